Background: an optimization exercise with open tools, aiming at small area and a short achievable clock period. Do not read the settings as production practice. RTL that was checked went through simulation tests only; none was proved equivalent to the original. Order is by start time. A run may have started before the one above it ended, and the first run may already hold edits. Not every run is shown, and edits may drop behaviour that the tests do not exercise. Only the layout flow was run in runs 4 to 6 and 10; the RTL was not checked for function there. Power is estimated from default activity; no workload was simulated.

--- config.mk ---
export PLATFORM = sky130hd
export DESIGN_NAME = TNS_dec_33
export DESIGN_NICKNAME = TNS_dec_33
export VERILOG_FILES = /design/flow/design.v
export SDC_FILE = /design/flow/constraint.sdc
export NUM_CORES = 4
export LEC_CHECK = 0
export ABC_AREA = 1
export CAP_MARGIN = 20
export CORE_MARGIN = 2
export CORE_UTILIZATION = 40
export SLEW_MARGIN = 20
--- constraint.sdc ---
create_clock -name core_clock -period 12.0 [get_ports {clk}]
set_input_delay 2.4000 -clock core_clock [delete_from_list [all_inputs] [get_ports {clk}]]
set_output_delay 2.4000 -clock core_clock [all_outputs]
set_load 0.01 [all_outputs]
--- design.v ---
`timescale 1ns / 1ps
module TNS_dec_33(
    input wire clk,
    input wire rst_n,
    input wire [32:0] codein,
    output reg [30 - 1 : 0] dataout
    );
    wire [30 - 1 : 0] dataout_wire;
    assign dataout_wire = (codein[32]*847425747) + (codein[31]*564950498) + (codein[30]*282475249) + 
                    (codein[29]*121060821) + (codein[28]*80707214) + (codein[27]*40353607) + 
                    (codein[26]*17294403) + (codein[25]*11529602) + (codein[24]*5764801) + 
                    (codein[23]*2470629) + (codein[22]*1647086) + (codein[21]*823543) + 
                    (codein[20]*352947) + (codein[19]*235298) + (codein[18]*117649) + (codein[17]*50421) + (codein[16]*33614) + 
                    (codein[15]*16807) + (codein[14]*7203) + (codein[13]*4802) + (codein[12]*2401) + (codein[11]*1029) +
                    (codein[10]*686) + (codein[9]*343) + (codein[8]*147) + (codein[7]*98) + (codein[6]*49) +
                    (codein[5]*21) + (codein[4]*14) + (codein[3]*7) + (codein[2]*3) + (codein[1]*2) +
                    (codein[0]*1);
    always @(posedge clk or negedge rst_n) begin
        if (~rst_n) begin
            dataout <= 0;
        end
        else begin
            dataout <= dataout_wire;
        end
    end
endmodule
--- run.sh ---
#!/bin/bash
# synth_recipe.tcl (not shown) runs the flow's synth.tcl, then flattens the netlist and writes it again
# the make line also repeats each setting of config.mk as NAME=value (left out here)
make -C /OpenROAD-flow-scripts/flow DESIGN_CONFIG=/design/flow/config.mk WORK_HOME=/design/flow/orfs CLKGATE_MAP_FILE= SYNTH_SCRIPT=/design/flow/synth_recipe.tcl finish
==> results of run 1 <==
[worst max-delay path by stage]
stage	start	to	slack, ns	cells past startpoint
floorplan	codein[27]	dataout[17]	4.28	23
global placement	codein[32]	dataout[19]	3.08	22
finish	codein[27]	dataout[17]	3.30	24
detailed placement	codein[27]	dataout[17]	3.01	24
CTS	codein[27]	dataout[17]	3.30	24
global route	codein[22]	dataout[17]	2.89	27
[metrics by stage]
step | util (%) | hold WS (ns) | std cells | setup slack (ns) | instance area [um2]
final | 45.49 | 2.509 | 1540 | 3.300 | 11390
after CTS | 45.49 | 2.526 | 1540 | 3.303 | 11390
after global routing | 45.49 | 2.566 | 1540 | 2.893 | 11390
after global placement | 44.82 | 2.824 | 1532 | 3.076 | 11220
after detailed placement | 44.82 | 2.825 | 1532 | 3.008 | 11220
after floorplan | - | 2.104 | 1137 | 4.284 | 10160
[critical path: cells and delay by family]
| kind | cells | cell delay (ns) |
|---|---|---|
| adder cells (fa/ha/maj) | 10 | 4.70 |
| buffers and inverters | 7 | 1.12 |
| AND/OR/NAND/NOR | 7 | 0.66 |
[cell families after synthesis]
| family | after synthesis | share of synthesized area (%) |
|---|---|---|
| buf+inv | 406 | 15.00 |
| compound gates | 24 | 1.342 |
| flops | 30 | 7.388 |
| simple gates | 259 | 11.09 |
| xor+xnor | 15 | 1.293 |
| fa+ha+maj | 403 | 63.88 |
[cell type report]
cell class	count	area share, %
clock buffers	8	1.461
inverters	406	13.38
multi-input cells	701	69.25
flip-flops and latches	30	6.592
well taps	330	3.626
repair buffers	65	5.691
[cells in the mapped netlist]
library cell and number:
nor3_1 1, or2_2 3, xnor2_1 6, nand3_1 28, nand2_1 166, nand3_2 3
nand4_1 8, nor2_1 23, fa_1 193, xor2_1 9, ha_1 210, nor2_2 10
inv_1 406, nand2_2 9, and2_1 4, or2_1 1, a31o_2 1, dfrtp_1 30
a21oi_1 18, and3_1 2, nor2_4 1, o21bai_1 5
[layer usage]
layer | global-route usage, % | vias up
li1 | - | 3431
met5 | 0 | -
met1 | 26.61 | 3484
met2 | 32.82 | 99
met4 | 1.931 | 0
met3 | 1.981 | 10
==> impl_metrics.py, run 1 <==
metrics = {
    "cells_and_area": {
        "reg.largest.list": "dataout (30)",
        "num_antenna_cells": 0,
        "multiInputGateArea_mm2": 0.007886,
        "num-fill-cells": 2455,
        "area_growth_pct": 12.08,
        "final_cell_mix": "406 x inv_1, 210 x ha_1, 193 x fa_1",
        "fin_nets": 1647,
        "largest_reg_flops": 30,
        "drive_above_1_share_pct": 2.975,
        "largest-register": "dataout",
        "regArea_um2": 750.7,
        "layout_commonest_cell": "inv_1",
    },
    "sta": {
        "fin_tns_setup_ns": 0,
        "rsz0062_at_grt": "false",
        "period_needed_ns": 8.700,
        "drv_slew": 0,
        "period_share_pct": 72.50,
        "worst_slew_pin_slew_ns": 0.6358,
        "maxSlewHeadroom_pct": 57.48,
        "setup_viol": 0,
        "fmax_mhz": 114.9,
        "hold_violations": 0,
    },
    "die": {
        "die_area_mm2": 0.02669,
        "die_w_um": 163.4,
        "start_util_pct": 40.58,
        "row_count": 58,
        "die_y_um": 163.4,
        "core-area_mm2": 0.02504,
        "ios": 65,
    },
    "drt": {
        "wl_met3_um": 773,
        "vias": 7024,
        "dr.pass1.iters": 5,
        "drc_errors": 0,
        "highest_layer": "met4",
        "wire_per_inst_um": 15.15,
        "drtIter0Drc": 336,
        "wl_met1_mm": 10.69,
        "wl_mm": 23.34,
        "routed-wl-met2_mm": 11.71,
        "viasPerCell": 4.561,
        "drtAntennaViolNets": 0,
    },
    "critical_path": {
        "end_kind": "flip-flop",
        "critPathLaunchType": "input port",
        "required_ns": 12.17,
        "path_class": "input port to flip-flop",
        "crit_chain": "clkdlybuf4s50_1, fa_1, inv_1, fa_1, fa_1, inv_1, fa_1, fa_1, fa_1, inv_1, fa_1, inv_1, fa_1, ha_1, inv_1, fa_1, inv_1, nand3_1, nand3_2, nand2_1, nand2_2, nand3_1, nand3_1, nand2_1",
        "path_max_fanout": 6,
        "crit_slowest_cell": "fa_1",
        "max_stage_delay_ns": 0.79,
        "crit_arrival_ns": 8.87,
        "cpMostUsedCell": "fa_1",
    },
    "place": {
        "dp_hpwl_mm": 22.04,
        "numPortBuffers": 64,
        "place_congestion": 0.9548,
    },
    "synth": {
        "yosysWarnings": 1,
        "ys_ff_latch": 30,
        "seq_area_frac_synth_pct": 7.388,
        "yosys.area.top_type": "fa_1",
        "synth_cells": 1137,
        "syn-cell-area_mm2": 0.01016,
        "syn_avg_cell_area_um2": 8.937,
        "synth_top_area_share_pct": 38.02,
        "yosysUniqueCellTypes": 22,
        "yosys-top-cells-area": "fa_1 38%, ha_1 26%, inv_1 15%, dfrtp_1 7.4%, nand2_1 6.1%",
    },
    "clock_tree": {
        "cts_resized": 0,
        "cts_tree": "built",
        "htreeDepth": 2,
        "cts_buffers": 5,
        "post_cts_buffers": 0,
        "cts.reportedPaths.clkPinSlew_ns": 0.05,
        "cts.sinks": 30,
        "root_buffer": "clkbuf_16",
        "cts_hold_buf": 0,
        "clk_path_buf_depth": 2,
    },
    "global_routing": {
        "grt_pass1_vias": 7481,
        "antenna_found_initial": 0,
        "grt_use_total_pct": 18.97,
        "grt_overflow_total": 0,
        "grt_max_degree": 31,
        "grt_pass1_wl_mm": 38.63,
    },
    "min_path": {
        "hold_class": "input port to asynchronous set/reset pin",
    },
    "run_status": {
        "status": "finished clean",
    },
    "run": {
        "maxCapViolCount": 0,
    },
}
Power of run 1 is left out: the tool's default activity adds up to more than one toggle a clock period on the data nets, which glitch-free logic cannot reach.
==> run 2: changes to the inputs <==
==> design.v (replaced) <==
`timescale 1ns / 1ps
module TNS_dec_33(
    input wire clk,
    input wire rst_n,
    input wire [32:0] codein,
    output reg [30 - 1 : 0] dataout
    );
    wire [29:0] sum;
    wire ci3;
    wire ci4;
    wire ci9;
    wire ci10;
    wire ci14;
    wire ci15;
    wire ci16;
    wire ci17;
    wire ci18;
    wire ci19;
    wire ci21;
    wire ci22;
    wire ci23;
    wire ci24;
    wire ci25;
    wire ci26;
    wire ci27;
    wire ci28;
    wire ci29;
    wire ci30;
    wire ci31;
    wire ci32;
    wire s1, c2;
    wire s3, c4;
    wire s5, c6;
    wire s7, c8;
    wire s9, c10;
    wire s11, c12;
    wire s13, c14;
    wire s15, c16;
    wire s17, c18;
    wire s19, c20;
    wire s21, c22;
    wire s23, c24;
    wire s25, c26;
    wire s27, c28;
    wire s29, c30;
    wire s31, c32;
    wire s33, c34;
    wire s35, c36;
    wire s37, c38;
    wire s39, c40;
    wire s41, c42;
    wire s43, c44;
    wire s45, c46;
    wire s47, c48;
    wire s49, c50;
    wire s51, c52;
    wire s53, c54;
    wire s55, c56;
    wire s57, c58;
    wire s59, c60;
    wire s61, c62;
    wire s63, c64;
    wire s65, c66;
    wire s67, c68;
    wire s69, c70;
    wire s71, c72;
    wire s73, c74;
    wire s75, c76;
    wire s77, c78;
    wire s79, c80;
    wire s81, c82;
    wire s83, c84;
    wire s85, c86;
    wire s87, c88;
    wire s89, c90;
    wire s91, c92;
    wire s93, c94;
    wire s95, c96;
    wire s97, c98;
    wire s99, c100;
    wire s101, c102;
    wire s103, c104;
    wire s105, c106;
    wire s107, c108;
    wire s109, c110;
    wire s111, c112;
    wire s113, c114;
    wire s115, c116;
    wire s117, c118;
    wire s119, c120;
    wire s121, c122;
    wire s123, c124;
    wire s125, c126;
    wire s127, c128;
    wire s129, c130;
    wire s131, c132;
    wire s133, c134;
    wire s135, c136;
    wire s137, c138;
    wire s139, c140;
    wire s141, c142;
    wire s143, c144;
    wire s145, c146;
    wire s147, c148;
    wire s149, c150;
    wire s151, c152;
    wire s153, c154;
    wire s155, c156;
    wire s157, c158;
    wire s159, c160;
    wire s161, c162;
    wire s163, c164;
    wire s165, c166;
    wire s167, c168;
    wire s169, c170;
    wire s171, c172;
    wire s173, c174;
    wire s175, c176;
    wire s177, c178;
    wire s179, c180;
    wire s181, c182;
    wire s183, c184;
    wire s185, c186;
    wire s187, c188;
    wire s189, c190;
    wire s191, c192;
    wire s193, c194;
    wire s195, c196;
    wire s197, c198;
    wire s199, c200;
    wire s201, c202;
    wire s203, c204;
    wire s205, c206;
    wire s207, c208;
    wire s209, c210;
    wire s211, c212;
    wire s213, c214;
    wire s215, c216;
    wire s217, c218;
    wire s219, c220;
    wire s221, c222;
    wire s223, c224;
    wire s225, c226;
    wire s227, c228;
    wire s229, c230;
    wire s231, c232;
    wire s233, c234;
    wire s235, c236;
    wire s237, c238;
    wire s239, c240;
    wire s241, c242;
    wire s243, c244;
    wire s245, c246;
    wire s247, c248;
    wire s249, c250;
    wire s251, c252;
    wire s253, c254;
    wire s255, c256;
    wire s257, c258;
    wire s259, c260;
    wire s261, c262;
    wire s263, c264;
    wire s265, c266;
    wire s267, c268;
    wire s269, c270;
    wire s271, c272;
    wire s273, c274;
    wire s275, c276;
    wire s277, c278;
    wire s279, c280;
    wire s281, c282;
    wire s283, c284;
    wire s285, c286;
    wire s287, c288;
    wire s289, c290;
    wire s291, c292;
    wire s293, c294;
    wire s295, c296;
    wire s297, c298;
    wire s299, c300;
    wire s301, c302;
    wire s303, c304;
    wire s305, c306;
    wire s307, c308;
    wire s309, c310;
    wire s311, c312;
    wire s313, c314;
    wire s315, c316;
    wire s317, c318;
    wire s319, c320;
    wire s321, c322;
    wire s323, c324;
    wire s325, c326;
    wire s327, c328;
    wire s329, c330;
    wire s331, c332;
    wire s333, c334;
    wire s335, c336;
    wire s337, c338;
    wire s339, c340;
    wire s341, c342;
    wire s343, c344;
    wire s345, c346;
    wire g0, p0;
    wire g1, p1;
    wire g2, p2;
    wire g3, p3;
    wire g4, p4;
    wire g5, p5;
    wire g6, p6;
    wire g7, p7;
    wire g8, p8;
    wire g9, p9;
    wire g10, p10;
    wire g11, p11;
    wire g12, p12;
    wire g13, p13;
    wire g14, p14;
    wire g15, p15;
    wire g16, p16;
    wire g17, p17;
    wire g18, p18;
    wire g19, p19;
    wire g20, p20;
    wire g21, p21;
    wire g22, p22;
    wire g23, p23;
    wire g24, p24;
    wire g25, p25;
    wire g26, p26;
    wire g27, p27;
    wire g28, p28;
    wire g29, p29;
    wire gg347;
    wire gp348;
    wire gg349;
    wire gp350;
    wire gg351;
    wire gp352;
    wire gg353;
    wire gp354;
    wire gg355;
    wire gp356;
    wire gg357;
    wire gp358;
    wire gg359;
    wire gp360;
    wire gg361;
    wire gp362;
    wire gg363;
    wire gp364;
    wire gg365;
    wire gp366;
    wire gg367;
    wire gp368;
    wire gg369;
    wire gp370;
    wire gg371;
    wire gp372;
    wire gg373;
    wire gp374;
    wire gg375;
    wire gp376;
    wire gg377;
    wire gp378;
    wire gg379;
    wire gp380;
    wire gg381;
    wire gp382;
    wire gg383;
    wire gp384;
    wire gg385;
    wire gp386;
    wire gg387;
    wire gp388;
    wire gg389;
    wire gp390;
    wire gg391;
    wire gp392;
    wire gg393;
    wire gp394;
    wire gg395;
    wire gp396;
    wire gg397;
    wire gp398;
    wire gg399;
    wire gp400;
    wire gg401;
    wire gp402;
    wire gg403;
    wire gp404;
    wire gg405;
    wire gp406;
    wire gg407;
    wire gp408;
    wire gg409;
    wire gp410;
    wire gg411;
    wire gp412;
    wire gg413;
    wire gp414;
    wire gg415;
    wire gp416;
    wire gg417;
    wire gp418;
    wire gg419;
    wire gp420;
    wire gg421;
    wire gp422;
    wire gg423;
    wire gp424;
    wire gg425;
    wire gp426;
    wire gg427;
    wire gp428;
    wire gg429;
    wire gp430;
    wire gg431;
    wire gp432;
    wire gg433;
    wire gp434;
    wire gg435;
    wire gp436;
    wire gg437;
    wire gp438;
    wire gg439;
    wire gp440;
    wire gg441;
    wire gp442;
    wire gg443;
    wire gp444;
    wire gg445;
    wire gp446;
    wire gg447;
    wire gp448;
    wire gg449;
    wire gp450;
    wire gg451;
    wire gp452;
    wire gg453;
    wire gp454;
    wire gg455;
    wire gp456;
    wire gg457;
    wire gp458;
    wire gg459;
    wire gp460;
    wire gg461;
    wire gp462;
    wire gg463;
    wire gp464;
    wire gg465;
    wire gp466;
    wire gg467;
    wire gp468;
    wire gg469;
    wire gp470;
    wire gg471;
    wire gp472;
    wire gg473;
    wire gp474;
    wire gg475;
    wire gp476;
    wire gg477;
    wire gp478;
    wire gg479;
    wire gp480;
    wire gg481;
    wire gp482;
    wire gg483;
    wire gp484;
    wire gg485;
    wire gp486;
    wire gg487;
    wire gp488;
    assign ci3 = ~codein[3];
    assign ci4 = ~codein[4];
    assign ci9 = ~codein[9];
    assign ci10 = ~codein[10];
    assign ci14 = ~codein[14];
    assign ci15 = ~codein[15];
    assign ci16 = ~codein[16];
    assign ci17 = ~codein[17];
    assign ci18 = ~codein[18];
    assign ci19 = ~codein[19];
    assign ci21 = ~codein[21];
    assign ci22 = ~codein[22];
    assign ci23 = ~codein[23];
    assign ci24 = ~codein[24];
    assign ci25 = ~codein[25];
    assign ci26 = ~codein[26];
    assign ci27 = ~codein[27];
    assign ci28 = ~codein[28];
    assign ci29 = ~codein[29];
    assign ci30 = ~codein[30];
    assign ci31 = ~codein[31];
    assign ci32 = ~codein[32];
    TNS_fa u_s1 (.a(codein[0]), .b(codein[2]), .ci(codein[5]), .s(s1), .co(c2));
    TNS_fa u_s3 (.a(codein[6]), .b(codein[8]), .ci(codein[11]), .s(s3), .co(c4));
    TNS_fa u_s5 (.a(codein[12]), .b(codein[17]), .ci(codein[18]), .s(s5), .co(c6));
    TNS_fa u_s7 (.a(codein[20]), .b(codein[23]), .ci(codein[24]), .s(s7), .co(c8));
    TNS_fa u_s9 (.a(codein[29]), .b(codein[30]), .ci(ci3), .s(s9), .co(c10));
    TNS_fa u_s11 (.a(ci9), .b(ci14), .ci(ci15), .s(s11), .co(c12));
    TNS_fa u_s13 (.a(ci21), .b(ci26), .ci(ci27), .s(s13), .co(c14));
    TNS_fa u_s15 (.a(ci32), .b(s1), .ci(s3), .s(s15), .co(c16));
    TNS_fa u_s17 (.a(s5), .b(s7), .ci(s9), .s(s17), .co(c18));
    TNS_fa u_s19 (.a(s11), .b(s13), .ci(s15), .s(s19), .co(c20));
    assign s21 = ~(codein[1] ^ codein[2]);
    assign c22 = codein[1] | codein[2];
    TNS_fa u_s23 (.a(codein[7]), .b(codein[8]), .ci(codein[13]), .s(s23), .co(c24));
    TNS_fa u_s25 (.a(codein[19]), .b(codein[20]), .ci(codein[25]), .s(s25), .co(c26));
    TNS_fa u_s27 (.a(codein[31]), .b(ci4), .ci(ci10), .s(s27), .co(c28));
    TNS_fa u_s29 (.a(ci16), .b(ci22), .ci(ci28), .s(s29), .co(c30));
    TNS_fa u_s31 (.a(s21), .b(c2), .ci(c4), .s(s31), .co(c32));
    TNS_fa u_s33 (.a(c6), .b(c8), .ci(c10), .s(s33), .co(c34));
    TNS_fa u_s35 (.a(c12), .b(c14), .ci(s23), .s(s35), .co(c36));
    TNS_fa u_s37 (.a(s25), .b(s27), .ci(s29), .s(s37), .co(c38));
    TNS_fa u_s39 (.a(c16), .b(s31), .ci(c18), .s(s39), .co(c40));
    TNS_fa u_s41 (.a(s33), .b(s35), .ci(s37), .s(s41), .co(c42));
    TNS_fa u_s43 (.a(c20), .b(s39), .ci(s41), .s(s43), .co(c44));
    assign s45 = ~(codein[5] ^ codein[11]);
    assign c46 = codein[5] | codein[11];
    TNS_fa u_s47 (.a(codein[14]), .b(codein[17]), .ci(codein[23]), .s(s47), .co(c48));
    TNS_fa u_s49 (.a(codein[26]), .b(codein[29]), .ci(codein[32]), .s(s49), .co(c50));
    TNS_fa u_s51 (.a(c22), .b(s45), .ci(c24), .s(s51), .co(c52));
    TNS_fa u_s53 (.a(c26), .b(c28), .ci(c30), .s(s53), .co(c54));
    TNS_fa u_s55 (.a(s47), .b(s49), .ci(c32), .s(s55), .co(c56));
    TNS_fa u_s57 (.a(c34), .b(c36), .ci(s51), .s(s57), .co(c58));
    TNS_fa u_s59 (.a(c38), .b(s53), .ci(s55), .s(s59), .co(c60));
    TNS_fa u_s61 (.a(c40), .b(s57), .ci(c42), .s(s61), .co(c62));
    TNS_fa u_s63 (.a(s59), .b(c44), .ci(s61), .s(s63), .co(c64));
    assign s65 = ~(codein[3] ^ codein[15]);
    assign c66 = codein[3] | codein[15];
    TNS_fa u_s67 (.a(codein[27]), .b(ci9), .ci(ci21), .s(s67), .co(c68));
    TNS_fa u_s69 (.a(c46), .b(s65), .ci(c48), .s(s69), .co(c70));
    TNS_fa u_s71 (.a(c50), .b(s67), .ci(c52), .s(s71), .co(c72));
    TNS_fa u_s73 (.a(c54), .b(s69), .ci(c56), .s(s73), .co(c74));
    TNS_fa u_s75 (.a(c58), .b(s71), .ci(c60), .s(s75), .co(c76));
    TNS_fa u_s77 (.a(s73), .b(c62), .ci(s75), .s(s77), .co(c78));
    assign s79 = ~(codein[4] ^ codein[5]);
    assign c80 = codein[4] | codein[5];
    TNS_fa u_s81 (.a(codein[6]), .b(codein[8]), .ci(codein[16]), .s(s81), .co(c82));
    TNS_fa u_s83 (.a(codein[18]), .b(codein[20]), .ci(codein[28]), .s(s83), .co(c84));
    TNS_fa u_s85 (.a(codein[29]), .b(codein[32]), .ci(ci10), .s(s85), .co(c86));
    TNS_fa u_s87 (.a(ci17), .b(ci22), .ci(ci30), .s(s87), .co(c88));
    TNS_fa u_s89 (.a(c66), .b(s79), .ci(c68), .s(s89), .co(c90));
    TNS_fa u_s91 (.a(s81), .b(s83), .ci(s85), .s(s91), .co(c92));
    TNS_fa u_s93 (.a(s87), .b(c70), .ci(s89), .s(s93), .co(c94));
    TNS_fa u_s95 (.a(s91), .b(c72), .ci(s93), .s(s95), .co(c96));
    TNS_fa u_s97 (.a(c74), .b(s95), .ci(c76), .s(s97), .co(c98));
    assign s99 = ~(codein[6] ^ codein[7]);
    assign c100 = codein[6] | codein[7];
    TNS_fa u_s101 (.a(codein[12]), .b(codein[14]), .ci(codein[15]), .s(s101), .co(c102));
    TNS_fa u_s103 (.a(codein[19]), .b(codein[20]), .ci(ci9), .s(s103), .co(c104));
    TNS_fa u_s105 (.a(ci23), .b(ci31), .ci(c80), .s(s105), .co(c106));
    TNS_fa u_s107 (.a(s99), .b(c82), .ci(c84), .s(s107), .co(c108));
    TNS_fa u_s109 (.a(c86), .b(c88), .ci(s101), .s(s109), .co(c110));
    TNS_fa u_s111 (.a(s103), .b(s105), .ci(c90), .s(s111), .co(c112));
    TNS_fa u_s113 (.a(s107), .b(c92), .ci(s109), .s(s113), .co(c114));
    TNS_fa u_s115 (.a(c94), .b(s111), .ci(s113), .s(s115), .co(c116));
    TNS_fa u_s117 (.a(c96), .b(s115), .ci(c98), .s(s117), .co(c118));
    TNS_fa u_s119 (.a(codein[7]), .b(codein[12]), .ci(codein[13]), .s(s119), .co(c120));
    TNS_fa u_s121 (.a(codein[16]), .b(codein[26]), .ci(codein[27]), .s(s121), .co(c122));
    TNS_fa u_s123 (.a(ci10), .b(ci24), .ci(ci29), .s(s123), .co(c124));
    TNS_fa u_s125 (.a(ci32), .b(c100), .ci(c102), .s(s125), .co(c126));
    TNS_fa u_s127 (.a(c104), .b(s119), .ci(s121), .s(s127), .co(c128));
    TNS_fa u_s129 (.a(s123), .b(c106), .ci(c108), .s(s129), .co(c130));
    TNS_fa u_s131 (.a(c110), .b(s125), .ci(s127), .s(s131), .co(c132));
    TNS_fa u_s133 (.a(c112), .b(s129), .ci(c114), .s(s133), .co(c134));
    TNS_fa u_s135 (.a(s131), .b(c116), .ci(s133), .s(s135), .co(c136));
    TNS_fa u_s137 (.a(codein[8]), .b(codein[13]), .ci(codein[20]), .s(s137), .co(c138));
    TNS_fa u_s139 (.a(codein[28]), .b(ci9), .ci(ci15), .s(s139), .co(c140));
    TNS_fa u_s141 (.a(ci18), .b(ci25), .ci(c120), .s(s141), .co(c142));
    TNS_fa u_s143 (.a(c122), .b(c124), .ci(s137), .s(s143), .co(c144));
    TNS_fa u_s145 (.a(s139), .b(c126), .ci(c128), .s(s145), .co(c146));
    TNS_fa u_s147 (.a(s141), .b(s143), .ci(c130), .s(s147), .co(c148));
    TNS_fa u_s149 (.a(c132), .b(s145), .ci(s147), .s(s149), .co(c150));
    TNS_fa u_s151 (.a(c134), .b(s149), .ci(c136), .s(s151), .co(c152));
    assign s153 = ~(codein[12] ^ codein[17]);
    assign c154 = codein[12] | codein[17];
    TNS_fa u_s155 (.a(codein[21]), .b(codein[32]), .ci(ci10), .s(s155), .co(c156));
    TNS_fa u_s157 (.a(ci16), .b(ci19), .ci(ci23), .s(s157), .co(c158));
    TNS_fa u_s159 (.a(ci24), .b(ci27), .ci(ci30), .s(s159), .co(c160));
    TNS_fa u_s161 (.a(s153), .b(c138), .ci(c140), .s(s161), .co(c162));
    TNS_fa u_s163 (.a(s155), .b(s157), .ci(s159), .s(s163), .co(c164));
    TNS_fa u_s165 (.a(c142), .b(c144), .ci(s161), .s(s165), .co(c166));
    TNS_fa u_s167 (.a(s163), .b(c146), .ci(s165), .s(s167), .co(c168));
    TNS_fa u_s169 (.a(c148), .b(s167), .ci(c150), .s(s169), .co(c170));
    TNS_fa u_s171 (.a(codein[9]), .b(codein[13]), .ci(codein[15]), .s(s171), .co(c172));
    TNS_fa u_s173 (.a(codein[20]), .b(codein[22]), .ci(ci25), .s(s173), .co(c174));
    TNS_fa u_s175 (.a(ci28), .b(ci29), .ci(ci31), .s(s175), .co(c176));
    TNS_fa u_s177 (.a(c154), .b(c156), .ci(c158), .s(s177), .co(c178));
    TNS_fa u_s179 (.a(c160), .b(s171), .ci(s173), .s(s179), .co(c180));
    TNS_fa u_s181 (.a(s175), .b(c162), .ci(c164), .s(s181), .co(c182));
    TNS_fa u_s183 (.a(s177), .b(s179), .ci(c166), .s(s183), .co(c184));
    TNS_fa u_s185 (.a(s181), .b(c168), .ci(s183), .s(s185), .co(c186));
    TNS_fa u_s187 (.a(codein[10]), .b(codein[11]), .ci(codein[16]), .s(s187), .co(c188));
    TNS_fa u_s189 (.a(codein[17]), .b(codein[23]), .ci(codein[26]), .s(s189), .co(c190));
    TNS_fa u_s191 (.a(ci14), .b(ci18), .ci(ci30), .s(s191), .co(c192));
    TNS_fa u_s193 (.a(c172), .b(c174), .ci(c176), .s(s193), .co(c194));
    TNS_fa u_s195 (.a(s187), .b(s189), .ci(s191), .s(s195), .co(c196));
    TNS_fa u_s197 (.a(c178), .b(c180), .ci(s193), .s(s197), .co(c198));
    TNS_fa u_s199 (.a(s195), .b(c182), .ci(s197), .s(s199), .co(c200));
    TNS_fa u_s201 (.a(c184), .b(s199), .ci(c186), .s(s201), .co(c202));
    assign s203 = ~(codein[12] ^ ci19);
    assign c204 = codein[12] | ci19;
    TNS_fa u_s205 (.a(ci24), .b(ci31), .ci(s203), .s(s205), .co(c206));
    TNS_fa u_s207 (.a(c188), .b(c190), .ci(c192), .s(s207), .co(c208));
    TNS_fa u_s209 (.a(s205), .b(c194), .ci(c196), .s(s209), .co(c210));
    TNS_fa u_s211 (.a(s207), .b(c198), .ci(s209), .s(s211), .co(c212));
    TNS_fa u_s213 (.a(c200), .b(s211), .ci(c202), .s(s213), .co(c214));
    assign s215 = ~(codein[13] ^ codein[18]);
    assign c216 = codein[13] | codein[18];
    TNS_fa u_s217 (.a(codein[21]), .b(ci23), .ci(ci25), .s(s217), .co(c218));
    TNS_fa u_s219 (.a(ci32), .b(c204), .ci(s215), .s(s219), .co(c220));
    TNS_fa u_s221 (.a(s217), .b(c206), .ci(s219), .s(s221), .co(c222));
    TNS_fa u_s223 (.a(c208), .b(s221), .ci(c210), .s(s223), .co(c224));
    TNS_fa u_s225 (.a(c212), .b(s223), .ci(c214), .s(s225), .co(c226));
    assign s227 = ~(codein[14] ^ codein[19]);
    assign c228 = codein[14] | codein[19];
    TNS_fa u_s229 (.a(codein[20]), .b(codein[22]), .ci(ci26), .s(s229), .co(c230));
    TNS_fa u_s231 (.a(c216), .b(s227), .ci(c218), .s(s231), .co(c232));
    TNS_fa u_s233 (.a(s229), .b(c220), .ci(s231), .s(s233), .co(c234));
    TNS_fa u_s235 (.a(c222), .b(s233), .ci(c224), .s(s235), .co(c236));
    TNS_fa u_s237 (.a(codein[15]), .b(codein[20]), .ci(codein[29]), .s(s237), .co(c238));
    TNS_fa u_s239 (.a(codein[30]), .b(ci17), .ci(ci18), .s(s239), .co(c240));
    TNS_fa u_s241 (.a(ci23), .b(ci27), .ci(ci32), .s(s241), .co(c242));
    TNS_fa u_s243 (.a(c228), .b(c230), .ci(s237), .s(s243), .co(c244));
    TNS_fa u_s245 (.a(s239), .b(s241), .ci(c232), .s(s245), .co(c246));
    TNS_fa u_s247 (.a(s243), .b(c234), .ci(s245), .s(s247), .co(c248));
    TNS_fa u_s249 (.a(codein[16]), .b(codein[21]), .ci(codein[31]), .s(s249), .co(c250));
    TNS_fa u_s251 (.a(ci19), .b(ci28), .ci(c238), .s(s251), .co(c252));
    TNS_fa u_s253 (.a(c240), .b(c242), .ci(s249), .s(s253), .co(c254));
    TNS_fa u_s255 (.a(c244), .b(s251), .ci(s253), .s(s255), .co(c256));
    TNS_fa u_s257 (.a(c246), .b(s255), .ci(c248), .s(s257), .co(c258));
    assign s259 = ~(codein[17] ^ codein[20]);
    assign c260 = codein[17] | codein[20];
    TNS_fa u_s261 (.a(codein[22]), .b(ci29), .ci(ci32), .s(s261), .co(c262));
    TNS_fa u_s263 (.a(s259), .b(c250), .ci(s261), .s(s263), .co(c264));
    TNS_fa u_s265 (.a(c252), .b(c254), .ci(s263), .s(s265), .co(c266));
    TNS_fa u_s267 (.a(c256), .b(s265), .ci(c258), .s(s267), .co(c268));
    assign s269 = ~(codein[18] ^ ci23);
    assign c270 = codein[18] | ci23;
    TNS_fa u_s271 (.a(ci30), .b(c260), .ci(s269), .s(s271), .co(c272));
    TNS_fa u_s273 (.a(c262), .b(s271), .ci(c264), .s(s273), .co(c274));
    TNS_fa u_s275 (.a(c266), .b(s273), .ci(c268), .s(s275), .co(c276));
    assign s277 = ~(codein[19] ^ codein[20]);
    assign c278 = codein[19] | codein[20];
    TNS_fa u_s279 (.a(codein[32]), .b(ci21), .ci(ci31), .s(s279), .co(c280));
    TNS_fa u_s281 (.a(c270), .b(s277), .ci(s279), .s(s281), .co(c282));
    TNS_fa u_s283 (.a(c272), .b(s281), .ci(c274), .s(s283), .co(c284));
    assign s285 = ~(codein[23] ^ codein[26]);
    assign c286 = codein[23] | codein[26];
    TNS_fa u_s287 (.a(codein[27]), .b(ci22), .ci(ci24), .s(s287), .co(c288));
    TNS_fa u_s289 (.a(ci29), .b(ci30), .ci(c278), .s(s289), .co(c290));
    TNS_fa u_s291 (.a(s285), .b(c280), .ci(s287), .s(s291), .co(c292));
    TNS_fa u_s293 (.a(s289), .b(c282), .ci(s291), .s(s293), .co(c294));
    TNS_fa u_s295 (.a(codein[21]), .b(codein[28]), .ci(ci25), .s(s295), .co(c296));
    TNS_fa u_s297 (.a(ci31), .b(c286), .ci(c288), .s(s297), .co(c298));
    TNS_fa u_s299 (.a(s295), .b(c290), .ci(c292), .s(s299), .co(c300));
    TNS_fa u_s301 (.a(s297), .b(c294), .ci(s299), .s(s301), .co(c302));
    TNS_fa u_s303 (.a(codein[22]), .b(codein[23]), .ci(ci24), .s(s303), .co(c304));
    TNS_fa u_s305 (.a(ci27), .b(ci30), .ci(c296), .s(s305), .co(c306));
    TNS_fa u_s307 (.a(s303), .b(c298), .ci(s305), .s(s307), .co(c308));
    TNS_fa u_s309 (.a(c300), .b(s307), .ci(c302), .s(s309), .co(c310));
    TNS_fa u_s311 (.a(codein[29]), .b(ci25), .ci(ci28), .s(s311), .co(c312));
    TNS_fa u_s313 (.a(ci31), .b(c304), .ci(s311), .s(s313), .co(c314));
    TNS_fa u_s315 (.a(c306), .b(s313), .ci(c308), .s(s315), .co(c316));
    assign s317 = ~(codein[24] ^ codein[27]);
    assign c318 = codein[24] | codein[27];
    TNS_fa u_s319 (.a(codein[32]), .b(s317), .ci(c312), .s(s319), .co(c320));
    TNS_fa u_s321 (.a(c314), .b(s319), .ci(c316), .s(s321), .co(c322));
    assign s323 = ~(codein[25] ^ codein[26]);
    assign c324 = codein[25] | codein[26];
    TNS_fa u_s325 (.a(codein[28]), .b(codein[30]), .ci(ci29), .s(s325), .co(c326));
    TNS_fa u_s327 (.a(c318), .b(s323), .ci(s325), .s(s327), .co(c328));
    TNS_fa u_s329 (.a(c320), .b(s327), .ci(c322), .s(s329), .co(c330));
    TNS_fa u_s331 (.a(codein[27]), .b(codein[31]), .ci(codein[32]), .s(s331), .co(c332));
    TNS_fa u_s333 (.a(c324), .b(c326), .ci(s331), .s(s333), .co(c334));
    TNS_fa u_s335 (.a(c328), .b(s333), .ci(c330), .s(s335), .co(c336));
    assign s337 = ~(codein[28] ^ c332);
    assign c338 = codein[28] | c332;
    TNS_fa u_s339 (.a(s337), .b(c334), .ci(c336), .s(s339), .co(c340));
    assign s341 = ~(codein[29] ^ c338);
    assign c342 = codein[29] | c338;
    TNS_fa u_s343 (.a(codein[30]), .b(ci32), .ci(c342), .s(s343), .co(c344));
    assign s345 = ~(codein[31] ^ c344);
    assign c346 = codein[31] | c344;
    assign g0 = s17 & s19;
    assign p0 = s17 ^ s19;
    assign g1 = s43 & 1'b0;
    assign p1 = s43 ^ 1'b0;
    assign g2 = s63 & 1'b0;
    assign p2 = s63 ^ 1'b0;
    assign g3 = c64 & s77;
    assign p3 = c64 ^ s77;
    assign g4 = c78 & s97;
    assign p4 = c78 ^ s97;
    assign g5 = s117 & 1'b0;
    assign p5 = s117 ^ 1'b0;
    assign g6 = c118 & s135;
    assign p6 = c118 ^ s135;
    assign g7 = s151 & 1'b0;
    assign p7 = s151 ^ 1'b0;
    assign g8 = c152 & s169;
    assign p8 = c152 ^ s169;
    assign g9 = c170 & s185;
    assign p9 = c170 ^ s185;
    assign g10 = s201 & 1'b0;
    assign p10 = s201 ^ 1'b0;
    assign g11 = s213 & 1'b0;
    assign p11 = s213 ^ 1'b0;
    assign g12 = s225 & 1'b0;
    assign p12 = s225 ^ 1'b0;
    assign g13 = c226 & s235;
    assign p13 = c226 ^ s235;
    assign g14 = c236 & s247;
    assign p14 = c236 ^ s247;
    assign g15 = s257 & 1'b0;
    assign p15 = s257 ^ 1'b0;
    assign g16 = s267 & 1'b0;
    assign p16 = s267 ^ 1'b0;
    assign g17 = s275 & 1'b0;
    assign p17 = s275 ^ 1'b0;
    assign g18 = c276 & s283;
    assign p18 = c276 ^ s283;
    assign g19 = c284 & s293;
    assign p19 = c284 ^ s293;
    assign g20 = s301 & 1'b0;
    assign p20 = s301 ^ 1'b0;
    assign g21 = s309 & 1'b0;
    assign p21 = s309 ^ 1'b0;
    assign g22 = c310 & s315;
    assign p22 = c310 ^ s315;
    assign g23 = s321 & 1'b0;
    assign p23 = s321 ^ 1'b0;
    assign g24 = s329 & 1'b0;
    assign p24 = s329 ^ 1'b0;
    assign g25 = s335 & 1'b0;
    assign p25 = s335 ^ 1'b0;
    assign g26 = s339 & 1'b0;
    assign p26 = s339 ^ 1'b0;
    assign g27 = c340 & s341;
    assign p27 = c340 ^ s341;
    assign g28 = s343 & 1'b0;
    assign p28 = s343 ^ 1'b0;
    assign g29 = s345 & 1'b0;
    assign p29 = s345 ^ 1'b0;
    assign gg347 = g1 | (p1 & g0);
    assign gp348 = p1 & p0;
    assign gg349 = g3 | (p3 & g2);
    assign gp350 = p3 & p2;
    assign gg351 = g5 | (p5 & g4);
    assign gp352 = p5 & p4;
    assign gg353 = g7 | (p7 & g6);
    assign gp354 = p7 & p6;
    assign gg355 = g9 | (p9 & g8);
    assign gp356 = p9 & p8;
    assign gg357 = g11 | (p11 & g10);
    assign gp358 = p11 & p10;
    assign gg359 = g13 | (p13 & g12);
    assign gp360 = p13 & p12;
    assign gg361 = g15 | (p15 & g14);
    assign gp362 = p15 & p14;
    assign gg363 = g17 | (p17 & g16);
    assign gp364 = p17 & p16;
    assign gg365 = g19 | (p19 & g18);
    assign gp366 = p19 & p18;
    assign gg367 = g21 | (p21 & g20);
    assign gp368 = p21 & p20;
    assign gg369 = g23 | (p23 & g22);
    assign gp370 = p23 & p22;
    assign gg371 = g25 | (p25 & g24);
    assign gp372 = p25 & p24;
    assign gg373 = g27 | (p27 & g26);
    assign gp374 = p27 & p26;
    assign gg375 = g29 | (p29 & g28);
    assign gp376 = p29 & p28;
    assign gg377 = g2 | (p2 & gg347);
    assign gp378 = p2 & gp348;
    assign gg379 = gg349 | (gp350 & gg347);
    assign gp380 = gp350 & gp348;
    assign gg381 = g6 | (p6 & gg351);
    assign gp382 = p6 & gp352;
    assign gg383 = gg353 | (gp354 & gg351);
    assign gp384 = gp354 & gp352;
    assign gg385 = g10 | (p10 & gg355);
    assign gp386 = p10 & gp356;
    assign gg387 = gg357 | (gp358 & gg355);
    assign gp388 = gp358 & gp356;
    assign gg389 = g14 | (p14 & gg359);
    assign gp390 = p14 & gp360;
    assign gg391 = gg361 | (gp362 & gg359);
    assign gp392 = gp362 & gp360;
    assign gg393 = g18 | (p18 & gg363);
    assign gp394 = p18 & gp364;
    assign gg395 = gg365 | (gp366 & gg363);
    assign gp396 = gp366 & gp364;
    assign gg397 = g22 | (p22 & gg367);
    assign gp398 = p22 & gp368;
    assign gg399 = gg369 | (gp370 & gg367);
    assign gp400 = gp370 & gp368;
    assign gg401 = g26 | (p26 & gg371);
    assign gp402 = p26 & gp372;
    assign gg403 = gg373 | (gp374 & gg371);
    assign gp404 = gp374 & gp372;
    assign gg405 = g4 | (p4 & gg379);
    assign gp406 = p4 & gp380;
    assign gg407 = gg351 | (gp352 & gg379);
    assign gp408 = gp352 & gp380;
    assign gg409 = gg381 | (gp382 & gg379);
    assign gp410 = gp382 & gp380;
    assign gg411 = gg383 | (gp384 & gg379);
    assign gp412 = gp384 & gp380;
    assign gg413 = g12 | (p12 & gg387);
    assign gp414 = p12 & gp388;
    assign gg415 = gg359 | (gp360 & gg387);
    assign gp416 = gp360 & gp388;
    assign gg417 = gg389 | (gp390 & gg387);
    assign gp418 = gp390 & gp388;
    assign gg419 = gg391 | (gp392 & gg387);
    assign gp420 = gp392 & gp388;
    assign gg421 = g20 | (p20 & gg395);
    assign gp422 = p20 & gp396;
    assign gg423 = gg367 | (gp368 & gg395);
    assign gp424 = gp368 & gp396;
    assign gg425 = gg397 | (gp398 & gg395);
    assign gp426 = gp398 & gp396;
    assign gg427 = gg399 | (gp400 & gg395);
    assign gp428 = gp400 & gp396;
    assign gg429 = g28 | (p28 & gg403);
    assign gp430 = p28 & gp404;
    assign gg431 = gg375 | (gp376 & gg403);
    assign gp432 = gp376 & gp404;
    assign gg433 = g8 | (p8 & gg411);
    assign gp434 = p8 & gp412;
    assign gg435 = gg355 | (gp356 & gg411);
    assign gp436 = gp356 & gp412;
    assign gg437 = gg385 | (gp386 & gg411);
    assign gp438 = gp386 & gp412;
    assign gg439 = gg387 | (gp388 & gg411);
    assign gp440 = gp388 & gp412;
    assign gg441 = gg413 | (gp414 & gg411);
    assign gp442 = gp414 & gp412;
    assign gg443 = gg415 | (gp416 & gg411);
    assign gp444 = gp416 & gp412;
    assign gg445 = gg417 | (gp418 & gg411);
    assign gp446 = gp418 & gp412;
    assign gg447 = gg419 | (gp420 & gg411);
    assign gp448 = gp420 & gp412;
    assign gg449 = g24 | (p24 & gg427);
    assign gp450 = p24 & gp428;
    assign gg451 = gg371 | (gp372 & gg427);
    assign gp452 = gp372 & gp428;
    assign gg453 = gg401 | (gp402 & gg427);
    assign gp454 = gp402 & gp428;
    assign gg455 = gg403 | (gp404 & gg427);
    assign gp456 = gp404 & gp428;
    assign gg457 = gg429 | (gp430 & gg427);
    assign gp458 = gp430 & gp428;
    assign gg459 = gg431 | (gp432 & gg427);
    assign gp460 = gp432 & gp428;
    assign gg461 = g16 | (p16 & gg447);
    assign gp462 = p16 & gp448;
    assign gg463 = gg363 | (gp364 & gg447);
    assign gp464 = gp364 & gp448;
    assign gg465 = gg393 | (gp394 & gg447);
    assign gp466 = gp394 & gp448;
    assign gg467 = gg395 | (gp396 & gg447);
    assign gp468 = gp396 & gp448;
    assign gg469 = gg421 | (gp422 & gg447);
    assign gp470 = gp422 & gp448;
    assign gg471 = gg423 | (gp424 & gg447);
    assign gp472 = gp424 & gp448;
    assign gg473 = gg425 | (gp426 & gg447);
    assign gp474 = gp426 & gp448;
    assign gg475 = gg427 | (gp428 & gg447);
    assign gp476 = gp428 & gp448;
    assign gg477 = gg449 | (gp450 & gg447);
    assign gp478 = gp450 & gp448;
    assign gg479 = gg451 | (gp452 & gg447);
    assign gp480 = gp452 & gp448;
    assign gg481 = gg453 | (gp454 & gg447);
    assign gp482 = gp454 & gp448;
    assign gg483 = gg455 | (gp456 & gg447);
    assign gp484 = gp456 & gp448;
    assign gg485 = gg457 | (gp458 & gg447);
    assign gp486 = gp458 & gp448;
    assign gg487 = gg459 | (gp460 & gg447);
    assign gp488 = gp460 & gp448;
    assign sum[0] = p0;
    assign sum[1] = p1 ^ g0;
    assign sum[2] = p2 ^ gg347;
    assign sum[3] = p3 ^ gg377;
    assign sum[4] = p4 ^ gg379;
    assign sum[5] = p5 ^ gg405;
    assign sum[6] = p6 ^ gg407;
    assign sum[7] = p7 ^ gg409;
    assign sum[8] = p8 ^ gg411;
    assign sum[9] = p9 ^ gg433;
    assign sum[10] = p10 ^ gg435;
    assign sum[11] = p11 ^ gg437;
    assign sum[12] = p12 ^ gg439;
    assign sum[13] = p13 ^ gg441;
    assign sum[14] = p14 ^ gg443;
    assign sum[15] = p15 ^ gg445;
    assign sum[16] = p16 ^ gg447;
    assign sum[17] = p17 ^ gg461;
    assign sum[18] = p18 ^ gg463;
    assign sum[19] = p19 ^ gg465;
    assign sum[20] = p20 ^ gg467;
    assign sum[21] = p21 ^ gg469;
    assign sum[22] = p22 ^ gg471;
    assign sum[23] = p23 ^ gg473;
    assign sum[24] = p24 ^ gg475;
    assign sum[25] = p25 ^ gg477;
    assign sum[26] = p26 ^ gg479;
    assign sum[27] = p27 ^ gg481;
    assign sum[28] = p28 ^ gg483;
    assign sum[29] = p29 ^ gg485;
    always @(posedge clk or negedge rst_n) begin
        if (~rst_n) begin
            dataout <= 0;
        end
        else begin
            dataout <= sum;
        end
    end
endmodule
module TNS_fa(
    input wire a,
    input wire b,
    input wire ci,
    output wire s,
    output wire co
    );
    assign s = a ^ b ^ ci;
    assign co = (a & b) | (a & ci) | (b & ci);
endmodule
--- a/config.mk
+++ b/config.mk
@@ -10,3 +10,5 @@
 export CORE_MARGIN = 2
 export CORE_UTILIZATION = 40
 export SLEW_MARGIN = 20
+export SYNTH_HIERARCHICAL = 1
+export SYNTH_MINIMUM_KEEP_SIZE = 0
==> run 2 against run 1 <==
Effect of this change: still clean; sequential cell count stayed put; global-route usage is 0.22 points lower; critical path type unchanged; synthesized cell count is 58% lower.
==> impl_metrics.py, run 2 <==
metrics = {
    "clock_tree": {
        "cts_hold_buf": 0,
        "cts_tree": "built",
        "clk_path_buf_depth": 2,
        "cts_resized": 0,
        "root_buffer": "clkbuf_16",
        "cts_buffers": 5,
        "cts.sinks": 30,
        "htreeDepth": 2,
        "cts.reportedPaths.clkPinSlew_ns": 0.05,
        "post_cts_buffers": 0,
    },
    "cells_and_area": {
        "multiInputGateArea_mm2": 0.004265,
        "layout_commonest_cell": "fa_1",
        "reg.largest.list": "dataout (30)",
        "largest-register": "dataout",
        "drive_above_1_share_pct": 4.702,
        "area_growth_pct": 19.23,
        "final_cells": 729,
        "num_antenna_cells": 0,
        "fin_area_mm2": 0.006492,
        "largest_reg_flops": 30,
        "fin_nets": 776,
        "final_util_pct": 49.03,
        "final_cell_mix": "157 x fa_1, 107 x inv_1, 74 x nand2_1",
        "num-fill-cells": 1210,
        "regArea_um2": 750.7,
    },
    "sta": {
        "period_needed_ns": 8.075,
        "drv_slew": 0,
        "fmax_mhz": 123.8,
        "maxSlewHeadroom_pct": 50.91,
        "fin_tns_setup_ns": 0,
        "period_share_pct": 67.29,
        "worst_slew_pin_slew_ns": 0.7341,
        "setup_viol": 0,
        "rsz0062_at_grt": "false",
        "hold_violations": 0,
    },
    "synth": {
        "synth_cells": 481,
        "seq_area_frac_synth_pct": 13.79,
        "yosys-top-cells-area": "fa_1 58%, dfrtp_1 14%, inv_1 7.4%, ha_1 7.4%, nand2_1 5.1%",
        "synth_ff_type": "dfrtp_1",
        "yosysWarnings": 7,
        "ys_ff_latch": 30,
        "synth_top_area_share_pct": 57.72,
        "yosysMostFrequentCell": "fa_1",
        "yosysUniqueCellTypes": 20,
        "ys_async_sr_fraction_pct": 100.0,
        "yosys.area.top_type": "fa_1",
        "yosys-top-cells-count": "157 x fa_1, 107 x inv_1, 74 x nand2_1",
        "synth-edff-count": 0,
        "syn_avg_cell_area_um2": 11.32,
        "syn-cell-area_mm2": 0.005445,
    },
    "drt": {
        "wl_met1_mm": 5.099,
        "highest_layer": "met4",
        "wl_met3_um": 578,
        "vias": 3409,
        "wl_mm": 11.99,
        "dr.pass1.iters": 4,
        "viasPerCell": 4.676,
        "drc_errors": 0,
        "routed-wl-met2_mm": 6.099,
        "wire_per_inst_um": 16.44,
        "drtAntennaViolNets": 0,
        "drtIter0Drc": 169,
    },
    "die": {
        "core-area_mm2": 0.01324,
        "die_area_mm2": 0.01456,
        "row_count": 42,
        "start_util_pct": 41.12,
        "ios": 65,
        "die_y_um": 120.7,
        "die_w_um": 120.7,
    },
    "critical_path": {
        "path_max_fanout": 16,
        "required_ns": 12.17,
        "critPathLaunchType": "input port",
        "path_class": "input port to flip-flop",
        "crit_arrival_ns": 8.25,
        "end_kind": "flip-flop",
    },
    "run_status": {
        "status": "finished clean",
    },
    "min_path": {
        "hold_class": "input port to asynchronous set/reset pin",
    },
    "global_routing": {
        "antenna_found_initial": 0,
        "grt_use_total_pct": 18.74,
        "grt_overflow_total": 0,
        "grt_pass1_vias": 3919,
        "grt_max_degree": 31,
        "grt_pass1_wl_mm": 20.14,
    },
    "run": {
        "maxCapViolCount": 0,
    },
    "place": {
        "place_inst": 721,
        "numPortBuffers": 64,
        "placed_area_mm2": 0.006294,
        "dp_hpwl_mm": 10.75,
        "place_congestion": 0.8976,
    },
}
==> run 2: cell count changes in the layout (fill, tap and decap cells not counted), sizes merged, moves of 4 or more <==
cell    previous run  this run
inv              406       109
ha               210        32
nand2            175        83
fa               193       157
nand3             31        15
a21oi             18         7
nand4              8         0
o21ai              0         5
o21bai             5         0
and2               4         0
nor2              34        30
xnor2              6         2
==> run 2: metal layers <==
metal / vias to the layer above / track usage (%)
li1: 1549 / -
met1: 1772 / 24.37
met2: 74 / 31.57
met3: 14 / 4.057
met4: 0 / 5.741
met5: - / 0
==> run 2: per-module statistics from Yosys, one instance, submodules excluded <==
module	flip-flops and latches	cell area, um2	cells inside
TNS_dec_33	30	2342	326
TNS_fa	0	20.02	1
==> run 2: area by class of cell <==
| type | instances | share of cell area [%] |
|---|---|---|
| Timing Repair Buffer | 65 | 9.983 |
| Clock inverter | 2 | 0.9250 |
| Tap cell | 176 | 3.392 |
| Clock buffer | 6 | 2.139 |
| Sequential cell | 30 | 11.56 |
| Inverter | 109 | 6.302 |
| Multi-Input combinational cell | 341 | 65.70 |
==> run 2: worst max path at each step <==
stage                     cells past startpoint     endpoint  startpoint  slack (ns)
after floorplan                              19  dataout[17]  codein[24]        4.86
after global placement                       19  dataout[17]  codein[29]        3.70
after detailed placement                     19  dataout[17]  codein[29]        3.61
after CTS                                    19  dataout[17]  codein[29]        3.90
after global routing                         19  dataout[17]  codein[29]        3.59
final                                        19  dataout[17]  codein[29]        3.93
==> run 2: cell families (layout without fill, tap and decap cells) <==
family	after synthesis	in the layout	share of synthesized area, %
adder cells (fa/ha/maj)	189	189	65.07
AND/OR/NAND/NOR	131	131	10.71
buffers and inverters	110	182	7.882
flip-flops	30	30	13.79
AO/OA/AOI/OAI	12	12	1.103
XOR/XNOR	9	9	1.448
==> run 2: worst max-delay path, cell delays in order <==
cell	delay [ns]
clkdlybuf4s50_1	0.78
inv_1	0.34
fa_1	0.51
fa_1	0.44
fa_1	0.48
fa_1	0.40
fa_1	0.42
fa_1	0.39
fa_1	0.39
fa_1	0.38
ha_1	0.33
nand2_1	0.11
inv_1	0.08
nand2_2	0.07
nor2_1	0.05
nor2_2	0.13
nand2_4	0.16
ha_1	0.23
xor2_1	0.15
==> run 2: stage by stage <==
stage                     setup WS [ns]  hold slack, ns
after CTS                         3.897           2.534
after floorplan                   4.857           2.104
after detailed placement          3.610           2.845
after global placement            3.704           2.840
after global routing              3.589           2.578
final                             3.925           2.514
Power of run 2 is not shown: the default activity estimate is doubtful for this run.
==> run 3: changes to the inputs <==
==> flow/run.sh (new file) <==
#!/bin/bash
# Standard ORFS layout with two changes: ports get buf_2 buffers instead of
# the resizer's default pick (a delay cell), and CTS uses small clock
# buffers without dummy loads.
set -euo pipefail
cd "$(dirname "$0")/.."
export BUFFER_PORTS_ARGS="-buffer_cell sky130_fd_sc_hd__buf_2"
export CTS_ARGS="-sink_clustering_enable -repair_clock_nets -dont_use_dummy_load -buf_list {sky130_fd_sc_hd__clkbuf_4 sky130_fd_sc_hd__clkbuf_8}"
bash standard.sh > flow_standard.log 2>&1
==> standard.sh (new file) <==
#!/bin/bash
# synth_recipe.tcl (not shown) runs the flow's synth.tcl, then flattens the netlist and writes it again
# the make line also repeats each setting of config.mk as NAME=value (left out here)
make -C /OpenROAD-flow-scripts/flow DESIGN_CONFIG=/design/flow/config.mk WORK_HOME=/design/flow/orfs CLKGATE_MAP_FILE= SYNTH_SCRIPT=/design/flow/synth_recipe.tcl "${@:-finish}"
removed: run.sh
==> run 3 against run 2 <==
Effect of this change: sequential share of layout area is 0.88 points higher; core utilization down 3.5 points; first-iteration DRC count down 8.3%; hold slack worse by 0.35 ns; synthesized cell count unchanged; worst setup slack better by 0.69 ns; critical path type unchanged; final area decreased by 7.1%; largest cell class unchanged; highest routed layer unchanged.
==> impl_metrics.py, run 3 <==
metrics = {
    "run_status": {
        "status": "finished clean",
    },
    "critical_path": {
        "crit_slowest_cell": "fa_1",
        "crit_chain": "buf_2, inv_1, fa_1, fa_1, fa_1, fa_1, fa_1, fa_1, fa_1, fa_1, ha_1, nand2_1, inv_1, nand2_2, nor2_1, nor2_2, nand2_4, ha_1, xor2_1",
        "path_max_fanout": 16,
        "crit_path_end": "dataout[17]",
        "cp-startpoint": "codein[29]",
        "path_class": "input port to flip-flop",
        "end_kind": "flip-flop",
        "critPathLaunchType": "input port",
        "required_ns": 12.18,
        "cpMostUsedCell": "fa_1",
        "cp.depth": 19,
        "crit_arrival_ns": 7.56,
        "crit_buf_inv": 3,
        "max_stage_delay_ns": 0.49,
        "critical_path.top_delay_family": "adder cells",
    },
    "die": {
        "core-area_mm2": 0.01324,
        "die_y_um": 120.7,
        "start_util_pct": 41.12,
        "ios": 65,
        "row_count": 42,
        "die_w_um": 120.7,
        "die_area_mm2": 0.01456,
    },
    "cells_and_area": {
        "layout_commonest_cell": "fa_1",
        "largest_reg_flops": 30,
        "reg.largest.list": "dataout (30)",
        "final_cell_mix": "157 x fa_1, 107 x inv_1, 74 x nand2_1",
        "drive_above_1_share_pct": 15.66,
        "area_growth_pct": 10.82,
        "fin_nets": 775,
        "largest-register": "dataout",
        "num_antenna_cells": 0,
    },
    "clock_tree": {
        "htreeDepth": 2,
        "cts_hold_buf": 0,
        "clk_path_buf_depth": 2,
        "cts_buffers": 5,
        "cts_resized": 0,
        "root_buffer": "clkbuf_8",
        "cts.sinks": 30,
        "cts.reportedPaths.clkPinSlew_ns": 0.08,
        "cts_tree": "built",
        "post_cts_buffers": 0,
    },
    "sta": {
        "period_needed_ns": 7.388,
        "rsz0062_at_grt": "false",
        "worst_slew_pin_slew_ns": 0.7545,
        "fin_tns_setup_ns": 0,
        "drv_slew": 0,
        "maxSlewHeadroom_pct": 49.70,
        "hold_violations": 0,
        "fmax_mhz": 135.4,
        "period_share_pct": 61.57,
        "setup_viol": 0,
    },
    "place": {
        "place_congestion": 0.9052,
        "dp_hpwl_mm": 10.67,
        "numPortBuffers": 64,
    },
    "synth": {
        "ys_ff_latch": 30,
        "yosys-top-cells-count": "157 x fa_1, 107 x inv_1, 74 x nand2_1",
        "yosys-top-cells-area": "fa_1 58%, dfrtp_1 14%, inv_1 7.4%, ha_1 7.4%, nand2_1 5.1%",
        "ys_async_sr_fraction_pct": 100.0,
        "synth_ff_type": "dfrtp_1",
        "yosysUniqueCellTypes": 20,
        "seq_area_frac_synth_pct": 13.79,
        "synth_cells": 481,
        "yosysWarnings": 7,
        "yosys.area.top_type": "fa_1",
        "syn-cell-area_mm2": 0.005445,
        "synth_top_area_share_pct": 57.72,
        "synth-edff-count": 0,
        "syn_avg_cell_area_um2": 11.32,
        "yosysMostFrequentCell": "fa_1",
    },
    "drt": {
        "drtIter0Drc": 155,
        "vias": 3413,
        "drc_errors": 0,
        "dr.pass1.iters": 7,
        "wire_per_inst_um": 16.72,
        "drtAntennaViolNets": 0,
        "viasPerCell": 4.708,
        "wl_mm": 12.12,
    },
    "global_routing": {
        "grt_pass1_wl_mm": 20.49,
        "grt_use_total_pct": 18.72,
        "grt_max_degree": 31,
        "grt_pass1_vias": 3983,
        "antenna_found_initial": 0,
        "grt_overflow_total": 0,
    },
    "min_path": {
        "hold_class": "input port to asynchronous set/reset pin",
    },
    "run": {
        "maxCapViolCount": 0,
    },
}
[run 3: cell types whose count changed in the layout (fill, tap and decap cells not counted)]
cell,delta
buf_2,+64
clkdlybuf4s50_1,-64
clkbuf_16,-5
clkbuf_8,+4
bufinv_16,-2
buf_4,-1
[run 3: cell type report]
type	count	area (um2)
clock buffers	5	68.82
flip-flops and latches	30	750.7
multi-input cells	341	4265
inverters	109	409.1
repair buffers	64	320.3
fillers	1246	7208
well taps	176	220.2
[run 3: how the worst min path moves through the flow]
stage | from | slack, ns | to
6_report | rst_n | 2.16 | dataout[26]
5_1_grt | rst_n | 2.23 | dataout[27]
4_1_cts | rst_n | 2.20 | dataout[27]
3_5_place_dp | rst_n | 2.53 | dataout[1]
3_3_place_gp | rst_n | 2.51 | dataout[0]
2_1_floorplan | rst_n | 2.10 | dataout[0]
[run 3: metrics by stage]
step                      cell area (um2)  setup WS, ns  cells  util (%)  hold slack (ns)
final                                6035         4.612    725     45.57            2.163
after global routing                 6035         4.289    725     45.57            2.228
after CTS                            6035         4.610    725     45.57            2.197
after detailed placement             5966         4.328    720     45.05            2.526
after global placement               5966         4.360    720     45.05            2.510
after floorplan                      5445         4.857    481         -            2.104
[run 3: modules after synthesis (local to each module, per instance)]
| module | cells | cell area [um2] |
|---|---|---|
| TNS_dec_33 | 326 | 2342 |
| TNS_fa | 1 | 20.02 |
[run 3: kinds of logic (layout without fill, tap and decap cells)]
kind of cell / after synthesis / in the layout / share of synthesized area (%)
XOR/XNOR: 9 / 9 / 1.448
adder cells (fa/ha/maj): 189 / 189 / 65.07
buffers and inverters: 110 / 178 / 7.882
AO/OA/AOI/OAI: 12 / 12 / 1.103
flip-flops: 30 / 30 / 13.79
AND/OR/NAND/NOR: 131 / 131 / 10.71
[run 3: layer usage]
metal / part of all wire [%] / vias up / track usage (%)
met5: 0 / - / 0
li1: - / 1535 / -
met1: 42 / 1772 / 25.05
met3: 5.4 / 16 / 3.349
met4: 2.0 / 0 / 5.087
met2: 51 / 90 / 31.57
Power of run 3 is not shown: the default activity estimate is doubtful for this run.
==> run 4: changes to the inputs <==
==> design.v (replaced) <==
`timescale 1ns / 1ps
module TNS_dec_33(
    input wire clk,
    input wire rst_n,
    input wire [32:0] codein,
    output reg [30 - 1 : 0] dataout
    );
    wire [29:0] sum;
    wire ci3;
    wire ci4;
    wire ci9;
    wire ci10;
    wire ci14;
    wire ci15;
    wire ci16;
    wire ci17;
    wire ci18;
    wire ci19;
    wire ci21;
    wire ci22;
    wire ci23;
    wire ci24;
    wire ci25;
    wire ci26;
    wire ci27;
    wire ci28;
    wire ci29;
    wire ci30;
    wire ci31;
    wire ci32;
    wire s1, c2;
    wire s3, c4;
    wire s5, c6;
    wire s7, c8;
    wire s9, c10;
    wire s11, c12;
    wire s13, c14;
    wire s15, c16;
    wire s17, c18;
    wire s19, c20;
    wire s21, c22;
    wire s23, c24;
    wire s25, c26;
    wire s27, c28;
    wire s29, c30;
    wire s31, c32;
    wire s33, c34;
    wire s35, c36;
    wire s37, c38;
    wire s39, c40;
    wire s41, c42;
    wire s43, c44;
    wire s45, c46;
    wire s47, c48;
    wire s49, c50;
    wire s51, c52;
    wire s53, c54;
    wire s55, c56;
    wire s57, c58;
    wire s59, c60;
    wire s61, c62;
    wire s63, c64;
    wire s65, c66;
    wire s67, c68;
    wire s69, c70;
    wire s71, c72;
    wire s73, c74;
    wire s75, c76;
    wire s77, c78;
    wire s79, c80;
    wire s81, c82;
    wire s83, c84;
    wire s85, c86;
    wire s87, c88;
    wire s89, c90;
    wire s91, c92;
    wire s93, c94;
    wire s95, c96;
    wire s97, c98;
    wire s99, c100;
    wire s101, c102;
    wire s103, c104;
    wire s105, c106;
    wire s107, c108;
    wire s109, c110;
    wire s111, c112;
    wire s113, c114;
    wire s115, c116;
    wire s117, c118;
    wire s119, c120;
    wire s121, c122;
    wire s123, c124;
    wire s125, c126;
    wire s127, c128;
    wire s129, c130;
    wire s131, c132;
    wire s133, c134;
    wire s135, c136;
    wire s137, c138;
    wire s139, c140;
    wire s141, c142;
    wire s143, c144;
    wire s145, c146;
    wire s147, c148;
    wire s149, c150;
    wire s151, c152;
    wire s153, c154;
    wire s155, c156;
    wire s157, c158;
    wire s159, c160;
    wire s161, c162;
    wire s163, c164;
    wire s165, c166;
    wire s167, c168;
    wire s169, c170;
    wire s171, c172;
    wire s173, c174;
    wire s175, c176;
    wire s177, c178;
    wire s179, c180;
    wire s181, c182;
    wire s183, c184;
    wire s185, c186;
    wire s187, c188;
    wire s189, c190;
    wire s191, c192;
    wire s193, c194;
    wire s195, c196;
    wire s197, c198;
    wire s199, c200;
    wire s201, c202;
    wire s203, c204;
    wire s205, c206;
    wire s207, c208;
    wire s209, c210;
    wire s211, c212;
    wire s213, c214;
    wire s215, c216;
    wire s217, c218;
    wire s219, c220;
    wire s221, c222;
    wire s223, c224;
    wire s225, c226;
    wire s227, c228;
    wire s229, c230;
    wire s231, c232;
    wire s233, c234;
    wire s235, c236;
    wire s237, c238;
    wire s239, c240;
    wire s241, c242;
    wire s243, c244;
    wire s245, c246;
    wire s247, c248;
    wire s249, c250;
    wire s251, c252;
    wire s253, c254;
    wire s255, c256;
    wire s257, c258;
    wire s259, c260;
    wire s261, c262;
    wire s263, c264;
    wire s265, c266;
    wire s267, c268;
    wire s269, c270;
    wire s271, c272;
    wire s273, c274;
    wire s275, c276;
    wire s277, c278;
    wire s279, c280;
    wire s281, c282;
    wire s283, c284;
    wire s285, c286;
    wire s287, c288;
    wire s289, c290;
    wire s291, c292;
    wire s293, c294;
    wire s295, c296;
    wire s297, c298;
    wire s299, c300;
    wire s301, c302;
    wire s303, c304;
    wire s305, c306;
    wire s307, c308;
    wire s309, c310;
    wire s311, c312;
    wire s313, c314;
    wire s315, c316;
    wire s317, c318;
    wire s319, c320;
    wire s321, c322;
    wire s323, c324;
    wire s325, c326;
    wire s327, c328;
    wire s329, c330;
    wire s331, c332;
    wire s333, c334;
    wire s335, c336;
    wire s337, c338;
    wire s339, c340;
    wire s341, c342;
    wire s343, c344;
    wire s345, c346;
    wire s347, c348;
    wire s349, c350;
    wire s351, c352;
    wire s353, c354;
    wire s355, c356;
    wire g0, p0;
    wire g1, p1;
    wire g2, p2;
    wire g3, p3;
    wire g4, p4;
    wire g5, p5;
    wire g6, p6;
    wire g7, p7;
    wire g8, p8;
    wire g9, p9;
    wire g10, p10;
    wire g11, p11;
    wire g12, p12;
    wire g13, p13;
    wire g14, p14;
    wire g15, p15;
    wire g16, p16;
    wire g17, p17;
    wire g18, p18;
    wire g19, p19;
    wire g20, p20;
    wire g21, p21;
    wire g22, p22;
    wire g23, p23;
    wire g24, p24;
    wire g25, p25;
    wire g26, p26;
    wire g27, p27;
    wire g28, p28;
    wire g29, p29;
    wire gg357;
    wire gp358;
    wire gg359;
    wire gp360;
    wire gg361;
    wire gp362;
    wire gg363;
    wire gp364;
    wire gg365;
    wire gp366;
    wire gg367;
    wire gp368;
    wire gg369;
    wire gp370;
    wire gg371;
    wire gp372;
    wire gg373;
    wire gp374;
    wire gg375;
    wire gp376;
    wire gg377;
    wire gp378;
    wire gg379;
    wire gp380;
    wire gg381;
    wire gp382;
    wire gg383;
    wire gp384;
    wire gg385;
    wire gp386;
    wire gg387;
    wire gp388;
    wire gg389;
    wire gp390;
    wire gg391;
    wire gp392;
    wire gg393;
    wire gp394;
    wire gg395;
    wire gp396;
    wire gg397;
    wire gp398;
    wire gg399;
    wire gp400;
    wire gg401;
    wire gp402;
    wire gg403;
    wire gp404;
    wire gg405;
    wire gp406;
    wire gg407;
    wire gp408;
    wire gg409;
    wire gp410;
    wire gg411;
    wire gp412;
    wire gg413;
    wire gp414;
    wire gg415;
    wire gp416;
    wire gg417;
    wire gp418;
    wire gg419;
    wire gp420;
    wire gg421;
    wire gp422;
    wire gg423;
    wire gp424;
    wire gg425;
    wire gp426;
    wire gg427;
    wire gp428;
    wire gg429;
    wire gp430;
    wire gg431;
    wire gp432;
    wire gg433;
    wire gp434;
    wire gg435;
    wire gp436;
    wire gg437;
    wire gp438;
    wire gg439;
    wire gp440;
    wire gg441;
    wire gp442;
    wire gg443;
    wire gp444;
    wire gg445;
    wire gp446;
    wire gg447;
    wire gp448;
    wire gg449;
    wire gp450;
    wire gg451;
    wire gp452;
    wire gg453;
    wire gp454;
    wire gg455;
    wire gp456;
    wire gg457;
    wire gp458;
    wire gg459;
    wire gp460;
    wire gg461;
    wire gp462;
    wire gg463;
    wire gp464;
    wire gg465;
    wire gp466;
    wire gg467;
    wire gp468;
    wire gg469;
    wire gp470;
    assign ci3 = ~codein[3];
    assign ci4 = ~codein[4];
    assign ci9 = ~codein[9];
    assign ci10 = ~codein[10];
    assign ci14 = ~codein[14];
    assign ci15 = ~codein[15];
    assign ci16 = ~codein[16];
    assign ci17 = ~codein[17];
    assign ci18 = ~codein[18];
    assign ci19 = ~codein[19];
    assign ci21 = ~codein[21];
    assign ci22 = ~codein[22];
    assign ci23 = ~codein[23];
    assign ci24 = ~codein[24];
    assign ci25 = ~codein[25];
    assign ci26 = ~codein[26];
    assign ci27 = ~codein[27];
    assign ci28 = ~codein[28];
    assign ci29 = ~codein[29];
    assign ci30 = ~codein[30];
    assign ci31 = ~codein[31];
    assign ci32 = ~codein[32];
    TNS_fa u_s1 (.a(codein[0]), .b(codein[2]), .ci(codein[5]), .s(s1), .co(c2));
    TNS_fa u_s3 (.a(codein[6]), .b(codein[8]), .ci(codein[11]), .s(s3), .co(c4));
    TNS_fa u_s5 (.a(codein[12]), .b(codein[17]), .ci(codein[18]), .s(s5), .co(c6));
    TNS_fa u_s7 (.a(codein[20]), .b(codein[23]), .ci(codein[24]), .s(s7), .co(c8));
    TNS_fa u_s9 (.a(codein[29]), .b(codein[30]), .ci(ci3), .s(s9), .co(c10));
    TNS_fa u_s11 (.a(ci9), .b(ci14), .ci(ci15), .s(s11), .co(c12));
    TNS_fa u_s13 (.a(ci21), .b(ci26), .ci(ci27), .s(s13), .co(c14));
    TNS_fa u_s15 (.a(ci32), .b(s1), .ci(s3), .s(s15), .co(c16));
    TNS_fa u_s17 (.a(s5), .b(s7), .ci(s9), .s(s17), .co(c18));
    TNS_fa u_s19 (.a(s11), .b(s13), .ci(s15), .s(s19), .co(c20));
    TNS_ha u_s21 (.a(s17), .b(s19), .s(s21), .co(c22));
    assign s23 = ~(codein[1] ^ codein[2]);
    TNS_or u_c24 (.a(codein[1]), .b(codein[2]), .y(c24));
    TNS_fa u_s25 (.a(codein[7]), .b(codein[8]), .ci(codein[13]), .s(s25), .co(c26));
    TNS_fa u_s27 (.a(codein[19]), .b(codein[20]), .ci(codein[25]), .s(s27), .co(c28));
    TNS_fa u_s29 (.a(codein[31]), .b(ci4), .ci(ci10), .s(s29), .co(c30));
    TNS_fa u_s31 (.a(ci16), .b(ci22), .ci(ci28), .s(s31), .co(c32));
    TNS_fa u_s33 (.a(s23), .b(c2), .ci(c4), .s(s33), .co(c34));
    TNS_fa u_s35 (.a(c6), .b(c8), .ci(s25), .s(s35), .co(c36));
    TNS_fa u_s37 (.a(s27), .b(c10), .ci(c12), .s(s37), .co(c38));
    TNS_fa u_s39 (.a(c14), .b(s29), .ci(s31), .s(s39), .co(c40));
    TNS_fa u_s41 (.a(c16), .b(s33), .ci(s35), .s(s41), .co(c42));
    TNS_fa u_s43 (.a(c18), .b(s37), .ci(s39), .s(s43), .co(c44));
    TNS_fa u_s45 (.a(c20), .b(s41), .ci(s43), .s(s45), .co(c46));
    TNS_ha u_s47 (.a(c22), .b(s45), .s(s47), .co(c48));
    assign s49 = ~(codein[5] ^ codein[11]);
    TNS_or u_c50 (.a(codein[5]), .b(codein[11]), .y(c50));
    TNS_fa u_s51 (.a(codein[14]), .b(codein[17]), .ci(codein[23]), .s(s51), .co(c52));
    TNS_fa u_s53 (.a(codein[26]), .b(codein[29]), .ci(codein[32]), .s(s53), .co(c54));
    TNS_fa u_s55 (.a(c24), .b(s49), .ci(c26), .s(s55), .co(c56));
    TNS_fa u_s57 (.a(c28), .b(s51), .ci(s53), .s(s57), .co(c58));
    TNS_fa u_s59 (.a(c30), .b(c32), .ci(c34), .s(s59), .co(c60));
    TNS_fa u_s61 (.a(c36), .b(s55), .ci(s57), .s(s61), .co(c62));
    TNS_fa u_s63 (.a(c38), .b(c40), .ci(s59), .s(s63), .co(c64));
    TNS_fa u_s65 (.a(c42), .b(s61), .ci(c44), .s(s65), .co(c66));
    TNS_fa u_s67 (.a(s63), .b(s65), .ci(c46), .s(s67), .co(c68));
    TNS_ha u_s69 (.a(c48), .b(s67), .s(s69), .co(c70));
    assign s71 = ~(codein[3] ^ codein[15]);
    TNS_or u_c72 (.a(codein[3]), .b(codein[15]), .y(c72));
    TNS_fa u_s73 (.a(codein[27]), .b(c50), .ci(ci9), .s(s73), .co(c74));
    TNS_fa u_s75 (.a(ci21), .b(s71), .ci(c52), .s(s75), .co(c76));
    TNS_fa u_s77 (.a(c54), .b(s73), .ci(c56), .s(s77), .co(c78));
    TNS_fa u_s79 (.a(c58), .b(s75), .ci(c60), .s(s79), .co(c80));
    TNS_fa u_s81 (.a(s77), .b(c62), .ci(c64), .s(s81), .co(c82));
    TNS_fa u_s83 (.a(s79), .b(c66), .ci(s81), .s(s83), .co(c84));
    TNS_fa u_s85 (.a(c68), .b(s83), .ci(c70), .s(s85), .co(c86));
    assign s87 = ~(codein[4] ^ codein[5]);
    TNS_or u_c88 (.a(codein[4]), .b(codein[5]), .y(c88));
    TNS_fa u_s89 (.a(codein[6]), .b(codein[8]), .ci(codein[16]), .s(s89), .co(c90));
    TNS_fa u_s91 (.a(codein[18]), .b(codein[20]), .ci(codein[28]), .s(s91), .co(c92));
    TNS_fa u_s93 (.a(codein[29]), .b(codein[32]), .ci(c72), .s(s93), .co(c94));
    TNS_fa u_s95 (.a(ci10), .b(ci17), .ci(ci22), .s(s95), .co(c96));
    TNS_fa u_s97 (.a(ci30), .b(s87), .ci(s89), .s(s97), .co(c98));
    TNS_fa u_s99 (.a(s91), .b(c74), .ci(s93), .s(s99), .co(c100));
    TNS_fa u_s101 (.a(s95), .b(c76), .ci(s97), .s(s101), .co(c102));
    TNS_fa u_s103 (.a(s99), .b(c78), .ci(s101), .s(s103), .co(c104));
    TNS_fa u_s105 (.a(c80), .b(s103), .ci(c82), .s(s105), .co(c106));
    TNS_fa u_s107 (.a(c84), .b(s105), .ci(c86), .s(s107), .co(c108));
    assign s109 = ~(codein[6] ^ codein[7]);
    TNS_or u_c110 (.a(codein[6]), .b(codein[7]), .y(c110));
    TNS_fa u_s111 (.a(codein[12]), .b(codein[14]), .ci(codein[15]), .s(s111), .co(c112));
    TNS_fa u_s113 (.a(codein[19]), .b(codein[20]), .ci(c88), .s(s113), .co(c114));
    TNS_fa u_s115 (.a(ci9), .b(ci23), .ci(ci31), .s(s115), .co(c116));
    TNS_fa u_s117 (.a(s109), .b(c90), .ci(c92), .s(s117), .co(c118));
    TNS_fa u_s119 (.a(s111), .b(c94), .ci(c96), .s(s119), .co(c120));
    TNS_fa u_s121 (.a(s113), .b(s115), .ci(c98), .s(s121), .co(c122));
    TNS_fa u_s123 (.a(s117), .b(c100), .ci(s119), .s(s123), .co(c124));
    TNS_fa u_s125 (.a(c102), .b(s121), .ci(s123), .s(s125), .co(c126));
    TNS_fa u_s127 (.a(c104), .b(s125), .ci(c106), .s(s127), .co(c128));
    TNS_fa u_s129 (.a(codein[7]), .b(codein[12]), .ci(codein[13]), .s(s129), .co(c130));
    TNS_fa u_s131 (.a(codein[16]), .b(codein[26]), .ci(codein[27]), .s(s131), .co(c132));
    TNS_fa u_s133 (.a(c110), .b(ci10), .ci(ci24), .s(s133), .co(c134));
    TNS_fa u_s135 (.a(ci29), .b(ci32), .ci(c112), .s(s135), .co(c136));
    TNS_fa u_s137 (.a(s129), .b(s131), .ci(c114), .s(s137), .co(c138));
    TNS_fa u_s139 (.a(c116), .b(s133), .ci(c118), .s(s139), .co(c140));
    TNS_fa u_s141 (.a(s135), .b(c120), .ci(s137), .s(s141), .co(c142));
    TNS_fa u_s143 (.a(c122), .b(s139), .ci(c124), .s(s143), .co(c144));
    TNS_fa u_s145 (.a(s141), .b(s143), .ci(c126), .s(s145), .co(c146));
    TNS_fa u_s147 (.a(codein[8]), .b(codein[13]), .ci(codein[20]), .s(s147), .co(c148));
    TNS_fa u_s149 (.a(codein[28]), .b(ci9), .ci(ci15), .s(s149), .co(c150));
    TNS_fa u_s151 (.a(ci18), .b(ci25), .ci(c130), .s(s151), .co(c152));
    TNS_fa u_s153 (.a(c132), .b(s147), .ci(c134), .s(s153), .co(c154));
    TNS_fa u_s155 (.a(s149), .b(c136), .ci(s151), .s(s155), .co(c156));
    TNS_fa u_s157 (.a(c138), .b(s153), .ci(c140), .s(s157), .co(c158));
    TNS_fa u_s159 (.a(s155), .b(c142), .ci(s157), .s(s159), .co(c160));
    TNS_fa u_s161 (.a(c144), .b(s159), .ci(c146), .s(s161), .co(c162));
    assign s163 = ~(codein[12] ^ codein[17]);
    TNS_or u_c164 (.a(codein[12]), .b(codein[17]), .y(c164));
    TNS_fa u_s165 (.a(codein[21]), .b(codein[32]), .ci(ci10), .s(s165), .co(c166));
    TNS_fa u_s167 (.a(ci16), .b(ci19), .ci(ci23), .s(s167), .co(c168));
    TNS_fa u_s169 (.a(ci24), .b(ci27), .ci(ci30), .s(s169), .co(c170));
    TNS_fa u_s171 (.a(s163), .b(c148), .ci(c150), .s(s171), .co(c172));
    TNS_fa u_s173 (.a(s165), .b(s167), .ci(s169), .s(s173), .co(c174));
    TNS_fa u_s175 (.a(c152), .b(c154), .ci(s171), .s(s175), .co(c176));
    TNS_fa u_s177 (.a(s173), .b(c156), .ci(s175), .s(s177), .co(c178));
    TNS_fa u_s179 (.a(c158), .b(s177), .ci(c160), .s(s179), .co(c180));
    TNS_fa u_s181 (.a(codein[9]), .b(codein[13]), .ci(codein[15]), .s(s181), .co(c182));
    TNS_fa u_s183 (.a(codein[20]), .b(codein[22]), .ci(c164), .s(s183), .co(c184));
    TNS_fa u_s185 (.a(ci25), .b(ci28), .ci(ci29), .s(s185), .co(c186));
    TNS_fa u_s187 (.a(ci31), .b(s181), .ci(c166), .s(s187), .co(c188));
    TNS_fa u_s189 (.a(c168), .b(c170), .ci(s183), .s(s189), .co(c190));
    TNS_fa u_s191 (.a(s185), .b(c172), .ci(c174), .s(s191), .co(c192));
    TNS_fa u_s193 (.a(s187), .b(s189), .ci(c176), .s(s193), .co(c194));
    TNS_fa u_s195 (.a(s191), .b(s193), .ci(c178), .s(s195), .co(c196));
    TNS_fa u_s197 (.a(codein[10]), .b(codein[11]), .ci(codein[16]), .s(s197), .co(c198));
    TNS_fa u_s199 (.a(codein[17]), .b(codein[23]), .ci(codein[26]), .s(s199), .co(c200));
    TNS_fa u_s201 (.a(ci14), .b(ci18), .ci(ci30), .s(s201), .co(c202));
    TNS_fa u_s203 (.a(c182), .b(s197), .ci(s199), .s(s203), .co(c204));
    TNS_fa u_s205 (.a(c184), .b(c186), .ci(s201), .s(s205), .co(c206));
    TNS_fa u_s207 (.a(s203), .b(c188), .ci(c190), .s(s207), .co(c208));
    TNS_fa u_s209 (.a(s205), .b(c192), .ci(s207), .s(s209), .co(c210));
    TNS_fa u_s211 (.a(c194), .b(s209), .ci(c196), .s(s211), .co(c212));
    assign s213 = ~(codein[12] ^ ci19);
    TNS_or u_c214 (.a(codein[12]), .b(ci19), .y(c214));
    TNS_fa u_s215 (.a(ci24), .b(ci31), .ci(c198), .s(s215), .co(c216));
    TNS_fa u_s217 (.a(c200), .b(s213), .ci(c202), .s(s217), .co(c218));
    TNS_fa u_s219 (.a(c204), .b(s215), .ci(c206), .s(s219), .co(c220));
    TNS_fa u_s221 (.a(s217), .b(c208), .ci(s219), .s(s221), .co(c222));
    TNS_fa u_s223 (.a(c210), .b(s221), .ci(c212), .s(s223), .co(c224));
    assign s225 = ~(codein[13] ^ codein[18]);
    TNS_or u_c226 (.a(codein[13]), .b(codein[18]), .y(c226));
    TNS_fa u_s227 (.a(codein[21]), .b(ci23), .ci(ci25), .s(s227), .co(c228));
    TNS_fa u_s229 (.a(ci32), .b(s225), .ci(c214), .s(s229), .co(c230));
    TNS_fa u_s231 (.a(s227), .b(c216), .ci(s229), .s(s231), .co(c232));
    TNS_fa u_s233 (.a(c218), .b(s231), .ci(c220), .s(s233), .co(c234));
    TNS_fa u_s235 (.a(s233), .b(c222), .ci(c224), .s(s235), .co(c236));
    assign s237 = ~(codein[14] ^ codein[19]);
    TNS_or u_c238 (.a(codein[14]), .b(codein[19]), .y(c238));
    TNS_fa u_s239 (.a(codein[20]), .b(codein[22]), .ci(c226), .s(s239), .co(c240));
    TNS_fa u_s241 (.a(ci26), .b(s237), .ci(c228), .s(s241), .co(c242));
    TNS_fa u_s243 (.a(s239), .b(c230), .ci(s241), .s(s243), .co(c244));
    TNS_fa u_s245 (.a(c232), .b(s243), .ci(c234), .s(s245), .co(c246));
    TNS_fa u_s247 (.a(codein[15]), .b(codein[20]), .ci(codein[29]), .s(s247), .co(c248));
    TNS_fa u_s249 (.a(codein[30]), .b(c238), .ci(ci17), .s(s249), .co(c250));
    TNS_fa u_s251 (.a(ci18), .b(ci23), .ci(ci27), .s(s251), .co(c252));
    TNS_fa u_s253 (.a(ci32), .b(s247), .ci(c240), .s(s253), .co(c254));
    TNS_fa u_s255 (.a(s249), .b(s251), .ci(c242), .s(s255), .co(c256));
    TNS_fa u_s257 (.a(s253), .b(c244), .ci(s255), .s(s257), .co(c258));
    TNS_fa u_s259 (.a(codein[16]), .b(codein[21]), .ci(codein[31]), .s(s259), .co(c260));
    TNS_fa u_s261 (.a(ci19), .b(ci28), .ci(c248), .s(s261), .co(c262));
    TNS_fa u_s263 (.a(s259), .b(c250), .ci(c252), .s(s263), .co(c264));
    TNS_fa u_s265 (.a(s261), .b(c254), .ci(s263), .s(s265), .co(c266));
    TNS_fa u_s267 (.a(c256), .b(s265), .ci(c258), .s(s267), .co(c268));
    assign s269 = ~(codein[17] ^ codein[20]);
    TNS_or u_c270 (.a(codein[17]), .b(codein[20]), .y(c270));
    TNS_fa u_s271 (.a(codein[22]), .b(ci29), .ci(ci32), .s(s271), .co(c272));
    TNS_fa u_s273 (.a(s269), .b(c260), .ci(s271), .s(s273), .co(c274));
    TNS_fa u_s275 (.a(c262), .b(c264), .ci(s273), .s(s275), .co(c276));
    TNS_fa u_s277 (.a(c266), .b(s275), .ci(c268), .s(s277), .co(c278));
    assign s279 = ~(codein[18] ^ c270);
    TNS_or u_c280 (.a(codein[18]), .b(c270), .y(c280));
    TNS_fa u_s281 (.a(ci23), .b(ci30), .ci(s279), .s(s281), .co(c282));
    TNS_fa u_s283 (.a(c272), .b(s281), .ci(c274), .s(s283), .co(c284));
    TNS_fa u_s285 (.a(c276), .b(s283), .ci(c278), .s(s285), .co(c286));
    assign s287 = ~(codein[19] ^ codein[20]);
    TNS_or u_c288 (.a(codein[19]), .b(codein[20]), .y(c288));
    TNS_fa u_s289 (.a(codein[32]), .b(ci21), .ci(ci31), .s(s289), .co(c290));
    TNS_fa u_s291 (.a(s287), .b(c280), .ci(s289), .s(s291), .co(c292));
    TNS_fa u_s293 (.a(c282), .b(s291), .ci(c284), .s(s293), .co(c294));
    assign s295 = ~(codein[23] ^ codein[26]);
    TNS_or u_c296 (.a(codein[23]), .b(codein[26]), .y(c296));
    TNS_fa u_s297 (.a(codein[27]), .b(c288), .ci(ci22), .s(s297), .co(c298));
    TNS_fa u_s299 (.a(ci24), .b(ci29), .ci(ci30), .s(s299), .co(c300));
    TNS_fa u_s301 (.a(s295), .b(c290), .ci(s297), .s(s301), .co(c302));
    TNS_fa u_s303 (.a(s299), .b(c292), .ci(s301), .s(s303), .co(c304));
    TNS_fa u_s305 (.a(codein[21]), .b(codein[28]), .ci(c296), .s(s305), .co(c306));
    TNS_fa u_s307 (.a(ci25), .b(ci31), .ci(c298), .s(s307), .co(c308));
    TNS_fa u_s309 (.a(c300), .b(s305), .ci(c302), .s(s309), .co(c310));
    TNS_fa u_s311 (.a(s307), .b(c304), .ci(s309), .s(s311), .co(c312));
    TNS_fa u_s313 (.a(codein[22]), .b(codein[23]), .ci(ci24), .s(s313), .co(c314));
    TNS_fa u_s315 (.a(ci27), .b(ci30), .ci(c306), .s(s315), .co(c316));
    TNS_fa u_s317 (.a(s313), .b(c308), .ci(s315), .s(s317), .co(c318));
    TNS_fa u_s319 (.a(c310), .b(s317), .ci(c312), .s(s319), .co(c320));
    TNS_fa u_s321 (.a(codein[29]), .b(ci25), .ci(ci28), .s(s321), .co(c322));
    TNS_fa u_s323 (.a(ci31), .b(c314), .ci(s321), .s(s323), .co(c324));
    TNS_fa u_s325 (.a(c316), .b(s323), .ci(c318), .s(s325), .co(c326));
    assign s327 = ~(codein[24] ^ codein[27]);
    TNS_or u_c328 (.a(codein[24]), .b(codein[27]), .y(c328));
    TNS_fa u_s329 (.a(codein[32]), .b(s327), .ci(c322), .s(s329), .co(c330));
    TNS_fa u_s331 (.a(c324), .b(s329), .ci(c326), .s(s331), .co(c332));
    assign s333 = ~(codein[25] ^ codein[26]);
    TNS_or u_c334 (.a(codein[25]), .b(codein[26]), .y(c334));
    TNS_fa u_s335 (.a(codein[28]), .b(codein[30]), .ci(c328), .s(s335), .co(c336));
    TNS_fa u_s337 (.a(ci29), .b(s333), .ci(s335), .s(s337), .co(c338));
    TNS_fa u_s339 (.a(c330), .b(s337), .ci(c332), .s(s339), .co(c340));
    TNS_fa u_s341 (.a(codein[27]), .b(codein[31]), .ci(codein[32]), .s(s341), .co(c342));
    TNS_fa u_s343 (.a(c334), .b(s341), .ci(c336), .s(s343), .co(c344));
    TNS_fa u_s345 (.a(c338), .b(s343), .ci(c340), .s(s345), .co(c346));
    assign s347 = ~(codein[28] ^ c342);
    TNS_or u_c348 (.a(codein[28]), .b(c342), .y(c348));
    TNS_fa u_s349 (.a(s347), .b(c344), .ci(c346), .s(s349), .co(c350));
    assign s351 = ~(codein[29] ^ c348);
    TNS_or u_c352 (.a(codein[29]), .b(c348), .y(c352));
    TNS_fa u_s353 (.a(codein[30]), .b(ci32), .ci(c352), .s(s353), .co(c354));
    assign s355 = ~(codein[31] ^ c354);
    TNS_or u_c356 (.a(codein[31]), .b(c354), .y(c356));
    assign g0 = s21 & 1'b0;
    assign p0 = s21 ^ 1'b0;
    assign g1 = s47 & 1'b0;
    assign p1 = s47 ^ 1'b0;
    assign g2 = s69 & 1'b0;
    assign p2 = s69 ^ 1'b0;
    assign g3 = s85 & 1'b0;
    assign p3 = s85 ^ 1'b0;
    assign g4 = s107 & 1'b0;
    assign p4 = s107 ^ 1'b0;
    assign g5 = c108 & s127;
    assign p5 = c108 ^ s127;
    assign g6 = c128 & s145;
    assign p6 = c128 ^ s145;
    assign g7 = s161 & 1'b0;
    assign p7 = s161 ^ 1'b0;
    assign g8 = c162 & s179;
    assign p8 = c162 ^ s179;
    assign g9 = c180 & s195;
    assign p9 = c180 ^ s195;
    assign g10 = s211 & 1'b0;
    assign p10 = s211 ^ 1'b0;
    assign g11 = s223 & 1'b0;
    assign p11 = s223 ^ 1'b0;
    assign g12 = s235 & 1'b0;
    assign p12 = s235 ^ 1'b0;
    assign g13 = c236 & s245;
    assign p13 = c236 ^ s245;
    assign g14 = c246 & s257;
    assign p14 = c246 ^ s257;
    assign g15 = s267 & 1'b0;
    assign p15 = s267 ^ 1'b0;
    assign g16 = s277 & 1'b0;
    assign p16 = s277 ^ 1'b0;
    assign g17 = s285 & 1'b0;
    assign p17 = s285 ^ 1'b0;
    assign g18 = c286 & s293;
    assign p18 = c286 ^ s293;
    assign g19 = c294 & s303;
    assign p19 = c294 ^ s303;
    assign g20 = s311 & 1'b0;
    assign p20 = s311 ^ 1'b0;
    assign g21 = s319 & 1'b0;
    assign p21 = s319 ^ 1'b0;
    assign g22 = c320 & s325;
    assign p22 = c320 ^ s325;
    assign g23 = s331 & 1'b0;
    assign p23 = s331 ^ 1'b0;
    assign g24 = s339 & 1'b0;
    assign p24 = s339 ^ 1'b0;
    assign g25 = s345 & 1'b0;
    assign p25 = s345 ^ 1'b0;
    assign g26 = s349 & 1'b0;
    assign p26 = s349 ^ 1'b0;
    assign g27 = c350 & s351;
    assign p27 = c350 ^ s351;
    assign g28 = s353 & 1'b0;
    assign p28 = s353 ^ 1'b0;
    assign g29 = s355 & 1'b0;
    assign p29 = s355 ^ 1'b0;
    assign gg357 = g5 | (p5 & g4);
    assign gp358 = p5 & p4;
    assign gg359 = g7 | (p7 & g6);
    assign gp360 = p7 & p6;
    assign gg361 = g9 | (p9 & g8);
    assign gp362 = p9 & p8;
    assign gg363 = g11 | (p11 & g10);
    assign gp364 = p11 & p10;
    assign gg365 = g13 | (p13 & g12);
    assign gp366 = p13 & p12;
    assign gg367 = g15 | (p15 & g14);
    assign gp368 = p15 & p14;
    assign gg369 = g17 | (p17 & g16);
    assign gp370 = p17 & p16;
    assign gg371 = g19 | (p19 & g18);
    assign gp372 = p19 & p18;
    assign gg373 = g21 | (p21 & g20);
    assign gp374 = p21 & p20;
    assign gg375 = g23 | (p23 & g22);
    assign gp376 = p23 & p22;
    assign gg377 = g25 | (p25 & g24);
    assign gp378 = p25 & p24;
    assign gg379 = g27 | (p27 & g26);
    assign gp380 = p27 & p26;
    assign gg381 = g29 | (p29 & g28);
    assign gp382 = p29 & p28;
    assign gg383 = g6 | (p6 & gg357);
    assign gp384 = p6 & gp358;
    assign gg385 = gg359 | (gp360 & gg357);
    assign gp386 = gp360 & gp358;
    assign gg387 = g10 | (p10 & gg361);
    assign gp388 = p10 & gp362;
    assign gg389 = gg363 | (gp364 & gg361);
    assign gp390 = gp364 & gp362;
    assign gg391 = g14 | (p14 & gg365);
    assign gp392 = p14 & gp366;
    assign gg393 = gg367 | (gp368 & gg365);
    assign gp394 = gp368 & gp366;
    assign gg395 = g18 | (p18 & gg369);
    assign gp396 = p18 & gp370;
    assign gg397 = gg371 | (gp372 & gg369);
    assign gp398 = gp372 & gp370;
    assign gg399 = g22 | (p22 & gg373);
    assign gp400 = p22 & gp374;
    assign gg401 = gg375 | (gp376 & gg373);
    assign gp402 = gp376 & gp374;
    assign gg403 = g26 | (p26 & gg377);
    assign gp404 = p26 & gp378;
    assign gg405 = gg379 | (gp380 & gg377);
    assign gp406 = gp380 & gp378;
    assign gg407 = g8 | (p8 & gg385);
    assign gp408 = p8 & gp386;
    assign gg409 = gg361 | (gp362 & gg385);
    assign gp410 = gp362 & gp386;
    assign gg411 = gg387 | (gp388 & gg385);
    assign gp412 = gp388 & gp386;
    assign gg413 = gg389 | (gp390 & gg385);
    assign gp414 = gp390 & gp386;
    assign gg415 = g16 | (p16 & gg393);
    assign gp416 = p16 & gp394;
    assign gg417 = gg369 | (gp370 & gg393);
    assign gp418 = gp370 & gp394;
    assign gg419 = gg395 | (gp396 & gg393);
    assign gp420 = gp396 & gp394;
    assign gg421 = gg397 | (gp398 & gg393);
    assign gp422 = gp398 & gp394;
    assign gg423 = g24 | (p24 & gg401);
    assign gp424 = p24 & gp402;
    assign gg425 = gg377 | (gp378 & gg401);
    assign gp426 = gp378 & gp402;
    assign gg427 = gg403 | (gp404 & gg401);
    assign gp428 = gp404 & gp402;
    assign gg429 = gg405 | (gp406 & gg401);
    assign gp430 = gp406 & gp402;
    assign gg431 = g12 | (p12 & gg413);
    assign gp432 = p12 & gp414;
    assign gg433 = gg365 | (gp366 & gg413);
    assign gp434 = gp366 & gp414;
    assign gg435 = gg391 | (gp392 & gg413);
    assign gp436 = gp392 & gp414;
    assign gg437 = gg393 | (gp394 & gg413);
    assign gp438 = gp394 & gp414;
    assign gg439 = gg415 | (gp416 & gg413);
    assign gp440 = gp416 & gp414;
    assign gg441 = gg417 | (gp418 & gg413);
    assign gp442 = gp418 & gp414;
    assign gg443 = gg419 | (gp420 & gg413);
    assign gp444 = gp420 & gp414;
    assign gg445 = gg421 | (gp422 & gg413);
    assign gp446 = gp422 & gp414;
    assign gg447 = g28 | (p28 & gg429);
    assign gp448 = p28 & gp430;
    assign gg449 = gg381 | (gp382 & gg429);
    assign gp450 = gp382 & gp430;
    assign gg451 = g20 | (p20 & gg445);
    assign gp452 = p20 & gp446;
    assign gg453 = gg373 | (gp374 & gg445);
    assign gp454 = gp374 & gp446;
    assign gg455 = gg399 | (gp400 & gg445);
    assign gp456 = gp400 & gp446;
    assign gg457 = gg401 | (gp402 & gg445);
    assign gp458 = gp402 & gp446;
    assign gg459 = gg423 | (gp424 & gg445);
    assign gp460 = gp424 & gp446;
    assign gg461 = gg425 | (gp426 & gg445);
    assign gp462 = gp426 & gp446;
    assign gg463 = gg427 | (gp428 & gg445);
    assign gp464 = gp428 & gp446;
    assign gg465 = gg429 | (gp430 & gg445);
    assign gp466 = gp430 & gp446;
    assign gg467 = gg447 | (gp448 & gg445);
    assign gp468 = gp448 & gp446;
    assign gg469 = gg449 | (gp450 & gg445);
    assign gp470 = gp450 & gp446;
    assign sum[0] = p0;
    assign sum[1] = p1 ^ 1'b0;
    assign sum[2] = p2 ^ 1'b0;
    assign sum[3] = p3 ^ 1'b0;
    assign sum[4] = p4 ^ 1'b0;
    assign sum[5] = p5 ^ g4;
    assign sum[6] = p6 ^ gg357;
    assign sum[7] = p7 ^ gg383;
    assign sum[8] = p8 ^ gg385;
    assign sum[9] = p9 ^ gg407;
    assign sum[10] = p10 ^ gg409;
    assign sum[11] = p11 ^ gg411;
    assign sum[12] = p12 ^ gg413;
    assign sum[13] = p13 ^ gg431;
    assign sum[14] = p14 ^ gg433;
    assign sum[15] = p15 ^ gg435;
    assign sum[16] = p16 ^ gg437;
    assign sum[17] = p17 ^ gg439;
    assign sum[18] = p18 ^ gg441;
    assign sum[19] = p19 ^ gg443;
    assign sum[20] = p20 ^ gg445;
    assign sum[21] = p21 ^ gg451;
    assign sum[22] = p22 ^ gg453;
    assign sum[23] = p23 ^ gg455;
    assign sum[24] = p24 ^ gg457;
    assign sum[25] = p25 ^ gg459;
    assign sum[26] = p26 ^ gg461;
    assign sum[27] = p27 ^ gg463;
    assign sum[28] = p28 ^ gg465;
    assign sum[29] = p29 ^ gg467;
    always @(posedge clk or negedge rst_n) begin
        if (~rst_n) begin
            dataout <= 0;
        end
        else begin
            dataout <= sum;
        end
    end
endmodule
module TNS_fa(
    input wire a,
    input wire b,
    input wire ci,
    output wire s,
    output wire co
    );
    assign s = a ^ b ^ ci;
    assign co = (a & b) | (a & ci) | (b & ci);
endmodule
module TNS_ha(
    input wire a,
    input wire b,
    output wire s,
    output wire co
    );
    assign s = a ^ b;
    assign co = a & b;
endmodule
module TNS_or(
    input wire a,
    input wire b,
    output wire y
    );
    assign y = a | b;
endmodule
==> run 4 against run 3 <==
Effect of this change: still clean; global-route usage is 0.11 points lower; final area is 4.0% lower; first-iteration DRC count is 9.0% lower; hold slack better by 0.010 ns; worst setup slack better by 0.057 ns; clock-buffer cell count stayed put; non-clock buffer count stayed put; maximum frequency is 0.78% higher; via count is 7.0% lower; wire length is 3.2% lower; critical path type unchanged.
==> impl_metrics.py, run 4 <==
metrics = {
    "synth": {
        "yosys-top-cells-count": "159 x fa_1, 84 x inv_1, 59 x nand2_1",
        "ys_async_sr_fraction_pct": 100.0,
        "synth-edff-count": 0,
        "syn_avg_cell_area_um2": 11.95,
        "seq_area_frac_synth_pct": 14.44,
        "yosysWarnings": 7,
        "yosysMostFrequentCell": "fa_1",
        "ys_ff_latch": 30,
        "yosys-top-cells-area": "fa_1 61%, dfrtp_1 14%, inv_1 6.1%, nand2_1 4.3%, ha_1 3.6%",
        "synth_ff_type": "dfrtp_1",
        "yosys.area.top_type": "fa_1",
        "synth_cells": 435,
        "synth_top_area_share_pct": 61.23,
        "syn-cell-area_mm2": 0.005199,
        "yosysUniqueCellTypes": 22,
    },
    "clock_tree": {
        "root_buffer": "clkbuf_8",
        "cts_resized": 0,
        "cts_hold_buf": 0,
        "clk_path_buf_depth": 2,
        "cts_tree": "built",
        "cts.reportedPaths.clkPinSlew_ns": 0.07,
        "cts.sinks": 30,
        "cts_buffers": 5,
        "post_cts_buffers": 0,
        "htreeDepth": 2,
    },
    "drt": {
        "drtAntennaViolNets": 0,
        "drtIter0Drc": 141,
        "wire_per_inst_um": 17.39,
        "drc_errors": 0,
        "vias": 3174,
        "wl_mm": 11.74,
        "dr.pass1.iters": 6,
        "viasPerCell": 4.702,
    },
    "critical_path": {
        "crit_arrival_ns": 7.51,
        "end_kind": "flip-flop",
        "required_ns": 12.18,
        "critPathLaunchType": "input port",
        "path_max_fanout": 12,
        "path_class": "input port to flip-flop",
    },
    "sta": {
        "rsz0062_at_grt": "false",
        "finalHoldWorstSlack_ns": 2.173,
        "drv_slew": 0,
        "worst_slew_pin_slew_ns": 0.7391,
        "hold_violations": 0,
        "period_needed_ns": 7.331,
        "fmax_mhz": 136.4,
        "setup_viol": 0,
        "fin_tns_setup_ns": 0,
        "maxSlewHeadroom_pct": 50.73,
        "period_share_pct": 61.09,
    },
    "global_routing": {
        "grt_overflow_total": 0,
        "antenna_found_initial": 0,
        "grt_pass1_wl_mm": 19.44,
        "grt_pass1_vias": 3672,
        "grt_use_total_pct": 18.61,
        "grt_max_degree": 31,
    },
    "die": {
        "die_y_um": 118.0,
        "row_count": 41,
        "core-area_mm2": 0.01267,
        "ios": 65,
        "die_w_um": 118.0,
        "die_area_mm2": 0.01393,
        "start_util_pct": 41.03,
    },
    "place": {
        "numPortBuffers": 64,
        "placed_area_mm2": 0.005723,
        "dp_hpwl_mm": 10.31,
        "place_congestion": 0.9358,
    },
    "cells_and_area": {
        "layout_commonest_cell": "fa_1",
        "reg.largest.list": "dataout (30)",
        "num_antenna_cells": 0,
        "largest-register": "dataout",
        "fin_nets": 714,
        "multiInputGateArea_mm2": 0.004121,
        "num-fill-cells": 1184,
        "final_cell_mix": "159 x fa_1, 84 x inv_1, 64 x buf_2",
        "largest_reg_flops": 30,
        "fin_area_mm2": 0.005792,
        "drive_above_1_share_pct": 15.90,
        "regArea_um2": 750.7,
        "area_growth_pct": 11.41,
    },
    "pwr": {
        "power_w": 0.001588,
        "power_leakage_nw": 2.696,
        "powerDensity_mw_per_mm2": 274.2,
        "irDropWorstVdd_uv": 153.1,
    },
    "run": {
        "maxCapViolCount": 0,
    },
    "min_path": {
        "hold_class": "input port to asynchronous set/reset pin",
    },
    "run_status": {
        "status": "finished clean",
    },
}
-- run 4: stage by stage --
stage / setup slack [ns] / utilization, % / std cells
finish: 4.669 / 45.71 / 675
global placement: 4.410 / 45.17 / 670
global route: 4.398 / 45.71 / 675
CTS: 4.650 / 45.71 / 675
floorplan: 5.026 / - / 435
detailed placement: 4.317 / 45.17 / 670
-- run 4: report_power, final --
group	switching (W)	total, W	internal, W
Clock	0.0000377	0.0000751	0.0000373
Sequential	0.0000106	0.000192	0.000182
Combinational	0.000750	0.00132	0.000570
Total	0.000798	0.00159	0.000790
-- run 4: cell families (layout without fill, tap and decap cells) --
group,after synthesis,in the layout,share of synthesized area (%)
flip-flops,30,30,14.44
AO/OA/AOI/OAI,14,14,1.492
buffers and inverters,85,153,6.282
XOR/XNOR,24,24,4.043
adder cells (fa/ha/maj),174,174,64.84
AND/OR/NAND/NOR,108,108,8.905
-- run 4: final cells by class --
cell class | count | share of cell area, %
sequential | 30 | 12.96
tap | 172 | 3.716
timing repair buffer | 64 | 5.530
clock buffer | 5 | 1.188
multi-input combinational | 320 | 71.16
inverter | 84 | 5.444
-- run 4: worst paths after layout --
path	start	end	slack [ns]	cells past startpoint
worst max-delay path	codein[20]	dataout[21]	4.67	18
worst min-delay path	rst_n	dataout[24]	2.17	1
max in group asynchronous	rst_n	dataout[19]	9.35	1
min in group core_clock	codein[31]	dataout[29]	2.57	4
-- run 4: layer usage --
metal / track usage (%) / share of wire [%]
met1: 25.70 / 44
met2: 30.74 / 49
met3: 3.343 / 5.2
met4: 4.593 / 1.6
met5: 0 / 0
-- run 4: critical path, cell delays in order --
cell,delay [ns]
buf_2,0.38
fa_1,0.54
fa_1,0.53
fa_1,0.42
fa_1,0.52
fa_1,0.44
ha_1,0.21
fa_1,0.38
fa_1,0.38
ha_1,0.28
nand3_1,0.09
nand2_1,0.07
nand2_1,0.10
nand2_4,0.10
nand2_2,0.07
nand2_2,0.17
ha_1,0.26
xor2_1,0.15
-- run 4: modules after synthesis (local to each module, per instance) --
module,copies in the design,cells inside,area (um2),flops+latches
TNS_dec_33,1,224,1827,30
TNS_fa,157,1,20.02,0
TNS_ha,3,1,12.51,0
TNS_or,17,3,11.26,0
==> run 5: changes to the inputs <==
--- a/config.mk
+++ b/config.mk
@@ -9,6 +9,7 @@
 export CAP_MARGIN = 20
 export CORE_MARGIN = 2
 export CORE_UTILIZATION = 40
+export SETUP_SLACK_MARGIN = 5
 export SLEW_MARGIN = 20
 export SYNTH_HIERARCHICAL = 1
 export SYNTH_MINIMUM_KEEP_SIZE = 0
==> run 5 against run 4 <==
Effect of this change: still clean; global-route usage increased by 0.37 points; non-clock buffer count increased by 16; cell count increased by 2.5%; maximum frequency increased by 6.8%; via count increased by 2.6%; critical path depth unchanged; critical path type unchanged; critical endpoint unchanged.
==> impl_metrics.py, run 5 <==
metrics = {
    "synth": {
        "synth_cells": 435,
        "seq_area_frac_synth_pct": 14.44,
        "yosys-top-cells-area": "fa_1 61%, dfrtp_1 14%, inv_1 6.1%, nand2_1 4.3%, ha_1 3.6%",
        "synth_ff_type": "dfrtp_1",
        "yosysMostFrequentCell": "fa_1",
        "synthAdderAreaFrac_pct": 64.84,
        "ys_async_sr_fraction_pct": 100.0,
        "yosys-top-cells-count": "159 x fa_1, 84 x inv_1, 59 x nand2_1",
        "synth_top_area_share_pct": 61.23,
        "yosysWarnings": 7,
        "synth_top_family_by_area": "adder cells",
        "synthMuxAreaShare_pct": 0,
        "synth_compound_area_share_pct": 1.492,
        "ys_ff_latch": 30,
        "synth-edff-count": 0,
        "yosys.area.top_type": "fa_1",
        "synth_xor_area_share_pct": 4.043,
        "synthSimpleGateAreaFrac_pct": 8.905,
        "yosysUniqueCellTypes": 22,
        "syn_avg_cell_area_um2": 11.95,
        "syn-cell-area_mm2": 0.005199,
    },
    "critical_path": {
        "cpMostUsedCell": "fa_1",
        "required_ns": 12.18,
        "crit_arrival_ns": 7.05,
        "critPathLaunchType": "input port",
        "crit_chain": "buf_8, fa_1, fa_1, fa_1, fa_1, fa_1, ha_2, fa_2, fa_2, ha_4, nand3_2, nand2_2, nand2_2, nand2_4, nand2_8, nand2_8, ha_4, xor2_1",
        "crit_buf_inv": 1,
        "end_kind": "flip-flop",
        "cp.depth": 18,
        "path_max_fanout": 8,
        "critical_path.top_delay_family": "adder cells",
        "path_class": "input port to flip-flop",
        "max_stage_delay_ns": 0.59,
        "crit_slowest_cell": "fa_1",
    },
    "global_routing": {
        "grt_max_degree": 31,
        "grt_overflow_total": 0,
        "grt_pass1_wl_mm": 19.78,
        "grt_pass1_vias": 3764,
        "grt_use_total_pct": 18.98,
        "antenna_found_initial": 0,
    },
    "cells_and_area": {
        "final_cell_mix": "138 x fa_1, 74 x inv_1, 56 x nand2_1",
        "num-fill-cells": 1155,
        "drive_above_1_share_pct": 26.92,
        "largest_reg_flops": 30,
        "num_antenna_cells": 0,
        "fin_area_mm2": 0.006150,
        "area_growth_pct": 18.29,
        "reg.largest.list": "dataout (30)",
        "fin_nets": 731,
        "layout_commonest_cell": "fa_1",
        "largest-register": "dataout",
    },
    "place": {
        "place_congestion": 0.9358,
        "dp_hpwl_mm": 10.31,
        "placed_area_mm2": 0.005723,
        "numPortBuffers": 64,
    },
    "drt": {
        "drtIter0Drc": 138,
        "vias": 3255,
        "drc_errors": 0,
        "wl_mm": 12.20,
        "viasPerCell": 4.704,
        "wire_per_inst_um": 17.64,
        "dr.pass1.iters": 7,
        "drtAntennaViolNets": 0,
    },
    "sta": {
        "period_needed_ns": 6.865,
        "rsz0062_at_grt": "true",
        "maxSlewHeadroom_pct": 50.80,
        "drv_slew": 0,
        "period_share_pct": 57.21,
        "worst_slew_pin_slew_ns": 0.7380,
        "setup_viol": 0,
        "hold_violations": 0,
        "fmax_mhz": 145.7,
        "fin_tns_setup_ns": 0,
    },
    "clock_tree": {
        "clk_path_buf_depth": 2,
        "htreeDepth": 2,
        "cts.sinks": 30,
        "cts_tree": "built",
        "cts_buffers": 5,
        "cts_hold_buf": 0,
        "root_buffer": "clkbuf_8",
        "cts.reportedPaths.clkPinSlew_ns": 0.07,
    },
    "run": {
        "maxCapViolCount": 0,
    },
    "die": {
        "die_w_um": 118.0,
        "row_count": 41,
        "ios": 65,
        "die_y_um": 118.0,
        "core-area_mm2": 0.01267,
        "die_area_mm2": 0.01393,
        "start_util_pct": 41.03,
    },
    "run_status": {
        "status": "finished clean",
    },
    "min_path": {
        "hold_class": "input port to asynchronous set/reset pin",
    },
}
==> run 5: worst max-delay path by stage <==
stage	start	end	slack [ns]
4_1_cts	codein[9]	dataout[21]	5.00
6_report	codein[17]	dataout[21]	5.13
2_1_floorplan	codein[0]	dataout[21]	5.03
5_1_grt	codein[17]	dataout[21]	4.99
3_3_place_gp	codein[20]	dataout[21]	4.41
3_5_place_dp	codein[20]	dataout[21]	4.32
==> run 5: per-stage QoR <==
stage                     setup WS (ns)  cells  hold slack [ns]  utilization (%)
after global placement            4.410    670            2.505            45.17
after CTS                         5.003    680            2.196            46.72
after detailed placement          4.317    670            2.512            45.17
after global routing              4.992    692            2.243            48.53
after floorplan                   5.026    435            2.104                -
final                             5.135    692            2.175            48.53
==> run 5: per-layer routing <==
metal  vias up  GRT usage (%)  share of wire (%)
met2        91          31.40                 50
li1       1443              -                  -
met4         0          4.669                1.4
met5         -              0                  0
met3        12          3.634                5.0
met1      1709          26.02                 43
==> run 5: timing repair <==
action | in CTS | in global routing
gates resized for setup | 31 | 40
pin swaps | 9 | 21
setup endpoints to repair | 15 | 14
setup buffers | 4 | 12
cloned | 1 | 0
hold endpoints to repair | 0 | 0
==> run 5: Yosys stat by module, one instance, submodules excluded <==
module      copies in the design  flip-flops and latches  cells inside
TNS_fa                       157                       0             1
TNS_ha                         3                       0             1
TNS_or                        17                       0             3
TNS_dec_33                     1                      30           224
==> run 5: layout make-up <==
class	instances	area, um2	area share, %
clock buffers	5	68.82	1.119
inverters	84	330.3	5.371
multi-input cells	321	4293	69.81
flip-flops and latches	30	750.7	12.21
well taps	172	215.2	3.499
repair buffers	80	491.7	7.996
==> run 5: kinds of logic (layout without fill, tap and decap cells) <==
kind of cell | count (synthesis) | count (layout)
adder cells (fa/ha/maj) | 174 | 174
AND/OR/NAND/NOR | 108 | 109
buffers and inverters | 85 | 169
flip-flops | 30 | 30
XOR/XNOR | 24 | 24
AO/OA/AOI/OAI | 14 | 14
Power of run 5 is not shown: the default activity estimate is doubtful for this run.
==> run 6: changes to the inputs <==
==> design.v (replaced) <==
`timescale 1ns / 1ps
module TNS_dec_33(
    input wire clk,
    input wire rst_n,
    input wire [32:0] codein,
    output reg [30 - 1 : 0] dataout
    );
    wire [29:0] sum;
    wire ci2;
    wire ci3;
    wire ci4;
    wire ci6;
    wire ci7;
    wire ci8;
    wire ci9;
    wire ci10;
    wire ci12;
    wire ci13;
    wire ci14;
    wire ci15;
    wire ci16;
    wire ci17;
    wire ci18;
    wire ci19;
    wire ci20;
    wire ci21;
    wire ci22;
    wire ci23;
    wire ci24;
    wire ci25;
    wire ci26;
    wire ci27;
    wire ci28;
    wire ci29;
    wire ci30;
    wire ci31;
    wire ci32;
    wire s1, c2;
    wire s3, c4;
    wire s5, c6;
    wire s7, c8;
    wire s9, c10;
    wire s11, c12;
    wire s13, c14;
    wire s15, c16;
    wire s17, c18;
    wire s19, c20;
    wire s21, c22;
    wire s23, c24;
    wire s25, c26;
    wire s27, c28;
    wire s29, c30;
    wire s31, c32;
    wire s33, c34;
    wire s35, c36;
    wire s37, c38;
    wire s39, c40;
    wire s41, c42;
    wire s43, c44;
    wire s45, c46;
    wire s47, c48;
    wire s49, c50;
    wire s51, c52;
    wire s53, c54;
    wire s55, c56;
    wire s57, c58;
    wire s59, c60;
    wire s61, c62;
    wire s63, c64;
    wire s65, c66;
    wire s67, c68;
    wire s69, c70;
    wire s71, c72;
    wire s73, c74;
    wire s75, c76;
    wire s77, c78;
    wire s79, c80;
    wire s81, c82;
    wire s83, c84;
    wire s85, c86;
    wire s87, c88;
    wire s89, c90;
    wire s91, c92;
    wire s93, c94;
    wire s95, c96;
    wire s97, c98;
    wire s99, c100;
    wire s101, c102;
    wire s103, c104;
    wire s105, c106;
    wire s107, c108;
    wire s109, c110;
    wire s111, c112;
    wire s113, c114;
    wire s115, c116;
    wire s117, c118;
    wire s119, c120;
    wire s121, c122;
    wire s123, c124;
    wire s125, c126;
    wire s127, c128;
    wire s129, c130;
    wire s131, c132;
    wire s133, c134;
    wire s135, c136;
    wire s137, c138;
    wire s139, c140;
    wire s141, c142;
    wire s143, c144;
    wire s145, c146;
    wire s147, c148;
    wire s149, c150;
    wire s151, c152;
    wire s153, c154;
    wire s155, c156;
    wire s157, c158;
    wire s159, c160;
    wire s161, c162;
    wire s163, c164;
    wire s165, c166;
    wire s167, c168;
    wire s169, c170;
    wire s171, c172;
    wire s173, c174;
    wire s175, c176;
    wire s177, c178;
    wire s179, c180;
    wire s181, c182;
    wire s183, c184;
    wire s185, c186;
    wire s187, c188;
    wire s189, c190;
    wire s191, c192;
    wire s193, c194;
    wire s195, c196;
    wire s197, c198;
    wire s199, c200;
    wire s201, c202;
    wire s203, c204;
    wire s205, c206;
    wire s207, c208;
    wire s209, c210;
    wire s211, c212;
    wire s213, c214;
    wire s215, c216;
    wire s217, c218;
    wire s219, c220;
    wire s221, c222;
    wire s223, c224;
    wire s225, c226;
    wire s227, c228;
    wire s229, c230;
    wire s231, c232;
    wire s233, c234;
    wire s235, c236;
    wire s237, c238;
    wire s239, c240;
    wire s241, c242;
    wire s243, c244;
    wire s245, c246;
    wire s247, c248;
    wire s249, c250;
    wire s251, c252;
    wire s253, c254;
    wire s255, c256;
    wire s257, c258;
    wire s259, c260;
    wire s261, c262;
    wire s263, c264;
    wire s265, c266;
    wire s267, c268;
    wire s269, c270;
    wire s271, c272;
    wire s273, c274;
    wire s275, c276;
    wire s277, c278;
    wire s279, c280;
    wire s281, c282;
    wire s283, c284;
    wire s285, c286;
    wire s287, c288;
    wire s289, c290;
    wire s291, c292;
    wire s293, c294;
    wire s295, c296;
    wire s297, c298;
    wire s299, c300;
    wire s301, c302;
    wire s303, c304;
    wire s305, c306;
    wire s307, c308;
    wire s309, c310;
    wire s311, c312;
    wire s313, c314;
    wire s315, c316;
    wire s317, c318;
    wire s319, c320;
    wire s321, c322;
    wire s323, c324;
    wire s325, c326;
    wire s327, c328;
    wire s329, c330;
    wire s331, c332;
    wire s333, c334;
    wire s335, c336;
    wire s337, c338;
    wire g4, p4;
    wire g5, p5;
    wire g6, p6;
    wire g7, p7;
    wire g8, p8;
    wire g9, p9;
    wire g10, p10;
    wire g11, p11;
    wire g12, p12;
    wire g13, p13;
    wire g14, p14;
    wire g15, p15;
    wire g16, p16;
    wire g17, p17;
    wire g18, p18;
    wire g19, p19;
    wire g20, p20;
    wire g21, p21;
    wire g22, p22;
    wire g23, p23;
    wire g24, p24;
    wire g25, p25;
    wire g26, p26;
    wire g27, p27;
    wire g28, p28;
    wire g29, p29;
    wire gg339;
    wire gp340;
    wire gg341;
    wire gp342;
    wire gg343;
    wire gp344;
    wire gg345;
    wire gp346;
    wire gg347;
    wire gp348;
    wire gg349;
    wire gp350;
    wire gg351;
    wire gp352;
    wire gg353;
    wire gp354;
    wire gg355;
    wire gp356;
    wire gg357;
    wire gp358;
    wire gg359;
    wire gp360;
    wire gg361;
    wire gp362;
    wire gg363;
    wire gp364;
    wire gg365;
    wire gp366;
    wire gg367;
    wire gp368;
    wire gg369;
    wire gp370;
    wire gg371;
    wire gp372;
    wire gg373;
    wire gp374;
    wire gg375;
    wire gp376;
    wire gg377;
    wire gp378;
    wire gg379;
    wire gp380;
    wire gg381;
    wire gp382;
    wire gg383;
    wire gp384;
    wire gg385;
    wire gp386;
    wire gg387;
    wire gp388;
    wire gg389;
    wire gp390;
    wire gg391;
    wire gp392;
    wire gg393;
    wire gp394;
    wire gg395;
    wire gp396;
    wire gg397;
    wire gp398;
    wire gg399;
    wire gp400;
    wire gg401;
    wire gp402;
    wire gg403;
    wire gp404;
    wire gg405;
    wire gp406;
    wire gg407;
    wire gp408;
    wire gg409;
    wire gp410;
    wire gg411;
    wire gp412;
    wire gg413;
    wire gp414;
    wire gg415;
    wire gp416;
    wire gg417;
    wire gp418;
    wire gg419;
    wire gp420;
    wire gg421;
    wire gp422;
    wire gg423;
    wire gp424;
    wire gg425;
    wire gp426;
    wire gg427;
    wire gp428;
    wire gg429;
    wire gp430;
    wire gg431;
    wire gp432;
    wire gg433;
    wire gp434;
    wire gg435;
    wire gp436;
    wire gg437;
    wire gp438;
    wire gg439;
    wire gp440;
    wire gg441;
    wire gp442;
    wire gg443;
    wire gp444;
    wire gg445;
    wire gp446;
    wire gg447;
    wire gp448;
    wire gg449;
    wire gp450;
    wire gg451;
    wire gp452;
    assign ci2 = ~codein[2];
    assign ci3 = ~codein[3];
    assign ci4 = ~codein[4];
    assign ci6 = ~codein[6];
    assign ci7 = ~codein[7];
    assign ci8 = ~codein[8];
    assign ci9 = ~codein[9];
    assign ci10 = ~codein[10];
    assign ci12 = ~codein[12];
    assign ci13 = ~codein[13];
    assign ci14 = ~codein[14];
    assign ci15 = ~codein[15];
    assign ci16 = ~codein[16];
    assign ci17 = ~codein[17];
    assign ci18 = ~codein[18];
    assign ci19 = ~codein[19];
    assign ci20 = ~codein[20];
    assign ci21 = ~codein[21];
    assign ci22 = ~codein[22];
    assign ci23 = ~codein[23];
    assign ci24 = ~codein[24];
    assign ci25 = ~codein[25];
    assign ci26 = ~codein[26];
    assign ci27 = ~codein[27];
    assign ci28 = ~codein[28];
    assign ci29 = ~codein[29];
    assign ci30 = ~codein[30];
    assign ci31 = ~codein[31];
    assign ci32 = ~codein[32];
    TNS_fa u_s1 (.a(codein[0]), .b(codein[5]), .ci(1'b1), .s(s1), .co(c2));
    TNS_fa u_s3 (.a(codein[6]), .b(codein[11]), .ci(codein[12]), .s(s3), .co(c4));
    TNS_fa u_s5 (.a(codein[17]), .b(codein[18]), .ci(codein[23]), .s(s5), .co(c6));
    TNS_fa u_s7 (.a(codein[24]), .b(codein[29]), .ci(codein[30]), .s(s7), .co(c8));
    TNS_fa u_s9 (.a(ci2), .b(ci3), .ci(ci8), .s(s9), .co(c10));
    TNS_fa u_s11 (.a(ci9), .b(ci14), .ci(ci15), .s(s11), .co(c12));
    TNS_fa u_s13 (.a(ci20), .b(ci21), .ci(ci26), .s(s13), .co(c14));
    TNS_fa u_s15 (.a(ci27), .b(ci32), .ci(s1), .s(s15), .co(c16));
    TNS_fa u_s17 (.a(s3), .b(s5), .ci(s7), .s(s17), .co(c18));
    TNS_fa u_s19 (.a(s9), .b(s11), .ci(s13), .s(s19), .co(c20));
    TNS_fa u_s21 (.a(s15), .b(s17), .ci(s19), .s(s21), .co(c22));
    TNS_fa u_s23 (.a(codein[1]), .b(codein[7]), .ci(1'b1), .s(s23), .co(c24));
    TNS_fa u_s25 (.a(codein[13]), .b(codein[19]), .ci(codein[25]), .s(s25), .co(c26));
    TNS_fa u_s27 (.a(codein[31]), .b(ci4), .ci(ci10), .s(s27), .co(c28));
    TNS_fa u_s29 (.a(ci16), .b(ci22), .ci(ci28), .s(s29), .co(c30));
    TNS_fa u_s31 (.a(c2), .b(c4), .ci(c6), .s(s31), .co(c32));
    TNS_fa u_s33 (.a(c8), .b(s23), .ci(s25), .s(s33), .co(c34));
    TNS_fa u_s35 (.a(c10), .b(c12), .ci(c14), .s(s35), .co(c36));
    TNS_fa u_s37 (.a(s27), .b(s29), .ci(c16), .s(s37), .co(c38));
    TNS_fa u_s39 (.a(c18), .b(s31), .ci(s33), .s(s39), .co(c40));
    TNS_fa u_s41 (.a(c20), .b(s35), .ci(s37), .s(s41), .co(c42));
    TNS_fa u_s43 (.a(s39), .b(c22), .ci(s41), .s(s43), .co(c44));
    TNS_fa u_s45 (.a(codein[2]), .b(codein[5]), .ci(codein[11]), .s(s45), .co(c46));
    TNS_fa u_s47 (.a(codein[14]), .b(codein[20]), .ci(codein[23]), .s(s47), .co(c48));
    TNS_fa u_s49 (.a(codein[26]), .b(codein[29]), .ci(codein[32]), .s(s49), .co(c50));
    TNS_fa u_s51 (.a(ci8), .b(ci17), .ci(c24), .s(s51), .co(c52));
    TNS_fa u_s53 (.a(c26), .b(s45), .ci(s47), .s(s53), .co(c54));
    TNS_fa u_s55 (.a(s49), .b(c28), .ci(c30), .s(s55), .co(c56));
    TNS_fa u_s57 (.a(c32), .b(c34), .ci(s51), .s(s57), .co(c58));
    TNS_fa u_s59 (.a(s53), .b(c36), .ci(s55), .s(s59), .co(c60));
    TNS_fa u_s61 (.a(c38), .b(c40), .ci(s57), .s(s61), .co(c62));
    TNS_fa u_s63 (.a(s59), .b(c42), .ci(s61), .s(s63), .co(c64));
    TNS_ha u_s65 (.a(c44), .b(s63), .s(s65), .co(c66));
    TNS_fa u_s67 (.a(codein[3]), .b(codein[8]), .ci(1'b1), .s(s67), .co(c68));
    TNS_fa u_s69 (.a(codein[15]), .b(codein[27]), .ci(ci9), .s(s69), .co(c70));
    TNS_fa u_s71 (.a(ci17), .b(ci21), .ci(c46), .s(s71), .co(c72));
    TNS_fa u_s73 (.a(c48), .b(c50), .ci(s67), .s(s73), .co(c74));
    TNS_fa u_s75 (.a(s69), .b(c52), .ci(c54), .s(s75), .co(c76));
    TNS_fa u_s77 (.a(s71), .b(s73), .ci(c56), .s(s77), .co(c78));
    TNS_fa u_s79 (.a(c58), .b(s75), .ci(c60), .s(s79), .co(c80));
    TNS_fa u_s81 (.a(s77), .b(c62), .ci(s79), .s(s81), .co(c82));
    TNS_fa u_s83 (.a(c64), .b(s81), .ci(c66), .s(s83), .co(c84));
    TNS_fa u_s85 (.a(codein[4]), .b(codein[5]), .ci(codein[8]), .s(s85), .co(c86));
    TNS_fa u_s87 (.a(codein[16]), .b(codein[28]), .ci(codein[29]), .s(s87), .co(c88));
    TNS_fa u_s89 (.a(codein[32]), .b(ci6), .ci(ci10), .s(s89), .co(c90));
    TNS_fa u_s91 (.a(ci18), .b(ci20), .ci(ci22), .s(s91), .co(c92));
    TNS_fa u_s93 (.a(ci30), .b(c68), .ci(s85), .s(s93), .co(c94));
    TNS_fa u_s95 (.a(s87), .b(c70), .ci(s89), .s(s95), .co(c96));
    TNS_fa u_s97 (.a(s91), .b(c72), .ci(c74), .s(s97), .co(c98));
    TNS_fa u_s99 (.a(s93), .b(s95), .ci(c76), .s(s99), .co(c100));
    TNS_fa u_s101 (.a(s97), .b(c78), .ci(s99), .s(s101), .co(c102));
    TNS_fa u_s103 (.a(c80), .b(s101), .ci(c82), .s(s103), .co(c104));
    TNS_fa u_s105 (.a(codein[14]), .b(codein[15]), .ci(1'b1), .s(s105), .co(c106));
    TNS_fa u_s107 (.a(codein[18]), .b(codein[19]), .ci(codein[31]), .s(s107), .co(c108));
    TNS_fa u_s109 (.a(ci7), .b(ci9), .ci(ci12), .s(s109), .co(c110));
    TNS_fa u_s111 (.a(ci23), .b(c86), .ci(c88), .s(s111), .co(c112));
    TNS_fa u_s113 (.a(s105), .b(s107), .ci(c90), .s(s113), .co(c114));
    TNS_fa u_s115 (.a(c92), .b(s109), .ci(c94), .s(s115), .co(c116));
    TNS_fa u_s117 (.a(s111), .b(c96), .ci(s113), .s(s117), .co(c118));
    TNS_fa u_s119 (.a(c98), .b(s115), .ci(s117), .s(s119), .co(c120));
    TNS_fa u_s121 (.a(c100), .b(s119), .ci(c102), .s(s121), .co(c122));
    TNS_fa u_s123 (.a(codein[6]), .b(codein[16]), .ci(codein[26]), .s(s123), .co(c124));
    TNS_fa u_s125 (.a(codein[27]), .b(ci10), .ci(ci13), .s(s125), .co(c126));
    TNS_fa u_s127 (.a(ci20), .b(ci24), .ci(ci29), .s(s127), .co(c128));
    TNS_fa u_s129 (.a(ci31), .b(ci32), .ci(c106), .s(s129), .co(c130));
    TNS_fa u_s131 (.a(c108), .b(s123), .ci(c110), .s(s131), .co(c132));
    TNS_fa u_s133 (.a(s125), .b(s127), .ci(c112), .s(s133), .co(c134));
    TNS_fa u_s135 (.a(s129), .b(c114), .ci(s131), .s(s135), .co(c136));
    TNS_fa u_s137 (.a(c116), .b(s133), .ci(c118), .s(s137), .co(c138));
    TNS_fa u_s139 (.a(s135), .b(c120), .ci(s137), .s(s139), .co(c140));
    TNS_fa u_s141 (.a(codein[8]), .b(codein[12]), .ci(1'b1), .s(s141), .co(c142));
    TNS_fa u_s143 (.a(codein[28]), .b(ci7), .ci(ci9), .s(s143), .co(c144));
    TNS_fa u_s145 (.a(ci15), .b(ci18), .ci(ci25), .s(s145), .co(c146));
    TNS_fa u_s147 (.a(c124), .b(s141), .ci(c126), .s(s147), .co(c148));
    TNS_fa u_s149 (.a(c128), .b(s143), .ci(s145), .s(s149), .co(c150));
    TNS_fa u_s151 (.a(c130), .b(c132), .ci(s147), .s(s151), .co(c152));
    TNS_fa u_s153 (.a(s149), .b(c134), .ci(c136), .s(s153), .co(c154));
    TNS_fa u_s155 (.a(s151), .b(c138), .ci(s153), .s(s155), .co(c156));
    TNS_fa u_s157 (.a(codein[7]), .b(codein[13]), .ci(codein[17]), .s(s157), .co(c158));
    TNS_fa u_s159 (.a(codein[32]), .b(ci10), .ci(ci12), .s(s159), .co(c160));
    TNS_fa u_s161 (.a(ci16), .b(ci19), .ci(ci20), .s(s161), .co(c162));
    TNS_fa u_s163 (.a(ci21), .b(ci23), .ci(ci24), .s(s163), .co(c164));
    TNS_fa u_s165 (.a(ci27), .b(ci30), .ci(c142), .s(s165), .co(c166));
    TNS_fa u_s167 (.a(s157), .b(c144), .ci(c146), .s(s167), .co(c168));
    TNS_fa u_s169 (.a(s159), .b(s161), .ci(s163), .s(s169), .co(c170));
    TNS_fa u_s171 (.a(s165), .b(c148), .ci(c150), .s(s171), .co(c172));
    TNS_fa u_s173 (.a(s167), .b(s169), .ci(c152), .s(s173), .co(c174));
    TNS_fa u_s175 (.a(s171), .b(c154), .ci(s173), .s(s175), .co(c176));
    TNS_fa u_s177 (.a(codein[9]), .b(codein[12]), .ci(codein[13]), .s(s177), .co(c178));
    TNS_fa u_s179 (.a(codein[15]), .b(codein[21]), .ci(codein[22]), .s(s179), .co(c180));
    TNS_fa u_s181 (.a(ci25), .b(ci28), .ci(ci29), .s(s181), .co(c182));
    TNS_fa u_s183 (.a(ci31), .b(c158), .ci(s177), .s(s183), .co(c184));
    TNS_fa u_s185 (.a(s179), .b(c160), .ci(c162), .s(s185), .co(c186));
    TNS_fa u_s187 (.a(c164), .b(s181), .ci(c166), .s(s187), .co(c188));
    TNS_fa u_s189 (.a(s183), .b(c168), .ci(c170), .s(s189), .co(c190));
    TNS_fa u_s191 (.a(s185), .b(s187), .ci(c172), .s(s191), .co(c192));
    TNS_fa u_s193 (.a(s189), .b(c174), .ci(s191), .s(s193), .co(c194));
    TNS_fa u_s195 (.a(codein[10]), .b(codein[11]), .ci(codein[16]), .s(s195), .co(c196));
    TNS_fa u_s197 (.a(codein[17]), .b(codein[20]), .ci(codein[26]), .s(s197), .co(c198));
    TNS_fa u_s199 (.a(ci14), .b(ci18), .ci(ci23), .s(s199), .co(c200));
    TNS_fa u_s201 (.a(ci30), .b(c178), .ci(c180), .s(s201), .co(c202));
    TNS_fa u_s203 (.a(s195), .b(s197), .ci(c182), .s(s203), .co(c204));
    TNS_fa u_s205 (.a(s199), .b(c184), .ci(s201), .s(s205), .co(c206));
    TNS_fa u_s207 (.a(c186), .b(s203), .ci(c188), .s(s207), .co(c208));
    TNS_fa u_s209 (.a(s205), .b(c190), .ci(s207), .s(s209), .co(c210));
    TNS_fa u_s211 (.a(c192), .b(s209), .ci(c194), .s(s211), .co(c212));
    TNS_fa u_s213 (.a(codein[12]), .b(codein[23]), .ci(ci19), .s(s213), .co(c214));
    TNS_fa u_s215 (.a(ci24), .b(ci31), .ci(c196), .s(s215), .co(c216));
    TNS_fa u_s217 (.a(c198), .b(c200), .ci(s213), .s(s217), .co(c218));
    TNS_fa u_s219 (.a(c202), .b(s215), .ci(c204), .s(s219), .co(c220));
    TNS_fa u_s221 (.a(s217), .b(c206), .ci(s219), .s(s221), .co(c222));
    TNS_fa u_s223 (.a(c208), .b(s221), .ci(c210), .s(s223), .co(c224));
    TNS_fa u_s225 (.a(codein[18]), .b(codein[21]), .ci(ci13), .s(s225), .co(c226));
    TNS_fa u_s227 (.a(ci23), .b(ci25), .ci(ci32), .s(s227), .co(c228));
    TNS_fa u_s229 (.a(c214), .b(s225), .ci(s227), .s(s229), .co(c230));
    TNS_fa u_s231 (.a(c216), .b(c218), .ci(s229), .s(s231), .co(c232));
    TNS_fa u_s233 (.a(c220), .b(s231), .ci(c222), .s(s233), .co(c234));
    TNS_fa u_s235 (.a(codein[13]), .b(codein[14]), .ci(codein[19]), .s(s235), .co(c236));
    TNS_fa u_s237 (.a(codein[22]), .b(ci20), .ci(ci26), .s(s237), .co(c238));
    TNS_fa u_s239 (.a(s235), .b(c226), .ci(c228), .s(s239), .co(c240));
    TNS_fa u_s241 (.a(s237), .b(c230), .ci(s239), .s(s241), .co(c242));
    TNS_fa u_s243 (.a(c232), .b(s241), .ci(c234), .s(s243), .co(c244));
    TNS_fa u_s245 (.a(codein[15]), .b(codein[17]), .ci(1'b1), .s(s245), .co(c246));
    TNS_fa u_s247 (.a(codein[29]), .b(codein[30]), .ci(ci18), .s(s247), .co(c248));
    TNS_fa u_s249 (.a(ci23), .b(ci27), .ci(ci32), .s(s249), .co(c250));
    TNS_fa u_s251 (.a(c236), .b(s245), .ci(c238), .s(s251), .co(c252));
    TNS_fa u_s253 (.a(s247), .b(s249), .ci(c240), .s(s253), .co(c254));
    TNS_fa u_s255 (.a(s251), .b(c242), .ci(s253), .s(s255), .co(c256));
    TNS_fa u_s257 (.a(codein[17]), .b(codein[21]), .ci(codein[31]), .s(s257), .co(c258));
    TNS_fa u_s259 (.a(ci16), .b(ci19), .ci(ci20), .s(s259), .co(c260));
    TNS_fa u_s261 (.a(ci28), .b(c246), .ci(s257), .s(s261), .co(c262));
    TNS_fa u_s263 (.a(c248), .b(c250), .ci(s259), .s(s263), .co(c264));
    TNS_fa u_s265 (.a(s261), .b(c252), .ci(s263), .s(s265), .co(c266));
    TNS_fa u_s267 (.a(c254), .b(s265), .ci(c256), .s(s267), .co(c268));
    TNS_fa u_s269 (.a(codein[16]), .b(codein[22]), .ci(ci29), .s(s269), .co(c270));
    TNS_fa u_s271 (.a(ci32), .b(c258), .ci(c260), .s(s271), .co(c272));
    TNS_fa u_s273 (.a(s269), .b(c262), .ci(c264), .s(s273), .co(c274));
    TNS_fa u_s275 (.a(s271), .b(c266), .ci(s273), .s(s275), .co(c276));
    TNS_fa u_s277 (.a(codein[18]), .b(ci20), .ci(ci23), .s(s277), .co(c278));
    TNS_fa u_s279 (.a(ci30), .b(c270), .ci(s277), .s(s279), .co(c280));
    TNS_fa u_s281 (.a(c272), .b(s279), .ci(c274), .s(s281), .co(c282));
    TNS_fa u_s283 (.a(codein[19]), .b(codein[32]), .ci(1'b1), .s(s283), .co(c284));
    TNS_fa u_s285 (.a(ci21), .b(ci31), .ci(s283), .s(s285), .co(c286));
    TNS_fa u_s287 (.a(c278), .b(s285), .ci(c280), .s(s287), .co(c288));
    TNS_fa u_s289 (.a(codein[20]), .b(codein[23]), .ci(codein[26]), .s(s289), .co(c290));
    TNS_fa u_s291 (.a(ci22), .b(ci24), .ci(ci27), .s(s291), .co(c292));
    TNS_fa u_s293 (.a(ci29), .b(ci30), .ci(c284), .s(s293), .co(c294));
    TNS_fa u_s295 (.a(s289), .b(s291), .ci(c286), .s(s295), .co(c296));
    TNS_fa u_s297 (.a(s293), .b(s295), .ci(c288), .s(s297), .co(c298));
    TNS_fa u_s299 (.a(codein[21]), .b(codein[25]), .ci(codein[28]), .s(s299), .co(c300));
    TNS_fa u_s301 (.a(ci27), .b(ci31), .ci(c290), .s(s301), .co(c302));
    TNS_fa u_s303 (.a(s299), .b(c292), .ci(c294), .s(s303), .co(c304));
    TNS_fa u_s305 (.a(s301), .b(c296), .ci(s303), .s(s305), .co(c306));
    TNS_fa u_s307 (.a(codein[22]), .b(codein[23]), .ci(codein[24]), .s(s307), .co(c308));
    TNS_fa u_s309 (.a(codein[25]), .b(ci30), .ci(c300), .s(s309), .co(c310));
    TNS_fa u_s311 (.a(s307), .b(c302), .ci(s309), .s(s311), .co(c312));
    TNS_fa u_s313 (.a(c304), .b(s311), .ci(c306), .s(s313), .co(c314));
    TNS_fa u_s315 (.a(codein[24]), .b(codein[29]), .ci(ci28), .s(s315), .co(c316));
    TNS_fa u_s317 (.a(ci31), .b(c308), .ci(s315), .s(s317), .co(c318));
    TNS_fa u_s319 (.a(c310), .b(s317), .ci(c312), .s(s319), .co(c320));
    TNS_fa u_s321 (.a(codein[25]), .b(codein[27]), .ci(codein[32]), .s(s321), .co(c322));
    TNS_fa u_s323 (.a(s321), .b(c316), .ci(c318), .s(s323), .co(c324));
    TNS_fa u_s325 (.a(codein[26]), .b(codein[28]), .ci(codein[30]), .s(s325), .co(c326));
    TNS_fa u_s327 (.a(ci29), .b(c322), .ci(s325), .s(s327), .co(c328));
    TNS_fa u_s329 (.a(codein[27]), .b(codein[31]), .ci(1'b1), .s(s329), .co(c330));
    TNS_fa u_s331 (.a(codein[32]), .b(c326), .ci(s329), .s(s331), .co(c332));
    TNS_fa u_s333 (.a(codein[28]), .b(c330), .ci(1'b1), .s(s333), .co(c334));
    TNS_fa u_s335 (.a(codein[29]), .b(codein[30]), .ci(1'b1), .s(s335), .co(c336));
    TNS_fa u_s337 (.a(codein[31]), .b(codein[32]), .ci(1'b1), .s(s337), .co(c338));
    assign g4 = c84 & s103;
    assign p4 = c84 ^ s103;
    assign g5 = c104 & s121;
    assign p5 = c104 ^ s121;
    assign g6 = c122 & s139;
    assign p6 = c122 ^ s139;
    assign g7 = c140 & s155;
    assign p7 = c140 ^ s155;
    assign g8 = c156 & s175;
    assign p8 = c156 ^ s175;
    assign g9 = c176 & s193;
    assign p9 = c176 ^ s193;
    assign g10 = s211 & 1'b0;
    assign p10 = s211 ^ 1'b0;
    assign g11 = c212 & s223;
    assign p11 = c212 ^ s223;
    assign g12 = c224 & s233;
    assign p12 = c224 ^ s233;
    assign g13 = s243 & 1'b0;
    assign p13 = s243 ^ 1'b0;
    assign g14 = c244 & s255;
    assign p14 = c244 ^ s255;
    assign g15 = s267 & 1'b0;
    assign p15 = s267 ^ 1'b0;
    assign g16 = c268 & s275;
    assign p16 = c268 ^ s275;
    assign g17 = c276 & s281;
    assign p17 = c276 ^ s281;
    assign g18 = c282 & s287;
    assign p18 = c282 ^ s287;
    assign g19 = s297 & 1'b0;
    assign p19 = s297 ^ 1'b0;
    assign g20 = c298 & s305;
    assign p20 = c298 ^ s305;
    assign g21 = s313 & 1'b0;
    assign p21 = s313 ^ 1'b0;
    assign g22 = c314 & s319;
    assign p22 = c314 ^ s319;
    assign g23 = c320 & s323;
    assign p23 = c320 ^ s323;
    assign g24 = c324 & s327;
    assign p24 = c324 ^ s327;
    assign g25 = c328 & s331;
    assign p25 = c328 ^ s331;
    assign g26 = c332 & s333;
    assign p26 = c332 ^ s333;
    assign g27 = ci29 & c334;
    assign p27 = ci29 ^ c334;
    assign g28 = codein[32] & s335;
    assign p28 = codein[32] ^ s335;
    assign g29 = c336 & s337;
    assign p29 = c336 ^ s337;
    assign gg339 = g5 | (p5 & g4);
    assign gp340 = p5 & p4;
    assign gg341 = g7 | (p7 & g6);
    assign gp342 = p7 & p6;
    assign gg343 = g9 | (p9 & g8);
    assign gp344 = p9 & p8;
    assign gg345 = g11 | (p11 & g10);
    assign gp346 = p11 & p10;
    assign gg347 = g13 | (p13 & g12);
    assign gp348 = p13 & p12;
    assign gg349 = g15 | (p15 & g14);
    assign gp350 = p15 & p14;
    assign gg351 = g17 | (p17 & g16);
    assign gp352 = p17 & p16;
    assign gg353 = g19 | (p19 & g18);
    assign gp354 = p19 & p18;
    assign gg355 = g21 | (p21 & g20);
    assign gp356 = p21 & p20;
    assign gg357 = g23 | (p23 & g22);
    assign gp358 = p23 & p22;
    assign gg359 = g25 | (p25 & g24);
    assign gp360 = p25 & p24;
    assign gg361 = g27 | (p27 & g26);
    assign gp362 = p27 & p26;
    assign gg363 = g29 | (p29 & g28);
    assign gp364 = p29 & p28;
    assign gg365 = g6 | (p6 & gg339);
    assign gp366 = p6 & gp340;
    assign gg367 = gg341 | (gp342 & gg339);
    assign gp368 = gp342 & gp340;
    assign gg369 = g10 | (p10 & gg343);
    assign gp370 = p10 & gp344;
    assign gg371 = gg345 | (gp346 & gg343);
    assign gp372 = gp346 & gp344;
    assign gg373 = g14 | (p14 & gg347);
    assign gp374 = p14 & gp348;
    assign gg375 = gg349 | (gp350 & gg347);
    assign gp376 = gp350 & gp348;
    assign gg377 = g18 | (p18 & gg351);
    assign gp378 = p18 & gp352;
    assign gg379 = gg353 | (gp354 & gg351);
    assign gp380 = gp354 & gp352;
    assign gg381 = g22 | (p22 & gg355);
    assign gp382 = p22 & gp356;
    assign gg383 = gg357 | (gp358 & gg355);
    assign gp384 = gp358 & gp356;
    assign gg385 = g26 | (p26 & gg359);
    assign gp386 = p26 & gp360;
    assign gg387 = gg361 | (gp362 & gg359);
    assign gp388 = gp362 & gp360;
    assign gg389 = g8 | (p8 & gg367);
    assign gp390 = p8 & gp368;
    assign gg391 = gg343 | (gp344 & gg367);
    assign gp392 = gp344 & gp368;
    assign gg393 = gg369 | (gp370 & gg367);
    assign gp394 = gp370 & gp368;
    assign gg395 = gg371 | (gp372 & gg367);
    assign gp396 = gp372 & gp368;
    assign gg397 = g16 | (p16 & gg375);
    assign gp398 = p16 & gp376;
    assign gg399 = gg351 | (gp352 & gg375);
    assign gp400 = gp352 & gp376;
    assign gg401 = gg377 | (gp378 & gg375);
    assign gp402 = gp378 & gp376;
    assign gg403 = gg379 | (gp380 & gg375);
    assign gp404 = gp380 & gp376;
    assign gg405 = g24 | (p24 & gg383);
    assign gp406 = p24 & gp384;
    assign gg407 = gg359 | (gp360 & gg383);
    assign gp408 = gp360 & gp384;
    assign gg409 = gg385 | (gp386 & gg383);
    assign gp410 = gp386 & gp384;
    assign gg411 = gg387 | (gp388 & gg383);
    assign gp412 = gp388 & gp384;
    assign gg413 = g12 | (p12 & gg395);
    assign gp414 = p12 & gp396;
    assign gg415 = gg347 | (gp348 & gg395);
    assign gp416 = gp348 & gp396;
    assign gg417 = gg373 | (gp374 & gg395);
    assign gp418 = gp374 & gp396;
    assign gg419 = gg375 | (gp376 & gg395);
    assign gp420 = gp376 & gp396;
    assign gg421 = gg397 | (gp398 & gg395);
    assign gp422 = gp398 & gp396;
    assign gg423 = gg399 | (gp400 & gg395);
    assign gp424 = gp400 & gp396;
    assign gg425 = gg401 | (gp402 & gg395);
    assign gp426 = gp402 & gp396;
    assign gg427 = gg403 | (gp404 & gg395);
    assign gp428 = gp404 & gp396;
    assign gg429 = g28 | (p28 & gg411);
    assign gp430 = p28 & gp412;
    assign gg431 = gg363 | (gp364 & gg411);
    assign gp432 = gp364 & gp412;
    assign gg433 = g20 | (p20 & gg427);
    assign gp434 = p20 & gp428;
    assign gg435 = gg355 | (gp356 & gg427);
    assign gp436 = gp356 & gp428;
    assign gg437 = gg381 | (gp382 & gg427);
    assign gp438 = gp382 & gp428;
    assign gg439 = gg383 | (gp384 & gg427);
    assign gp440 = gp384 & gp428;
    assign gg441 = gg405 | (gp406 & gg427);
    assign gp442 = gp406 & gp428;
    assign gg443 = gg407 | (gp408 & gg427);
    assign gp444 = gp408 & gp428;
    assign gg445 = gg409 | (gp410 & gg427);
    assign gp446 = gp410 & gp428;
    assign gg447 = gg411 | (gp412 & gg427);
    assign gp448 = gp412 & gp428;
    assign gg449 = gg429 | (gp430 & gg427);
    assign gp450 = gp430 & gp428;
    assign gg451 = gg431 | (gp432 & gg427);
    assign gp452 = gp432 & gp428;
    assign sum[0] = s21;
    assign sum[1] = s43;
    assign sum[2] = s65;
    assign sum[3] = s83;
    assign sum[4] = p4;
    assign sum[5] = p5 ^ g4;
    assign sum[6] = p6 ^ gg339;
    assign sum[7] = p7 ^ gg365;
    assign sum[8] = p8 ^ gg367;
    assign sum[9] = p9 ^ gg389;
    assign sum[10] = p10 ^ gg391;
    assign sum[11] = p11 ^ gg393;
    assign sum[12] = p12 ^ gg395;
    assign sum[13] = p13 ^ gg413;
    assign sum[14] = p14 ^ gg415;
    assign sum[15] = p15 ^ gg417;
    assign sum[16] = p16 ^ gg419;
    assign sum[17] = p17 ^ gg421;
    assign sum[18] = p18 ^ gg423;
    assign sum[19] = p19 ^ gg425;
    assign sum[20] = p20 ^ gg427;
    assign sum[21] = p21 ^ gg433;
    assign sum[22] = p22 ^ gg435;
    assign sum[23] = p23 ^ gg437;
    assign sum[24] = p24 ^ gg439;
    assign sum[25] = p25 ^ gg441;
    assign sum[26] = p26 ^ gg443;
    assign sum[27] = p27 ^ gg445;
    assign sum[28] = p28 ^ gg447;
    assign sum[29] = p29 ^ gg449;
    always @(posedge clk or negedge rst_n) begin
        if (~rst_n) begin
            dataout <= 0;
        end
        else begin
            dataout <= sum;
        end
    end
endmodule
module TNS_fa(
    input wire a,
    input wire b,
    input wire ci,
    output wire s,
    output wire co
    );
    assign s = a ^ b ^ ci;
    assign co = (a & b) | (a & ci) | (b & ci);
endmodule
module TNS_ha(
    input wire a,
    input wire b,
    output wire s,
    output wire co
    );
    assign s = a ^ b;
    assign co = a & b;
endmodule
--- a/config.mk
+++ b/config.mk
@@ -9,7 +9,6 @@
 export CAP_MARGIN = 20
 export CORE_MARGIN = 2
 export CORE_UTILIZATION = 40
-export SETUP_SLACK_MARGIN = 5
 export SLEW_MARGIN = 20
 export SYNTH_HIERARCHICAL = 1
 export SYNTH_MINIMUM_KEEP_SIZE = 0
==> run 6 against run 5 <==
Effect of this change: first-iteration DRC count grew 18%; die area grew 5.6%; maximum frequency shrank 3.4%; cell count grew 1.4%; critical endpoint unchanged; via count grew 4.1%; hold slack lost 0.035 ns; clock-buffer cell count is the same; synthesized cell count grew 2.8%; global-route usage grew 0.88 points; wire length grew 4.6%; core utilization shrank 2.5 points; area after synthesis grew 5.8%.
==> impl_metrics.py, run 6 <==
metrics = {
    "cells_and_area": {
        "largest_reg_flops": 30,
        "regArea_um2": 750.7,
        "largest-register": "dataout",
        "num-fill-cells": 1270,
        "multiInputGateArea_mm2": 0.004472,
        "final_util_pct": 46.05,
        "reg.largest.list": "dataout (30)",
        "fin_nets": 756,
        "layout_commonest_cell": "fa_1",
        "num_antenna_cells": 0,
        "final_cell_mix": "173 x fa_1, 82 x inv_1, 70 x nand2_1",
        "area_growth_pct": 11.76,
        "drive_above_1_share_pct": 17.87,
    },
    "synth": {
        "yosysUniqueCellTypes": 25,
        "yosys-top-cells-area": "fa_1 63%, dfrtp_1 14%, inv_1 5.6%, nand2_1 4.8%, ha_1 4.5%",
        "synth_top_area_share_pct": 62.97,
        "synth_cells": 447,
        "syn_avg_cell_area_um2": 12.30,
        "seq_area_frac_synth_pct": 13.65,
        "syn-cell-area_mm2": 0.005500,
        "yosys.area.top_type": "fa_1",
        "yosys-top-cells-count": "173 x fa_1, 82 x inv_1, 70 x nand2_1",
        "yosysMostFrequentCell": "fa_1",
        "synth-edff-count": 0,
        "synth_ff_type": "dfrtp_1",
        "yosysWarnings": 7,
        "ys_ff_latch": 30,
        "ys_async_sr_fraction_pct": 100.0,
    },
    "sta": {
        "fmax_mhz": 140.6,
        "setup_viol": 0,
        "setup_slack_ns": 4.890,
        "hold_violations": 0,
        "maxSlewHeadroom_pct": 51.19,
        "period_share_pct": 59.25,
        "drv_slew": 0,
        "rsz0062_at_grt": "false",
        "period_needed_ns": 7.110,
        "fin_tns_setup_ns": 0,
        "worst_slew_pin_slew_ns": 0.7322,
    },
    "die": {
        "die_w_um": 121.3,
        "ios": 65,
        "row_count": 42,
        "start_util_pct": 41.21,
        "core-area_mm2": 0.01335,
        "die_y_um": 121.3,
        "die_area_mm2": 0.01471,
    },
    "run_status": {
        "status": "finished clean",
    },
    "clock_tree": {
        "root_buffer": "clkbuf_8",
        "cts.sinks": 30,
        "cts_resized": 0,
        "cts.reportedPaths.clkPinSlew_ns": 0.08,
        "cts_tree": "built",
        "post_cts_buffers": 0,
        "htreeDepth": 2,
        "cts_hold_buf": 0,
        "cts_buffers": 5,
        "clk_path_buf_depth": 2,
    },
    "place": {
        "pre_cts_ws_ns": 4.558,
        "numPortBuffers": 64,
        "place_congestion": 0.9666,
        "dp_hpwl_mm": 11.38,
    },
    "critical_path": {
        "end_kind": "flip-flop",
        "required_ns": 12.19,
        "critPathLaunchType": "input port",
        "crit_arrival_ns": 7.30,
        "path_class": "input port to flip-flop",
        "path_max_fanout": 9,
    },
    "min_path": {
        "hold_class": "input port to asynchronous set/reset pin",
    },
    "drt": {
        "drtIter0Drc": 163,
        "drtAntennaViolNets": 0,
        "wl_met1_mm": 5.438,
        "drc_errors": 0,
        "highest_layer": "met4",
        "vias": 3390,
        "wl_met3_um": 804,
        "wire_per_inst_um": 18.19,
        "wl_mm": 12.77,
        "dr.pass1.iters": 4,
        "routed-wl-met2_mm": 6.408,
        "viasPerCell": 4.829,
    },
    "global_routing": {
        "grt_pass1_vias": 4013,
        "grt_overflow_total": 0,
        "grt_use_total_pct": 19.86,
        "antenna_found_initial": 0,
        "grt_max_degree": 31,
        "grt_pass1_wl_mm": 21.22,
    },
    "run": {
        "maxCapViolCount": 0,
    },
}
run 6: changes by cell type in the layout (fill, tap and decap cells not counted), moves of 13 or more:
| cell | before | now |
|---|---|---|
| fa_1 | 138 | 173 |
| xnor2_1 | 18 | 5 |
| nand2_1 | 56 | 70 |
| fa_2 | 21 | 0 |
| buf_4 | 25 | 0 |
| buf_2 | 51 | 64 |
run 6: area by class of cell:
cell class / count / share of cell area (%)
inverters: 84 / 5.129
multi-input cells: 343 / 72.75
well taps: 176 / 3.582
clock buffers: 5 / 1.119
repair buffers: 64 / 5.211
flip-flops and latches: 30 / 12.21
run 6: modules after synthesis, one instance, submodules excluded:
module | cells inside | flops+latches | cell area, um2 | copies in the design
TNS_fa | 1 | 0 | 20.02 | 168
TNS_dec_33 | 278 | 30 | 2125 | 1
TNS_ha | 1 | 0 | 12.51 | 1
run 6: final timing paths:
check	end	slack (ns)	startpoint	cells after the start
setup / recovery	dataout[21]	4.89	codein[28]	21
hold / removal	dataout[0]	2.14	rst_n	1
max in group asynchronous	dataout[18]	9.37	rst_n	1
min in group core_clock	dataout[29]	2.73	codein[30]	5
run 6: kinds of logic (layout without fill, tap and decap cells):
kind of cell             after synthesis  count (layout)  share of synthesized area (%)
other                                  1              11                        0.06818
buffers and inverters                 84             153                          5.733
AO/OA/AOI/OAI                         13              13                          1.501
adder cells (fa/ha/maj)              193             193                          67.52
flip-flops                            30              30                          13.65
XOR/XNOR                               8               8                          1.274
AND/OR/NAND/NOR                      118             118                          10.26
run 6: per-layer routing:
layer | global-route usage, % | vias up
met4 | 3.520 | 0
met2 | 32.62 | 96
met1 | 27.49 | 1835
li1 | - | 1452
met3 | 4.793 | 7
met5 | 0 | -
run 6: worst max-delay path: stages:
cell and delay (ns):
buf_2 0.22, inv_1 0.20, fa_1 0.43, fa_1 0.47
fa_1 0.40, fa_1 0.46, fa_1 0.39, fa_1 0.50
ha_1 0.14, inv_1 0.05, fa_1 0.46, inv_1 0.08
nand2_1 0.05, nand2_1 0.08, nand3_2 0.08, nand2_4 0.11
nand2_4 0.05, nand2_4 0.13, inv_1 0.08, fa_1 0.37
xnor2_1 0.13
run 6: through the flow:
stage,instance area [um2],hold slack [ns],std cells
6_report,6147,2.139,702
5_1_grt,6147,2.224,702
4_1_cts,6147,2.179,702
3_5_place_dp,6078,2.524,697
3_3_place_gp,6078,2.519,697
2_1_floorplan,5538,2.104,457
Power of run 6 is not shown: the default activity estimate is doubtful for this run.
==> run 7: changes to the inputs <==
==> design.v (replaced) <==
`timescale 1ns / 1ps
module TNS_dec_33(
    input wire clk,
    input wire rst_n,
    input wire [32:0] codein,
    output reg [30 - 1 : 0] dataout
    );
    wire [29:0] sum;
    wire ci2;
    wire ci3;
    wire ci4;
    wire ci6;
    wire ci7;
    wire ci8;
    wire ci9;
    wire ci10;
    wire ci12;
    wire ci13;
    wire ci14;
    wire ci15;
    wire ci16;
    wire ci17;
    wire ci18;
    wire ci19;
    wire ci20;
    wire ci21;
    wire ci22;
    wire ci23;
    wire ci24;
    wire ci25;
    wire ci26;
    wire ci27;
    wire ci28;
    wire ci29;
    wire ci30;
    wire ci31;
    wire ci32;
    wire s1, c2;
    wire s3, c4;
    wire s5, c6;
    wire s7, c8;
    wire s9, c10;
    wire s11, c12;
    wire s13, c14;
    wire s15, c16;
    wire s17, c18;
    wire s19, c20;
    wire s21, c22;
    wire s23, c24;
    wire s25, c26;
    wire s27, c28;
    wire s29, c30;
    wire s31, c32;
    wire s33, c34;
    wire s35, c36;
    wire s37, c38;
    wire s39, c40;
    wire s41, c42;
    wire s43, c44;
    wire s45, c46;
    wire s47, c48;
    wire s49, c50;
    wire s51, c52;
    wire s53, c54;
    wire s55, c56;
    wire s57, c58;
    wire s59, c60;
    wire s61, c62;
    wire s63, c64;
    wire s65, c66;
    wire s67, c68;
    wire s69, c70;
    wire s71, c72;
    wire s73, c74;
    wire s75, c76;
    wire s77, c78;
    wire s79, c80;
    wire s81, c82;
    wire s83, c84;
    wire s85, c86;
    wire s87, c88;
    wire s89, c90;
    wire s91, c92;
    wire s93, c94;
    wire s95, c96;
    wire s97, c98;
    wire s99, c100;
    wire s101, c102;
    wire s103, c104;
    wire s105, c106;
    wire s107, c108;
    wire s109, c110;
    wire s111, c112;
    wire s113, c114;
    wire s115, c116;
    wire s117, c118;
    wire s119, c120;
    wire s121, c122;
    wire s123, c124;
    wire s125, c126;
    wire s127, c128;
    wire s129, c130;
    wire s131, c132;
    wire s133, c134;
    wire s135, c136;
    wire s137, c138;
    wire s139, c140;
    wire s141, c142;
    wire s143, c144;
    wire s145, c146;
    wire s147, c148;
    wire s149, c150;
    wire s151, c152;
    wire s153, c154;
    wire s155, c156;
    wire s157, c158;
    wire s159, c160;
    wire s161, c162;
    wire s163, c164;
    wire s165, c166;
    wire s167, c168;
    wire s169, c170;
    wire s171, c172;
    wire s173, c174;
    wire s175, c176;
    wire s177, c178;
    wire s179, c180;
    wire s181, c182;
    wire s183, c184;
    wire s185, c186;
    wire s187, c188;
    wire s189, c190;
    wire s191, c192;
    wire s193, c194;
    wire s195, c196;
    wire s197, c198;
    wire s199, c200;
    wire s201, c202;
    wire s203, c204;
    wire s205, c206;
    wire s207, c208;
    wire s209, c210;
    wire s211, c212;
    wire s213, c214;
    wire s215, c216;
    wire s217, c218;
    wire s219, c220;
    wire s221, c222;
    wire s223, c224;
    wire s225, c226;
    wire s227, c228;
    wire s229, c230;
    wire s231, c232;
    wire s233, c234;
    wire s235, c236;
    wire s237, c238;
    wire s239, c240;
    wire s241, c242;
    wire s243, c244;
    wire s245, c246;
    wire s247, c248;
    wire s249, c250;
    wire s251, c252;
    wire s253, c254;
    wire s255, c256;
    wire s257, c258;
    wire s259, c260;
    wire s261, c262;
    wire s263, c264;
    wire s265, c266;
    wire s267, c268;
    wire s269, c270;
    wire s271, c272;
    wire s273, c274;
    wire s275, c276;
    wire s277, c278;
    wire s279, c280;
    wire s281, c282;
    wire s283, c284;
    wire s285, c286;
    wire s287, c288;
    wire s289, c290;
    wire s291, c292;
    wire s293, c294;
    wire s295, c296;
    wire s297, c298;
    wire s299, c300;
    wire s301, c302;
    wire s303, c304;
    wire s305, c306;
    wire s307, c308;
    wire s309, c310;
    wire s311, c312;
    wire s313, c314;
    wire s315, c316;
    wire s317, c318;
    wire s319, c320;
    wire s321, c322;
    wire s323, c324;
    wire g4, p4;
    wire g5, p5;
    wire g6, p6;
    wire g7, p7;
    wire g8, p8;
    wire g9, p9;
    wire g10, p10;
    wire g11, p11;
    wire g12, p12;
    wire g13, p13;
    wire g14, p14;
    wire g15, p15;
    wire g16, p16;
    wire g17, p17;
    wire g18, p18;
    wire g19, p19;
    wire g20, p20;
    wire g21, p21;
    wire g22, p22;
    wire g23, p23;
    wire g24, p24;
    wire g25, p25;
    wire g26, p26;
    wire g27, p27;
    wire g28, p28;
    wire g29, p29;
    wire gg325;
    wire gp326;
    wire gg327;
    wire gp328;
    wire gg329;
    wire gp330;
    wire gg331;
    wire gp332;
    wire gg333;
    wire gp334;
    wire gg335;
    wire gp336;
    wire gg337;
    wire gp338;
    wire gg339;
    wire gp340;
    wire gg341;
    wire gp342;
    wire gg343;
    wire gp344;
    wire gg345;
    wire gp346;
    wire gg347;
    wire gp348;
    wire gg349;
    wire gp350;
    wire gg351;
    wire gp352;
    wire gg353;
    wire gp354;
    wire gg355;
    wire gp356;
    wire gg357;
    wire gp358;
    wire gg359;
    wire gp360;
    wire gg361;
    wire gp362;
    wire gg363;
    wire gp364;
    wire gg365;
    wire gp366;
    wire gg367;
    wire gp368;
    wire gg369;
    wire gp370;
    wire gg371;
    wire gp372;
    wire gg373;
    wire gp374;
    wire gg375;
    wire gp376;
    wire gg377;
    wire gp378;
    wire gg379;
    wire gp380;
    wire gg381;
    wire gp382;
    wire gg383;
    wire gp384;
    wire gg385;
    wire gp386;
    wire gg387;
    wire gp388;
    wire gg389;
    wire gp390;
    wire gg391;
    wire gp392;
    wire gg393;
    wire gp394;
    wire gg395;
    wire gp396;
    wire gg397;
    wire gp398;
    wire gg399;
    wire gp400;
    wire gg401;
    wire gp402;
    wire gg403;
    wire gp404;
    wire gg405;
    wire gp406;
    wire gg407;
    wire gp408;
    wire gg409;
    wire gp410;
    wire gg411;
    wire gp412;
    wire gg413;
    wire gp414;
    wire gg415;
    wire gp416;
    wire gg417;
    wire gp418;
    wire gg419;
    wire gp420;
    wire gg421;
    wire gp422;
    wire gg423;
    wire gp424;
    wire gg425;
    wire gp426;
    wire gg427;
    wire gp428;
    wire gg429;
    wire gp430;
    wire gg431;
    wire gp432;
    wire gg433;
    wire gp434;
    wire gg435;
    wire gp436;
    wire gg437;
    wire gp438;
    assign ci2 = ~codein[2];
    assign ci3 = ~codein[3];
    assign ci4 = ~codein[4];
    assign ci6 = ~codein[6];
    assign ci7 = ~codein[7];
    assign ci8 = ~codein[8];
    assign ci9 = ~codein[9];
    assign ci10 = ~codein[10];
    assign ci12 = ~codein[12];
    assign ci13 = ~codein[13];
    assign ci14 = ~codein[14];
    assign ci15 = ~codein[15];
    assign ci16 = ~codein[16];
    assign ci17 = ~codein[17];
    assign ci18 = ~codein[18];
    assign ci19 = ~codein[19];
    assign ci20 = ~codein[20];
    assign ci21 = ~codein[21];
    assign ci22 = ~codein[22];
    assign ci23 = ~codein[23];
    assign ci24 = ~codein[24];
    assign ci25 = ~codein[25];
    assign ci26 = ~codein[26];
    assign ci27 = ~codein[27];
    assign ci28 = ~codein[28];
    assign ci29 = ~codein[29];
    assign ci30 = ~codein[30];
    assign ci31 = ~codein[31];
    assign ci32 = ~codein[32];
    TNS_fa u_s1 (.a(codein[0]), .b(codein[5]), .ci(codein[6]), .s(s1), .co(c2));
    TNS_fa u_s3 (.a(codein[11]), .b(codein[12]), .ci(codein[17]), .s(s3), .co(c4));
    TNS_fa u_s5 (.a(codein[18]), .b(codein[23]), .ci(codein[24]), .s(s5), .co(c6));
    TNS_fa u_s7 (.a(codein[29]), .b(codein[30]), .ci(codein[32]), .s(s7), .co(c8));
    TNS_fa u_s9 (.a(ci2), .b(ci3), .ci(ci8), .s(s9), .co(c10));
    TNS_fa u_s11 (.a(ci9), .b(ci14), .ci(ci15), .s(s11), .co(c12));
    TNS_fa u_s13 (.a(ci20), .b(ci21), .ci(ci26), .s(s13), .co(c14));
    TNS_fa u_s15 (.a(ci27), .b(s1), .ci(s3), .s(s15), .co(c16));
    TNS_fa u_s17 (.a(s5), .b(s7), .ci(s9), .s(s17), .co(c18));
    TNS_fa u_s19 (.a(s11), .b(s13), .ci(s15), .s(s19), .co(c20));
    TNS_ha u_s21 (.a(s17), .b(s19), .s(s21), .co(c22));
    TNS_fa u_s23 (.a(codein[1]), .b(codein[7]), .ci(codein[13]), .s(s23), .co(c24));
    TNS_fa u_s25 (.a(codein[19]), .b(codein[25]), .ci(codein[31]), .s(s25), .co(c26));
    TNS_fa u_s27 (.a(codein[32]), .b(ci4), .ci(ci10), .s(s27), .co(c28));
    TNS_fa u_s29 (.a(ci16), .b(ci22), .ci(ci28), .s(s29), .co(c30));
    TNS_fa u_s31 (.a(c2), .b(c4), .ci(c6), .s(s31), .co(c32));
    TNS_fa u_s33 (.a(c8), .b(s23), .ci(s25), .s(s33), .co(c34));
    TNS_fa u_s35 (.a(c10), .b(c12), .ci(c14), .s(s35), .co(c36));
    TNS_fa u_s37 (.a(s27), .b(s29), .ci(c16), .s(s37), .co(c38));
    TNS_fa u_s39 (.a(s31), .b(s33), .ci(c18), .s(s39), .co(c40));
    TNS_fa u_s41 (.a(s35), .b(c20), .ci(s37), .s(s41), .co(c42));
    TNS_fa u_s43 (.a(s39), .b(c22), .ci(s41), .s(s43), .co(c44));
    TNS_fa u_s45 (.a(codein[2]), .b(codein[5]), .ci(codein[8]), .s(s45), .co(c46));
    TNS_fa u_s47 (.a(codein[11]), .b(codein[14]), .ci(codein[20]), .s(s47), .co(c48));
    TNS_fa u_s49 (.a(codein[23]), .b(codein[26]), .ci(codein[29]), .s(s49), .co(c50));
    TNS_fa u_s51 (.a(ci17), .b(c24), .ci(c26), .s(s51), .co(c52));
    TNS_fa u_s53 (.a(s45), .b(s47), .ci(s49), .s(s53), .co(c54));
    TNS_fa u_s55 (.a(c28), .b(c30), .ci(c32), .s(s55), .co(c56));
    TNS_fa u_s57 (.a(c34), .b(s51), .ci(s53), .s(s57), .co(c58));
    TNS_fa u_s59 (.a(c36), .b(c38), .ci(s55), .s(s59), .co(c60));
    TNS_fa u_s61 (.a(s57), .b(c40), .ci(c42), .s(s61), .co(c62));
    TNS_fa u_s63 (.a(s59), .b(c44), .ci(s61), .s(s63), .co(c64));
    TNS_fa u_s65 (.a(codein[3]), .b(codein[15]), .ci(codein[27]), .s(s65), .co(c66));
    TNS_fa u_s67 (.a(ci9), .b(ci17), .ci(ci21), .s(s67), .co(c68));
    TNS_fa u_s69 (.a(c46), .b(c48), .ci(c50), .s(s69), .co(c70));
    TNS_fa u_s71 (.a(s65), .b(s67), .ci(c52), .s(s71), .co(c72));
    TNS_fa u_s73 (.a(c54), .b(s69), .ci(c56), .s(s73), .co(c74));
    TNS_fa u_s75 (.a(s71), .b(c58), .ci(c60), .s(s75), .co(c76));
    TNS_fa u_s77 (.a(s73), .b(c62), .ci(s75), .s(s77), .co(c78));
    TNS_ha u_s79 (.a(c64), .b(s77), .s(s79), .co(c80));
    TNS_fa u_s81 (.a(codein[4]), .b(codein[5]), .ci(codein[8]), .s(s81), .co(c82));
    TNS_fa u_s83 (.a(codein[16]), .b(codein[18]), .ci(codein[28]), .s(s83), .co(c84));
    TNS_fa u_s85 (.a(codein[29]), .b(codein[32]), .ci(ci6), .s(s85), .co(c86));
    TNS_fa u_s87 (.a(ci10), .b(ci20), .ci(ci22), .s(s87), .co(c88));
    TNS_fa u_s89 (.a(ci30), .b(c66), .ci(s81), .s(s89), .co(c90));
    TNS_fa u_s91 (.a(s83), .b(c68), .ci(s85), .s(s91), .co(c92));
    TNS_fa u_s93 (.a(s87), .b(c70), .ci(s89), .s(s93), .co(c94));
    TNS_fa u_s95 (.a(s91), .b(c72), .ci(s93), .s(s95), .co(c96));
    TNS_fa u_s97 (.a(c74), .b(s95), .ci(c76), .s(s97), .co(c98));
    TNS_fa u_s99 (.a(c78), .b(s97), .ci(c80), .s(s99), .co(c100));
    TNS_fa u_s101 (.a(codein[14]), .b(codein[15]), .ci(codein[19]), .s(s101), .co(c102));
    TNS_fa u_s103 (.a(codein[31]), .b(ci7), .ci(ci9), .s(s103), .co(c104));
    TNS_fa u_s105 (.a(ci12), .b(ci23), .ci(c82), .s(s105), .co(c106));
    TNS_fa u_s107 (.a(c84), .b(s101), .ci(c86), .s(s107), .co(c108));
    TNS_fa u_s109 (.a(c88), .b(s103), .ci(c90), .s(s109), .co(c110));
    TNS_fa u_s111 (.a(s105), .b(c92), .ci(s107), .s(s111), .co(c112));
    TNS_fa u_s113 (.a(c94), .b(s109), .ci(s111), .s(s113), .co(c114));
    TNS_fa u_s115 (.a(c96), .b(s113), .ci(c98), .s(s115), .co(c116));
    TNS_fa u_s117 (.a(codein[6]), .b(codein[26]), .ci(codein[27]), .s(s117), .co(c118));
    TNS_fa u_s119 (.a(ci10), .b(ci13), .ci(ci16), .s(s119), .co(c120));
    TNS_fa u_s121 (.a(ci20), .b(ci24), .ci(ci29), .s(s121), .co(c122));
    TNS_fa u_s123 (.a(ci31), .b(ci32), .ci(c102), .s(s123), .co(c124));
    TNS_fa u_s125 (.a(s117), .b(c104), .ci(s119), .s(s125), .co(c126));
    TNS_fa u_s127 (.a(s121), .b(c106), .ci(s123), .s(s127), .co(c128));
    TNS_fa u_s129 (.a(c108), .b(s125), .ci(c110), .s(s129), .co(c130));
    TNS_fa u_s131 (.a(s127), .b(c112), .ci(s129), .s(s131), .co(c132));
    TNS_fa u_s133 (.a(c114), .b(s131), .ci(c116), .s(s133), .co(c134));
    TNS_fa u_s135 (.a(codein[7]), .b(codein[8]), .ci(codein[9]), .s(s135), .co(c136));
    TNS_fa u_s137 (.a(ci12), .b(ci15), .ci(ci16), .s(s137), .co(c138));
    TNS_fa u_s139 (.a(ci18), .b(ci25), .ci(ci28), .s(s139), .co(c140));
    TNS_fa u_s141 (.a(c118), .b(s135), .ci(c120), .s(s141), .co(c142));
    TNS_fa u_s143 (.a(c122), .b(s137), .ci(s139), .s(s143), .co(c144));
    TNS_fa u_s145 (.a(c124), .b(c126), .ci(s141), .s(s145), .co(c146));
    TNS_fa u_s147 (.a(s143), .b(c128), .ci(s145), .s(s147), .co(c148));
    TNS_fa u_s149 (.a(c130), .b(s147), .ci(c132), .s(s149), .co(c150));
    TNS_fa u_s151 (.a(codein[9]), .b(codein[17]), .ci(1'b1), .s(s151), .co(c152));
    TNS_fa u_s153 (.a(codein[21]), .b(codein[32]), .ci(ci10), .s(s153), .co(c154));
    TNS_fa u_s155 (.a(ci13), .b(ci19), .ci(ci20), .s(s155), .co(c156));
    TNS_fa u_s157 (.a(ci23), .b(ci24), .ci(ci27), .s(s157), .co(c158));
    TNS_fa u_s159 (.a(ci28), .b(ci30), .ci(c136), .s(s159), .co(c160));
    TNS_fa u_s161 (.a(s151), .b(c138), .ci(c140), .s(s161), .co(c162));
    TNS_fa u_s163 (.a(s153), .b(s155), .ci(s157), .s(s163), .co(c164));
    TNS_fa u_s165 (.a(s159), .b(c142), .ci(c144), .s(s165), .co(c166));
    TNS_fa u_s167 (.a(s161), .b(s163), .ci(c146), .s(s167), .co(c168));
    TNS_fa u_s169 (.a(s165), .b(c148), .ci(s167), .s(s169), .co(c170));
    TNS_fa u_s171 (.a(codein[15]), .b(codein[22]), .ci(ci12), .s(s171), .co(c172));
    TNS_fa u_s173 (.a(ci25), .b(ci29), .ci(ci31), .s(s173), .co(c174));
    TNS_fa u_s175 (.a(c152), .b(c154), .ci(c156), .s(s175), .co(c176));
    TNS_fa u_s177 (.a(c158), .b(s171), .ci(s173), .s(s177), .co(c178));
    TNS_fa u_s179 (.a(c160), .b(c162), .ci(c164), .s(s179), .co(c180));
    TNS_fa u_s181 (.a(s175), .b(s177), .ci(c166), .s(s181), .co(c182));
    TNS_fa u_s183 (.a(s179), .b(c168), .ci(s181), .s(s183), .co(c184));
    TNS_fa u_s185 (.a(codein[10]), .b(codein[11]), .ci(codein[13]), .s(s185), .co(c186));
    TNS_fa u_s187 (.a(codein[16]), .b(codein[17]), .ci(codein[20]), .s(s187), .co(c188));
    TNS_fa u_s189 (.a(codein[23]), .b(codein[26]), .ci(ci12), .s(s189), .co(c190));
    TNS_fa u_s191 (.a(ci14), .b(ci18), .ci(ci30), .s(s191), .co(c192));
    TNS_fa u_s193 (.a(s185), .b(s187), .ci(c172), .s(s193), .co(c194));
    TNS_fa u_s195 (.a(c174), .b(s189), .ci(s191), .s(s195), .co(c196));
    TNS_fa u_s197 (.a(c176), .b(c178), .ci(s193), .s(s197), .co(c198));
    TNS_fa u_s199 (.a(s195), .b(c180), .ci(s197), .s(s199), .co(c200));
    TNS_fa u_s201 (.a(c182), .b(s199), .ci(c184), .s(s201), .co(c202));
    TNS_fa u_s203 (.a(ci19), .b(ci24), .ci(ci31), .s(s203), .co(c204));
    TNS_fa u_s205 (.a(c186), .b(c188), .ci(c190), .s(s205), .co(c206));
    TNS_fa u_s207 (.a(c192), .b(s203), .ci(c194), .s(s207), .co(c208));
    TNS_fa u_s209 (.a(c196), .b(s205), .ci(c198), .s(s209), .co(c210));
    TNS_fa u_s211 (.a(s207), .b(c200), .ci(s209), .s(s211), .co(c212));
    TNS_fa u_s213 (.a(codein[12]), .b(codein[18]), .ci(codein[21]), .s(s213), .co(c214));
    TNS_fa u_s215 (.a(ci13), .b(ci23), .ci(ci25), .s(s215), .co(c216));
    TNS_fa u_s217 (.a(ci32), .b(s213), .ci(c204), .s(s217), .co(c218));
    TNS_fa u_s219 (.a(s215), .b(c206), .ci(s217), .s(s219), .co(c220));
    TNS_fa u_s221 (.a(c208), .b(s219), .ci(c210), .s(s221), .co(c222));
    TNS_fa u_s223 (.a(codein[13]), .b(codein[14]), .ci(codein[19]), .s(s223), .co(c224));
    TNS_fa u_s225 (.a(codein[22]), .b(ci20), .ci(ci26), .s(s225), .co(c226));
    TNS_fa u_s227 (.a(c214), .b(s223), .ci(c216), .s(s227), .co(c228));
    TNS_fa u_s229 (.a(s225), .b(c218), .ci(s227), .s(s229), .co(c230));
    TNS_fa u_s231 (.a(c220), .b(s229), .ci(c222), .s(s231), .co(c232));
    TNS_fa u_s233 (.a(codein[15]), .b(codein[17]), .ci(codein[29]), .s(s233), .co(c234));
    TNS_fa u_s235 (.a(codein[30]), .b(codein[32]), .ci(ci18), .s(s235), .co(c236));
    TNS_fa u_s237 (.a(ci23), .b(ci27), .ci(c224), .s(s237), .co(c238));
    TNS_fa u_s239 (.a(s233), .b(c226), .ci(s235), .s(s239), .co(c240));
    TNS_fa u_s241 (.a(s237), .b(c228), .ci(s239), .s(s241), .co(c242));
    TNS_fa u_s243 (.a(c230), .b(s241), .ci(c232), .s(s243), .co(c244));
    TNS_fa u_s245 (.a(codein[16]), .b(codein[17]), .ci(codein[21]), .s(s245), .co(c246));
    TNS_fa u_s247 (.a(codein[31]), .b(codein[32]), .ci(ci19), .s(s247), .co(c248));
    TNS_fa u_s249 (.a(ci20), .b(ci28), .ci(c234), .s(s249), .co(c250));
    TNS_fa u_s251 (.a(s245), .b(c236), .ci(s247), .s(s251), .co(c252));
    TNS_fa u_s253 (.a(c238), .b(s249), .ci(c240), .s(s253), .co(c254));
    TNS_fa u_s255 (.a(s251), .b(c242), .ci(s253), .s(s255), .co(c256));
    TNS_fa u_s257 (.a(codein[22]), .b(ci29), .ci(c246), .s(s257), .co(c258));
    TNS_fa u_s259 (.a(c248), .b(c250), .ci(s257), .s(s259), .co(c260));
    TNS_fa u_s261 (.a(c252), .b(s259), .ci(c254), .s(s261), .co(c262));
    TNS_fa u_s263 (.a(codein[18]), .b(codein[23]), .ci(codein[32]), .s(s263), .co(c264));
    TNS_fa u_s265 (.a(ci20), .b(ci30), .ci(s263), .s(s265), .co(c266));
    TNS_fa u_s267 (.a(c258), .b(s265), .ci(c260), .s(s267), .co(c268));
    TNS_fa u_s269 (.a(codein[19]), .b(codein[23]), .ci(ci21), .s(s269), .co(c270));
    TNS_fa u_s271 (.a(ci31), .b(c264), .ci(s269), .s(s271), .co(c272));
    TNS_fa u_s273 (.a(c266), .b(s271), .ci(c268), .s(s273), .co(c274));
    TNS_fa u_s275 (.a(codein[20]), .b(codein[22]), .ci(codein[26]), .s(s275), .co(c276));
    TNS_fa u_s277 (.a(codein[27]), .b(codein[30]), .ci(ci24), .s(s277), .co(c278));
    TNS_fa u_s279 (.a(ci29), .b(s275), .ci(c270), .s(s279), .co(c280));
    TNS_fa u_s281 (.a(s277), .b(c272), .ci(s279), .s(s281), .co(c282));
    TNS_fa u_s283 (.a(codein[21]), .b(codein[22]), .ci(codein[25]), .s(s283), .co(c284));
    TNS_fa u_s285 (.a(codein[28]), .b(ci30), .ci(ci31), .s(s285), .co(c286));
    TNS_fa u_s287 (.a(c276), .b(s283), .ci(c278), .s(s287), .co(c288));
    TNS_fa u_s289 (.a(s285), .b(c280), .ci(s287), .s(s289), .co(c290));
    TNS_fa u_s291 (.a(codein[23]), .b(codein[24]), .ci(codein[25]), .s(s291), .co(c292));
    TNS_fa u_s293 (.a(ci27), .b(ci30), .ci(c284), .s(s293), .co(c294));
    TNS_fa u_s295 (.a(s291), .b(c286), .ci(s293), .s(s295), .co(c296));
    TNS_fa u_s297 (.a(c288), .b(s295), .ci(c290), .s(s297), .co(c298));
    TNS_fa u_s299 (.a(codein[24]), .b(codein[29]), .ci(ci28), .s(s299), .co(c300));
    TNS_fa u_s301 (.a(ci31), .b(c292), .ci(s299), .s(s301), .co(c302));
    TNS_fa u_s303 (.a(c294), .b(s301), .ci(c296), .s(s303), .co(c304));
    TNS_fa u_s305 (.a(codein[25]), .b(codein[27]), .ci(codein[32]), .s(s305), .co(c306));
    TNS_fa u_s307 (.a(s305), .b(c300), .ci(c302), .s(s307), .co(c308));
    TNS_fa u_s309 (.a(codein[26]), .b(codein[28]), .ci(codein[30]), .s(s309), .co(c310));
    TNS_fa u_s311 (.a(ci29), .b(c306), .ci(s309), .s(s311), .co(c312));
    TNS_fa u_s313 (.a(codein[27]), .b(codein[31]), .ci(1'b1), .s(s313), .co(c314));
    TNS_fa u_s315 (.a(codein[32]), .b(c310), .ci(s313), .s(s315), .co(c316));
    TNS_fa u_s317 (.a(ci28), .b(c314), .ci(c316), .s(s317), .co(c318));
    TNS_fa u_s319 (.a(codein[28]), .b(codein[29]), .ci(1'b1), .s(s319), .co(c320));
    TNS_fa u_s321 (.a(codein[30]), .b(codein[32]), .ci(1'b1), .s(s321), .co(c322));
    TNS_fa u_s323 (.a(codein[31]), .b(codein[32]), .ci(1'b1), .s(s323), .co(c324));
    assign g4 = s99 & 1'b0;
    assign p4 = s99 ^ 1'b0;
    assign g5 = c100 & s115;
    assign p5 = c100 ^ s115;
    assign g6 = s133 & 1'b0;
    assign p6 = s133 ^ 1'b0;
    assign g7 = c134 & s149;
    assign p7 = c134 ^ s149;
    assign g8 = c150 & s169;
    assign p8 = c150 ^ s169;
    assign g9 = c170 & s183;
    assign p9 = c170 ^ s183;
    assign g10 = s201 & 1'b0;
    assign p10 = s201 ^ 1'b0;
    assign g11 = c202 & s211;
    assign p11 = c202 ^ s211;
    assign g12 = c212 & s221;
    assign p12 = c212 ^ s221;
    assign g13 = s231 & 1'b0;
    assign p13 = s231 ^ 1'b0;
    assign g14 = s243 & 1'b0;
    assign p14 = s243 ^ 1'b0;
    assign g15 = c244 & s255;
    assign p15 = c244 ^ s255;
    assign g16 = c256 & s261;
    assign p16 = c256 ^ s261;
    assign g17 = c262 & s267;
    assign p17 = c262 ^ s267;
    assign g18 = s273 & 1'b0;
    assign p18 = s273 ^ 1'b0;
    assign g19 = c274 & s281;
    assign p19 = c274 ^ s281;
    assign g20 = c282 & s289;
    assign p20 = c282 ^ s289;
    assign g21 = s297 & 1'b0;
    assign p21 = s297 ^ 1'b0;
    assign g22 = c298 & s303;
    assign p22 = c298 ^ s303;
    assign g23 = c304 & s307;
    assign p23 = c304 ^ s307;
    assign g24 = c308 & s311;
    assign p24 = c308 ^ s311;
    assign g25 = c312 & s315;
    assign p25 = c312 ^ s315;
    assign g26 = s317 & 1'b0;
    assign p26 = s317 ^ 1'b0;
    assign g27 = c318 & s319;
    assign p27 = c318 ^ s319;
    assign g28 = c320 & s321;
    assign p28 = c320 ^ s321;
    assign g29 = c322 & s323;
    assign p29 = c322 ^ s323;
    assign gg325 = g5 | (p5 & g4);
    assign gp326 = p5 & p4;
    assign gg327 = g7 | (p7 & g6);
    assign gp328 = p7 & p6;
    assign gg329 = g9 | (p9 & g8);
    assign gp330 = p9 & p8;
    assign gg331 = g11 | (p11 & g10);
    assign gp332 = p11 & p10;
    assign gg333 = g13 | (p13 & g12);
    assign gp334 = p13 & p12;
    assign gg335 = g15 | (p15 & g14);
    assign gp336 = p15 & p14;
    assign gg337 = g17 | (p17 & g16);
    assign gp338 = p17 & p16;
    assign gg339 = g19 | (p19 & g18);
    assign gp340 = p19 & p18;
    assign gg341 = g21 | (p21 & g20);
    assign gp342 = p21 & p20;
    assign gg343 = g23 | (p23 & g22);
    assign gp344 = p23 & p22;
    assign gg345 = g25 | (p25 & g24);
    assign gp346 = p25 & p24;
    assign gg347 = g27 | (p27 & g26);
    assign gp348 = p27 & p26;
    assign gg349 = g29 | (p29 & g28);
    assign gp350 = p29 & p28;
    assign gg351 = g6 | (p6 & gg325);
    assign gp352 = p6 & gp326;
    assign gg353 = gg327 | (gp328 & gg325);
    assign gp354 = gp328 & gp326;
    assign gg355 = g10 | (p10 & gg329);
    assign gp356 = p10 & gp330;
    assign gg357 = gg331 | (gp332 & gg329);
    assign gp358 = gp332 & gp330;
    assign gg359 = g14 | (p14 & gg333);
    assign gp360 = p14 & gp334;
    assign gg361 = gg335 | (gp336 & gg333);
    assign gp362 = gp336 & gp334;
    assign gg363 = g18 | (p18 & gg337);
    assign gp364 = p18 & gp338;
    assign gg365 = gg339 | (gp340 & gg337);
    assign gp366 = gp340 & gp338;
    assign gg367 = g22 | (p22 & gg341);
    assign gp368 = p22 & gp342;
    assign gg369 = gg343 | (gp344 & gg341);
    assign gp370 = gp344 & gp342;
    assign gg371 = g26 | (p26 & gg345);
    assign gp372 = p26 & gp346;
    assign gg373 = gg347 | (gp348 & gg345);
    assign gp374 = gp348 & gp346;
    assign gg375 = g8 | (p8 & gg353);
    assign gp376 = p8 & gp354;
    assign gg377 = gg329 | (gp330 & gg353);
    assign gp378 = gp330 & gp354;
    assign gg379 = gg355 | (gp356 & gg353);
    assign gp380 = gp356 & gp354;
    assign gg381 = gg357 | (gp358 & gg353);
    assign gp382 = gp358 & gp354;
    assign gg383 = g16 | (p16 & gg361);
    assign gp384 = p16 & gp362;
    assign gg385 = gg337 | (gp338 & gg361);
    assign gp386 = gp338 & gp362;
    assign gg387 = gg363 | (gp364 & gg361);
    assign gp388 = gp364 & gp362;
    assign gg389 = gg365 | (gp366 & gg361);
    assign gp390 = gp366 & gp362;
    assign gg391 = g24 | (p24 & gg369);
    assign gp392 = p24 & gp370;
    assign gg393 = gg345 | (gp346 & gg369);
    assign gp394 = gp346 & gp370;
    assign gg395 = gg371 | (gp372 & gg369);
    assign gp396 = gp372 & gp370;
    assign gg397 = gg373 | (gp374 & gg369);
    assign gp398 = gp374 & gp370;
    assign gg399 = g12 | (p12 & gg381);
    assign gp400 = p12 & gp382;
    assign gg401 = gg333 | (gp334 & gg381);
    assign gp402 = gp334 & gp382;
    assign gg403 = gg359 | (gp360 & gg381);
    assign gp404 = gp360 & gp382;
    assign gg405 = gg361 | (gp362 & gg381);
    assign gp406 = gp362 & gp382;
    assign gg407 = gg383 | (gp384 & gg381);
    assign gp408 = gp384 & gp382;
    assign gg409 = gg385 | (gp386 & gg381);
    assign gp410 = gp386 & gp382;
    assign gg411 = gg387 | (gp388 & gg381);
    assign gp412 = gp388 & gp382;
    assign gg413 = gg389 | (gp390 & gg381);
    assign gp414 = gp390 & gp382;
    assign gg415 = g28 | (p28 & gg397);
    assign gp416 = p28 & gp398;
    assign gg417 = gg349 | (gp350 & gg397);
    assign gp418 = gp350 & gp398;
    assign gg419 = g20 | (p20 & gg413);
    assign gp420 = p20 & gp414;
    assign gg421 = gg341 | (gp342 & gg413);
    assign gp422 = gp342 & gp414;
    assign gg423 = gg367 | (gp368 & gg413);
    assign gp424 = gp368 & gp414;
    assign gg425 = gg369 | (gp370 & gg413);
    assign gp426 = gp370 & gp414;
    assign gg427 = gg391 | (gp392 & gg413);
    assign gp428 = gp392 & gp414;
    assign gg429 = gg393 | (gp394 & gg413);
    assign gp430 = gp394 & gp414;
    assign gg431 = gg395 | (gp396 & gg413);
    assign gp432 = gp396 & gp414;
    assign gg433 = gg397 | (gp398 & gg413);
    assign gp434 = gp398 & gp414;
    assign gg435 = gg415 | (gp416 & gg413);
    assign gp436 = gp416 & gp414;
    assign gg437 = gg417 | (gp418 & gg413);
    assign gp438 = gp418 & gp414;
    assign sum[0] = s21;
    assign sum[1] = s43;
    assign sum[2] = s63;
    assign sum[3] = s79;
    assign sum[4] = p4;
    assign sum[5] = p5 ^ g4;
    assign sum[6] = p6 ^ gg325;
    assign sum[7] = p7 ^ gg351;
    assign sum[8] = p8 ^ gg353;
    assign sum[9] = p9 ^ gg375;
    assign sum[10] = p10 ^ gg377;
    assign sum[11] = p11 ^ gg379;
    assign sum[12] = p12 ^ gg381;
    assign sum[13] = p13 ^ gg399;
    assign sum[14] = p14 ^ gg401;
    assign sum[15] = p15 ^ gg403;
    assign sum[16] = p16 ^ gg405;
    assign sum[17] = p17 ^ gg407;
    assign sum[18] = p18 ^ gg409;
    assign sum[19] = p19 ^ gg411;
    assign sum[20] = p20 ^ gg413;
    assign sum[21] = p21 ^ gg419;
    assign sum[22] = p22 ^ gg421;
    assign sum[23] = p23 ^ gg423;
    assign sum[24] = p24 ^ gg425;
    assign sum[25] = p25 ^ gg427;
    assign sum[26] = p26 ^ gg429;
    assign sum[27] = p27 ^ gg431;
    assign sum[28] = p28 ^ gg433;
    assign sum[29] = p29 ^ gg435;
    always @(posedge clk or negedge rst_n) begin
        if (~rst_n) begin
            dataout <= 0;
        end
        else begin
            dataout <= sum;
        end
    end
endmodule
module TNS_fa(
    input wire a,
    input wire b,
    input wire ci,
    output wire s,
    output wire co
    );
    assign s = a ^ b ^ ci;
    assign co = (a & b) | (a & ci) | (b & ci);
endmodule
module TNS_ha(
    input wire a,
    input wire b,
    output wire s,
    output wire co
    );
    assign s = a ^ b;
    assign co = a & b;
endmodule
--- a/config.mk
+++ b/config.mk
@@ -5,7 +5,7 @@
 export SDC_FILE = /design/flow/constraint.sdc
 export NUM_CORES = 4
 export LEC_CHECK = 0
-export ABC_AREA = 1
+export ABC_AREA = 0
 export CAP_MARGIN = 20
 export CORE_MARGIN = 2
 export CORE_UTILIZATION = 40
==> run 7 against run 6 <==
Effect of this change: first-iteration DRC count shrank 28%; worst setup slack lost 0.55 ns; area after synthesis shrank 9.0%; sequential share of layout area grew 1.1 points; critical endpoint unchanged; still clean; maximum frequency shrank 7.2%.
==> impl_metrics.py, run 7 <==
metrics = {
    "synth": {
        "synth_top_area_share_pct": 65.18,
        "syn-cell-area_mm2": 0.005006,
        "syn_avg_cell_area_um2": 14.94,
        "yosysMostFrequentCell": "fa_1",
        "yosys.area.top_type": "fa_1",
        "yosysWarnings": 7,
        "synth-edff-count": 0,
        "yosys-top-cells-area": "fa_1 65%, dfrtp_1 15%, ha_1 5.0%, inv_1 3.3%, xnor2_1 2.1%",
        "synth_cells": 335,
        "seq_area_frac_synth_pct": 15.00,
        "yosys-top-cells-count": "163 x fa_1, 44 x inv_1, 30 x dfrtp_1",
        "ys_ff_latch": 30,
        "yosysUniqueCellTypes": 40,
        "synth_ff_type": "dfrtp_1",
        "ys_async_sr_fraction_pct": 100.0,
    },
    "sta": {
        "period_needed_ns": 7.660,
        "rsz0062_at_grt": "false",
        "hold_violations": 0,
        "period_share_pct": 63.83,
        "fmax_mhz": 130.5,
        "drv_slew": 0,
        "worst_slew_pin_slew_ns": 0.7375,
        "fin_tns_setup_ns": 0,
        "setup_viol": 0,
        "maxSlewHeadroom_pct": 50.84,
    },
    "drt": {
        "drtAntennaViolNets": 0,
        "viasPerCell": 4.990,
        "dr.pass1.iters": 4,
        "drtIter0Drc": 117,
        "vias": 2874,
        "wire_per_inst_um": 19.90,
        "drc_errors": 0,
        "wl_mm": 11.46,
    },
    "global_routing": {
        "grt_pass1_vias": 3539,
        "antenna_found_initial": 0,
        "grt_pass1_wl_mm": 19.17,
        "grt_max_degree": 31,
        "grt_use_total_pct": 20.07,
        "grt_overflow_total": 0,
    },
    "pwr": {
        "power_leakage_nw": 2.412,
        "irDropWorstVdd_uv": 218.8,
        "power_w": 0.001553,
        "powerDensity_mw_per_mm2": 276.3,
    },
    "place": {
        "dp_hpwl_mm": 10.11,
        "place_congestion": 0.8838,
        "place_inst": 571,
        "numPortBuffers": 64,
    },
    "critical_path": {
        "end_kind": "flip-flop",
        "critPathLaunchType": "input port",
        "crit_arrival_ns": 7.85,
        "path_class": "input port to flip-flop",
        "path_max_fanout": 6,
        "required_ns": 12.19,
    },
    "clock_tree": {
        "cts.reportedPaths.clkPinSlew_ns": 0.07,
        "cts_resized": 0,
        "cts.sinks": 30,
        "cts_hold_buf": 0,
        "cts_buffers": 5,
        "root_buffer": "clkbuf_8",
        "htreeDepth": 2,
        "post_cts_buffers": 0,
        "clk_path_buf_depth": 2,
        "cts_tree": "built",
    },
    "cells_and_area": {
        "reg.largest.list": "dataout (30)",
        "final_util_pct": 46.41,
        "final_cells": 576,
        "largest-register": "dataout",
        "area_growth_pct": 12.27,
        "fin_nets": 628,
        "final_cell_mix": "163 x fa_1, 64 x buf_2, 44 x inv_1",
        "layout_commonest_cell": "fa_1",
        "num_antenna_cells": 0,
        "num-fill-cells": 1132,
        "largest_reg_flops": 30,
        "drive_above_1_share_pct": 19.36,
    },
    "die": {
        "core-area_mm2": 0.01211,
        "die_area_mm2": 0.01343,
        "start_util_pct": 41.33,
        "row_count": 40,
        "die_w_um": 115.9,
        "ios": 65,
        "die_y_um": 115.9,
    },
    "run_status": {
        "status": "finished clean",
    },
    "run": {
        "maxCapViolCount": 0,
    },
    "min_path": {
        "hold_class": "input port to asynchronous set/reset pin",
    },
}
-- run 7: worst paths after layout --
check                      startpoint          end  slack (ns)  depth (start not counted)
max                        codein[17]  dataout[21]        4.34                         16
min                             rst_n   dataout[3]        2.16                          1
max in group asynchronous       rst_n  dataout[12]        9.36                          1
min in group core_clock    codein[24]   dataout[0]        2.79                          4
-- run 7: area by class of cell --
| type | count | area [um2] | share of cell area [%] |
|---|---|---|---|
| Clock buffer | 5 | 68.82 | 1.224 |
| Inverter | 44 | 165.2 | 2.939 |
| Multi-Input combinational cell | 265 | 4105 | 73.04 |
| Sequential cell | 30 | 750.7 | 13.36 |
| Tap cell | 168 | 210.2 | 3.740 |
| Timing Repair Buffer | 64 | 320.3 | 5.699 |
-- run 7: critical path: stages --
cell and delay (ns):
buf_2 0.22, fa_1 0.51, fa_1 0.41, fa_1 0.40
fa_1 0.41, fa_1 0.39, fa_1 0.39, fa_1 0.38
fa_1 0.37, ha_1 0.33, a31oi_2 0.13, a22o_1 0.36
o32a_4 0.45, and2_4 0.19, fa_1 0.39, xnor2_1 0.14
-- run 7: logic make-up (layout without fill, tap and decap cells) --
| group | after synthesis | after routing | synth area share, % |
|---|---|---|---|
| AO/OA/AOI/OAI | 31 | 31 | 5.024 |
| XOR/XNOR | 18 | 18 | 3.299 |
| adder cells (fa/ha/maj) | 183 | 183 | 70.18 |
| buffers and inverters | 44 | 113 | 3.299 |
| flip-flops | 30 | 30 | 15.00 |
| other | 1 | 5 | 0.07491 |
| AND/OR/NAND/NOR | 28 | 28 | 3.124 |
-- run 7: per-module statistics from Yosys (local to each module, per instance) --
module | times used | flops+latches | area [um2]
TNS_fa | 160 | 0 | 20.02
TNS_dec_33 | 1 | 30 | 1778
TNS_ha | 2 | 0 | 12.51
-- run 7: through the flow --
step / hold WS, ns / area [um2] / worst slack, ns
after floorplan: 2.104 / 5021 / 4.484
after global routing: 2.214 / 5620 / 4.191
after global placement: 2.512 / 5552 / 4.091
final: 2.157 / 5620 / 4.340
after CTS: 2.178 / 5620 / 4.354
after detailed placement: 2.520 / 5552 / 4.007
-- run 7: metal layers --
metal / vias up / global-route usage, % / share of wire, %
li1: 1196 / - / -
met1: 1567 / 27.48 / 42
met2: 95 / 31.85 / 50
met3: 16 / 4.812 / 5.9
met4: 0 / 6.905 / 2.4
met5: - / 0 / 0
-- run 7: report_power, final --
part / internal (W) / switching [W]
Clock: 0.0000373 / 0.0000407
Sequential: 0.000184 / 0.0000112
Combinational: 0.000572 / 0.000707
Total: 0.000794 / 0.000759
==> run 8: changes to the inputs <==
==> flow/run.sh (replaced) <==
#!/bin/bash
# Standard ORFS layout with these changes: ports get plain buffers instead of
# the resizer's default pick (a delay cell), resized before detailed placement
# (buf_4 on inputs, buf_1 on outputs); CTS uses small clock buffers without
# dummy loads.
set -euo pipefail
cd "$(dirname "$0")/.."
export BUFFER_PORTS_ARGS="-buffer_cell sky130_fd_sc_hd__buf_2"
export PRE_DETAIL_PLACE_TCL="$PWD/flow/bufsize.tcl"
export CTS_ARGS="-sink_clustering_enable -repair_clock_nets -dont_use_dummy_load -buf_list {sky130_fd_sc_hd__clkbuf_4 sky130_fd_sc_hd__clkbuf_8}"
bash standard.sh > flow_standard.log 2>&1
==> flow/bufsize.tcl (new file) <==
# Resize the port buffers: inputs feed many full adders, outputs only a pad load.
foreach inst [get_cells input*] {
  if {[get_property [get_lib_cells -of_objects $inst] name] == "sky130_fd_sc_hd__buf_2"} {
    replace_cell $inst sky130_fd_sc_hd__buf_4
  }
}
foreach inst [get_cells output*] {
  if {[get_property [get_lib_cells -of_objects $inst] name] == "sky130_fd_sc_hd__buf_2"} {
    replace_cell $inst sky130_fd_sc_hd__buf_1
  }
}
--- a/config.mk
+++ b/config.mk
@@ -5,7 +5,7 @@
 export SDC_FILE = /design/flow/constraint.sdc
 export NUM_CORES = 4
 export LEC_CHECK = 0
-export ABC_AREA = 0
+export ABC_AREA = 1
 export CAP_MARGIN = 20
 export CORE_MARGIN = 2
 export CORE_UTILIZATION = 40
==> run 8 against run 7 <==
Effect of this change: largest cell class unchanged; power hardly changed; cell count is 13% higher; critical endpoint unchanged; sequential share of layout area is 0.56 points lower; highest routed layer unchanged; synthesized cell count is 22% higher; critical path depth is 1 higher; die area is 3.7% higher; sequential cell count stayed put; non-clock buffer count stayed put; first-iteration DRC count is 38% lower; via count is 5.9% higher.
==> impl_metrics.py, run 8 <==
metrics = {
    "cells_and_area": {
        "reg.largest.list": "dataout (30)",
        "area_growth_pct": 12.83,
        "num_antenna_cells": 0,
        "drive_above_1_share_pct": 12.89,
        "final_cells": 653,
        "final_cell_mix": "163 x fa_1, 72 x inv_1, 51 x nand2_1",
        "layout_commonest_cell": "fa_1",
        "largest-register": "dataout",
        "largest_reg_flops": 30,
        "fin_nets": 701,
    },
    "place": {
        "pre_cts_ws_ns": 4.464,
        "place_congestion": 1.024,
        "numPortBuffers": 64,
        "dp_hpwl_mm": 10.62,
        "place_inst": 648,
    },
    "die": {
        "ios": 65,
        "die_y_um": 118.0,
        "die_area_mm2": 0.01393,
        "die_w_um": 118.0,
        "start_util_pct": 41.03,
        "row_count": 41,
        "core-area_mm2": 0.01267,
    },
    "global_routing": {
        "grt_overflow_total": 0,
        "antenna_found_initial": 0,
        "grt_use_total_pct": 19.03,
        "grt_max_degree": 31,
        "grt_pass1_wl_mm": 19.69,
        "grt_pass1_vias": 3673,
    },
    "pwr": {
        "switching_share_pct": 51.09,
        "clockPowerShare_pct": 4.9,
        "seq_power_share_pct": 12.5,
        "power_w": 0.001554,
        "power.internal_w": 0.0007601,
        "switchingPower_w": 0.0007941,
        "power_leakage_nw": 2.655,
        "powerDensity_mw_per_mm2": 265.0,
        "combPwrFrac_pct": 82.6,
        "irDropWorstVdd_uv": 203.4,
    },
    "drt": {
        "drtAntennaViolNets": 0,
        "dr.pass1.iters": 4,
        "viasPerCell": 4.663,
        "vias": 3045,
        "wl_mm": 11.76,
        "drc_errors": 0,
        "drtIter0Drc": 73,
        "wire_per_inst_um": 18.01,
    },
    "clock_tree": {
        "htreeDepth": 2,
        "cts_resized": 0,
        "cts.reportedPaths.clkPinSlew_ns": 0.07,
        "cts_buffers": 5,
        "clk_path_buf_depth": 2,
        "post_cts_buffers": 0,
        "cts.sinks": 30,
        "root_buffer": "clkbuf_8",
        "cts_tree": "built",
        "cts_hold_buf": 0,
    },
    "synth": {
        "synth_cells": 408,
        "synth_ff_type": "dfrtp_1",
        "yosysMostFrequentCell": "fa_1",
        "seq_area_frac_synth_pct": 14.44,
        "ys_ff_latch": 30,
        "yosys.area.top_type": "fa_1",
        "yosys-top-cells-count": "163 x fa_1, 72 x inv_1, 51 x nand2_1",
        "syn_avg_cell_area_um2": 12.74,
        "synth-edff-count": 0,
        "yosysWarnings": 7,
        "yosysUniqueCellTypes": 26,
        "synth_top_area_share_pct": 62.77,
        "yosys-top-cells-area": "fa_1 63%, dfrtp_1 14%, inv_1 5.2%, ha_1 4.8%, nand2_1 3.7%",
        "ys_async_sr_fraction_pct": 100.0,
        "syn-cell-area_mm2": 0.005199,
    },
    "sta": {
        "worst_slew_pin_slew_ns": 0.5196,
        "drv_slew": 0,
        "finalHoldWorstSlack_ns": 2.024,
        "hold_violations": 0,
        "fin_tns_setup_ns": 0,
        "setup_viol": 0,
        "setup_slack_ns": 4.827,
        "period_needed_ns": 7.173,
        "rsz0062_at_grt": "false",
        "period_share_pct": 59.78,
        "fmax_mhz": 139.4,
        "maxSlewHeadroom_pct": 65.32,
    },
    "critical_path": {
        "end_kind": "flip-flop",
        "crit_arrival_ns": 7.37,
        "path_class": "input port to flip-flop",
        "cp-startpoint": "codein[31]",
        "path_max_fanout": 9,
        "critPathLaunchType": "input port",
        "required_ns": 12.20,
    },
    "run_status": {
        "status": "finished clean",
    },
    "run": {
        "maxCapViolCount": 0,
    },
    "min_path": {
        "hold_class": "input port to asynchronous set/reset pin",
    },
}
[run 8: cell types whose count changed in the layout (fill, tap and decap cells not counted), sizes merged, moves of 3 or more]
cell,change
nand3,+7
nand2,+61
and3,-3
o21ai,-4
xnor2,-8
nor2,+12
inv,+28
a21oi,+4
o311ai,-3
[run 8: cell type report]
type,instances,area (um2)
multi-input combinational,310,4193
clock buffer,5,68.82
fill,1192,6805
tap,172,215.2
inverter,72,270.3
sequential,30,750.7
timing repair buffer,64,367.9
[run 8: kinds of logic after synthesis]
| logic type | after synthesis | share of synthesized area (%) |
|---|---|---|
| adders and majority gates | 183 | 67.58 |
| and+or+nand+nor | 99 | 9.410 |
| buffers and inverters | 72 | 5.199 |
| DFF | 30 | 14.44 |
| AOI/OAI and AO/OA | 14 | 1.781 |
| xor gates and xnor gates | 9 | 1.516 |
| other | 1 | 0.07213 |
[run 8: Yosys stat by module (local to each module, per instance)]
module | cells inside | copies in the design | cell area, um2 | flops+latches
TNS_fa | 1 | 160 | 20.02 | 0
TNS_dec_33 | 246 | 1 | 1971 | 30
TNS_ha | 1 | 2 | 12.51 | 0
[run 8: routing by layer]
metal  global-route usage, %  part of all wire (%)  routed length [um]  vias up
li1                        -                     -                   -     1349
met1                   24.69                    41                4872     1606
met2                   30.41                    49                5750       80
met3                   6.831                   8.1                 955       10
met4                   5.196                   1.5                 182        0
met5                       0                     0                   0        -
[run 8: power groups by stage]
stage               Sequential (W)   Clock, W  Combinational [W]
floorplan                 0.000226          0           0.000944
global placement          0.000195          0            0.00129
detailed placement        0.000197          0            0.00131
CTS                       0.000195  0.0000835            0.00132
finish                    0.000194  0.0000767            0.00128
global route              0.000200  0.0000848            0.00151
[run 8: through the flow]
| stage | instance area [um2] | utilization [%] |
|---|---|---|
| floorplan | 5214 | - |
| global placement | 5749 | 45.37 |
| detailed placement | 5797 | 45.75 |
| CTS | 5866 | 46.29 |
| global route | 5866 | 46.29 |
| finish | 5866 | 46.29 |
[run 8: worst max path at each step]
stage,endpoint,depth (start not counted)
2_1_floorplan,dataout[21],18
3_5_place_dp,dataout[21],19
3_3_place_gp,dataout[20],17
5_1_grt,dataout[21],17
6_report,dataout[21],17
4_1_cts,dataout[21],19
[run 8: critical path: stages]
cell and delay, ns:
buf_4 0.17, inv_1 0.34, fa_1 0.51, fa_1 0.45, fa_1 0.43, fa_1 0.39
fa_1 0.39, fa_1 0.39, fa_1 0.38, ha_1 0.32, nand2_1 0.08, o21bai_1 0.29
a21oi_2 0.12, nand2_4 0.16, inv_1 0.07, fa_1 0.37, xnor2_1 0.13
==> run 9: changes to the inputs <==
--- a/design.v
+++ b/design.v
@@ -197,175 +197,209 @@
     wire s319, c320;
     wire s321, c322;
     wire s323, c324;
-    wire g4, p4;
-    wire g5, p5;
-    wire g6, p6;
-    wire g7, p7;
-    wire g8, p8;
-    wire g9, p9;
-    wire g10, p10;
-    wire g11, p11;
-    wire g12, p12;
-    wire g13, p13;
-    wire g14, p14;
-    wire g15, p15;
-    wire g16, p16;
-    wire g17, p17;
-    wire g18, p18;
-    wire g19, p19;
-    wire g20, p20;
-    wire g21, p21;
-    wire g22, p22;
-    wire g23, p23;
-    wire g24, p24;
-    wire g25, p25;
-    wire g26, p26;
-    wire g27, p27;
-    wire g28, p28;
-    wire g29, p29;
-    wire gg325;
-    wire gp326;
-    wire gg327;
-    wire gp328;
-    wire gg329;
-    wire gp330;
-    wire gg331;
-    wire gp332;
-    wire gg333;
-    wire gp334;
-    wire gg335;
-    wire gp336;
-    wire gg337;
-    wire gp338;
-    wire gg339;
-    wire gp340;
-    wire gg341;
-    wire gp342;
-    wire gg343;
-    wire gp344;
-    wire gg345;
-    wire gp346;
-    wire gg347;
-    wire gp348;
-    wire gg349;
-    wire gp350;
-    wire gg351;
-    wire gp352;
-    wire gg353;
-    wire gp354;
-    wire gg355;
-    wire gp356;
-    wire gg357;
-    wire gp358;
-    wire gg359;
-    wire gp360;
-    wire gg361;
-    wire gp362;
-    wire gg363;
-    wire gp364;
-    wire gg365;
-    wire gp366;
-    wire gg367;
-    wire gp368;
-    wire gg369;
-    wire gp370;
-    wire gg371;
-    wire gp372;
-    wire gg373;
-    wire gp374;
-    wire gg375;
-    wire gp376;
-    wire gg377;
-    wire gp378;
-    wire gg379;
-    wire gp380;
-    wire gg381;
-    wire gp382;
-    wire gg383;
-    wire gp384;
-    wire gg385;
-    wire gp386;
-    wire gg387;
-    wire gp388;
-    wire gg389;
-    wire gp390;
-    wire gg391;
-    wire gp392;
-    wire gg393;
-    wire gp394;
-    wire gg395;
-    wire gp396;
-    wire gg397;
-    wire gp398;
-    wire gg399;
-    wire gp400;
-    wire gg401;
-    wire gp402;
-    wire gg403;
-    wire gp404;
-    wire gg405;
-    wire gp406;
-    wire gg407;
-    wire gp408;
-    wire gg409;
-    wire gp410;
-    wire gg411;
-    wire gp412;
-    wire gg413;
-    wire gp414;
-    wire gg415;
-    wire gp416;
-    wire gg417;
-    wire gp418;
-    wire gg419;
-    wire gp420;
-    wire gg421;
-    wire gp422;
-    wire gg423;
-    wire gp424;
-    wire gg425;
-    wire gp426;
-    wire gg427;
-    wire gp428;
-    wire gg429;
-    wire gp430;
-    wire gg431;
-    wire gp432;
-    wire gg433;
-    wire gp434;
-    wire gg435;
-    wire gp436;
-    wire gg437;
-    wire gp438;
-    assign ci2 = ~codein[2];
-    assign ci3 = ~codein[3];
-    assign ci4 = ~codein[4];
-    assign ci6 = ~codein[6];
-    assign ci7 = ~codein[7];
-    assign ci8 = ~codein[8];
-    assign ci9 = ~codein[9];
-    assign ci10 = ~codein[10];
-    assign ci12 = ~codein[12];
-    assign ci13 = ~codein[13];
-    assign ci14 = ~codein[14];
-    assign ci15 = ~codein[15];
-    assign ci16 = ~codein[16];
-    assign ci17 = ~codein[17];
-    assign ci18 = ~codein[18];
-    assign ci19 = ~codein[19];
-    assign ci20 = ~codein[20];
-    assign ci21 = ~codein[21];
-    assign ci22 = ~codein[22];
-    assign ci23 = ~codein[23];
-    assign ci24 = ~codein[24];
-    assign ci25 = ~codein[25];
-    assign ci26 = ~codein[26];
-    assign ci27 = ~codein[27];
-    assign ci28 = ~codein[28];
-    assign ci29 = ~codein[29];
-    assign ci30 = ~codein[30];
-    assign ci31 = ~codein[31];
-    assign ci32 = ~codein[32];
+    wire y325;
+    wire y326;
+    wire y327;
+    wire y328;
+    wire y329;
+    wire y330;
+    wire y331;
+    wire y332;
+    wire y333;
+    wire y334;
+    wire y335;
+    wire y336;
+    wire y337;
+    wire y338;
+    wire y339;
+    wire y340;
+    wire y341;
+    wire y342;
+    wire y343;
+    wire y344;
+    wire y345;
+    wire y346;
+    wire y347;
+    wire y348;
+    wire y349;
+    wire y350;
+    wire y351;
+    wire y352;
+    wire y353;
+    wire y354;
+    wire y355;
+    wire y356;
+    wire y357;
+    wire y358;
+    wire y360;
+    wire y361;
+    wire y363;
+    wire y364;
+    wire y365;
+    wire y366;
+    wire y367;
+    wire y368;
+    wire y369;
+    wire y370;
+    wire y371;
+    wire y372;
+    wire y373;
+    wire y374;
+    wire y375;
+    wire y376;
+    wire y377;
+    wire y378;
+    wire y379;
+    wire y380;
+    wire y381;
+    wire y382;
+    wire y383;
+    wire y384;
+    wire y385;
+    wire y386;
+    wire y387;
+    wire y388;
+    wire y391;
+    wire y392;
+    wire y395;
+    wire y397;
+    wire y398;
+    wire y399;
+    wire y400;
+    wire y401;
+    wire y402;
+    wire y403;
+    wire y404;
+    wire y405;
+    wire y406;
+    wire y407;
+    wire y408;
+    wire y409;
+    wire y410;
+    wire y411;
+    wire y412;
+    wire y413;
+    wire y414;
+    wire y415;
+    wire y416;
+    wire y417;
+    wire y418;
+    wire y419;
+    wire y420;
+    wire y421;
+    wire y422;
+    wire y423;
+    wire y424;
+    wire y425;
+    wire y426;
+    wire y427;
+    wire y428;
+    wire y431;
+    wire y433;
+    wire y436;
+    wire y437;
+    wire y439;
+    wire y440;
+    wire y441;
+    wire y442;
+    wire y443;
+    wire y444;
+    wire y445;
+    wire y446;
+    wire y447;
+    wire y448;
+    wire y449;
+    wire y450;
+    wire y451;
+    wire y452;
+    wire y453;
+    wire y454;
+    wire y455;
+    wire y456;
+    wire y457;
+    wire y458;
+    wire y459;
+    wire y460;
+    wire y461;
+    wire y462;
+    wire y464;
+    wire y466;
+    wire y468;
+    wire y469;
+    wire y472;
+    wire y473;
+    wire y475;
+    wire y477;
+    wire y478;
+    wire y480;
+    wire y482;
+    wire y483;
+    wire y484;
+    wire y485;
+    wire y488;
+    wire y489;
+    wire y491;
+    wire y493;
+    wire y495;
+    wire y497;
+    wire y499;
+    wire y502;
+    wire y504;
+    wire y506;
+    wire y507;
+    wire y512;
+    wire y513;
+    wire y514;
+    wire y515;
+    wire y516;
+    wire y517;
+    wire y518;
+    wire y519;
+    wire y520;
+    wire y521;
+    wire y522;
+    wire y523;
+    wire y524;
+    wire y525;
+    wire y526;
+    wire y527;
+    wire y528;
+    wire y529;
+    wire y530;
+    wire y531;
+    wire y532;
+    wire y533;
+    wire y534;
+    wire y535;
+    TNS_inv u_ci2 (.a(codein[2]), .y(ci2));
+    TNS_inv u_ci3 (.a(codein[3]), .y(ci3));
+    TNS_inv u_ci4 (.a(codein[4]), .y(ci4));
+    TNS_inv u_ci6 (.a(codein[6]), .y(ci6));
+    TNS_inv u_ci7 (.a(codein[7]), .y(ci7));
+    TNS_inv u_ci8 (.a(codein[8]), .y(ci8));
+    TNS_inv u_ci9 (.a(codein[9]), .y(ci9));
+    TNS_inv u_ci10 (.a(codein[10]), .y(ci10));
+    TNS_inv u_ci12 (.a(codein[12]), .y(ci12));
+    TNS_inv u_ci13 (.a(codein[13]), .y(ci13));
+    TNS_inv u_ci14 (.a(codein[14]), .y(ci14));
+    TNS_inv u_ci15 (.a(codein[15]), .y(ci15));
+    TNS_inv u_ci16 (.a(codein[16]), .y(ci16));
+    TNS_inv u_ci17 (.a(codein[17]), .y(ci17));
+    TNS_inv u_ci18 (.a(codein[18]), .y(ci18));
+    TNS_inv u_ci19 (.a(codein[19]), .y(ci19));
+    TNS_inv u_ci20 (.a(codein[20]), .y(ci20));
+    TNS_inv u_ci21 (.a(codein[21]), .y(ci21));
+    TNS_inv u_ci22 (.a(codein[22]), .y(ci22));
+    TNS_inv u_ci23 (.a(codein[23]), .y(ci23));
+    TNS_inv u_ci24 (.a(codein[24]), .y(ci24));
+    TNS_inv u_ci25 (.a(codein[25]), .y(ci25));
+    TNS_inv u_ci26 (.a(codein[26]), .y(ci26));
+    TNS_inv u_ci27 (.a(codein[27]), .y(ci27));
+    TNS_inv u_ci28 (.a(codein[28]), .y(ci28));
+    TNS_inv u_ci29 (.a(codein[29]), .y(ci29));
+    TNS_inv u_ci30 (.a(codein[30]), .y(ci30));
+    TNS_inv u_ci31 (.a(codein[31]), .y(ci31));
+    TNS_inv u_ci32 (.a(codein[32]), .y(ci32));
     TNS_fa u_s1 (.a(codein[0]), .b(codein[5]), .ci(codein[6]), .s(s1), .co(c2));
     TNS_fa u_s3 (.a(codein[11]), .b(codein[12]), .ci(codein[17]), .s(s3), .co(c4));
     TNS_fa u_s5 (.a(codein[18]), .b(codein[23]), .ci(codein[24]), .s(s5), .co(c6));
@@ -528,202 +562,210 @@
     TNS_fa u_s319 (.a(codein[28]), .b(codein[29]), .ci(1'b1), .s(s319), .co(c320));
     TNS_fa u_s321 (.a(codein[30]), .b(codein[32]), .ci(1'b1), .s(s321), .co(c322));
     TNS_fa u_s323 (.a(codein[31]), .b(codein[32]), .ci(1'b1), .s(s323), .co(c324));
-    assign g4 = s99 & 1'b0;
-    assign p4 = s99 ^ 1'b0;
-    assign g5 = c100 & s115;
-    assign p5 = c100 ^ s115;
-    assign g6 = s133 & 1'b0;
-    assign p6 = s133 ^ 1'b0;
-    assign g7 = c134 & s149;
-    assign p7 = c134 ^ s149;
-    assign g8 = c150 & s169;
-    assign p8 = c150 ^ s169;
-    assign g9 = c170 & s183;
-    assign p9 = c170 ^ s183;
-    assign g10 = s201 & 1'b0;
-    assign p10 = s201 ^ 1'b0;
-    assign g11 = c202 & s211;
-    assign p11 = c202 ^ s211;
-    assign g12 = c212 & s221;
-    assign p12 = c212 ^ s221;
-    assign g13 = s231 & 1'b0;
-    assign p13 = s231 ^ 1'b0;
-    assign g14 = s243 & 1'b0;
-    assign p14 = s243 ^ 1'b0;
-    assign g15 = c244 & s255;
-    assign p15 = c244 ^ s255;
-    assign g16 = c256 & s261;
-    assign p16 = c256 ^ s261;
-    assign g17 = c262 & s267;
-    assign p17 = c262 ^ s267;
-    assign g18 = s273 & 1'b0;
-    assign p18 = s273 ^ 1'b0;
-    assign g19 = c274 & s281;
-    assign p19 = c274 ^ s281;
-    assign g20 = c282 & s289;
-    assign p20 = c282 ^ s289;
-    assign g21 = s297 & 1'b0;
-    assign p21 = s297 ^ 1'b0;
-    assign g22 = c298 & s303;
-    assign p22 = c298 ^ s303;
-    assign g23 = c304 & s307;
-    assign p23 = c304 ^ s307;
-    assign g24 = c308 & s311;
-    assign p24 = c308 ^ s311;
-    assign g25 = c312 & s315;
-    assign p25 = c312 ^ s315;
-    assign g26 = s317 & 1'b0;
-    assign p26 = s317 ^ 1'b0;
-    assign g27 = c318 & s319;
-    assign p27 = c318 ^ s319;
-    assign g28 = c320 & s321;
-    assign p28 = c320 ^ s321;
-    assign g29 = c322 & s323;
-    assign p29 = c322 ^ s323;
-    assign gg325 = g5 | (p5 & g4);
-    assign gp326 = p5 & p4;
-    assign gg327 = g7 | (p7 & g6);
-    assign gp328 = p7 & p6;
-    assign gg329 = g9 | (p9 & g8);
-    assign gp330 = p9 & p8;
-    assign gg331 = g11 | (p11 & g10);
-    assign gp332 = p11 & p10;
-    assign gg333 = g13 | (p13 & g12);
-    assign gp334 = p13 & p12;
-    assign gg335 = g15 | (p15 & g14);
-    assign gp336 = p15 & p14;
-    assign gg337 = g17 | (p17 & g16);
-    assign gp338 = p17 & p16;
-    assign gg339 = g19 | (p19 & g18);
-    assign gp340 = p19 & p18;
-    assign gg341 = g21 | (p21 & g20);
-    assign gp342 = p21 & p20;
-    assign gg343 = g23 | (p23 & g22);
-    assign gp344 = p23 & p22;
-    assign gg345 = g25 | (p25 & g24);
-    assign gp346 = p25 & p24;
-    assign gg347 = g27 | (p27 & g26);
-    assign gp348 = p27 & p26;
-    assign gg349 = g29 | (p29 & g28);
-    assign gp350 = p29 & p28;
-    assign gg351 = g6 | (p6 & gg325);
-    assign gp352 = p6 & gp326;
-    assign gg353 = gg327 | (gp328 & gg325);
-    assign gp354 = gp328 & gp326;
-    assign gg355 = g10 | (p10 & gg329);
-    assign gp356 = p10 & gp330;
-    assign gg357 = gg331 | (gp332 & gg329);
-    assign gp358 = gp332 & gp330;
-    assign gg359 = g14 | (p14 & gg333);
-    assign gp360 = p14 & gp334;
-    assign gg361 = gg335 | (gp336 & gg333);
-    assign gp362 = gp336 & gp334;
-    assign gg363 = g18 | (p18 & gg337);
-    assign gp364 = p18 & gp338;
-    assign gg365 = gg339 | (gp340 & gg337);
-    assign gp366 = gp340 & gp338;
-    assign gg367 = g22 | (p22 & gg341);
-    assign gp368 = p22 & gp342;
-    assign gg369 = gg343 | (gp344 & gg341);
-    assign gp370 = gp344 & gp342;
-    assign gg371 = g26 | (p26 & gg345);
-    assign gp372 = p26 & gp346;
-    assign gg373 = gg347 | (gp348 & gg345);
-    assign gp374 = gp348 & gp346;
-    assign gg375 = g8 | (p8 & gg353);
-    assign gp376 = p8 & gp354;
-    assign gg377 = gg329 | (gp330 & gg353);
-    assign gp378 = gp330 & gp354;
-    assign gg379 = gg355 | (gp356 & gg353);
-    assign gp380 = gp356 & gp354;
-    assign gg381 = gg357 | (gp358 & gg353);
-    assign gp382 = gp358 & gp354;
-    assign gg383 = g16 | (p16 & gg361);
-    assign gp384 = p16 & gp362;
-    assign gg385 = gg337 | (gp338 & gg361);
-    assign gp386 = gp338 & gp362;
-    assign gg387 = gg363 | (gp364 & gg361);
-    assign gp388 = gp364 & gp362;
-    assign gg389 = gg365 | (gp366 & gg361);
-    assign gp390 = gp366 & gp362;
-    assign gg391 = g24 | (p24 & gg369);
-    assign gp392 = p24 & gp370;
-    assign gg393 = gg345 | (gp346 & gg369);
-    assign gp394 = gp346 & gp370;
-    assign gg395 = gg371 | (gp372 & gg369);
-    assign gp396 = gp372 & gp370;
-    assign gg397 = gg373 | (gp374 & gg369);
-    assign gp398 = gp374 & gp370;
-    assign gg399 = g12 | (p12 & gg381);
-    assign gp400 = p12 & gp382;
-    assign gg401 = gg333 | (gp334 & gg381);
-    assign gp402 = gp334 & gp382;
-    assign gg403 = gg359 | (gp360 & gg381);
-    assign gp404 = gp360 & gp382;
-    assign gg405 = gg361 | (gp362 & gg381);
-    assign gp406 = gp362 & gp382;
-    assign gg407 = gg383 | (gp384 & gg381);
-    assign gp408 = gp384 & gp382;
-    assign gg409 = gg385 | (gp386 & gg381);
-    assign gp410 = gp386 & gp382;
-    assign gg411 = gg387 | (gp388 & gg381);
-    assign gp412 = gp388 & gp382;
-    assign gg413 = gg389 | (gp390 & gg381);
-    assign gp414 = gp390 & gp382;
-    assign gg415 = g28 | (p28 & gg397);
-    assign gp416 = p28 & gp398;
-    assign gg417 = gg349 | (gp350 & gg397);
-    assign gp418 = gp350 & gp398;
-    assign gg419 = g20 | (p20 & gg413);
-    assign gp420 = p20 & gp414;
-    assign gg421 = gg341 | (gp342 & gg413);
-    assign gp422 = gp342 & gp414;
-    assign gg423 = gg367 | (gp368 & gg413);
-    assign gp424 = gp368 & gp414;
-    assign gg425 = gg369 | (gp370 & gg413);
-    assign gp426 = gp370 & gp414;
-    assign gg427 = gg391 | (gp392 & gg413);
-    assign gp428 = gp392 & gp414;
-    assign gg429 = gg393 | (gp394 & gg413);
-    assign gp430 = gp394 & gp414;
-    assign gg431 = gg395 | (gp396 & gg413);
-    assign gp432 = gp396 & gp414;
-    assign gg433 = gg397 | (gp398 & gg413);
-    assign gp434 = gp398 & gp414;
-    assign gg435 = gg415 | (gp416 & gg413);
-    assign gp436 = gp416 & gp414;
-    assign gg437 = gg417 | (gp418 & gg413);
-    assign gp438 = gp418 & gp414;
+    TNS_nand2 u_y325 (.a(c100), .b(s115), .y(y325));
+    TNS_xnor2 u_y326 (.a(c100), .b(s115), .y(y326));
+    TNS_nand2 u_y327 (.a(c134), .b(s149), .y(y327));
+    TNS_xnor2 u_y328 (.a(c134), .b(s149), .y(y328));
+    TNS_nand2 u_y329 (.a(c150), .b(s169), .y(y329));
+    TNS_xnor2 u_y330 (.a(c150), .b(s169), .y(y330));
+    TNS_nand2 u_y331 (.a(c170), .b(s183), .y(y331));
+    TNS_xnor2 u_y332 (.a(c170), .b(s183), .y(y332));
+    TNS_nand2 u_y333 (.a(c202), .b(s211), .y(y333));
+    TNS_xnor2 u_y334 (.a(c202), .b(s211), .y(y334));
+    TNS_nand2 u_y335 (.a(c212), .b(s221), .y(y335));
+    TNS_xnor2 u_y336 (.a(c212), .b(s221), .y(y336));
+    TNS_nand2 u_y337 (.a(c244), .b(s255), .y(y337));
+    TNS_xnor2 u_y338 (.a(c244), .b(s255), .y(y338));
+    TNS_nand2 u_y339 (.a(c256), .b(s261), .y(y339));
+    TNS_xnor2 u_y340 (.a(c256), .b(s261), .y(y340));
+    TNS_nand2 u_y341 (.a(c262), .b(s267), .y(y341));
+    TNS_xnor2 u_y342 (.a(c262), .b(s267), .y(y342));
+    TNS_nand2 u_y343 (.a(c274), .b(s281), .y(y343));
+    TNS_xnor2 u_y344 (.a(c274), .b(s281), .y(y344));
+    TNS_nand2 u_y345 (.a(c282), .b(s289), .y(y345));
+    TNS_xnor2 u_y346 (.a(c282), .b(s289), .y(y346));
+    TNS_nand2 u_y347 (.a(c298), .b(s303), .y(y347));
+    TNS_xnor2 u_y348 (.a(c298), .b(s303), .y(y348));
+    TNS_nand2 u_y349 (.a(c304), .b(s307), .y(y349));
+    TNS_xnor2 u_y350 (.a(c304), .b(s307), .y(y350));
+    TNS_nand2 u_y351 (.a(c308), .b(s311), .y(y351));
+    TNS_xnor2 u_y352 (.a(c308), .b(s311), .y(y352));
+    TNS_nand2 u_y353 (.a(c312), .b(s315), .y(y353));
+    TNS_xnor2 u_y354 (.a(c312), .b(s315), .y(y354));
+    TNS_nand2 u_y355 (.a(c318), .b(s319), .y(y355));
+    TNS_xnor2 u_y356 (.a(c318), .b(s319), .y(y356));
+    TNS_nand2 u_y357 (.a(c320), .b(s321), .y(y357));
+    TNS_xnor2 u_y358 (.a(c320), .b(s321), .y(y358));
+    TNS_xnor2 u_y360 (.a(c322), .b(s323), .y(y360));
+    TNS_inv u_y361 (.a(y326), .y(y361));
+    TNS_inv u_y363 (.a(y328), .y(y363));
+    TNS_nand2 u_y364 (.a(y363), .b(s133), .y(y364));
+    TNS_oai21 u_y365 (.a(y332), .b(y329), .c(y331), .y(y365));
+    TNS_nor2 u_y366 (.a(y332), .b(y330), .y(y366));
+    TNS_inv u_y367 (.a(y334), .y(y367));
+    TNS_nand2 u_y368 (.a(y367), .b(s201), .y(y368));
+    TNS_inv u_y369 (.a(y335), .y(y369));
+    TNS_nand2 u_y370 (.a(s231), .b(y369), .y(y370));
+    TNS_inv u_y371 (.a(y336), .y(y371));
+    TNS_nand2 u_y372 (.a(s231), .b(y371), .y(y372));
+    TNS_inv u_y373 (.a(y338), .y(y373));
+    TNS_nand2 u_y374 (.a(y373), .b(s243), .y(y374));
+    TNS_oai21 u_y375 (.a(y342), .b(y339), .c(y341), .y(y375));
+    TNS_nor2 u_y376 (.a(y342), .b(y340), .y(y376));
+    TNS_inv u_y377 (.a(y344), .y(y377));
+    TNS_nand2 u_y378 (.a(y377), .b(s273), .y(y378));
+    TNS_inv u_y379 (.a(y345), .y(y379));
+    TNS_nand2 u_y380 (.a(s297), .b(y379), .y(y380));
+    TNS_inv u_y381 (.a(y346), .y(y381));
+    TNS_nand2 u_y382 (.a(s297), .b(y381), .y(y382));
+    TNS_oai21 u_y383 (.a(y350), .b(y347), .c(y349), .y(y383));
+    TNS_nor2 u_y384 (.a(y350), .b(y348), .y(y384));
+    TNS_oai21 u_y385 (.a(y354), .b(y351), .c(y353), .y(y385));
+    TNS_nor2 u_y386 (.a(y354), .b(y352), .y(y386));
+    TNS_inv u_y387 (.a(y356), .y(y387));
+    TNS_nand2 u_y388 (.a(y387), .b(s317), .y(y388));
+    TNS_inv u_y391 (.a(y325), .y(y391));
+    TNS_nand2 u_y392 (.a(s133), .b(y391), .y(y392));
+    TNS_oai21 u_y395 (.a(y364), .b(y325), .c(y327), .y(y395));
+    TNS_nand2 u_y397 (.a(s201), .b(y365), .y(y397));
+    TNS_nand2 u_y398 (.a(s201), .b(y366), .y(y398));
+    TNS_inv u_y399 (.a(y365), .y(y399));
+    TNS_oai21 u_y400 (.a(y368), .b(y399), .c(y333), .y(y400));
+    TNS_inv u_y401 (.a(y368), .y(y401));
+    TNS_nand2 u_y402 (.a(y401), .b(y366), .y(y402));
+    TNS_inv u_y403 (.a(y370), .y(y403));
+    TNS_nand2 u_y404 (.a(s243), .b(y403), .y(y404));
+    TNS_inv u_y405 (.a(y372), .y(y405));
+    TNS_nand2 u_y406 (.a(s243), .b(y405), .y(y406));
+    TNS_oai21 u_y407 (.a(y374), .b(y370), .c(y337), .y(y407));
+    TNS_nor2 u_y408 (.a(y374), .b(y372), .y(y408));
+    TNS_nand2 u_y409 (.a(s273), .b(y375), .y(y409));
+    TNS_nand2 u_y410 (.a(s273), .b(y376), .y(y410));
+    TNS_inv u_y411 (.a(y375), .y(y411));
+    TNS_oai21 u_y412 (.a(y378), .b(y411), .c(y343), .y(y412));
+    TNS_inv u_y413 (.a(y378), .y(y413));
+    TNS_nand2 u_y414 (.a(y413), .b(y376), .y(y414));
+    TNS_oai21 u_y415 (.a(y348), .b(y380), .c(y347), .y(y415));
+    TNS_nor2 u_y416 (.a(y348), .b(y382), .y(y416));
+    TNS_inv u_y417 (.a(y380), .y(y417));
+    TNS_aoi21 u_y418 (.a(y384), .b(y417), .c(y383), .y(y418));
+    TNS_inv u_y419 (.a(y382), .y(y419));
+    TNS_nand2 u_y420 (.a(y384), .b(y419), .y(y420));
+    TNS_nand2 u_y421 (.a(s317), .b(y385), .y(y421));
+    TNS_nand2 u_y422 (.a(s317), .b(y386), .y(y422));
+    TNS_inv u_y423 (.a(y385), .y(y423));
+    TNS_oai21 u_y424 (.a(y388), .b(y423), .c(y355), .y(y424));
+    TNS_inv u_y425 (.a(y388), .y(y425));
+    TNS_nand2 u_y426 (.a(y425), .b(y386), .y(y426));
+    TNS_inv u_y427 (.a(y395), .y(y427));
+    TNS_oai21 u_y428 (.a(y330), .b(y427), .c(y329), .y(y428));
+    TNS_aoi21 u_y431 (.a(y366), .b(y395), .c(y365), .y(y431));
+    TNS_oai21 u_y433 (.a(y398), .b(y427), .c(y397), .y(y433));
+    TNS_inv u_y436 (.a(y402), .y(y436));
+    TNS_aoi21 u_y437 (.a(y436), .b(y395), .c(y400), .y(y437));
+    TNS_inv u_y439 (.a(y407), .y(y439));
+    TNS_oai21 u_y440 (.a(y340), .b(y439), .c(y339), .y(y440));
+    TNS_inv u_y441 (.a(y340), .y(y441));
+    TNS_nand2 u_y442 (.a(y441), .b(y408), .y(y442));
+    TNS_aoi21 u_y443 (.a(y376), .b(y407), .c(y375), .y(y443));
+    TNS_nand2 u_y444 (.a(y376), .b(y408), .y(y444));
+    TNS_oai21 u_y445 (.a(y410), .b(y439), .c(y409), .y(y445));
+    TNS_inv u_y446 (.a(y410), .y(y446));
+    TNS_nand2 u_y447 (.a(y446), .b(y408), .y(y447));
+    TNS_inv u_y448 (.a(y414), .y(y448));
+    TNS_aoi21 u_y449 (.a(y448), .b(y407), .c(y412), .y(y449));
+    TNS_nand2 u_y450 (.a(y448), .b(y408), .y(y450));
+    TNS_oai21 u_y451 (.a(y352), .b(y418), .c(y351), .y(y451));
+    TNS_nor2 u_y452 (.a(y352), .b(y420), .y(y452));
+    TNS_inv u_y453 (.a(y418), .y(y453));
+    TNS_aoi21 u_y454 (.a(y386), .b(y453), .c(y385), .y(y454));
+    TNS_inv u_y455 (.a(y420), .y(y455));
+    TNS_nand2 u_y456 (.a(y386), .b(y455), .y(y456));
+    TNS_oai21 u_y457 (.a(y422), .b(y418), .c(y421), .y(y457));
+    TNS_nor2 u_y458 (.a(y422), .b(y420), .y(y458));
+    TNS_inv u_y459 (.a(y424), .y(y459));
+    TNS_oai21 u_y460 (.a(y426), .b(y418), .c(y459), .y(y460));
+    TNS_nor2 u_y461 (.a(y426), .b(y420), .y(y461));
+    TNS_oai21 u_y462 (.a(y336), .b(y437), .c(y335), .y(y462));
+    TNS_oai21 u_y464 (.a(y372), .b(y437), .c(y370), .y(y464));
+    TNS_oai21 u_y466 (.a(y406), .b(y437), .c(y404), .y(y466));
+    TNS_inv u_y468 (.a(y437), .y(y468));
+    TNS_aoi21 u_y469 (.a(y408), .b(y468), .c(y407), .y(y469));
+    TNS_inv u_y472 (.a(y440), .y(y472));
+    TNS_oai21 u_y473 (.a(y442), .b(y437), .c(y472), .y(y473));
+    TNS_oai21 u_y475 (.a(y444), .b(y437), .c(y443), .y(y475));
+    TNS_inv u_y477 (.a(y445), .y(y477));
+    TNS_oai21 u_y478 (.a(y447), .b(y437), .c(y477), .y(y478));
+    TNS_oai21 u_y480 (.a(y450), .b(y437), .c(y449), .y(y480));
+    TNS_inv u_y482 (.a(y460), .y(y482));
+    TNS_oai21 u_y483 (.a(y358), .b(y482), .c(y357), .y(y483));
+    TNS_inv u_y484 (.a(y358), .y(y484));
+    TNS_nand2 u_y485 (.a(y484), .b(y461), .y(y485));
+    TNS_inv u_y488 (.a(y480), .y(y488));
+    TNS_oai21 u_y489 (.a(y346), .b(y488), .c(y345), .y(y489));
+    TNS_oai21 u_y491 (.a(y382), .b(y488), .c(y380), .y(y491));
+    TNS_aoi21 u_y493 (.a(y416), .b(y480), .c(y415), .y(y493));
+    TNS_oai21 u_y495 (.a(y420), .b(y488), .c(y418), .y(y495));
+    TNS_aoi21 u_y497 (.a(y452), .b(y480), .c(y451), .y(y497));
+    TNS_oai21 u_y499 (.a(y456), .b(y488), .c(y454), .y(y499));
+    TNS_aoi21 u_y502 (.a(y458), .b(y480), .c(y457), .y(y502));
+    TNS_aoi21 u_y504 (.a(y461), .b(y480), .c(y460), .y(y504));
+    TNS_inv u_y506 (.a(y485), .y(y506));
+    TNS_aoi21 u_y507 (.a(y506), .b(y480), .c(y483), .y(y507));
     assign sum[0] = s21;
     assign sum[1] = s43;
     assign sum[2] = s63;
     assign sum[3] = s79;
-    assign sum[4] = p4;
-    assign sum[5] = p5 ^ g4;
-    assign sum[6] = p6 ^ gg325;
-    assign sum[7] = p7 ^ gg351;
-    assign sum[8] = p8 ^ gg353;
-    assign sum[9] = p9 ^ gg375;
-    assign sum[10] = p10 ^ gg377;
-    assign sum[11] = p11 ^ gg379;
-    assign sum[12] = p12 ^ gg381;
-    assign sum[13] = p13 ^ gg399;
-    assign sum[14] = p14 ^ gg401;
-    assign sum[15] = p15 ^ gg403;
-    assign sum[16] = p16 ^ gg405;
-    assign sum[17] = p17 ^ gg407;
-    assign sum[18] = p18 ^ gg409;
-    assign sum[19] = p19 ^ gg411;
-    assign sum[20] = p20 ^ gg413;
-    assign sum[21] = p21 ^ gg419;
-    assign sum[22] = p22 ^ gg421;
-    assign sum[23] = p23 ^ gg423;
-    assign sum[24] = p24 ^ gg425;
-    assign sum[25] = p25 ^ gg427;
-    assign sum[26] = p26 ^ gg429;
-    assign sum[27] = p27 ^ gg431;
-    assign sum[28] = p28 ^ gg433;
-    assign sum[29] = p29 ^ gg435;
+    assign sum[4] = s99;
+    assign sum[5] = y361;
+    TNS_xnor2 u_y512 (.a(s133), .b(y325), .y(y512));
+    assign sum[6] = y512;
+    TNS_xor2 u_y513 (.a(y328), .b(y392), .y(y513));
+    assign sum[7] = y513;
+    TNS_xnor2 u_y514 (.a(y330), .b(y395), .y(y514));
+    assign sum[8] = y514;
+    TNS_xnor2 u_y515 (.a(y332), .b(y428), .y(y515));
+    assign sum[9] = y515;
+    TNS_xnor2 u_y516 (.a(s201), .b(y431), .y(y516));
+    assign sum[10] = y516;
+    TNS_xnor2 u_y517 (.a(y334), .b(y433), .y(y517));
+    assign sum[11] = y517;
+    TNS_xor2 u_y518 (.a(y336), .b(y437), .y(y518));
+    assign sum[12] = y518;
+    TNS_xor2 u_y519 (.a(s231), .b(y462), .y(y519));
+    assign sum[13] = y519;
+    TNS_xor2 u_y520 (.a(s243), .b(y464), .y(y520));
+    assign sum[14] = y520;
+    TNS_xnor2 u_y521 (.a(y338), .b(y466), .y(y521));
+    assign sum[15] = y521;
+    TNS_xor2 u_y522 (.a(y340), .b(y469), .y(y522));
+    assign sum[16] = y522;
+    TNS_xnor2 u_y523 (.a(y342), .b(y473), .y(y523));
+    assign sum[17] = y523;
+    TNS_xor2 u_y524 (.a(s273), .b(y475), .y(y524));
+    assign sum[18] = y524;
+    TNS_xnor2 u_y525 (.a(y344), .b(y478), .y(y525));
+    assign sum[19] = y525;
+    TNS_xnor2 u_y526 (.a(y346), .b(y480), .y(y526));
+    assign sum[20] = y526;
+    TNS_xor2 u_y527 (.a(s297), .b(y489), .y(y527));
+    assign sum[21] = y527;
+    TNS_xnor2 u_y528 (.a(y348), .b(y491), .y(y528));
+    assign sum[22] = y528;
+    TNS_xor2 u_y529 (.a(y350), .b(y493), .y(y529));
+    assign sum[23] = y529;
+    TNS_xnor2 u_y530 (.a(y352), .b(y495), .y(y530));
+    assign sum[24] = y530;
+    TNS_xor2 u_y531 (.a(y354), .b(y497), .y(y531));
+    assign sum[25] = y531;
+    TNS_xor2 u_y532 (.a(s317), .b(y499), .y(y532));
+    assign sum[26] = y532;
+    TNS_xor2 u_y533 (.a(y356), .b(y502), .y(y533));
+    assign sum[27] = y533;
+    TNS_xor2 u_y534 (.a(y358), .b(y504), .y(y534));
+    assign sum[28] = y534;
+    TNS_xor2 u_y535 (.a(y360), .b(y507), .y(y535));
+    assign sum[29] = y535;
     always @(posedge clk or negedge rst_n) begin
         if (~rst_n) begin
             dataout <= 0;
@@ -752,3 +794,53 @@
     assign s = a ^ b;
     assign co = a & b;
 endmodule
+module TNS_inv(
+    input wire a,
+    output wire y
+    );
+    assign y = ~a;
+endmodule
+module TNS_nand2(
+    input wire a,
+    input wire b,
+    output wire y
+    );
+    assign y = ~(a & b);
+endmodule
+module TNS_nor2(
+    input wire a,
+    input wire b,
+    output wire y
+    );
+    assign y = ~(a | b);
+endmodule
+module TNS_xor2(
+    input wire a,
+    input wire b,
+    output wire y
+    );
+    assign y = a ^ b;
+endmodule
+module TNS_xnor2(
+    input wire a,
+    input wire b,
+    output wire y
+    );
+    assign y = ~(a ^ b);
+endmodule
+module TNS_aoi21(
+    input wire a,
+    input wire b,
+    input wire c,
+    output wire y
+    );
+    assign y = ~((a & b) | c);
+endmodule
+module TNS_oai21(
+    input wire a,
+    input wire b,
+    input wire c,
+    output wire y
+    );
+    assign y = ~((a | b) & c);
+endmodule
==> flow/run.sh (replaced) <==
#!/bin/bash
# Standard ORFS layout with two changes: ports get buf_2 buffers instead of
# the resizer's default pick (a delay cell), and CTS uses small clock
# buffers without dummy loads.
set -euo pipefail
cd "$(dirname "$0")/.."
export BUFFER_PORTS_ARGS="-buffer_cell sky130_fd_sc_hd__buf_2"
export CTS_ARGS="-sink_clustering_enable -repair_clock_nets -dont_use_dummy_load -buf_list {sky130_fd_sc_hd__clkbuf_4 sky130_fd_sc_hd__clkbuf_8}"
bash standard.sh > flow_standard.log 2>&1
--- a/config.mk
+++ b/config.mk
@@ -5,7 +5,8 @@
 export SDC_FILE = /design/flow/constraint.sdc
 export NUM_CORES = 4
 export LEC_CHECK = 0
-export ABC_AREA = 1
+export ABC_AREA = 0
+export ABC_CLOCK_PERIOD_IN_PS = 10000
 export CAP_MARGIN = 20
 export CORE_MARGIN = 2
 export CORE_UTILIZATION = 40
removed: flow/bufsize.tcl
==> run 9 against run 8 <==
Effect of this change: die area is 2.7% lower; synthesized cell count is 2.9% lower; non-clock buffer count stayed put; global-route usage is 0.59 points higher; sequential cell count stayed put; area after synthesis is 2.8% lower; wire length is 4.6% lower; via count is 1.9% lower; core utilization is 0.80 points lower; hold slack better by 0.15 ns; cell count is 1.8% lower; critical endpoint is now dataout[26].
==> impl_metrics.py, run 9 <==
metrics = {
    "synth": {
        "syn_avg_cell_area_um2": 12.76,
        "yosysWarnings": 7,
        "syn-cell-area_mm2": 0.005051,
        "yosys-top-cells-count": "160 x fa_1, 66 x inv_1, 45 x nand2_1",
        "yosysUniqueCellTypes": 11,
        "synth_ff_type": "dfrtp_1",
        "seq_area_frac_synth_pct": 14.86,
        "synth_top_area_share_pct": 63.41,
        "synth-edff-count": 0,
        "yosys-top-cells-area": "fa_1 63%, dfrtp_1 15%, xnor2_1 5.0%, inv_1 4.9%, nand2_1 3.3%",
        "ys_async_sr_fraction_pct": 100.0,
        "yosys.area.top_type": "fa_1",
        "yosysMostFrequentCell": "fa_1",
        "ys_ff_latch": 30,
        "synth_cells": 396,
    },
    "sta": {
        "fin_tns_setup_ns": 0,
        "fmax_mhz": 126.4,
        "period_share_pct": 65.93,
        "hold_violations": 0,
        "drv_slew": 0,
        "rsz0062_at_grt": "false",
        "period_needed_ns": 7.911,
        "worst_slew_pin_slew_ns": 0.8034,
        "setup_viol": 0,
        "maxSlewHeadroom_pct": 46.08,
    },
    "drt": {
        "viasPerCell": 4.661,
        "drtIter0Drc": 188,
        "drtAntennaViolNets": 0,
        "vias": 2988,
        "drc_errors": 0,
        "wire_per_inst_um": 17.51,
        "wl_mm": 11.22,
        "dr.pass1.iters": 4,
    },
    "clock_tree": {
        "cts_tree": "built",
        "cts_resized": 0,
        "htreeDepth": 2,
        "cts_hold_buf": 0,
        "cts.reportedPaths.clkPinSlew_ns": 0.07,
        "post_cts_buffers": 0,
        "root_buffer": "clkbuf_8",
        "clk_path_buf_depth": 2,
        "cts_buffers": 5,
        "cts.sinks": 30,
    },
    "global_routing": {
        "grt_pass1_wl_mm": 19.29,
        "grt_use_total_pct": 19.62,
        "grt_max_degree": 31,
        "grt_overflow_total": 0,
        "antenna_found_initial": 0,
        "grt_pass1_vias": 3613,
    },
    "critical_path": {
        "path_class": "input port to flip-flop",
        "crit_chain": "buf_2, fa_1, fa_1, fa_1, fa_1, fa_1, fa_1, fa_1, fa_1, xnor2_1, inv_1, nand2_1, o21ai_1, a21oi_2, o21ai_1, inv_1, o21ai_1, xor2_1",
        "crit_slowest_cell": "o21ai_1",
        "crit_arrival_ns": 8.14,
        "path_max_fanout": 9,
        "critPathLaunchType": "input port",
        "cpMostUsedCell": "fa_1",
        "required_ns": 12.23,
        "max_stage_delay_ns": 0.71,
        "end_kind": "flip-flop",
    },
    "place": {
        "place_congestion": 0.9696,
        "numPortBuffers": 64,
        "dp_hpwl_mm": 10.11,
    },
    "die": {
        "start_util_pct": 40.52,
        "die_y_um": 116.4,
        "core-area_mm2": 0.01247,
        "die_area_mm2": 0.01354,
        "die_w_um": 116.4,
        "row_count": 41,
        "ios": 65,
    },
    "cells_and_area": {
        "drive_above_1_share_pct": 17.27,
        "reg.largest.list": "dataout (30)",
        "largest-register": "dataout",
        "final_cell_mix": "160 x fa_1, 66 x inv_1, 64 x buf_2",
        "fin_nets": 668,
        "layout_commonest_cell": "fa_1",
        "num_antenna_cells": 0,
        "area_growth_pct": 12.26,
        "largest_reg_flops": 30,
    },
    "min_path": {
        "hold_class": "input port to asynchronous set/reset pin",
    },
    "run_status": {
        "status": "finished clean",
    },
    "run": {
        "maxCapViolCount": 0,
    },
}
run 9: critical path: cells and delay by family:
| family | cells | cell delay (ns) |
|---|---|---|
| adder cells (fa/ha/maj) | 8 | 3.27 |
| AND/OR/NAND/NOR | 1 | 0.05 |
| AO/OA/AOI/OAI | 4 | 1.58 |
| XOR/XNOR | 2 | 0.33 |
| buffers and inverters | 3 | 0.51 |
run 9: per-stage QoR:
step                hold WS, ns  util [%]  instances  setup WS, ns  cell area, um2
floorplan                 2.104         -        400         4.582            5066
global placement          2.505     44.94        636         3.976            5602
detailed placement        2.522     44.94        636         3.749            5602
CTS                       2.191     45.49        641         4.068            5670
global route              2.244     45.49        641         3.769            5670
finish                    2.170     45.49        641         4.089            5670
run 9: logic make-up (layout without fill, tap and decap cells):
family	Yosys count	count (layout)	synth area share, %
adder cells (fa/ha/maj)	162	162	63.91
other	1	5	0.07424
XOR/XNOR	42	42	7.283
AND/OR/NAND/NOR	54	54	4.013
flip-flops	30	30	14.86
buffers and inverters	66	135	4.905
AO/OA/AOI/OAI	41	41	4.954
run 9: per-module statistics from Yosys (local to each module, per instance):
module | copies in the design | flip-flops and latches
TNS_xor2 | 13 | 0
TNS_nor2 | 9 | 0
TNS_fa | 160 | 0
TNS_oai21 | 29 | 0
TNS_xnor2 | 29 | 0
TNS_inv | 66 | 0
TNS_dec_33 | 1 | 30
TNS_aoi21 | 12 | 0
TNS_ha | 2 | 0
TNS_nand2 | 45 | 0
run 9: final timing paths:
check / startpoint / to / slack (ns) / depth (start not counted)
max: codein[17] / dataout[26] / 4.09 / 18
min: rst_n / dataout[22] / 2.17 / 1
max in group asynchronous: rst_n / dataout[18] / 9.34 / 1
min in group core_clock: codein[28] / dataout[27] / 2.80 / 4
run 9: area by class of cell:
class                      count  area [um2]
multi-input combinational    304        4068
clock buffer                   5       68.82
inverter                      66       247.7
tap                          172       215.2
sequential                    30       750.7
timing repair buffer          64       320.3
fill                        1176        6795
run 9: layer usage:
metal  part of all wire [%]  vias up  GRT usage, %
met5                      0        -             0
met4                    1.3        0         4.524
met3                    7.1        8         4.774
met2                     51       85         32.95
met1                     40     1586         26.09
li1                       -     1309             -
Power of run 9 is not shown: the default activity estimate is doubtful for this run.
==> run 10: changes to the inputs <==
--- a/design.v
+++ b/design.v
@@ -260,8 +260,10 @@
     wire y387;
     wire y388;
     wire y391;
-    wire y392;
+    wire y393;
+    wire y394;
     wire y395;
+    wire y396;
     wire y397;
     wire y398;
     wire y399;
@@ -278,7 +280,6 @@
     wire y410;
     wire y411;
     wire y412;
-    wire y413;
     wire y414;
     wire y415;
     wire y416;
@@ -286,7 +287,6 @@
     wire y418;
     wire y419;
     wire y420;
-    wire y421;
     wire y422;
     wire y423;
     wire y424;
@@ -294,10 +294,14 @@
     wire y426;
     wire y427;
     wire y428;
+    wire y429;
+    wire y430;
     wire y431;
-    wire y433;
+    wire y432;
+    wire y435;
     wire y436;
     wire y437;
+    wire y438;
     wire y439;
     wire y440;
     wire y441;
@@ -322,55 +326,21 @@
     wire y460;
     wire y461;
     wire y462;
+    wire y463;
     wire y464;
+    wire y465;
     wire y466;
+    wire y467;
     wire y468;
     wire y469;
+    wire y470;
+    wire y471;
     wire y472;
     wire y473;
+    wire y474;
     wire y475;
+    wire y476;
     wire y477;
-    wire y478;
-    wire y480;
-    wire y482;
-    wire y483;
-    wire y484;
-    wire y485;
-    wire y488;
-    wire y489;
-    wire y491;
-    wire y493;
-    wire y495;
-    wire y497;
-    wire y499;
-    wire y502;
-    wire y504;
-    wire y506;
-    wire y507;
-    wire y512;
-    wire y513;
-    wire y514;
-    wire y515;
-    wire y516;
-    wire y517;
-    wire y518;
-    wire y519;
-    wire y520;
-    wire y521;
-    wire y522;
-    wire y523;
-    wire y524;
-    wire y525;
-    wire y526;
-    wire y527;
-    wire y528;
-    wire y529;
-    wire y530;
-    wire y531;
-    wire y532;
-    wire y533;
-    wire y534;
-    wire y535;
     TNS_inv u_ci2 (.a(codein[2]), .y(ci2));
     TNS_inv u_ci3 (.a(codein[3]), .y(ci3));
     TNS_inv u_ci4 (.a(codein[4]), .y(ci4));
@@ -624,148 +594,118 @@
     TNS_nor2 u_y386 (.a(y354), .b(y352), .y(y386));
     TNS_inv u_y387 (.a(y356), .y(y387));
     TNS_nand2 u_y388 (.a(y387), .b(s317), .y(y388));
-    TNS_inv u_y391 (.a(y325), .y(y391));
-    TNS_nand2 u_y392 (.a(s133), .b(y391), .y(y392));
-    TNS_oai21 u_y395 (.a(y364), .b(y325), .c(y327), .y(y395));
-    TNS_nand2 u_y397 (.a(s201), .b(y365), .y(y397));
-    TNS_nand2 u_y398 (.a(s201), .b(y366), .y(y398));
-    TNS_inv u_y399 (.a(y365), .y(y399));
-    TNS_oai21 u_y400 (.a(y368), .b(y399), .c(y333), .y(y400));
-    TNS_inv u_y401 (.a(y368), .y(y401));
-    TNS_nand2 u_y402 (.a(y401), .b(y366), .y(y402));
-    TNS_inv u_y403 (.a(y370), .y(y403));
-    TNS_nand2 u_y404 (.a(s243), .b(y403), .y(y404));
-    TNS_inv u_y405 (.a(y372), .y(y405));
-    TNS_nand2 u_y406 (.a(s243), .b(y405), .y(y406));
-    TNS_oai21 u_y407 (.a(y374), .b(y370), .c(y337), .y(y407));
-    TNS_nor2 u_y408 (.a(y374), .b(y372), .y(y408));
-    TNS_nand2 u_y409 (.a(s273), .b(y375), .y(y409));
-    TNS_nand2 u_y410 (.a(s273), .b(y376), .y(y410));
-    TNS_inv u_y411 (.a(y375), .y(y411));
-    TNS_oai21 u_y412 (.a(y378), .b(y411), .c(y343), .y(y412));
-    TNS_inv u_y413 (.a(y378), .y(y413));
-    TNS_nand2 u_y414 (.a(y413), .b(y376), .y(y414));
-    TNS_oai21 u_y415 (.a(y348), .b(y380), .c(y347), .y(y415));
-    TNS_nor2 u_y416 (.a(y348), .b(y382), .y(y416));
-    TNS_inv u_y417 (.a(y380), .y(y417));
-    TNS_aoi21 u_y418 (.a(y384), .b(y417), .c(y383), .y(y418));
-    TNS_inv u_y419 (.a(y382), .y(y419));
-    TNS_nand2 u_y420 (.a(y384), .b(y419), .y(y420));
-    TNS_nand2 u_y421 (.a(s317), .b(y385), .y(y421));
-    TNS_nand2 u_y422 (.a(s317), .b(y386), .y(y422));
-    TNS_inv u_y423 (.a(y385), .y(y423));
-    TNS_oai21 u_y424 (.a(y388), .b(y423), .c(y355), .y(y424));
-    TNS_inv u_y425 (.a(y388), .y(y425));
-    TNS_nand2 u_y426 (.a(y425), .b(y386), .y(y426));
-    TNS_inv u_y427 (.a(y395), .y(y427));
-    TNS_oai21 u_y428 (.a(y330), .b(y427), .c(y329), .y(y428));
-    TNS_aoi21 u_y431 (.a(y366), .b(y395), .c(y365), .y(y431));
-    TNS_oai21 u_y433 (.a(y398), .b(y427), .c(y397), .y(y433));
-    TNS_inv u_y436 (.a(y402), .y(y436));
-    TNS_aoi21 u_y437 (.a(y436), .b(y395), .c(y400), .y(y437));
-    TNS_inv u_y439 (.a(y407), .y(y439));
-    TNS_oai21 u_y440 (.a(y340), .b(y439), .c(y339), .y(y440));
-    TNS_inv u_y441 (.a(y340), .y(y441));
-    TNS_nand2 u_y442 (.a(y441), .b(y408), .y(y442));
-    TNS_aoi21 u_y443 (.a(y376), .b(y407), .c(y375), .y(y443));
-    TNS_nand2 u_y444 (.a(y376), .b(y408), .y(y444));
-    TNS_oai21 u_y445 (.a(y410), .b(y439), .c(y409), .y(y445));
-    TNS_inv u_y446 (.a(y410), .y(y446));
-    TNS_nand2 u_y447 (.a(y446), .b(y408), .y(y447));
-    TNS_inv u_y448 (.a(y414), .y(y448));
-    TNS_aoi21 u_y449 (.a(y448), .b(y407), .c(y412), .y(y449));
-    TNS_nand2 u_y450 (.a(y448), .b(y408), .y(y450));
-    TNS_oai21 u_y451 (.a(y352), .b(y418), .c(y351), .y(y451));
-    TNS_nor2 u_y452 (.a(y352), .b(y420), .y(y452));
-    TNS_inv u_y453 (.a(y418), .y(y453));
-    TNS_aoi21 u_y454 (.a(y386), .b(y453), .c(y385), .y(y454));
-    TNS_inv u_y455 (.a(y420), .y(y455));
-    TNS_nand2 u_y456 (.a(y386), .b(y455), .y(y456));
-    TNS_oai21 u_y457 (.a(y422), .b(y418), .c(y421), .y(y457));
-    TNS_nor2 u_y458 (.a(y422), .b(y420), .y(y458));
-    TNS_inv u_y459 (.a(y424), .y(y459));
-    TNS_oai21 u_y460 (.a(y426), .b(y418), .c(y459), .y(y460));
-    TNS_nor2 u_y461 (.a(y426), .b(y420), .y(y461));
-    TNS_oai21 u_y462 (.a(y336), .b(y437), .c(y335), .y(y462));
-    TNS_oai21 u_y464 (.a(y372), .b(y437), .c(y370), .y(y464));
-    TNS_oai21 u_y466 (.a(y406), .b(y437), .c(y404), .y(y466));
-    TNS_inv u_y468 (.a(y437), .y(y468));
-    TNS_aoi21 u_y469 (.a(y408), .b(y468), .c(y407), .y(y469));
-    TNS_inv u_y472 (.a(y440), .y(y472));
-    TNS_oai21 u_y473 (.a(y442), .b(y437), .c(y472), .y(y473));
-    TNS_oai21 u_y475 (.a(y444), .b(y437), .c(y443), .y(y475));
-    TNS_inv u_y477 (.a(y445), .y(y477));
-    TNS_oai21 u_y478 (.a(y447), .b(y437), .c(y477), .y(y478));
-    TNS_oai21 u_y480 (.a(y450), .b(y437), .c(y449), .y(y480));
-    TNS_inv u_y482 (.a(y460), .y(y482));
-    TNS_oai21 u_y483 (.a(y358), .b(y482), .c(y357), .y(y483));
-    TNS_inv u_y484 (.a(y358), .y(y484));
-    TNS_nand2 u_y485 (.a(y484), .b(y461), .y(y485));
-    TNS_inv u_y488 (.a(y480), .y(y488));
-    TNS_oai21 u_y489 (.a(y346), .b(y488), .c(y345), .y(y489));
-    TNS_oai21 u_y491 (.a(y382), .b(y488), .c(y380), .y(y491));
-    TNS_aoi21 u_y493 (.a(y416), .b(y480), .c(y415), .y(y493));
-    TNS_oai21 u_y495 (.a(y420), .b(y488), .c(y418), .y(y495));
-    TNS_aoi21 u_y497 (.a(y452), .b(y480), .c(y451), .y(y497));
-    TNS_oai21 u_y499 (.a(y456), .b(y488), .c(y454), .y(y499));
-    TNS_aoi21 u_y502 (.a(y458), .b(y480), .c(y457), .y(y502));
-    TNS_aoi21 u_y504 (.a(y461), .b(y480), .c(y460), .y(y504));
-    TNS_inv u_y506 (.a(y485), .y(y506));
-    TNS_aoi21 u_y507 (.a(y506), .b(y480), .c(y483), .y(y507));
+    TNS_oai21 u_y391 (.a(y364), .b(y325), .c(y327), .y(y391));
+    TNS_inv u_y393 (.a(y365), .y(y393));
+    TNS_oai21 u_y394 (.a(y368), .b(y393), .c(y333), .y(y394));
+    TNS_inv u_y395 (.a(y368), .y(y395));
+    TNS_nand2 u_y396 (.a(y395), .b(y366), .y(y396));
+    TNS_oai21 u_y397 (.a(y374), .b(y370), .c(y337), .y(y397));
+    TNS_nor2 u_y398 (.a(y374), .b(y372), .y(y398));
+    TNS_inv u_y399 (.a(y375), .y(y399));
+    TNS_oai21 u_y400 (.a(y378), .b(y399), .c(y343), .y(y400));
+    TNS_inv u_y401 (.a(y378), .y(y401));
+    TNS_nand2 u_y402 (.a(y401), .b(y376), .y(y402));
+    TNS_inv u_y403 (.a(y380), .y(y403));
+    TNS_aoi21 u_y404 (.a(y384), .b(y403), .c(y383), .y(y404));
+    TNS_inv u_y405 (.a(y382), .y(y405));
+    TNS_nand2 u_y406 (.a(y384), .b(y405), .y(y406));
+    TNS_inv u_y407 (.a(y385), .y(y407));
+    TNS_oai21 u_y408 (.a(y388), .b(y407), .c(y355), .y(y408));
+    TNS_inv u_y409 (.a(y388), .y(y409));
+    TNS_nand2 u_y410 (.a(y409), .b(y386), .y(y410));
+    TNS_inv u_y411 (.a(y396), .y(y411));
+    TNS_aoi21 u_y412 (.a(y411), .b(y391), .c(y394), .y(y412));
+    TNS_inv u_y414 (.a(y402), .y(y414));
+    TNS_aoi21 u_y415 (.a(y414), .b(y397), .c(y400), .y(y415));
+    TNS_nand2 u_y416 (.a(y414), .b(y398), .y(y416));
+    TNS_inv u_y417 (.a(y408), .y(y417));
+    TNS_oai21 u_y418 (.a(y410), .b(y404), .c(y417), .y(y418));
+    TNS_nor2 u_y419 (.a(y410), .b(y406), .y(y419));
+    TNS_oai21 u_y420 (.a(y416), .b(y412), .c(y415), .y(y420));
+    TNS_aoi21 u_y422 (.a(y419), .b(y420), .c(y418), .y(y422));
+    TNS_inv u_y423 (.a(y412), .y(y423));
+    TNS_aoi21 u_y424 (.a(y398), .b(y423), .c(y397), .y(y424));
+    TNS_inv u_y425 (.a(y420), .y(y425));
+    TNS_oai21 u_y426 (.a(y406), .b(y425), .c(y404), .y(y426));
+    TNS_aoi21 u_y427 (.a(y366), .b(y391), .c(y365), .y(y427));
+    TNS_oai21 u_y428 (.a(y372), .b(y412), .c(y370), .y(y428));
+    TNS_inv u_y429 (.a(y424), .y(y429));
+    TNS_aoi21 u_y430 (.a(y376), .b(y429), .c(y375), .y(y430));
+    TNS_oai21 u_y431 (.a(y382), .b(y425), .c(y380), .y(y431));
+    TNS_aoi21 u_y432 (.a(y386), .b(y426), .c(y385), .y(y432));
+    TNS_inv u_y435 (.a(y325), .y(y435));
+    TNS_nand2 u_y436 (.a(s133), .b(y435), .y(y436));
+    TNS_inv u_y437 (.a(y391), .y(y437));
+    TNS_oai21 u_y438 (.a(y330), .b(y437), .c(y329), .y(y438));
+    TNS_inv u_y439 (.a(y427), .y(y439));
+    TNS_nand2 u_y440 (.a(s201), .b(y439), .y(y440));
+    TNS_oai21 u_y441 (.a(y336), .b(y412), .c(y335), .y(y441));
+    TNS_nand2 u_y442 (.a(s243), .b(y428), .y(y442));
+    TNS_oai21 u_y443 (.a(y340), .b(y424), .c(y339), .y(y443));
+    TNS_inv u_y444 (.a(y430), .y(y444));
+    TNS_nand2 u_y445 (.a(s273), .b(y444), .y(y445));
+    TNS_oai21 u_y446 (.a(y346), .b(y425), .c(y345), .y(y446));
+    TNS_inv u_y447 (.a(y431), .y(y447));
+    TNS_oai21 u_y448 (.a(y348), .b(y447), .c(y347), .y(y448));
+    TNS_inv u_y449 (.a(y426), .y(y449));
+    TNS_oai21 u_y450 (.a(y352), .b(y449), .c(y351), .y(y450));
+    TNS_inv u_y451 (.a(y432), .y(y451));
+    TNS_nand2 u_y452 (.a(s317), .b(y451), .y(y452));
+    TNS_oai21 u_y453 (.a(y358), .b(y422), .c(y357), .y(y453));
     assign sum[0] = s21;
     assign sum[1] = s43;
     assign sum[2] = s63;
     assign sum[3] = s79;
     assign sum[4] = s99;
     assign sum[5] = y361;
-    TNS_xnor2 u_y512 (.a(s133), .b(y325), .y(y512));
-    assign sum[6] = y512;
-    TNS_xor2 u_y513 (.a(y328), .b(y392), .y(y513));
-    assign sum[7] = y513;
-    TNS_xnor2 u_y514 (.a(y330), .b(y395), .y(y514));
-    assign sum[8] = y514;
-    TNS_xnor2 u_y515 (.a(y332), .b(y428), .y(y515));
-    assign sum[9] = y515;
-    TNS_xnor2 u_y516 (.a(s201), .b(y431), .y(y516));
-    assign sum[10] = y516;
-    TNS_xnor2 u_y517 (.a(y334), .b(y433), .y(y517));
-    assign sum[11] = y517;
-    TNS_xor2 u_y518 (.a(y336), .b(y437), .y(y518));
-    assign sum[12] = y518;
-    TNS_xor2 u_y519 (.a(s231), .b(y462), .y(y519));
-    assign sum[13] = y519;
-    TNS_xor2 u_y520 (.a(s243), .b(y464), .y(y520));
-    assign sum[14] = y520;
-    TNS_xnor2 u_y521 (.a(y338), .b(y466), .y(y521));
-    assign sum[15] = y521;
-    TNS_xor2 u_y522 (.a(y340), .b(y469), .y(y522));
-    assign sum[16] = y522;
-    TNS_xnor2 u_y523 (.a(y342), .b(y473), .y(y523));
-    assign sum[17] = y523;
-    TNS_xor2 u_y524 (.a(s273), .b(y475), .y(y524));
-    assign sum[18] = y524;
-    TNS_xnor2 u_y525 (.a(y344), .b(y478), .y(y525));
-    assign sum[19] = y525;
-    TNS_xnor2 u_y526 (.a(y346), .b(y480), .y(y526));
-    assign sum[20] = y526;
-    TNS_xor2 u_y527 (.a(s297), .b(y489), .y(y527));
-    assign sum[21] = y527;
-    TNS_xnor2 u_y528 (.a(y348), .b(y491), .y(y528));
-    assign sum[22] = y528;
-    TNS_xor2 u_y529 (.a(y350), .b(y493), .y(y529));
-    assign sum[23] = y529;
-    TNS_xnor2 u_y530 (.a(y352), .b(y495), .y(y530));
-    assign sum[24] = y530;
-    TNS_xor2 u_y531 (.a(y354), .b(y497), .y(y531));
-    assign sum[25] = y531;
-    TNS_xor2 u_y532 (.a(s317), .b(y499), .y(y532));
-    assign sum[26] = y532;
-    TNS_xor2 u_y533 (.a(y356), .b(y502), .y(y533));
-    assign sum[27] = y533;
-    TNS_xor2 u_y534 (.a(y358), .b(y504), .y(y534));
-    assign sum[28] = y534;
-    TNS_xor2 u_y535 (.a(y360), .b(y507), .y(y535));
-    assign sum[29] = y535;
+    TNS_xnor2 u_y454 (.a(s133), .b(y325), .y(y454));
+    assign sum[6] = y454;
+    TNS_xor2 u_y455 (.a(y328), .b(y436), .y(y455));
+    assign sum[7] = y455;
+    TNS_xnor2 u_y456 (.a(y330), .b(y391), .y(y456));
+    assign sum[8] = y456;
+    TNS_xnor2 u_y457 (.a(y332), .b(y438), .y(y457));
+    assign sum[9] = y457;
+    TNS_xnor2 u_y458 (.a(s201), .b(y427), .y(y458));
+    assign sum[10] = y458;
+    TNS_xor2 u_y459 (.a(y334), .b(y440), .y(y459));
+    assign sum[11] = y459;
+    TNS_xor2 u_y460 (.a(y336), .b(y412), .y(y460));
+    assign sum[12] = y460;
+    TNS_xor2 u_y461 (.a(s231), .b(y441), .y(y461));
+    assign sum[13] = y461;
+    TNS_xor2 u_y462 (.a(s243), .b(y428), .y(y462));
+    assign sum[14] = y462;
+    TNS_xor2 u_y463 (.a(y338), .b(y442), .y(y463));
+    assign sum[15] = y463;
+    TNS_xor2 u_y464 (.a(y340), .b(y424), .y(y464));
+    assign sum[16] = y464;
+    TNS_xnor2 u_y465 (.a(y342), .b(y443), .y(y465));
+    assign sum[17] = y465;
+    TNS_xnor2 u_y466 (.a(s273), .b(y430), .y(y466));
+    assign sum[18] = y466;
+    TNS_xor2 u_y467 (.a(y344), .b(y445), .y(y467));
+    assign sum[19] = y467;
+    TNS_xnor2 u_y468 (.a(y346), .b(y420), .y(y468));
+    assign sum[20] = y468;
+    TNS_xor2 u_y469 (.a(s297), .b(y446), .y(y469));
+    assign sum[21] = y469;
+    TNS_xnor2 u_y470 (.a(y348), .b(y431), .y(y470));
+    assign sum[22] = y470;
+    TNS_xnor2 u_y471 (.a(y350), .b(y448), .y(y471));
+    assign sum[23] = y471;
+    TNS_xnor2 u_y472 (.a(y352), .b(y426), .y(y472));
+    assign sum[24] = y472;
+    TNS_xnor2 u_y473 (.a(y354), .b(y450), .y(y473));
+    assign sum[25] = y473;
+    TNS_xnor2 u_y474 (.a(s317), .b(y432), .y(y474));
+    assign sum[26] = y474;
+    TNS_xor2 u_y475 (.a(y356), .b(y452), .y(y475));
+    assign sum[27] = y475;
+    TNS_xor2 u_y476 (.a(y358), .b(y422), .y(y476));
+    assign sum[28] = y476;
+    TNS_xnor2 u_y477 (.a(y360), .b(y453), .y(y477));
+    assign sum[29] = y477;
     always @(posedge clk or negedge rst_n) begin
         if (~rst_n) begin
             dataout <= 0;
==> run 10 against run 9 <==
Effect of this change: first-iteration DRC count decreased by 39%; highest routed layer unchanged; largest cell class unchanged; synthesized cell count decreased by 7.6%; critical path depth increased by 3; cell count decreased by 8.6%; sequential cell count unchanged.
==> impl_metrics.py, run 10 <==
metrics = {
    "synth": {
        "synth-edff-count": 0,
        "syn_avg_cell_area_um2": 13.41,
        "synth_cells": 366,
        "synthSimpleGateAreaFrac_pct": 3.212,
        "yosys-top-cells-count": "160 x fa_1, 60 x inv_1, 36 x nand2_1",
        "syn-cell-area_mm2": 0.004908,
        "yosysMostFrequentCell": "fa_1",
        "seq_area_frac_synth_pct": 15.29,
        "synth_top_family_by_area": "adder cells",
        "synth_ff_type": "dfrtp_1",
        "synthAdderAreaFrac_pct": 65.77,
        "synth_compound_area_share_pct": 3.569,
        "yosys-top-cells-area": "fa_1 65%, dfrtp_1 15%, xnor2_1 5.5%, inv_1 4.6%, nand2_1 2.8%",
        "synth_xor_area_share_pct": 7.494,
        "ys_async_sr_fraction_pct": 100.0,
        "yosys.area.top_type": "fa_1",
        "ys_ff_latch": 30,
        "synthMuxAreaShare_pct": 0,
        "yosysUniqueCellTypes": 11,
        "synth_top_area_share_pct": 65.26,
        "yosysWarnings": 7,
    },
    "drt": {
        "dr.pass1.iters": 4,
        "drtIter0Drc": 114,
        "wire_per_inst_um": 19.69,
        "viasPerCell": 4.951,
        "highest_layer": "met4",
        "wl_met3_um": 643,
        "wl_mm": 11.54,
        "drtAntennaViolNets": 0,
        "wl_met1_mm": 4.781,
        "routed-wl-met2_mm": 5.815,
        "drc_errors": 0,
        "vias": 2901,
    },
    "sta": {
        "setup_viol": 0,
        "fin_tns_setup_ns": 0,
        "worst_slew_pin_slew_ns": 0.7166,
        "period_share_pct": 64.67,
        "rsz0062_at_grt": "false",
        "fmax_mhz": 128.9,
        "drv_slew": 0,
        "period_needed_ns": 7.760,
        "hold_violations": 0,
        "maxSlewHeadroom_pct": 52.22,
    },
    "critical_path": {
        "crit_slowest_cell": "fa_1",
        "path_max_fanout": 5,
        "crit_arrival_ns": 7.93,
        "critPathLaunchType": "input port",
        "crit_chain": "buf_2, fa_1, fa_1, fa_1, fa_1, fa_1, fa_1, fa_1, fa_1, xnor2_1, inv_1, nand2_1, o21ai_1, a21oi_2, o21ai_1, inv_1, o21ai_1, a21oi_2, inv_1, nand2_1, xor2_1",
        "crit_buf_inv": 4,
        "path_class": "input port to flip-flop",
        "required_ns": 12.17,
        "critical_path.top_delay_family": "adder cells",
        "end_kind": "flip-flop",
        "max_stage_delay_ns": 0.48,
        "cpMostUsedCell": "fa_1",
    },
    "cells_and_area": {
        "layout_commonest_cell": "fa_1",
        "final_cell_mix": "160 x fa_1, 64 x buf_2, 60 x inv_1",
        "fin_nets": 638,
        "area_growth_pct": 11.98,
        "multiInputGateArea_mm2": 0.003948,
        "reg.largest.list": "dataout (30)",
        "final_util_pct": 45.76,
        "largest_reg_flops": 30,
        "drive_above_1_share_pct": 17.54,
        "num-fill-cells": 1128,
        "regArea_um2": 750.7,
        "largest-register": "dataout",
        "num_antenna_cells": 0,
    },
    "global_routing": {
        "antenna_found_initial": 0,
        "grt_max_degree": 31,
        "grt_overflow_total": 0,
        "grt_pass1_vias": 3460,
        "grt_use_total_pct": 20.13,
        "grt_pass1_wl_mm": 19.03,
    },
    "run_status": {
        "status": "finished clean",
    },
    "die": {
        "ios": 65,
        "die_w_um": 114.8,
        "core-area_mm2": 0.01201,
        "die_area_mm2": 0.01317,
        "row_count": 40,
        "start_util_pct": 40.86,
        "die_y_um": 114.8,
    },
    "clock_tree": {
        "cts_tree": "built",
        "root_buffer": "clkbuf_8",
        "cts.sinks": 30,
        "cts_hold_buf": 0,
        "post_cts_buffers": 0,
        "cts_resized": 0,
        "cts.reportedPaths.clkPinSlew_ns": 0.06,
        "htreeDepth": 2,
        "clk_path_buf_depth": 2,
        "cts_buffers": 5,
    },
    "place": {
        "place_congestion": 0.9738,
        "dp_hpwl_mm": 10.17,
        "numPortBuffers": 64,
    },
    "run": {
        "maxCapViolCount": 0,
    },
    "min_path": {
        "hold_class": "input port to asynchronous set/reset pin",
    },
}
-- run 10: cells by family after synthesis --
kind of cell    Yosys count
fa+ha+maj               162
other cells               1
xor+xnor                 42
flops                    30
simple gates             42
buf+inv                  60
compound gates           29
-- run 10: Yosys stat by module (local to each module, per instance) --
module / flops+latches / cells inside / area (um2)
TNS_aoi21: 0 / 1 / 8.758
TNS_dec_33: 30 / 31 / 754.5
TNS_ha: 0 / 1 / 12.51
TNS_xnor2: 0 / 1 / 8.758
TNS_nand2: 0 / 1 / 3.754
TNS_nor2: 0 / 1 / 3.754
TNS_inv: 0 / 1 / 3.754
TNS_fa: 0 / 1 / 20.02
TNS_xor2: 0 / 1 / 8.758
TNS_oai21: 0 / 1 / 5.005
-- run 10: worst paths after layout --
check                      cells past startpoint        from  slack [ns]     endpoint
min in group core_clock                        5  codein[28]        2.81  dataout[29]
max in group asynchronous                      1       rst_n        9.38  dataout[12]
setup / recovery                              21   codein[5]        4.24  dataout[27]
hold / removal                                 1       rst_n        2.15  dataout[22]
-- run 10: through the flow --
step / area [um2] / worst slack [ns] / hold slack, ns / std cells
2_1_floorplan: 4923 / 4.585 / 2.104 / 370
5_1_grt: 5497 / 3.922 / 2.225 / 586
6_report: 5497 / 4.240 / 2.151 / 586
3_5_place_dp: 5428 / 3.950 / 2.515 / 581
3_3_place_gp: 5428 / 4.118 / 2.500 / 581
4_1_cts: 5497 / 4.271 / 2.189 / 586
-- run 10: area by class of cell --
cell class,count,area share (%)
sequential,30,13.66
multi-input combinational,280,71.82
clock buffer,5,1.252
inverter,60,4.097
timing repair buffer,64,5.827
tap,147,3.346
-- run 10: routing by layer --
metal  GRT usage, %  up-vias
met4          7.470        0
met3          4.217       19
li1               -     1213
met2          32.86       89
met5              0        -
met1          26.98     1580
Power of run 10 is not shown: the default activity estimate is doubtful for this run.
==> run 11: changes to the inputs <==
==> design.v: back to that of run 7 <==
--- a/config.mk
+++ b/config.mk
@@ -5,8 +5,7 @@
 export SDC_FILE = /design/flow/constraint.sdc
 export NUM_CORES = 4
 export LEC_CHECK = 0
-export ABC_AREA = 0
-export ABC_CLOCK_PERIOD_IN_PS = 10000
+export ABC_AREA = 1
 export CAP_MARGIN = 20
 export CORE_MARGIN = 2
 export CORE_UTILIZATION = 40
==> run 11 against run 10 <==
Effect of this change: final area grew 5.9%; cell count grew 11%; maximum frequency increased by 7.4%; core utilization is 0.16 points higher; critical path depth decreased by 2; die area up 5.7%; critical endpoint is now dataout[21].
==> impl_metrics.py, run 11 <==
metrics = {
    "clock_tree": {
        "post_cts_buffers": 0,
        "cts.reportedPaths.clkPinSlew_ns": 0.07,
        "clk_path_buf_depth": 2,
        "cts_tree": "built",
        "htreeDepth": 2,
        "cts_buffers": 5,
        "cts_resized": 0,
        "root_buffer": "clkbuf_8",
        "cts_hold_buf": 0,
        "cts.sinks": 30,
    },
    "die": {
        "start_util_pct": 41.03,
        "core-area_mm2": 0.01267,
        "row_count": 41,
        "die_y_um": 118.0,
        "die_area_mm2": 0.01393,
        "die_w_um": 118.0,
        "ios": 65,
    },
    "cells_and_area": {
        "largest_reg_flops": 30,
        "drive_above_1_share_pct": 19.13,
        "fin_nets": 701,
        "reg.largest.list": "dataout (30)",
        "num_antenna_cells": 0,
        "area_growth_pct": 11.91,
        "largest-register": "dataout",
        "final_util_pct": 45.92,
        "final_cell_mix": "163 x fa_1, 72 x inv_1, 64 x buf_2",
        "layout_commonest_cell": "fa_1",
        "fin_area_mm2": 0.005818,
        "final_cells": 653,
    },
    "place": {
        "dp_hpwl_mm": 10.54,
        "pre_cts_ws_ns": 4.425,
        "place_congestion": 1.024,
        "place_inst": 648,
        "numPortBuffers": 64,
        "placed_area_mm2": 0.005749,
    },
    "global_routing": {
        "grt_pass1_vias": 3628,
        "grt_pass1_wl_mm": 19.70,
        "grt_max_degree": 31,
        "grt_use_total_pct": 18.96,
        "grt_overflow_total": 0,
        "antenna_found_initial": 0,
    },
    "critical_path": {
        "crit_arrival_ns": 7.41,
        "required_ns": 12.18,
        "path_class": "input port to flip-flop",
        "critPathLaunchType": "input port",
        "end_kind": "flip-flop",
        "path_max_fanout": 9,
    },
    "synth": {
        "synth-edff-count": 0,
        "seq_area_frac_synth_pct": 14.44,
        "synth_ff_type": "dfrtp_1",
        "yosysUniqueCellTypes": 26,
        "ys_ff_latch": 30,
        "synth_top_area_share_pct": 62.77,
        "syn-cell-area_mm2": 0.005199,
        "yosys.area.top_type": "fa_1",
        "ys_async_sr_fraction_pct": 100.0,
        "yosysMostFrequentCell": "fa_1",
        "yosysWarnings": 7,
        "synth_cells": 408,
        "syn_avg_cell_area_um2": 12.74,
        "yosys-top-cells-count": "163 x fa_1, 72 x inv_1, 51 x nand2_1",
        "yosys-top-cells-area": "fa_1 63%, dfrtp_1 14%, inv_1 5.2%, ha_1 4.8%, nand2_1 3.7%",
    },
    "drt": {
        "drtAntennaViolNets": 0,
        "wl_met1_mm": 4.933,
        "highest_layer": "met4",
        "vias": 3040,
        "wl_mm": 11.64,
        "drc_errors": 0,
        "viasPerCell": 4.655,
        "dr.pass1.iters": 4,
        "routed-wl-met2_mm": 5.662,
        "wire_per_inst_um": 17.83,
        "drtIter0Drc": 121,
        "wl_met3_um": 843,
    },
    "pwr": {
        "power_leakage_nw": 2.709,
        "power.internal_w": 0.0007702,
        "combPwrFrac_pct": 82.7,
        "switching_share_pct": 50.73,
        "powerDensity_mw_per_mm2": 268.7,
        "irDropWorstVdd_uv": 264.4,
        "clockPowerShare_pct": 4.9,
        "seq_power_share_pct": 12.3,
        "switchingPower_w": 0.0007929,
    },
    "sta": {
        "rsz0062_at_grt": "false",
        "period_share_pct": 60.24,
        "drv_slew": 0,
        "period_needed_ns": 7.229,
        "fmax_mhz": 138.3,
        "setup_slack_ns": 4.771,
        "fin_tns_setup_ns": 0,
        "setup_viol": 0,
        "hold_violations": 0,
        "worst_slew_pin_slew_ns": 0.7219,
        "maxSlewHeadroom_pct": 51.87,
    },
    "run": {
        "maxCapViolCount": 0,
    },
    "run_status": {
        "status": "finished clean",
    },
    "min_path": {
        "hold_class": "input port to asynchronous set/reset pin",
    },
}
## run 11: cell types whose count changed in the layout (fill, tap and decap cells not counted), moves of 3 or more
cell	previous run	this run
xor2_1	11	5
xnor2_1	31	4
nand3_1	0	12
inv_1	60	72
a21oi_1	0	7
nand2_1	36	51
ha_1	2	20
nor2_1	6	12
fa_1	160	163
nand2_2	0	11
o21ai_1	21	0
a21oi_2	8	3
## run 11: Yosys stat by module (local to each module, per instance)
module / flip-flops and latches / times used / cells / area [um2]
TNS_ha: 0 / 2 / 1 / 12.51
TNS_fa: 0 / 160 / 1 / 20.02
TNS_dec_33: 30 / 1 / 246 / 1971
## run 11: layer usage
layer  up-vias  GRT usage [%]
li1       1347              -
met1      1584          26.68
met2        97          29.69
met3        12          4.603
met4         0          5.120
met5         -              0
## run 11: logic make-up after synthesis
kind of cell               count (synthesis)  synth area share, %
and+or+nand+nor                           99                9.410
AOI/OAI and AO/OA                         14                1.781
other                                      1              0.07213
DFF                                       30                14.44
buffers and inverters                     72                5.199
xor gates and xnor gates                   9                1.516
adders and majority gates                183                67.58
## run 11: final cells by class
class / count / area [um2]
multi-input combinational: 310 / 4193
clock buffer: 5 / 68.82
fill: 1186 / 6853
tap: 172 / 215.2
timing repair buffer: 64 / 320.3
inverter: 72 / 270.3
sequential: 30 / 750.7
## run 11: power by group through the flow
stage | Clock [W] | Sequential, W | Combinational, W
4_1_cts | 0.0000842 | 0.000193 | 0.00133
5_1_grt | 0.0000866 | 0.000198 | 0.00151
3_5_place_dp | 0 | 0.000195 | 0.00132
3_3_place_gp | 0 | 0.000195 | 0.00129
6_report | 0.0000772 | 0.000193 | 0.00129
2_1_floorplan | 0 | 0.000226 | 0.000944
## run 11: path summary, 6_finish.rpt
kind	startpoint	endpoint	slack, ns	depth (start not counted)
max	codein[17]	dataout[21]	4.77	19
min	rst_n	dataout[5]	2.16	1
max in group asynchronous	rst_n	dataout[0]	9.37	1
min in group core_clock	codein[30]	dataout[29]	2.80	5
## run 11: through the flow
stage | total power [W] | hold slack (ns)
5_1_grt | 0.001795 | 2.237
6_report | 0.001563 | 2.155
4_1_cts | 0.001603 | 2.189
2_1_floorplan | 0.001170 | 2.104
3_3_place_gp | 0.001483 | 2.515
3_5_place_dp | 0.001513 | 2.523
## run 11: critical path, stage by stage
cell and delay (ns):
buf_2 0.22, fa_1 0.47, fa_1 0.39, fa_1 0.40, fa_1 0.43, fa_1 0.40
fa_1 0.39, fa_1 0.39, fa_1 0.37, ha_1 0.32, nand3_1 0.07, nand2_1 0.10
nand2_1 0.07, nand2_2 0.19, nand2_4 0.07, nand2_4 0.14, inv_1 0.07, fa_1 0.37
xnor2_1 0.13

what the ideal ports hide:
How much do the figures lean on ideal ports? The routed layouts below were timed once more, with nothing changed but the port constraints.
Step 1: set_driving_cell puts a clkbuf_16 on clk and a buf_2 on each other input, an assumption about the parent block.
Step 2 moves the port delays by t, midway between the first and last clock arrival at a register: inputs arrive t later, outputs are due t later. That takes back most of the time a late clock gives input paths.
a / b / c = ideal ports / drivers / drivers and shift; a / b = the first two.
run	shift t [ns]	slack for setup (ns)	worst hold slack (ns)
run 1	0.310	3.300 / 3.309 / 2.999	2.509 / 2.501 / 2.811
run 2	0.327	3.925 / 3.943 / 3.616	2.514 / 2.500 / 2.827
run 3	0.324	4.612 / 4.618 / 4.294	2.163 / 2.150 / 2.473
run 4	0.321	4.669 / 4.683 / 4.363	2.173 / 2.165 / 2.486
run 5	0.320	5.135 / 5.131 / 4.811	2.175 / 2.166 / 2.486
run 6	0.335	4.890 / 4.894 / 4.560	2.139 / 2.134 / 2.468
run 7	0.331	4.340 / 4.354 / 4.024	2.157 / 2.145 / 2.476
run 8	0.337	4.827 / 4.840 / 4.503	2.024 / 2.016 / 2.353
run 9	0.327	4.089 / 4.093 / 3.766	2.170 / 2.156 / 2.483
run 10	0.336	4.240 / 4.258 / 3.923	2.151 / 2.135 / 2.471
run 11	0.326	4.771 / 4.779 / 4.453	2.155 / 2.146 / 2.472
After both steps setup and hold are still met in every run listed. The setup slack of run 6, which loses most, moves by +0.004 ns with the drivers and by -0.330 ns with both steps.
